This is an optimization exercise on Yosys and OpenROAD, whose aim is small area, a short achievable clock period and few clock cycles, not a production implementation. RTL that was checked went through simulation tests only; none was proved equivalent to the original. Order is by start time. A run may have started before the one above it ended, and the first run may already hold edits. The series may have gaps, and a smaller design here may also do less where the tests do not look. The RTL of runs 1 to 5, 10 to 14 and 16 was laid out without a check of its function.

==> design.v <==
`timescale 1ns / 1ps
`timescale 1ns / 1ps
module cpu8080(addr,      
               data_in,   
               data_out,  
               readmem,   
               writemem,  
               intr,      
               inta,      
               reset,     
               clock);    
   output [15:0] addr;
   input  [7:0] data_in;
   output [7:0] data_out;
   output readmem;
   output writemem;
   input  intr;
   output inta;
   input  reset;
   input  clock;
   wire   waitr = 1'b0;  
   reg           readmem;
   reg           writemem;
   reg    [15:0] pc;
   reg    [15:0] addr;
   reg           readio;
   reg           writeio;
   reg           inta;
   reg    [15:0] sp;
   reg    [5:0]  state;        
   reg    [2:0]  regd;         
   reg    [7:0]  datao;        
   reg           dataeno;      
   reg    [15:0] waddrhold;    
   reg    [15:0] raddrhold;    
   reg    [7:0]  wdatahold;    
   reg    [7:0]  wdatahold2;   
   reg    [7:0]  rdatahold;    
   reg    [7:0]  rdatahold2;   
   reg    [1:0]  popdes;       
   reg    [5:0]  statesel;     
   reg    [5:0]  nextstate;    
   reg           eienb;        
   reg    [7:0]  opcode;       
   reg    [7:0]  regfil[0:7];
   reg           carry;  
   reg           auxcar;  
   reg           sign;  
   reg           zero;  
   reg           parity;  
   reg           ei;  
   reg           intcyc;  
   wire   [7:0]  alures;   
   reg    [7:0]  aluopra;  
   reg    [7:0]  aluoprb;  
   reg           alucin;   
   wire          alucout;  
   wire          alupar;   
   wire          aluaxc;   
   reg    [2:0]  alusel;   
   alu alu(alures, aluopra, aluoprb, alucin, alucout, aluzout, alusout, alupar,
           aluaxc, alusel);
   always @(posedge clock)
      if (reset) begin  
      state    <= 6'h01;  
      pc       <= 0;  
      dataeno  <= 0;  
      readmem  <= 0;  
      writemem <= 0;
      readio   <= 0;
      writeio  <= 0;
      inta     <= 0;
      intcyc   <= 0;
      ei       <= 1;  
      eienb    <= 0;
   end else case (state)
      6'h01: begin  
         if (intr&&ei) begin
            intcyc <= 1;  
            inta   <= 1;  
            ei     <= 0;  
         end else begin
            intcyc  <= 0;  
            readmem <= 1;  
         end
         addr <= pc;  
         if (eienb) ei <=1;  
         eienb <=0;  
         state <= 6'h02;  
      end
      6'h02: begin  
         state <= 6'h03;  
       end
      6'h03: begin  
            begin  
            opcode <= data_in;  
            readmem <= 0;  
            inta <= 0;  
            state <= 6'h04;  
         end
      end
      6'h04: begin  
         case (opcode[7:6])  
            2'b00: begin  
               case (opcode[5:0])  
                  6'b000000: begin  
                     state <= 6'h01;  
                     pc <= pc+16'h1;  
                  end
                  6'b110111: begin  
                     carry <= 1;  
                     state <= 6'h01;  
                     pc <= pc+16'h1;  
                  end
                  6'b111111: begin  
                     carry <= ~carry;  
                     state <= 6'h01;  
                     pc <= pc+16'h1;  
                  end
                  6'b101111: begin  
                     regfil[3'b111] <= ~regfil[3'b111];  
                     state <= 6'h01;  
                     pc <= pc+16'h1;  
                  end
                  6'b100111: begin  
                     if (regfil[3'b111][3:0] > 9 || auxcar)
                        { auxcar, regfil[3'b111] } <= regfil[3'b111]+8'h06;
                     state <= 6'h22;  
                     pc <= pc+16'h1;  
                  end
                  6'b000100, 6'b001100, 6'b010100, 6'b011100, 6'b100100, 
                  6'b101100, 6'b110100, 6'b111100, 6'b000101, 6'b001101, 
                  6'b010101, 6'b011101, 6'b100101, 6'b101101, 6'b110101, 
                  6'b111101: begin  
                     regd <= opcode[5:3];  
                     aluopra <= regfil[opcode[5:3]];  
                     aluoprb <= 1;  
                     if (opcode[0]) alusel <= 3'b010;  
                     else alusel <= 3'b000;  
                     if (opcode[5:3] == 3'b110) begin
                        raddrhold <= regfil[3'b100]<<8|regfil[3'b101];
                        statesel <= 60;  
                        state <= 6'h12;  
                     end else state <= 6'h07;  
                     pc <= pc+16'h1;  
                  end
                  6'b000010, 6'b010010: begin  
                     wdatahold <= regfil[3'b111];  
                     if (opcode[4])  
                        waddrhold <= regfil[3'b010]<<8|regfil[3'b011];
                     else  
                        waddrhold <= regfil[3'b000]<<8|regfil[3'b001];
                     statesel <= 1;  
                     state <= 6'h0e;
                     pc <= pc+16'h1;  
                  end
                  6'b001010, 6'b011010: begin  
                     regd <= 3'b111;  
                     if (opcode[4])  
                        raddrhold <= regfil[3'b010]<<8|regfil[3'b011];
                     else  
                        raddrhold <= regfil[3'b000]<<8|regfil[3'b001];
                     statesel <= 2;  
                     state <= 6'h12;
                     pc <= pc+16'h1;  
                  end
                  6'b000111: begin  
                     { carry, regfil[3'b111] } <= 
                        (regfil[3'b111] << 1)+regfil[3'b111][7];
                     state <= 6'h01;  
                     pc <= pc+16'h1;  
                  end
                  6'b010111: begin  
                     { carry, regfil[3'b111] } <= (regfil[3'b111] << 1)+carry;
                     state <= 6'h01;  
                     pc <= pc+16'h1;  
                  end
                  6'b001111: begin  
                     regfil[3'b111] <= 
                        (regfil[3'b111] >> 1)+(regfil[3'b111][0] << 7);
                     carry <= regfil[3'b111][0];
                     state <= 6'h01;  
                     pc <= pc+16'h1;  
                  end
                  6'b011111: begin  
                     regfil[3'b111] <= (regfil[3'b111] >> 1)+(carry << 7);
                     carry <= regfil[3'b111][0];
                     state <= 6'h01;  
                     pc <= pc+16'h1;  
                  end
                  6'b001001: begin  
                     { carry, regfil[3'b100], regfil[3'b101] } <= 
                        (regfil[3'b100] << 8)+regfil[3'b101]+
                        (regfil[3'b000] << 8)+regfil[3'b001];
                     state <= 6'h01;  
                     pc <= pc+16'h1;  
                  end
                  6'b011001: begin  
                     { carry, regfil[3'b100], regfil[3'b101] } <= 
                        (regfil[3'b100] << 8)+regfil[3'b101]+
                        (regfil[3'b010] << 8)+regfil[3'b011];
                     state <= 6'h01;  
                     pc <= pc+16'h1;  
                  end
                  6'b101001: begin  
                     { carry, regfil[3'b100], regfil[3'b101] } <= 
                        (regfil[3'b100] << 8)+regfil[3'b101]+
                        (regfil[3'b100] << 8)+regfil[3'b101];
                     state <= 6'h01;  
                     pc <= pc+16'h1;  
                  end
                  6'b111001: begin  
                     { carry, regfil[3'b100], regfil[3'b101] } <= 
                        (regfil[3'b100] << 8)+regfil[3'b101]+sp;
                     state <= 6'h01;  
                     pc <= pc+16'h1;  
                  end
                  6'b000011: begin  
                     regfil[3'b000] <= 
                        (((regfil[3'b000] << 8)+regfil[3'b001])+16'h1)>>8;
                     regfil[3'b001] <= 
                        ((regfil[3'b000] << 8)+regfil[3'b001])+16'h1;
                     state <= 6'h01;  
                     pc <= pc+16'h1;  
                  end
                  6'b010011: begin  
                     regfil[3'b010] <= 
                        (((regfil[3'b010] << 8)+regfil[3'b011])+16'h1)>>8;
                     regfil[3'b011] <= 
                        ((regfil[3'b010] << 8)+regfil[3'b011])+16'h1;
                     state <= 6'h01;  
                     pc <= pc+16'h1;  
                  end
                  6'b100011: begin  
                     regfil[3'b100] <= 
                        (((regfil[3'b100] << 8)+regfil[3'b101])+16'h1)>>8;
                     regfil[3'b101] <= 
                        ((regfil[3'b100] << 8)+regfil[3'b101])+16'h1;
                     state <= 6'h01;  
                     pc <= pc+16'h1;  
                  end
                  6'b110011: begin  
                     sp <= sp + 16'b1;
                     state <= 6'h01;  
                     pc <= pc+16'h1;  
                  end
                  6'b001011: begin  
                     regfil[3'b000] <= 
                        (((regfil[3'b000] << 8)+regfil[3'b001])-16'h1)>>8;
                     regfil[3'b001] <= 
                        ((regfil[3'b000] << 8)+regfil[3'b001])-16'h1;
                     state <= 6'h01;  
                     pc <= pc+16'h1;  
                  end
                  6'b011011: begin  
                     regfil[3'b010] <= 
                        (((regfil[3'b010] << 8)+regfil[3'b011])-16'h1)>>8;
                     regfil[3'b011] <= 
                        ((regfil[3'b010] << 8)+regfil[3'b011])-16'h1;
                     state <= 6'h01;  
                     pc <= pc+16'h1;  
                  end
                  6'b101011: begin  
                     regfil[3'b100] <= 
                        (((regfil[3'b100] << 8)+regfil[3'b101])-16'h1)>>8;
                     regfil[3'b101] <= 
                        ((regfil[3'b100] << 8)+regfil[3'b101])-16'h1;
                     state <= 6'h01;  
                     pc <= pc+1'h1;  
                  end
                  6'b111011: begin  
                     sp <= sp-16'b1;
                     state <= 6'h01;  
                     pc <= pc+16'h1;  
                  end
                  6'b000001: begin  
                     raddrhold <= pc+16'h1;  
                     statesel <= 4;  
                     state <= 6'h12;
                     pc <= pc+16'h3;  
                  end
                  6'b010001: begin  
                     raddrhold <= pc+16'h1;  
                     statesel <= 6;  
                     state <= 6'h12;
                     pc <= pc+16'h3;  
                  end
                  6'b100001: begin  
                     raddrhold <= pc+16'h1;  
                     statesel <= 8;  
                     state <= 6'h12;
                     pc <= pc+16'h3;  
                  end
                  6'b110001: begin  
                     raddrhold <= pc+16'h1;  
                     statesel <= 10;  
                     state <= 6'h12;
                     pc <= pc+16'h3;  
                  end
                  6'b000110, 6'b001110, 6'b010110, 6'b011110, 6'b100110, 
                  6'b101110, 6'b110110, 6'b111110: begin  
                     regd <= opcode[5:3];  
                     raddrhold <= pc+16'h1;  
                     if (opcode[5:3] == 3'b110) begin  
                        regd <= opcode[5:3];  
                        waddrhold <= { regfil[3'b100], regfil[3'b101] };
                        statesel <= 12;  
                     end else 
                        statesel <= 15;  
                     state <= 6'h12;
                     pc <= pc+16'h2;  
                  end
                  6'b110010: begin  
                     wdatahold <= regfil[3'b111];  
                     raddrhold <= pc+16'h1;  
                     statesel <= 17;  
                     state <= 6'h12;
                     pc <= pc + 16'h3;  
                  end
                  6'b111010: begin  
                     raddrhold <= pc+16'h1;  
                     regd <= 3'b111;  
                     statesel <= 21;  
                     state <= 6'h12;
                     pc <= pc+16'h3;  
                  end
                  6'b100010: begin  
                     wdatahold <= regfil[3'b101];  
                     wdatahold2 <= regfil[3'b100];
                     raddrhold <= pc+16'h1;  
                     statesel <= 26;  
                     state <= 6'h12;
                     pc <= pc+16'h3;  
                  end
                  6'b101010: begin  
                     raddrhold <= pc+16'h1;  
                     statesel <= 31;  
                     state <= 6'h12;
                     pc <= pc+16'h3;  
                  end
                  6'b001000, 6'b010000, 6'b011000, 6'b100000, 6'b101000, 
                  6'b110000, 6'b111000: begin 
                     state <= 6'h01;  
                     pc <= pc+16'h1;  
                  end
               endcase
            end
            2'b01: begin  
               if (opcode == 8'b01110110) state <= 6'h05;
               else begin
                  if (opcode[2:0] == 3'b110) begin
                     raddrhold <= regfil[3'b100]<<8|regfil[3'b101];
                     regd <= opcode[5:3];  
                     statesel <= 2;  
                     state <= 6'h12;
                  end else if (opcode[5:3] == 3'b110) begin
                     waddrhold <= regfil[3'b100]<<8|regfil[3'b101];
                     wdatahold <= regfil[opcode[2:0]];  
                     statesel <= 1;  
                     state <= 6'h0e;
                  end else begin
                     regfil[opcode[5:3]] <= regfil[opcode[2:0]];
                     state <= 6'h01;  
                  end
               end
               pc <= pc+16'h1;  
            end
            2'b10: begin  
               aluopra <= regfil[3'b111];  
               aluoprb <= regfil[opcode[2:0]];  
               alusel <= opcode[5:3];  
               alucin <= carry;  
               if (opcode[2:0] == 3'b110) begin
                  raddrhold <= regfil[3'b100]<<8|regfil[3'b101];
                  statesel <= 58;  
                  state <= 6'h12;  
               end else
                  state <= 6'h06;  
               pc <= pc+16'h1;  
            end
            2'b11: begin  
               case (opcode[5:0])  
                  6'b000101, 6'b010101, 6'b100101, 6'b110101: begin  
                     waddrhold <= sp-16'h2;  
                     sp <= sp-16'h2;  
                     case (opcode[5:4])  
                        2'b00: { wdatahold2, wdatahold } <= 
                                  { regfil[3'b000], regfil[3'b001] };
                        2'b01: { wdatahold2, wdatahold } <= 
                                  { regfil[3'b010], regfil[3'b011] };
                        2'b10: { wdatahold2, wdatahold } <= 
                                  { regfil[3'b100], regfil[3'b101] };
                        2'b11: { wdatahold2, wdatahold } <= 
                                  { regfil[3'b111], sign, zero, 1'b0, auxcar, 
                                    1'b0, parity, 1'b1, carry };
                     endcase
                     statesel <= 37;  
                     state <= 6'h0e;
                     pc <= pc+16'h1;  
                  end
                  6'b000001, 6'b010001, 6'b100001, 6'b110001: begin  
                     popdes <= opcode[5:4];  
                     raddrhold <= sp;  
                     sp <= sp+16'h2;  
                     statesel <= 39;  
                     state <= 6'h12;
                     pc <= pc+16'h1;  
                  end
                  6'b101011: begin  
                     regfil[3'b010] <= regfil[3'b100];
                     regfil[3'b011] <= regfil[3'b101];
                     regfil[3'b100] <= regfil[3'b010];
                     regfil[3'b101] <= regfil[3'b011];
                     state <= 6'h01;  
                     pc <= pc+16'h1;  
                  end
                  6'b100011: begin  
                     raddrhold <= sp;  
                     waddrhold <= sp;  
                     wdatahold <= regfil[3'b101];  
                     wdatahold2 <= regfil[3'b100];
                     statesel <= 41;  
                     state <= 6'h12;
                     pc <= pc+16'h1;  
                  end
                  6'b111001: begin  
                     sp <= { regfil[3'b100], regfil[3'b101] };
                     state <= 6'h01;  
                     pc <= pc+16'h1;  
                  end
                  6'b000110, 6'b001110, 6'b010110, 6'b011110, 6'b100110, 
                  6'b101110, 6'b110110, 
                  6'b111110: begin  
                     aluopra <= regfil[3'b111];  
                     alusel <= opcode[5:3];  
                     alucin <= carry;  
                     raddrhold <= pc+16'h1;  
                     statesel <= 45;  
                     state <= 6'h12;
                     pc <= pc+16'h2;  
                  end
                  6'b101001: begin  
                     state <= 6'h01;  
                     pc <= { regfil[3'b100], regfil[3'b101] };
                  end
                  6'b000011: begin  
                     raddrhold <= pc+16'h1;  
                     statesel <= 46;  
                     state <= 6'h12;
                  end
                  6'b000010, 6'b001010, 6'b010010, 6'b011010, 6'b100010, 
                  6'b101010, 6'b110010, 6'b111010: begin  
                     raddrhold <= pc+16'h1;  
                     statesel <= 46;  
                     case (opcode[5:3])  
                        3'b000: if (zero) state <= 6'h01;
                                else state <= 6'h12;
                        3'b001: if (!zero) state <= 6'h01;
                                else state <= 6'h12;
                        3'b010: if (carry) state <= 6'h01;
                                else state <= 6'h12;
                        3'b011: if (!carry) state <= 6'h01;
                                else state <= 6'h12;
                        3'b100: if (parity) state <= 6'h01;
                                else state <= 6'h12;
                        3'b101: if (!parity) state <= 6'h01;
                                else state <= 6'h12;
                        3'b110: if (sign) state <= 6'h01;
                                else state <= 6'h12;
                        3'b111: if (!sign) state <= 6'h01;
                                else state <= 6'h12;
                     endcase
                     pc <= pc+16'h3;  
                  end
                  6'b001101: begin  
                     raddrhold <= pc+16'h1;  
                     waddrhold <= sp-16'h2;  
                     if (intcyc) { wdatahold2, wdatahold } <= pc;
                     else { wdatahold2, wdatahold } <= pc+16'h3;
                     statesel <= 48;  
                     state <= 6'h12;
                  end
                  6'b000100, 6'b001100, 6'b010100, 6'b011100, 6'b100100, 
                  6'b101100, 6'b110100, 6'b111100: begin  
                     raddrhold <= pc+16'h1;  
                     waddrhold <= sp-16'h2;  
                     { wdatahold2, wdatahold } <= pc + 16'h3;
                     statesel <= 48;  
                     case (opcode[5:3])  
                        3'b000: if (zero) state <= 6'h01; 
                                else state <= 6'h12;
                        3'b001: if (!zero) state <= 6'h01;
                                else state <= 6'h12;
                        3'b010: if (carry) state <= 6'h01;
                                else state <= 6'h12;
                        3'b011: if (!carry) state <= 6'h01;
                                else state <= 6'h12;
                        3'b100: if (parity) state <= 6'h01;
                                else state <= 6'h12;
                        3'b101: if (!parity) state <= 6'h01;
                                else state <= 6'h12;
                        3'b110: if (sign) state <= 6'h01;
                                else state <= 6'h12;
                        3'b111: if (!sign) state <= 6'h01;
                                else state <= 6'h12;
                     endcase
                     pc <= pc+16'h3;  
                  end
                  6'b001001: begin  
                     raddrhold <= sp;  
                     statesel <= 56;  
                     state <= 6'h12;
                  end
                  6'b000000, 6'b001000, 6'b010000, 6'b011000, 6'b100000, 
                  6'b101000, 6'b110000, 6'b111000: begin  
                     raddrhold <= sp;  
                     statesel <= 56;  
                     case (opcode[5:3])  
                        3'b000: if (zero) state <= 6'h01; 
                                else state <= 6'h12;
                        3'b001: if (!zero) state <= 6'h01;
                                else state <= 6'h12;
                        3'b010: if (carry) state <= 6'h01;
                                else state <= 6'h12;
                        3'b011: if (!carry) state <= 6'h01;
                                else state <= 6'h12;
                        3'b100: if (parity) state <= 6'h01;
                                else state <= 6'h12;
                        3'b101: if (!parity) state <= 6'h01;
                                else state <= 6'h12;
                        3'b110: if (sign) state <= 6'h01;
                                else state <= 6'h12;
                        3'b111: if (!sign) state <= 6'h01;
                                else state <= 6'h12;
                     endcase
                     pc <= pc+16'h1;  
                  end
                  6'b000111, 6'b001111, 6'b010111, 6'b011111, 6'b100111, 
                  6'b101111, 6'b110111, 6'b111111: begin  
                     pc <= opcode & 8'b00111000;  
                     waddrhold <= sp-16'h2;  
                     if (intcyc) { wdatahold2, wdatahold } <= pc;
                     else { wdatahold2, wdatahold } <= pc+16'h3;
                     { wdatahold2, wdatahold } <= pc+16'h1;  
                     sp <= sp-16'h2;  
                     statesel <= 37;  
                     state <= 6'h0e;  
                  end
                  6'b111011: begin  
                     eienb <= 1'b1;  
                     state <= 6'h01;  
                     pc <= pc+16'h1;  
                  end
                  6'b110011: begin  
                     ei <= 1'b0;
                     state <= 6'h01;  
                     pc <= pc+16'h1;  
                  end
                  6'b011011: begin  
                     state <= 6'h01;  
                     pc <= pc+16'h1;  
                  end
                  6'b010011: begin  
                     state <= 6'h01;  
                     pc <= pc+16'h1;  
                  end
                  6'b001011, 6'b011001, 6'b011101, 6'b101101, 
                  6'b111101: begin
                     state <= 6'h01;  
                     pc <= pc+16'h1;  
                  end
               endcase
            end
         endcase
      end
      6'h0e: begin
         addr <= waddrhold;  
         waddrhold <= waddrhold + 1'b1;  
         datao <= wdatahold;  
         wdatahold <= wdatahold2;  
         dataeno <= 1;  
         state <= 6'h0f;  
      end
      6'h0f: begin  
         writemem <= 1;  
         state <= 6'h10;  
      end
      6'h10: begin  
            begin  
            writemem <= 0;  
            state <= 6'h11;  
         end
      end
      6'h11: begin  
         dataeno <= 0;  
         state <= nextstate;  
         statesel <= statesel+6'b1;  
      end
      6'h12: begin
         addr <= raddrhold;  
         raddrhold <= raddrhold + 16'h1;  
         if (intcyc) inta <= 1;  
         else readmem <= 1;  
         state <= 6'h13;  
      end
      6'h13: begin  
         state <= 6'h14;  
      end
      6'h14: begin  
            begin  
            rdatahold2 <= rdatahold;  
            rdatahold <= data_in;  
            readmem <= 0;  
            inta <= 0;  
            state <= nextstate;  
            statesel <= statesel+6'b1;  
         end
      end
      6'h15: begin  
         case (popdes)  
            2'b00: { regfil[3'b000], regfil[3'b001] } <= 
                      { rdatahold, rdatahold2 };
            2'b01: { regfil[3'b010], regfil[3'b011] } <= 
                      { rdatahold, rdatahold2 };
            2'b10: { regfil[3'b100], regfil[3'b101] } <= 
                      { rdatahold, rdatahold2 };
            2'b11: begin
               regfil[3'b111] <= rdatahold;
               sign   <= ((rdatahold2 >> 7)& 1'b1) ? 1'b1:1'b0;
               zero   <= ((rdatahold2 >> 6)& 1'b1) ? 1'b1:1'b0;
               auxcar <= ((rdatahold2 >> 4)& 1'b1) ? 1'b1:1'b0;
               parity <= ((rdatahold2 >> 2)& 1'b1) ? 1'b1:1'b0;
               carry  <= ((rdatahold2 >> 0)& 1'b1) ? 1'b1:1'b0;
            end
         endcase
         state <= 6'h01;  
      end
      6'h0d: begin  
         state <= 6'h01;  
         pc <= { rdatahold, rdatahold2 };
      end
      6'h23: begin  
         sp <= sp-16'h2;  
         state <= 6'h01;  
         pc <= { rdatahold, rdatahold2 };
      end
      6'h24: begin  
         sp <= sp+16'h2;  
         state <= 6'h01;  
         pc <= { rdatahold, rdatahold2 };
      end
      6'h05: begin  
         if (intr&&ei) state <= 6'h01;  
         else state <= 6'h05;
      end
      6'h1d: begin  
         regfil[regd] <= rdatahold;  
         state <= nextstate;  
         statesel <= statesel+6'b1;  
      end
      6'h25: begin  
         aluopra <= rdatahold;  
         state <= nextstate;  
         statesel <= statesel+6'b1;  
      end
      6'h26: begin  
         aluoprb <= rdatahold;  
         state <= nextstate;  
         statesel <= statesel+6'b1;  
      end
      6'h06: begin  
         regfil[3'b111] <= alures;  
         carry <= alucout;  
         sign <= alusout;  
         zero <= aluzout;  
         parity <= alupar;  
         auxcar <= aluaxc;  
         state <= 6'h01;  
      end
      6'h07: begin  
         regfil[regd] <= alures;  
         sign <= alures[7];  
         zero <= aluzout;  
         parity <= alupar;  
         auxcar <= aluaxc;  
         state <= 6'h01;  
      end
      6'h27: begin  
         waddrhold <= regfil[3'b100]<<8|regfil[3'b101];  
         wdatahold <= alures;  
         sign <= alures[7];  
         zero <= aluzout;  
         parity <= alupar;  
         auxcar <= aluaxc;  
         state <= nextstate;  
         statesel <= statesel+6'b1;  
      end
      6'h08: begin  
         regfil[3'b000] <= rdatahold;  
         regfil[3'b001] <= rdatahold2;  
         state <= 6'h01;  
      end
      6'h09: begin  
         regfil[3'b010] <= rdatahold;  
         regfil[3'b011] <= rdatahold2;  
         state <= 6'h01;  
      end
      6'h0a: begin  
         regfil[3'b100] <= rdatahold;  
         regfil[3'b101] <= rdatahold2;  
         state <= 6'h01;  
      end
      6'h0b: begin  
         sp <= { rdatahold, rdatahold2 };  
         state <= 6'h01;  
      end
      6'h1e: begin  
         wdatahold <= rdatahold;  
         state <= nextstate;  
         statesel <= statesel+6'b1;  
      end
      6'h1f: begin  
         waddrhold <= { rdatahold, rdatahold2 };
         state <= nextstate;  
         statesel <= statesel+6'b1;  
      end
      6'h20: begin  
         raddrhold <= { rdatahold, rdatahold2 };
         state <= nextstate;  
         statesel <= statesel+6'b1;  
      end
      6'h0c: begin  
         regfil[3'b101] <= rdatahold2;  
         regfil[3'b100] <= rdatahold;  
         state <= nextstate;  
         statesel <= statesel+6'b1;  
      end
      6'h21: begin
         aluoprb <= rdatahold;  
         state <= 6'h06;  
      end
      6'h22: begin
         if (regfil[3'b111][7:4] > 9 || carry)
            { carry, regfil[3'b111] } <= regfil[3'b111]+8'h60;
         state <= 6'h01;  
      end
      default: state <= 6'h01;
   endcase
   assign data_out = datao;
   always @(statesel) case (statesel)
       1: nextstate = 6'h01;  
       2: nextstate = 6'h1d;  
       3: nextstate = 6'h01;  
       4: nextstate = 6'h12;  
       5: nextstate = 6'h08;  
       6: nextstate = 6'h12;  
       7: nextstate = 6'h09;  
       8: nextstate = 6'h12;  
       9: nextstate = 6'h0a;  
      10: nextstate = 6'h12;  
      11: nextstate = 6'h0b;  
      12: nextstate = 6'h1e;  
      13: nextstate = 6'h0e;  
      14: nextstate = 6'h01;  
      15: nextstate = 6'h1d;  
      16: nextstate = 6'h01;  
      17: nextstate = 6'h12;  
      18: nextstate = 6'h1f;  
      19: nextstate = 6'h0e;  
      20: nextstate = 6'h01;  
      21: nextstate = 6'h12;  
      22: nextstate = 6'h20;  
      23: nextstate = 6'h12;  
      24: nextstate = 6'h1d;  
      25: nextstate = 6'h01;  
      26: nextstate = 6'h12;  
      27: nextstate = 6'h1f;  
      28: nextstate = 6'h0e;  
      29: nextstate = 6'h0e;  
      30: nextstate = 6'h01;  
      31: nextstate = 6'h12;  
      32: nextstate = 6'h20;  
      33: nextstate = 6'h12;  
      34: nextstate = 6'h12;  
      35: nextstate = 6'h0c;  
      36: nextstate = 6'h01;  
      37: nextstate = 6'h0e;  
      38: nextstate = 6'h01;  
      39: nextstate = 6'h12;  
      40: nextstate = 6'h15;  
      41: nextstate = 6'h12;  
      42: nextstate = 6'h0e;  
      43: nextstate = 6'h0e;  
      44: nextstate = 6'h0a;  
      45: nextstate = 6'h21;  
      46: nextstate = 6'h12;  
      47: nextstate = 6'h0d;  
      48: nextstate = 6'h12;  
      49: nextstate = 6'h0e;  
      50: nextstate = 6'h0e;  
      51: nextstate = 6'h23;  
      52: nextstate = 6'h16;  
      53: nextstate = 6'h19;  
      54: nextstate = 6'h0e;  
      55: nextstate = 6'h0d;  
      56: nextstate = 6'h12;  
      57: nextstate = 6'h24;  
      58: nextstate = 6'h26;  
      59: nextstate = 6'h06;  
      60: nextstate = 6'h25;  
      61: nextstate = 6'h27;  
      62: nextstate = 6'h0e;  
      63: nextstate = 6'h01;  
      default nextstate = 6'h01;  
   endcase
endmodule
module alu(res, opra, oprb, cin, cout, zout, sout, parity, auxcar, sel);
   input  [7:0] opra;    
   input  [7:0] oprb;    
   input        cin;     
   output       cout;    
   output       zout;    
   output       sout;    
   output       parity;  
   output       auxcar;  
   input  [2:0] sel;     
   output [7:0] res;     
   reg       cout;    
   reg       zout;    
   reg       sout;    
   reg       parity;  
   reg       auxcar;  
   reg [7:0] resi;    
   reg [7:0] res;     
   always @(opra, oprb, cin, sel, res, resi) begin
      case (sel)
         3'b000: begin  
            { cout, resi } = opra+oprb;  
            auxcar = (((opra[3:0]+oprb[3:0]) >> 4) & 8'b1) ? 1'b1 : 1'b0;
         end
         3'b001: begin  
            { cout, resi } = opra+oprb+cin;  
            auxcar = (((opra[3:0]+oprb[3:0]+cin) >> 4) & 8'b1) ? 1'b1 : 1'b0;
         end
         3'b010, 3'b111: begin  
            { cout, resi } = opra-oprb;  
            auxcar = (((opra[3:0]-oprb[3:0]) >> 4) & 8'b1) ? 1'b1 : 1'b0;
         end
         3'b011: begin  
            { cout, resi } = opra-oprb-cin;  
            auxcar = (((opra[3:0]-oprb[3:0]-cin >> 4)) & 8'b1) ? 1'b1 : 1'b0;
         end
         3'b100: begin  
            { cout, resi } = {1'b0, opra&oprb};  
            auxcar = 1'b0;  
          end
         3'b101: begin  
            { cout, resi } = {1'b0, opra^oprb};  
            auxcar = 1'b0;  
         end
         3'b110:  begin  
            { cout, resi } = {1'b0, opra|oprb};  
            auxcar = 1'b0;  
         end
      endcase
      if (sel != 3'b111) res = resi; else res = opra;
      zout <= ~|resi;  
      sout <= resi[7];  
      parity <= ~^resi;  
   end
endmodule
==> run.sh <==
#!/bin/bash
# synth_recipe.tcl (not shown) runs the flow's synth.tcl, then flattens the netlist and writes it again
# the make line also repeats each setting of config.mk as NAME=value (left out here)
make -C /OpenROAD-flow-scripts/flow DESIGN_CONFIG=/design/flow/config.mk WORK_HOME=/design/flow/orfs CLKGATE_MAP_FILE= SYNTH_SCRIPT=/design/flow/synth_recipe.tcl finish
==> config.mk <==
export PLATFORM = sky130hd
export DESIGN_NAME = cpu8080
export DESIGN_NICKNAME = cpu8080
export VERILOG_FILES = /design/flow/design.v
export SDC_FILE = /design/flow/constraint.sdc
export NUM_CORES = 4
export LEC_CHECK = 0
export CAP_MARGIN = 20
export CORE_MARGIN = 2
export CORE_UTILIZATION = 40
export PLACE_DENSITY = 0.6
export SLEW_MARGIN = 20
==> constraint.sdc <==
create_clock -name core_clock -period 7.0 [get_ports {clock}]
set_input_delay 1.4000 -clock core_clock [delete_from_list [all_inputs] [get_ports {clock}]]
set_output_delay 1.4000 -clock core_clock [all_outputs]
set_load 0.01 [all_outputs]
==> results.ini, run 1 <==
[synthesis]
synth-seq-cells = 252
yosysWarnings = 4
synth_cells = 3677
synth.distinct_cells = 114
synth_edf_count = 212
avgSynthCellArea_um2 = 7.976
netlist_area_um2 = 29330
syn_nets = 3815
ys_seq_area_share_pct = 24.44
synthArstFlopShare_pct = 0
synth-main-ff-cell = edfxtp_1

[critical_path]
cp.arrival_ns = 5.20
setup.worst_path.end_class = flop
cp_cell_sequence = buf_4 -> nor2_1 -> nand2_1 -> o21a_1 -> nand2_1 -> nor2_1 -> nand4_1 -> o2111a_1
cp-start-kind = flop
reg2reg_slack_ns = 2.00
cpMaxStageDelayCell = nor2_1
cp_max_fo = 49
crit_required_ns = 7.20
path_class = flop to flop
max_stage_delay_ns = 0.87

[clocking]
cts_tree = built
cts_hold_buffers = 0
path_clk_slew_ns = 0.06
h-tree-depth = 2
ctsResizeCount = 0
cts_sinks = 252
numCtsBuffers = 35
cts_root_buffer = clkbuf_16
clk_latency_ns = 0.59
cts_setup_buffers = 0
cts_buffer_depth = 3

[sta]
skew_ns = 0.04781
final.period_utilization_pct = 71.42
finalMaxSlewViolations = 0
setup_viol = 0
min_period_ns = 4.999
rsz0062_at_grt = no
slew_headroom_pct = 18.94
max_freq_mhz = 200.0
fin_ws_ns = 2.001
fin_tns_setup_ns = 0
hold_viol_final = 0
tightest_slew_ns = 1.216

[placement]
io_buffers = 37
hpwl_mm = 100.5
dpl-instance-area_um2 = 30330
place_ws_ns = 2.063
dp.cells = 4445
gp_congestion = 1.031

[global_route]
grt_max_degree = 79
grt_antenna_before_repair = 3
grt-ovfl-total = 0
grt_usage_pct = 36.29
grt_pass1_vias = 28652
grt_pass1_wl_mm = 202.4

[finish]
drive_above_1_share_pct = 9.803
area_delta_synth_final_pct = 7.368
nets = 3662
stdcell_count = 4510
design_area_um2 = 31490

[run]
drv_cap = 0

[die]
start_util_pct = 40.34
core_area_um2 = 72710
io_pins = 38
die_w_um = 274.8
rows = 99
dieHeight_um = 274.8
design.die.area_um2 = 75500

[drt]
vias = 31649
post_drt_wl_per_cell_um = 31.14
drt_pre_antenna_iters = 7
drc = 0
drt_iter0_markers = 5513
wirelength_mm = 140.4
via_per_inst = 7.018
ant_nets = 0

[min_path]
min_path_type = flop to flop

[outcome]
status = timing/DRC/antenna clean

-- kinds of logic after synthesis --
kind of cell	after synthesis	share of synthesized area (%)
AO/OA/AOI/OAI	1299	30.69
XOR/XNOR	216	6.450
adder cells (fa/ha/maj)	127	5.572
buffers and inverters	456	6.480
flip-flops	252	24.44
multiplexers	149	7.167
AND/OR/NAND/NOR	1178	19.21
-- sequential cells by signal, summed over array words and instances, names as in the netlist, 16 cells and up, named ones only --
| register | count |
|---|---|
| regfil | 64 |
| pc | 16 |
| raddrhold | 16 |
| waddrhold | 16 |
| sp | 16 |
| addr | 16 |
-- through the flow --
stage,hold slack (ns),utilization [%]
2_1_floorplan,0.4003,-
3_3_place_gp,0.4009,41.71
3_5_place_dp,0.4056,41.72
4_1_cts,0.4196,43.28
5_1_grt,0.4282,43.30
6_report,0.4166,43.31
-- cell type report --
| type | count | area, µm² |
|---|---|---|
| timing repair buffer | 146 | 1184 |
| tap | 959 | 1200 |
| clock buffer | 48 | 1018 |
| antenna | 1 | 2.502 |
| inverter | 120 | 451.7 |
| fill | 7360 | 41220 |
| multi-input combinational | 2969 | 20340 |
| sequential | 252 | 7167 |
| clock inverter | 15 | 122.6 |
-- metal layers --
layer | vias to the layer above | track usage (%) | routed length [µm] | share of wire, %
li1 | 13728 | - | - | -
met1 | 15156 | 48.94 | 54100 | 39
met2 | 2306 | 50.56 | 55700 | 40
met3 | 455 | 9.331 | 19040 | 14
met4 | 4 | 24.69 | 11570 | 8.2
met5 | - | 0 | 21 | 0.015
-- layout by cell type, fill, tap and decap left out, drive strengths merged, types with 29 or more instances in the layout --
cell type,netlist,final
a221oi,99,99
o21ai,284,284
a22oi,54,54
o221ai,42,42
clkbuf,238,48
a211oi,72,72
nand2b,33,33
nor2,309,309
xnor2,144,144
clkdlybuf4s50,0,36
nor2b,31,31
ha,121,121
a31oi,46,46
mux4,45,45
o22ai,37,37
dfxtp,40,40
a221o,48,48
and3,32,32
or2,29,29
o211ai,67,67
xor2,72,72
a21oi,272,272
nor3,107,107
nand3,108,108
mux2,35,35
nand2,370,370
inv,118,119
mux2i,69,69
edfxtp,212,212
buf,98,110
-- synth_stat cells (67+ instances only) --
master    instances  area (µm²)
nand2_1         367        1378
nor2_1          309        1160
a21oi_1         269        1346
o21ai_0         265        1326
clkbuf_1        233       874.6
edfxtp_1        212        6366
xnor2_1         144        1261
ha_1            121        1514
inv_1           116       435.4
nand3_1         108       540.5
nor3_1          101       505.5
a221oi_1         98       858.3
xor2_1           72       630.6
a211oi_1         69       518.0
mux2i_1          68       680.7
o211ai_1         67       503.0
-- critical path: cells and delay by family, from the launching register on --
| kind | cells | cell delay (ns) |
|---|---|---|
| simple gates | 5 | 2.66 |
| buf+inv | 1 | 0.30 |
| compound gates | 2 | 1.30 |
| flops | 1 | 0.35 |
-- worst paths after layout --
check | start | endpoint | depth (start not counted)
worst max-delay path | opcode[2] | raddrhold[13] | 8
worst min register to register | wdatahold[2] | datao[2] | 0
worst max register to register | opcode[2] | raddrhold[13] | 8
worst min-delay path | wdatahold[2] | datao[2] | 0
Power of run 1 is not shown: the default activity estimate is doubtful for this run.
==> run 2, diff against run 1 <==
==> design.v (replaced) <==
`timescale 1ns / 1ps
module cpu8080(addr,      
               data_in,   
               data_out,  
               readmem,   
               writemem,  
               intr,      
               inta,      
               reset,     
               clock);    
   output [15:0] addr;
   input  [7:0]  data_in;
   output [7:0]  data_out;
   output        readmem;
   output        writemem;
   input         intr;
   output        inta;
   input         reset;
   input         clock;
   localparam S_EX   = 3'd0;  
   localparam S_1    = 3'd1;
   localparam S_2    = 3'd2;
   localparam S_3    = 3'd3;
   localparam S_4    = 3'd4;
   localparam S_HALT = 3'd5;  
   localparam S_IA   = 3'd6;  
   localparam S_F0   = 3'd7;  
   localparam A_PC = 3'd0, A_HL = 3'd1, A_BC = 3'd2, A_DE = 3'd3,
              A_SP = 3'd4, A_SM2 = 3'd5, A_WZ = 3'd6;
   localparam D_SRC = 3'd0, D_A = 3'd1, D_L = 3'd2, D_H = 3'd3,
              D_PL = 3'd4, D_PH = 3'd5, D_PCL = 3'd6, D_PCH = 3'd7;
   reg    [7:0]  A, B, C, D, E, H, L;
   reg    [7:0]  T;               
   reg    [15:0] SP, PC, WZ;
   reg    [7:0]  IR;
   reg    [2:0]  st;
   reg           fS, fZ, fAC, fP, fCY;
   reg           ei;
   wire   [2:0]  dd = IR[5:3];
   wire   [2:0]  ss = IR[2:0];
   wire   [1:0]  rp = IR[5:4];
   wire g0 = IR[7:6] == 2'b00;
   wire g1 = IR[7:6] == 2'b01;
   wire g2 = IR[7:6] == 2'b10;
   wire g3 = IR[7:6] == 2'b11;
   wire i_hlt   = IR == 8'h76;
   wire i_movrm = g1 && ss == 3'd6 && dd != 3'd6;
   wire i_movmr = g1 && dd == 3'd6 && ss != 3'd6;
   wire i_movrr = g1 && dd != 3'd6 && ss != 3'd6;
   wire i_alu   = g2;
   wire i_alum  = g2 && ss == 3'd6;
   wire i_lxi   = g0 && IR[3:0] == 4'h1;
   wire i_dad   = g0 && IR[3:0] == 4'h9;
   wire i_stax  = g0 && !IR[5] && IR[3:0] == 4'h2;
   wire i_ldax  = g0 && !IR[5] && IR[3:0] == 4'hA;
   wire i_shld  = IR == 8'h22;
   wire i_lhld  = IR == 8'h2A;
   wire i_sta   = IR == 8'h32;
   wire i_lda   = IR == 8'h3A;
   wire i_incx  = g0 && IR[2:0] == 3'd3;   
   wire i_incdec= g0 && IR[2:1] == 2'b10;  
   wire i_indm  = i_incdec && dd == 3'd6;
   wire i_mvi   = g0 && ss == 3'd6;
   wire i_mvim  = i_mvi && dd == 3'd6;
   wire i_rot   = g0 && ss == 3'd7 && !IR[5];
   wire i_daa   = IR == 8'h27;
   wire i_cma   = IR == 8'h2F;
   wire i_stc   = IR == 8'h37;
   wire i_cmc   = IR == 8'h3F;
   wire i_rcc   = g3 && ss == 3'd0;
   wire i_pop   = g3 && IR[3:0] == 4'h1;
   wire i_ret   = IR == 8'hC9;
   wire i_pchl  = IR == 8'hE9;
   wire i_sphl  = IR == 8'hF9;
   wire i_jcc   = g3 && ss == 3'd2;
   wire i_jmp   = IR == 8'hC3;
   wire i_xthl  = IR == 8'hE3;
   wire i_xchg  = IR == 8'hEB;
   wire i_di    = IR == 8'hF3;
   wire i_ei    = IR == 8'hFB;
   wire i_ccc   = g3 && ss == 3'd4;
   wire i_push  = g3 && IR[3:0] == 4'h5;
   wire i_call  = IR == 8'hCD;
   wire i_alui  = g3 && ss == 3'd6;
   wire i_rst   = g3 && ss == 3'd7;
   reg fl;
   always @* case (dd[2:1])
      2'd0: fl = fZ;
      2'd1: fl = fCY;
      2'd2: fl = fP;
      default: fl = fS;
   endcase
   wire cond = fl == dd[0];
   wire i_retx  = i_ret || (i_rcc && cond);             
   wire i_callx = i_call || (i_ccc && cond);            
   wire i_imm2  = i_shld || i_lhld || i_sta || i_lda || i_jmp || i_jcc ||
                  i_call || i_ccc;                      
   reg [7:0] src_s, src_d;
   always @* case (ss)
      3'd0: src_s = B; 3'd1: src_s = C; 3'd2: src_s = D; 3'd3: src_s = E;
      3'd4: src_s = H; 3'd5: src_s = L; 3'd6: src_s = T; default: src_s = A;
   endcase
   always @* case (dd)
      3'd0: src_d = B; 3'd1: src_d = C; 3'd2: src_d = D; 3'd3: src_d = E;
      3'd4: src_d = H; 3'd5: src_d = L; 3'd6: src_d = T; default: src_d = A;
   endcase
   wire [7:0] flagbyte = { fS, fZ, 1'b0, fAC, 1'b0, fP, 1'b1, fCY };
   reg  [7:0] rpl, rph;  
   always @* case (rp)
      2'd0: begin rpl = C; rph = B; end
      2'd1: begin rpl = E; rph = D; end
      2'd2: begin rpl = L; rph = H; end
      default: begin rpl = g3 ? flagbyte : SP[7:0]; rph = g3 ? A : SP[15:8]; end
   endcase
   reg [7:0] aa, bb;
   reg [2:0] aop;
   always @* begin
      aa = A; bb = src_s; aop = dd;
      if (i_incdec) begin
         aa = src_d; bb = 8'd1; aop = IR[0] ? 3'd2 : 3'd0;
      end else if (i_dad) begin
         aa = st[0] ? H : L; bb = st[0] ? rph : rpl; aop = st[0] ? 3'd1 : 3'd0;
      end else if (i_daa) begin
         bb = st[0] ? 8'h60 : 8'h06; aop = 3'd0;
      end
   end
   wire       asub = aop == 3'd2 || aop == 3'd3 || aop == 3'd7;
   wire       acin = aop == 3'd1 ? fCY : aop == 3'd3 ? ~fCY : asub;
   wire [7:0] bx   = bb ^ {8{asub}};
   wire [4:0] slo  = {1'b0, aa[3:0]} + {1'b0, bx[3:0]} + {4'd0, acin};
   wire [4:0] shi  = {1'b0, aa[7:4]} + {1'b0, bx[7:4]} + {4'd0, slo[4]};
   wire       arith = !aop[2] || aop == 3'd7;
   reg  [7:0] ares;
   always @* case (aop)
      3'd4: ares = aa & bb;
      3'd5: ares = aa ^ bb;
      3'd6: ares = aa | bb;
      default: ares = {shi[3:0], slo[3:0]};
   endcase
   wire a_cy = arith & (shi[4] ^ asub);
   wire a_ac = arith & (slo[4] ^ asub);
   wire a_z  = ares == 8'd0;
   wire a_p  = ~^ares;
   wire c8   = shi[4];        
   wire daa1 = (A[3:0] > 4'd9) || fAC;
   wire daa2 = (A[7:4] > 4'd9) || fCY;
   reg  [15:0] idu_in;
   reg         idu_dec;
   always @* begin
      idu_in = SP; idu_dec = 1'b0;
      if (i_incx) begin
         case (rp)
            2'd0: idu_in = {B, C};
            2'd1: idu_in = {D, E};
            2'd2: idu_in = {H, L};
            default: idu_in = SP;
         endcase
         idu_dec = IR[3];
      end else if (i_shld || i_lhld) idu_in = WZ;
      else if (i_push || i_rst || i_callx) idu_dec = 1'b1;
      else if (i_xthl) idu_dec = st[0];
   end
   wire [15:0] idu = idu_dec ? idu_in - 16'd1 : idu_in + 16'd1;
   wire [15:0] pcinc = PC + 16'd1;
   wire [15:0] spm2 = SP - 16'd2;
   reg       rd, wr, ia, fin;
   reg [2:0] asel, dsel;
   always @* begin
      rd = 1'b0; wr = 1'b0; ia = 1'b0; fin = 1'b0; asel = A_PC; dsel = D_SRC;
      case (st)
         S_F0: fin = 1'b1;
         S_IA: ia = 1'b1;
         S_HALT: ;
         S_EX: begin
            if (i_hlt || i_dad || i_daa || i_pchl) ;
            else if (i_movrm || i_alum || i_indm) begin rd = 1'b1; asel = A_HL; end
            else if (i_movmr) begin wr = 1'b1; asel = A_HL; dsel = D_SRC; end
            else if (i_alui || i_mvi || i_lxi || i_imm2) rd = 1'b1;
            else if (i_stax) begin wr = 1'b1; asel = IR[4] ? A_DE : A_BC; dsel = D_A; end
            else if (i_ldax) begin rd = 1'b1; asel = IR[4] ? A_DE : A_BC; end
            else if (i_retx || i_pop || i_xthl) begin rd = 1'b1; asel = A_SP; end
            else if (i_push) begin wr = 1'b1; asel = A_SM2; dsel = D_PL; end
            else if (i_rst) begin wr = 1'b1; asel = A_SM2; dsel = D_PCL; end
            else fin = 1'b1;
         end
         S_1: begin
            if (i_mvim) begin wr = 1'b1; asel = A_HL; dsel = D_SRC; end
            else if (i_indm) ;
            else if (i_lxi || i_imm2) rd = 1'b1;
            else if (i_retx || i_pop || i_xthl) begin rd = 1'b1; asel = A_SP; end
            else if (i_push) begin wr = 1'b1; asel = A_SP; dsel = D_PH; end
            else if (i_rst) begin wr = 1'b1; asel = A_SP; dsel = D_PCH; end
            else fin = 1'b1;
         end
         S_2: begin
            if (i_indm) begin wr = 1'b1; asel = A_HL; dsel = D_SRC; end
            else if (i_shld) begin wr = 1'b1; asel = A_WZ; dsel = D_L; end
            else if (i_sta) begin wr = 1'b1; asel = A_WZ; dsel = D_A; end
            else if (i_lhld || i_lda) begin rd = 1'b1; asel = A_WZ; end
            else if (i_callx) begin wr = 1'b1; asel = A_SM2; dsel = D_PCL; end
            else if (i_xthl) begin wr = 1'b1; asel = A_SP; dsel = D_L; end
            else fin = 1'b1;
         end
         S_3: begin
            if (i_shld) begin wr = 1'b1; asel = A_WZ; dsel = D_H; end
            else if (i_lhld) begin rd = 1'b1; asel = A_WZ; end
            else if (i_callx) begin wr = 1'b1; asel = A_SP; dsel = D_PCH; end
            else if (i_xthl) begin wr = 1'b1; asel = A_SP; dsel = D_H; end
            else fin = 1'b1;
         end
         default: fin = 1'b1;  
      endcase
      if (fin) rd = 1'b1;
   end
   reg [15:0] addr;
   always @* case (asel)
      A_PC:  addr = PC;
      A_HL:  addr = {H, L};
      A_BC:  addr = {B, C};
      A_DE:  addr = {D, E};
      A_SP:  addr = SP;
      A_SM2: addr = spm2;
      default: addr = WZ;
   endcase
   reg [7:0] data_out;
   always @* case (dsel)
      D_SRC: data_out = (st == S_EX) ? src_s : T;
      D_A:   data_out = A;
      D_L:   data_out = L;
      D_H:   data_out = H;
      D_PL:  data_out = rpl;
      D_PH:  data_out = rph;
      D_PCL: data_out = PC[7:0];
      default: data_out = PC[15:8];
   endcase
   assign readmem  = rd;
   assign writemem = wr;
   assign inta     = ia;
   wire ex     = st == S_EX;
   wire ei_eff = ei & ~(ex & i_di);
   wire take   = intr & ei_eff;
   always @(posedge clock) begin
      if (reset) begin
         st <= S_F0;
         PC <= 16'd0;
         ei <= 1'b1;
      end else begin
         case (st)
         S_EX: begin
            if (i_hlt) st <= S_HALT;
            else if (!fin) st <= S_1;
            if (i_movrr) begin
               case (dd)
                  3'd0: B <= src_s; 3'd1: C <= src_s; 3'd2: D <= src_s;
                  3'd3: E <= src_s; 3'd4: H <= src_s; 3'd5: L <= src_s;
                  default: A <= src_s;
               endcase
            end
            if (i_movrm || i_mvi) begin
               case (dd)
                  3'd0: B <= data_in; 3'd1: C <= data_in; 3'd2: D <= data_in;
                  3'd3: E <= data_in; 3'd4: H <= data_in; 3'd5: L <= data_in;
                  3'd6: T <= data_in; default: A <= data_in;
               endcase
            end
            if (i_alum || i_indm || i_alui) T <= data_in;
            if (i_ldax) A <= data_in;
            if (i_alu && !i_alum) begin
               if (aop != 3'd7) A <= ares;
               fS <= ares[7]; fZ <= a_z; fP <= a_p; fCY <= a_cy; fAC <= a_ac;
            end
            if (i_incdec && !i_indm) begin
               case (dd)
                  3'd0: B <= ares; 3'd1: C <= ares; 3'd2: D <= ares;
                  3'd3: E <= ares; 3'd4: H <= ares; 3'd5: L <= ares;
                  default: A <= ares;
               endcase
               fS <= ares[7]; fZ <= a_z; fP <= a_p; fAC <= a_ac;
            end
            if (i_incx) begin
               case (rp)
                  2'd0: {B, C} <= idu;
                  2'd1: {D, E} <= idu;
                  2'd2: {H, L} <= idu;
                  default: SP <= idu;
               endcase
            end
            if (i_lxi || i_pop) begin
               case (rp)
                  2'd0: C <= data_in;
                  2'd1: E <= data_in;
                  2'd2: L <= data_in;
                  default: if (g3) begin
                     fS <= data_in[7]; fZ <= data_in[6]; fAC <= data_in[4];
                     fP <= data_in[2]; fCY <= data_in[0];
                  end else SP[7:0] <= data_in;
               endcase
            end
            if (i_alui || i_mvi || i_lxi || i_imm2) PC <= pcinc;
            if (i_imm2 || i_retx || i_xthl) WZ[7:0] <= data_in;
            if (i_retx || i_pop || i_xthl || i_push || i_rst) SP <= idu;
            if (i_dad) begin L <= ares; fCY <= c8; end
            if (i_daa && daa1) begin A <= ares; fAC <= c8; end
            if (i_pchl) PC <= {H, L};
            if (i_rot) begin
               case (IR[4:3])
                  2'd0: begin A <= {A[6:0], A[7]}; fCY <= A[7]; end
                  2'd1: begin A <= {A[0], A[7:1]}; fCY <= A[0]; end
                  2'd2: begin A <= {A[6:0], fCY}; fCY <= A[7]; end
                  default: begin A <= {fCY, A[7:1]}; fCY <= A[0]; end
               endcase
            end
            if (i_cma) A <= ~A;
            if (i_stc) fCY <= 1'b1;
            if (i_cmc) fCY <= ~fCY;
            if (i_xchg) begin D <= H; E <= L; H <= D; L <= E; end
            if (i_sphl) SP <= {H, L};
         end
         S_1: begin
            st <= S_2;
            if (i_alum || i_alui) begin
               if (aop != 3'd7) A <= ares;
               fS <= ares[7]; fZ <= a_z; fP <= a_p; fCY <= a_cy; fAC <= a_ac;
            end
            if (i_dad) begin H <= ares; fCY <= c8; end
            if (i_daa && daa2) begin A <= ares; fCY <= c8; end
            if (i_indm) begin
               T <= ares;
               fS <= ares[7]; fZ <= a_z; fP <= a_p; fAC <= a_ac;
            end
            if (i_lxi) begin
               case (rp)
                  2'd0: B <= data_in;
                  2'd1: D <= data_in;
                  2'd2: H <= data_in;
                  default: SP[15:8] <= data_in;
               endcase
            end
            if (i_pop) begin
               case (rp)
                  2'd0: B <= data_in;
                  2'd1: D <= data_in;
                  2'd2: H <= data_in;
                  default: A <= data_in;
               endcase
            end
            if (i_lxi || i_shld || i_lhld || i_sta || i_lda || i_call || i_ccc ||
                (i_jcc && !cond)) PC <= pcinc;
            if (i_jmp || (i_jcc && cond) || i_retx) PC <= {data_in, WZ[7:0]};
            if (i_imm2 || i_xthl) WZ[15:8] <= data_in;
            if (i_retx || i_pop || i_xthl || i_push || i_rst) SP <= idu;
            if (i_rst) PC <= {10'd0, dd, 3'd0};
         end
         S_2: begin
            st <= S_3;
            if (i_shld || i_lhld) WZ <= idu;
            if (i_lhld) L <= data_in;
            if (i_lda) A <= data_in;
            if (i_callx || i_xthl) SP <= idu;
            if (i_xthl) L <= WZ[7:0];
         end
         S_3: begin
            st <= S_4;
            if (i_lhld) H <= data_in;
            if (i_callx || i_xthl) SP <= idu;
            if (i_callx) PC <= WZ;
            if (i_xthl) H <= WZ[15:8];
         end
         S_HALT: begin
            if (intr && ei) begin
               st <= S_IA;
               ei <= 1'b0;
            end
         end
         S_IA: begin
            IR <= data_in;
            PC <= pcinc;
            st <= S_EX;
         end
         default: ;
         endcase
         if (fin) begin
            if (take) st <= S_IA;
            else begin
               IR <= data_in;
               PC <= pcinc;
               st <= S_EX;
            end
            ei <= (ex & i_ei) | (ei_eff & ~take);
         end
      end
   end
endmodule
--- a/config.mk
+++ b/config.mk
@@ -5,8 +5,10 @@
 export SDC_FILE = /design/flow/constraint.sdc
 export NUM_CORES = 4
 export LEC_CHECK = 0
+export ABC_CLOCK_PERIOD_IN_PS = 3500
 export CAP_MARGIN = 20
 export CORE_MARGIN = 2
 export CORE_UTILIZATION = 40
 export PLACE_DENSITY = 0.6
+export SETUP_SLACK_MARGIN = 3.0
 export SLEW_MARGIN = 20
==> results.ini, run 2 <==
[critical_path]
cp_max_fo = 5  ; -90%
reg2reg_slack_ns = 1.61  ; -0.39 ns
path_class = flop to flop
setup.worst_path.end_class = flop
cp.arrival_ns = 5.67  ; +0.47 ns
cp-start-kind = flop
crit_required_ns = 7.28  ; +0.08 ns

[die]
start_util_pct = 40.48  ; +0.15 points
dieHeight_um = 215.6  ; -22%
io_pins = 38  ; unchanged
design.die.area_um2 = 46460  ; -38%
rows = 77  ; -22%
core_area_um2 = 44220  ; -39%
die_w_um = 215.6  ; -22%

[finish]
design_area_um2 = 24880  ; -21%
nets = 2729  ; -25%
drive_above_1_share_pct = 33.76  ; +24 points
fillerInstances = 4010  ; -46%
area_delta_synth_final_pct = 39.00
mostFrequentLayoutCells = nand2_1, buf_4, nor2_1, a21oi_1, o21ai_0
layout_commonest_cell = nand2_1

[clocking]
numCtsBuffers = 17  ; -51%
cts_buffer_depth = 2  ; -1
cts_sinks = 129  ; -49%
clk_latency_ns = 0.53  ; -0.06 ns
h-tree-depth = 4  ; +2
cts_tree = built
path_clk_slew_ns = 0.07  ; about the same
cts_root_buffer = clkbuf_16

[sta]
min_period_ns = 5.389  ; +0.3895 ns
rsz0062_at_grt = yes
skew_ns = 0.02670  ; -0.02110 ns
finalMaxSlewViolations = 0  ; unchanged
final.period_utilization_pct = 76.98  ; +5.6 points
hold_viol_final = 0  ; unchanged
tightest_slew_ns = 1.269  ; +0.05316 ns
slew_headroom_pct = 15.08  ; -3.9 points
setup_viol = 0  ; unchanged
max_freq_mhz = 185.6  ; -7.2%
fin_tns_setup_ns = 0  ; unchanged

[synthesis]
synth_edf_count = 109  ; -49%
yosysWarnings = 1  ; -3
synthTopCellsByArea = edfxtp_1, nand2_1, o21ai_0
synth_cells = 2436  ; -34%
syn_nets = 2494  ; -35%
synth_top_area_share_pct = 18.28  ; -3.4 points
synthArstFlopShare_pct = 0  ; unchanged
netlist_area_um2 = 17900  ; -39%
synth_most_common_cell = nand2_1
synth-seq-cells = 129  ; -49%
synth-main-ff-cell = edfxtp_1
avgSynthCellArea_um2 = 7.349  ; -7.9%
synth_common_cells = nand2_1, o21ai_0, nor2_1
synth_top_area_cell = edfxtp_1
synth.distinct_cells = 101  ; -11%
ys_seq_area_share_pct = 20.52  ; -3.9 points

[global_route]
grt_usage_pct = 49.16  ; +13 points
top_usage_layer = met2
grt_antenna_before_repair = 7  ; +4
grt_max_degree = 35  ; -56%
grt_pass1_vias = 22052  ; -23%
grt_pass1_wl_mm = 164.3  ; -19%
grtUsageMet2_pct = 66.09  ; +16 points
grt-ovfl-total = 0  ; unchanged
grtUsageMet3_pct = 22.78  ; +13 points
grt_use_met1_pct = 61.06  ; +12 points

[run]
drv_cap = 0  ; unchanged

[outcome]
status = timing/DRC/antenna clean

[drt]
vias = 24697  ; -22%
drc = 0  ; unchanged
drt_iter0_markers = 5013  ; -9.1%
wirelength_mm = 120.6  ; -14%
via_per_inst = 7.523  ; +7.2%
ant_nets = 0  ; unchanged
drt_pre_antenna_iters = 14  ; +7
post_drt_wl_per_cell_um = 36.75  ; +18%

[placement]
gp_congestion = 1.173  ; +14%
hpwl_mm = 76.71  ; -24%
dpl-instance-area_um2 = 19190  ; -37%
io_buffers = 37  ; unchanged

[min_path]
min_path_type = flop to flop

==> run 2: cell count changes after synthesis, moves of 78 or more <==
cell | before | now
a221oi_1 | 98 | 20
ha_1 | 121 | 42
a21oi_1 | 269 | 186
xnor2_1 | 144 | 49
edfxtp_1 | 212 | 109
nor2_1 | 309 | 197
==> run 2: worst max-delay path, cell delays in order, from the launching register on <==
cell	delay, ns
edfxtp_1	0.52
buf_6	0.20
buf_12	0.12
mux2_2	0.33
o22ai_1	0.26
a31oi_1	0.15
o311a_1	0.38
o21ai_2	0.13
xnor2_2	0.15
inv_1	0.08
fa_2	0.41
inv_2	0.08
a21o_1	0.13
a21oi_2	0.08
fa_2	0.36
inv_2	0.08
fa_2	0.49
mux2i_4	0.23
buf_12	0.16
nor2_2	0.05
a2111oi_2	0.27
a2111oi_1	0.13
a311o_1	0.36
==> run 2: cells by family (layout without fill, tap and decap cells) <==
| group | count (synthesis) | in the layout | share of synthesized area (%) |
|---|---|---|---|
| AO/OA/AOI/OAI | 889 | 890 | 33.32 |
| AND/OR/NAND/NOR | 858 | 860 | 22.16 |
| buffers and inverters | 280 | 525 | 6.444 |
| multiplexers | 160 | 160 | 10.48 |
| flip-flops | 129 | 129 | 20.52 |
| XOR/XNOR | 73 | 73 | 3.571 |
| adder cells (fa/ha/maj) | 47 | 47 | 3.495 |
| other | 0 | 7 | 0 |
==> run 2: worst paths after layout <==
check	startpoint	to	cells past startpoint
max reg2reg	IR[4]	H[5]	22
max	IR[4]	H[5]	22
min reg2reg	st[0]	st[0]	1
min	st[0]	st[0]	1
==> run 2: metrics by stage <==
step                cells  util, %  hold WS (ns)  setup slack [ns]
floorplan            2436        -        0.4877             2.072
global placement     2946    43.38        0.4826            0.9355
detailed placement   2946    43.39        0.4803            0.8937
CTS                  3171    51.44        0.4924             1.764
global route         3277    56.24        0.5195             1.535
finish               3283    56.27        0.5083             1.611
==> run 2: per-layer routing <==
layer	wire [µm]	up-vias
met1	42200	11597
met5	97	-
met4	11630	6
met3	20900	827
li1	-	9734
met2	45800	2533
==> run 2: timing repair <==
item	CTS	global route
endpoints found under the setup margin	143	125
cloned	15	5
resized for setup	409	293
hold buffers	0	0
setup buffers	178	100
pin swaps	100	171
==> run 2: final cells by class <==
type	instances	area [µm²]	share of cell area [%]
diodes	7	17.52	0.07039
clock buffers	17	425.4	1.710
clock inverters	15	143.9	0.5782
inverters	41	168.9	0.6788
multi-input cells	2030	15290	61.46
flip-flops and latches	129	3676	14.77
well taps	592	740.7	2.977
repair buffers	452	4418	17.75
Power of run 2 is not shown: the default activity estimate is doubtful for this run.
==> run 3, diff against run 2 <==
==> design.v (replaced) <==
`timescale 1ns / 1ps
module cpu8080_ctl(st, ir, cond,
                   rd, wr, ia, fin, asel, dsel,
                   aidx, bidx, aop, azero, bconst, bsp, bk);
   input  [2:0] st;
   input  [7:0] ir;
   input        cond;
   output reg   rd, wr, ia, fin;
   output reg [6:0] asel;    
   output reg [8:0] dsel;    
   output reg [2:0] aidx, bidx, aop;
   output reg   azero, bconst, bsp;
   output reg [7:0] bk;
   localparam S_EX = 3'd0, S_1 = 3'd1, S_2 = 3'd2, S_3 = 3'd3, S_4 = 3'd4,
              S_HALT = 3'd5, S_IA = 3'd6, S_F0 = 3'd7;
   wire [2:0] dd = ir[5:3];
   wire [2:0] ss = ir[2:0];
   wire [1:0] rp = ir[5:4];
   wire g0 = ir[7:6] == 2'b00;
   wire g1 = ir[7:6] == 2'b01;
   wire g2 = ir[7:6] == 2'b10;
   wire g3 = ir[7:6] == 2'b11;
   wire i_hlt   = ir == 8'h76;
   wire i_movrm = g1 && ss == 3'd6 && dd != 3'd6;
   wire i_movmr = g1 && dd == 3'd6 && ss != 3'd6;
   wire i_movrr = g1 && dd != 3'd6 && ss != 3'd6;
   wire i_alum  = g2 && ss == 3'd6;
   wire i_lxi   = g0 && ir[3:0] == 4'h1;
   wire i_dad   = g0 && ir[3:0] == 4'h9;
   wire i_stax  = g0 && !ir[5] && ir[3:0] == 4'h2;
   wire i_ldax  = g0 && !ir[5] && ir[3:0] == 4'hA;
   wire i_shld  = ir == 8'h22;
   wire i_lhld  = ir == 8'h2A;
   wire i_sta   = ir == 8'h32;
   wire i_lda   = ir == 8'h3A;
   wire i_incdec= g0 && ir[2:1] == 2'b10;
   wire i_indm  = i_incdec && dd == 3'd6;
   wire i_mvi   = g0 && ss == 3'd6;
   wire i_mvim  = i_mvi && dd == 3'd6;
   wire i_daa   = ir == 8'h27;
   wire i_cma   = ir == 8'h2F;
   wire i_rcc   = g3 && ss == 3'd0;
   wire i_pop   = g3 && ir[3:0] == 4'h1;
   wire i_ret   = ir == 8'hC9;
   wire i_pchl  = ir == 8'hE9;
   wire i_jcc   = g3 && ss == 3'd2;
   wire i_jmp   = ir == 8'hC3;
   wire i_xthl  = ir == 8'hE3;
   wire i_ccc   = g3 && ss == 3'd4;
   wire i_push  = g3 && ir[3:0] == 4'h5;
   wire i_call  = ir == 8'hCD;
   wire i_alui  = g3 && ss == 3'd6;
   wire i_rst   = g3 && ss == 3'd7;
   wire i_retx  = i_ret || (i_rcc && cond);
   wire i_callx = i_call || (i_ccc && cond);
   wire i_imm2  = i_shld || i_lhld || i_sta || i_lda || i_jmp || i_jcc ||
                  i_call || i_ccc;
   localparam P_PC = 0, P_HL = 1, P_BC = 2, P_DE = 3, P_SP = 4, P_SM2 = 5,
              P_WZ = 6;
   localparam Q_RB = 0, Q_Z = 1, Q_A = 2, Q_L = 3, Q_H = 4, Q_PL = 5,
              Q_PH = 6, Q_PCL = 7, Q_PCH = 8;
   always @* begin
      rd = 1'b0; wr = 1'b0; ia = 1'b0; fin = 1'b0;
      asel = 7'd0; dsel = 9'd0;
      case (st)
         S_F0: fin = 1'b1;
         S_IA: ia = 1'b1;
         S_HALT: ;
         S_EX: begin
            if (i_hlt || i_dad || i_daa || i_pchl) ;
            else if (i_movrm || i_alum || i_indm) begin rd = 1'b1; asel[P_HL] = 1'b1; end
            else if (i_movmr) begin wr = 1'b1; asel[P_HL] = 1'b1; dsel[Q_RB] = 1'b1; end
            else if (i_alui || i_mvi || i_lxi || i_imm2) begin rd = 1'b1; asel[P_PC] = 1'b1; end
            else if (i_stax) begin wr = 1'b1; asel[P_DE] = ir[4]; asel[P_BC] = !ir[4]; dsel[Q_A] = 1'b1; end
            else if (i_ldax) begin rd = 1'b1; asel[P_DE] = ir[4]; asel[P_BC] = !ir[4]; end
            else if (i_ret || i_rcc || i_pop || i_xthl) begin rd = 1'b1; asel[P_SP] = 1'b1; end
            else if (i_push) begin wr = 1'b1; asel[P_SM2] = 1'b1; dsel[Q_PL] = 1'b1; end
            else if (i_rst) begin wr = 1'b1; asel[P_SM2] = 1'b1; dsel[Q_PCL] = 1'b1; end
            else fin = 1'b1;
         end
         S_1: begin
            if (i_mvim) begin wr = 1'b1; asel[P_HL] = 1'b1; dsel[Q_Z] = 1'b1; end
            else if (i_indm) ;
            else if (i_lxi || i_imm2) begin rd = 1'b1; asel[P_PC] = 1'b1; end
            else if (i_retx || i_pop) begin rd = 1'b1; asel[P_SP] = 1'b1; end
            else if (i_xthl) begin wr = 1'b1; asel[P_SP] = 1'b1; dsel[Q_L] = 1'b1; end
            else if (i_push) begin wr = 1'b1; asel[P_SP] = 1'b1; dsel[Q_PH] = 1'b1; end
            else if (i_rst) begin wr = 1'b1; asel[P_SP] = 1'b1; dsel[Q_PCH] = 1'b1; end
            else fin = 1'b1;
         end
         S_2: begin
            if (i_indm) begin wr = 1'b1; asel[P_HL] = 1'b1; dsel[Q_Z] = 1'b1; end
            else if (i_shld) begin wr = 1'b1; asel[P_WZ] = 1'b1; dsel[Q_L] = 1'b1; end
            else if (i_sta) begin wr = 1'b1; asel[P_WZ] = 1'b1; dsel[Q_A] = 1'b1; end
            else if (i_lhld || i_lda) begin rd = 1'b1; asel[P_WZ] = 1'b1; end
            else if (i_callx) begin wr = 1'b1; asel[P_SM2] = 1'b1; dsel[Q_PCL] = 1'b1; end
            else if (i_xthl) begin rd = 1'b1; asel[P_SP] = 1'b1; end
            else fin = 1'b1;
         end
         S_3: begin
            if (i_shld) begin wr = 1'b1; asel[P_WZ] = 1'b1; dsel[Q_H] = 1'b1; end
            else if (i_lhld) begin rd = 1'b1; asel[P_WZ] = 1'b1; end
            else if (i_callx) begin wr = 1'b1; asel[P_SP] = 1'b1; dsel[Q_PCH] = 1'b1; end
            else if (i_xthl) begin wr = 1'b1; asel[P_SP] = 1'b1; dsel[Q_H] = 1'b1; end
            else fin = 1'b1;
         end
         default: fin = 1'b1;  
      endcase
      if (fin) begin rd = 1'b1; asel = 7'd1; end
   end
   always @* begin
      aidx = 3'd7; bidx = ss; aop = dd; azero = 1'b0; bconst = 1'b0;
      bsp = 1'b0; bk = 8'h01;
      if (i_movrr || i_xthl) begin           
         azero = 1'b1; aop = 3'd6;
         if (i_xthl) bidx = 3'd6;
      end else if (i_incdec) begin
         aidx = dd; bconst = 1'b1; aop = ir[0] ? 3'd2 : 3'd0;
      end else if (i_dad) begin
         aidx = st[0] ? 3'd4 : 3'd5; bidx = {rp, ~st[0]};
         bsp = rp == 2'd3; aop = {2'b00, st[0]};
      end else if (i_daa) begin
         bconst = 1'b1; bk = st[0] ? 8'h60 : 8'h06; aop = 3'd0;
      end else if (i_cma) begin
         bconst = 1'b1; bk = 8'hFF; aop = 3'd5;
      end
   end
endmodule
module cpu8080(addr,      
               data_in,   
               data_out,  
               readmem,   
               writemem,  
               intr,      
               inta,      
               reset,     
               clock);    
   output [15:0] addr;
   input  [7:0]  data_in;
   output [7:0]  data_out;
   output        readmem;
   output        writemem;
   input         intr;
   output        inta;
   input         reset;
   input         clock;
   localparam S_EX   = 3'd0;  
   localparam S_1    = 3'd1;
   localparam S_2    = 3'd2;
   localparam S_3    = 3'd3;
   localparam S_4    = 3'd4;
   localparam S_HALT = 3'd5;  
   localparam S_IA   = 3'd6;  
   localparam S_F0   = 3'd7;  
   reg    [7:0]  A, B, C, D, E, H, L;
   reg    [7:0]  W, Z;            
   reg    [15:0] SP, PC;
   reg    [7:0]  IR;
   reg    [2:0]  st;
   reg           fS, fZ, fAC, fP, fCY;
   reg           ei;
   wire   [2:0]  dd = IR[5:3];
   wire   [1:0]  rp = IR[5:4];
   wire   [15:0] WZ = {W, Z};
   wire g0 = IR[7:6] == 2'b00;
   wire g1 = IR[7:6] == 2'b01;
   wire g2 = IR[7:6] == 2'b10;
   wire g3 = IR[7:6] == 2'b11;
   wire i_hlt   = IR == 8'h76;
   wire i_movrm = g1 && IR[2:0] == 3'd6 && dd != 3'd6;
   wire i_movrr = g1 && dd != 3'd6 && IR[2:0] != 3'd6;
   wire i_alum  = g2 && IR[2:0] == 3'd6;
   wire i_lxi   = g0 && IR[3:0] == 4'h1;
   wire i_dad   = g0 && IR[3:0] == 4'h9;
   wire i_ldax  = g0 && !IR[5] && IR[3:0] == 4'hA;
   wire i_shld  = IR == 8'h22;
   wire i_lhld  = IR == 8'h2A;
   wire i_sta   = IR == 8'h32;
   wire i_lda   = IR == 8'h3A;
   wire i_incx  = g0 && IR[2:0] == 3'd3;   
   wire i_incdec= g0 && IR[2:1] == 2'b10;  
   wire i_indm  = i_incdec && dd == 3'd6;
   wire i_mvi   = g0 && IR[2:0] == 3'd6;
   wire i_rot   = g0 && IR[2:0] == 3'd7 && !IR[5];
   wire i_daa   = IR == 8'h27;
   wire i_cma   = IR == 8'h2F;
   wire i_stc   = IR == 8'h37;
   wire i_cmc   = IR == 8'h3F;
   wire i_rcc   = g3 && IR[2:0] == 3'd0;
   wire i_pop   = g3 && IR[3:0] == 4'h1;
   wire i_ret   = IR == 8'hC9;
   wire i_pchl  = IR == 8'hE9;
   wire i_sphl  = IR == 8'hF9;
   wire i_jcc   = g3 && IR[2:0] == 3'd2;
   wire i_jmp   = IR == 8'hC3;
   wire i_xthl  = IR == 8'hE3;
   wire i_xchg  = IR == 8'hEB;
   wire i_di    = IR == 8'hF3;
   wire i_ei    = IR == 8'hFB;
   wire i_ccc   = g3 && IR[2:0] == 3'd4;
   wire i_push  = g3 && IR[3:0] == 4'h5;
   wire i_call  = IR == 8'hCD;
   wire i_alui  = g3 && IR[2:0] == 3'd6;
   wire i_rst   = g3 && IR[2:0] == 3'd7;
   reg fl;
   always @* case (dd[2:1])
      2'd0: fl = fZ;
      2'd1: fl = fCY;
      2'd2: fl = fP;
      default: fl = fS;
   endcase
   wire cond = fl == dd[0];
   wire i_retx  = i_ret || (i_rcc && cond);             
   wire i_callx = i_call || (i_ccc && cond);            
   wire i_imm2  = i_shld || i_lhld || i_sta || i_lda || i_jmp || i_jcc ||
                  i_call || i_ccc;                      
   reg        rd, wr, ia, fin;
   reg  [6:0] asel;
   reg  [8:0] dsel;
   reg  [2:0] aidx, bidx, aop;
   reg        azero, bconst, bsp;
   reg  [7:0] bk;
   wire ex     = st == S_EX;
   wire ei_eff = ei & ~(ex & i_di);
   wire take   = intr & ei_eff;
   reg  [2:0] st_n;
   always @* begin
      if (fin) st_n = take ? S_IA : S_EX;
      else case (st)
         S_EX:   st_n = i_hlt ? S_HALT : S_1;
         S_1:    st_n = S_2;
         S_2:    st_n = S_3;
         S_3:    st_n = S_4;
         S_HALT: st_n = (intr && ei) ? S_IA : S_HALT;
         S_IA:   st_n = S_EX;
         default: st_n = S_EX;
      endcase
   end
   wire [7:0] ir_n = ((fin && !take) || st == S_IA) ? data_in : IR;
   wire       n_rd, n_wr, n_ia, n_fin;
   wire [6:0] n_asel;
   wire [8:0] n_dsel;
   wire [2:0] n_aidx, n_bidx, n_aop;
   wire       n_azero, n_bconst, n_bsp;
   wire [7:0] n_bk;
   cpu8080_ctl nxt(.st(st_n), .ir(ir_n), .cond(cond),
                   .rd(n_rd), .wr(n_wr), .ia(n_ia), .fin(n_fin),
                   .asel(n_asel), .dsel(n_dsel),
                   .aidx(n_aidx), .bidx(n_bidx), .aop(n_aop),
                   .azero(n_azero), .bconst(n_bconst), .bsp(n_bsp), .bk(n_bk));
   always @(posedge clock) begin
      if (reset) begin
         rd <= 1'b1; wr <= 1'b0; ia <= 1'b0; fin <= 1'b1; asel <= 7'd1;
         dsel <= 9'd0;
      end else begin
         rd <= n_rd; wr <= n_wr; ia <= n_ia; fin <= n_fin; asel <= n_asel;
         dsel <= n_dsel;
      end
      aidx <= n_aidx; bidx <= n_bidx; aop <= n_aop; azero <= n_azero;
      bconst <= n_bconst; bsp <= n_bsp; bk <= n_bk;
   end
   reg [7:0] ra, rb;
   always @* case (aidx)
      3'd0: ra = B; 3'd1: ra = C; 3'd2: ra = D; 3'd3: ra = E;
      3'd4: ra = H; 3'd5: ra = L; 3'd6: ra = Z; default: ra = A;
   endcase
   always @* case (bidx)
      3'd0: rb = B; 3'd1: rb = C; 3'd2: rb = D; 3'd3: rb = E;
      3'd4: rb = H; 3'd5: rb = L; 3'd6: rb = Z; default: rb = A;
   endcase
   wire [7:0] aa = azero ? 8'd0 : ra;
   wire [7:0] bb = bconst ? bk : bsp ? (st[0] ? SP[15:8] : SP[7:0]) : rb;
   wire       asub = aop == 3'd2 || aop == 3'd3 || aop == 3'd7;
   wire       acin = aop == 3'd1 ? fCY : aop == 3'd3 ? ~fCY : asub;
   wire [7:0] bx   = bb ^ {8{asub}};
   wire [4:0] slo  = {1'b0, aa[3:0]} + {1'b0, bx[3:0]} + {4'd0, acin};
   wire [4:0] shi  = {1'b0, aa[7:4]} + {1'b0, bx[7:4]} + {4'd0, slo[4]};
   wire       arith = !aop[2] || aop == 3'd7;
   reg  [7:0] ares;
   always @* case (aop)
      3'd4: ares = aa & bb;
      3'd5: ares = aa ^ bb;
      3'd6: ares = aa | bb;
      default: ares = {shi[3:0], slo[3:0]};
   endcase
   wire a_cy = arith & (shi[4] ^ asub);
   wire a_ac = arith & (slo[4] ^ asub);
   wire a_z  = ares == 8'd0;
   wire a_p  = ~^ares;
   wire c8   = shi[4];        
   reg [7:0] rres;
   reg       rcy;
   always @* case (IR[4:3])
      2'd0: begin rres = {A[6:0], A[7]}; rcy = A[7]; end
      2'd1: begin rres = {A[0], A[7:1]}; rcy = A[0]; end
      2'd2: begin rres = {A[6:0], fCY};  rcy = A[7]; end
      default: begin rres = {fCY, A[7:1]}; rcy = A[0]; end
   endcase
   wire daa1 = (A[3:0] > 4'd9) || fAC;
   wire daa2 = (A[7:4] > 4'd9) || fCY;
   reg  [15:0] idu_in;
   reg         idu_dec;
   always @* begin
      idu_in = SP; idu_dec = 1'b0;
      if (i_incx) begin
         case (rp)
            2'd0: idu_in = {B, C};
            2'd1: idu_in = {D, E};
            2'd2: idu_in = {H, L};
            default: idu_in = SP;
         endcase
         idu_dec = IR[3];
      end else if (i_shld || i_lhld) idu_in = WZ;
      else if (i_push || i_rst || i_callx) idu_dec = 1'b1;
      else if (i_xthl) idu_dec = st[1];
   end
   wire [15:0] idu = idu_dec ? idu_in - 16'd1 : idu_in + 16'd1;
   wire [15:0] pcinc = PC + 16'd1;
   wire [15:0] spm2 = SP - 16'd2;
   assign addr = ({16{asel[0]}} & PC) | ({16{asel[1]}} & {H, L}) |
                 ({16{asel[2]}} & {B, C}) | ({16{asel[3]}} & {D, E}) |
                 ({16{asel[4]}} & SP) | ({16{asel[5]}} & spm2) |
                 ({16{asel[6]}} & WZ);
   wire [7:0] flagbyte = { fS, fZ, 1'b0, fAC, 1'b0, fP, 1'b1, fCY };
   reg  [7:0] pl, ph;
   always @* case (rp)
      2'd0: begin pl = C; ph = B; end
      2'd1: begin pl = E; ph = D; end
      2'd2: begin pl = L; ph = H; end
      default: begin pl = flagbyte; ph = A; end
   endcase
   assign data_out = ({8{dsel[0]}} & rb) | ({8{dsel[1]}} & Z) |
                     ({8{dsel[2]}} & A) | ({8{dsel[3]}} & L) |
                     ({8{dsel[4]}} & H) | ({8{dsel[5]}} & pl) |
                     ({8{dsel[6]}} & ph) | ({8{dsel[7]}} & PC[7:0]) |
                     ({8{dsel[8]}} & PC[15:8]);
   assign readmem  = rd;
   assign writemem = wr;
   assign inta     = ia;
   reg        we, wdin, wrot;
   reg  [2:0] wi;
   reg        fl_alu, fl_szpa, fl_cy8, fl_ac8, fl_pop, fl_rot;
   always @* begin
      we = 1'b0; wdin = 1'b0; wrot = 1'b0; wi = dd;
      fl_alu = 1'b0; fl_szpa = 1'b0; fl_cy8 = 1'b0; fl_ac8 = 1'b0;
      fl_pop = 1'b0; fl_rot = 1'b0;
      case (st)
         S_EX: begin
            if (i_movrr) we = 1'b1;
            if (i_movrm || i_mvi) begin we = 1'b1; wdin = 1'b1; end
            if (i_alum || i_indm || i_alui || i_imm2 || i_retx || i_xthl) begin
               we = 1'b1; wdin = 1'b1; wi = 3'd6;
            end
            if (i_ldax) begin we = 1'b1; wdin = 1'b1; wi = 3'd7; end
            if (g2 && !i_alum) begin
               we = dd != 3'd7; wi = 3'd7; fl_alu = 1'b1;
            end
            if (i_incdec && !i_indm) begin we = 1'b1; fl_szpa = 1'b1; end
            if ((i_lxi || i_pop) && rp != 2'd3) begin
               we = 1'b1; wdin = 1'b1; wi = {rp, 1'b1};
            end
            if (i_pop && rp == 2'd3) fl_pop = 1'b1;
            if (i_dad) begin we = 1'b1; wi = 3'd5; fl_cy8 = 1'b1; end
            if (i_daa && daa1) begin we = 1'b1; wi = 3'd7; fl_ac8 = 1'b1; end
            if (i_cma) begin we = 1'b1; wi = 3'd7; end
            if (i_rot) begin we = 1'b1; wi = 3'd7; wrot = 1'b1; fl_rot = 1'b1; end
         end
         S_1: begin
            if (i_alum || i_alui) begin
               we = dd != 3'd7; wi = 3'd7; fl_alu = 1'b1;
            end
            if (i_dad) begin we = 1'b1; wi = 3'd4; fl_cy8 = 1'b1; end
            if (i_daa && daa2) begin we = 1'b1; wi = 3'd7; fl_cy8 = 1'b1; end
            if (i_indm) begin we = 1'b1; wi = 3'd6; fl_szpa = 1'b1; end
            if ((i_lxi && rp != 2'd3) || i_pop) begin
               we = 1'b1; wdin = 1'b1; wi = rp == 2'd3 ? 3'd7 : {rp, 1'b0};
            end
            if (i_xthl) begin we = 1'b1; wi = 3'd5; end
         end
         S_2: begin
            if (i_lhld) begin we = 1'b1; wdin = 1'b1; wi = 3'd5; end
            if (i_lda) begin we = 1'b1; wdin = 1'b1; wi = 3'd7; end
            if (i_xthl) begin we = 1'b1; wdin = 1'b1; wi = 3'd6; end
         end
         S_3: begin
            if (i_lhld) begin we = 1'b1; wdin = 1'b1; wi = 3'd4; end
            if (i_xthl) begin we = 1'b1; wi = 3'd4; end
         end
         default: ;
      endcase
   end
   wire [7:0] wv = wdin ? data_in : wrot ? rres : ares;
   always @(posedge clock) begin
      if (we) case (wi)
         3'd0: B <= wv; 3'd1: C <= wv; 3'd2: D <= wv; 3'd3: E <= wv;
         3'd4: H <= wv; 3'd5: L <= wv; 3'd6: Z <= wv; default: A <= wv;
      endcase
      if (ex && i_incx) begin
         case (rp)
            2'd0: {B, C} <= idu;
            2'd1: {D, E} <= idu;
            2'd2: {H, L} <= idu;
            default: ;
         endcase
      end
      if (ex && i_xchg) begin D <= H; E <= L; H <= D; L <= E; end
      if (st == S_1 && i_imm2) W <= data_in;
      if (st == S_2 && (i_shld || i_lhld)) {W, Z} <= idu;
      if (fl_alu || fl_szpa) begin
         fS <= ares[7]; fZ <= a_z; fP <= a_p; fAC <= a_ac;
      end
      if (fl_alu) fCY <= a_cy;
      if (fl_cy8) fCY <= c8;
      if (fl_ac8) fAC <= c8;
      if (fl_rot) fCY <= rcy;
      if (fl_pop) begin
         fS <= data_in[7]; fZ <= data_in[6]; fAC <= data_in[4];
         fP <= data_in[2]; fCY <= data_in[0];
      end
      if (ex && i_stc) fCY <= 1'b1;
      if (ex && i_cmc) fCY <= ~fCY;
      if (reset) begin
         st <= S_F0;
         PC <= 16'd0;
         ei <= 1'b1;
      end else begin
         st <= st_n;
         if (fin) begin
            if (!take) begin
               IR <= data_in;
               PC <= pcinc;
            end
            ei <= (ex & i_ei) | (ei_eff & ~take);
         end else case (st)
         S_EX: begin
            if (i_alui || i_mvi || i_lxi || i_imm2) PC <= pcinc;
            if (i_lxi && rp == 2'd3) SP[7:0] <= data_in;
            if (i_retx || i_pop || i_push || i_rst) SP <= idu;
            if (i_pchl) PC <= {H, L};
         end
         S_1: begin
            if (i_lxi && rp == 2'd3) SP[15:8] <= data_in;
            if (i_lxi || i_shld || i_lhld || i_sta || i_lda || i_call || i_ccc ||
                (i_jcc && !cond)) PC <= pcinc;
            if (i_jmp || (i_jcc && cond) || i_retx) PC <= {data_in, Z};
            if (i_retx || i_pop || i_xthl || i_push || i_rst) SP <= idu;
            if (i_rst) PC <= {10'd0, dd, 3'd0};
         end
         S_2: begin
            if (i_callx) SP <= idu;
         end
         S_3: begin
            if (i_callx || i_xthl) SP <= idu;
            if (i_callx) PC <= WZ;
         end
         S_HALT: begin
            if (intr && ei) ei <= 1'b0;
         end
         S_IA: begin
            IR <= data_in;
            PC <= pcinc;
         end
         default: ;
         endcase
         if (fin && ex) begin
            if (i_incx && rp == 2'd3) SP <= idu;
            if (i_sphl) SP <= {H, L};
         end
      end
   end
endmodule
--- a/config.mk
+++ b/config.mk
@@ -5,10 +5,10 @@
 export SDC_FILE = /design/flow/constraint.sdc
 export NUM_CORES = 4
 export LEC_CHECK = 0
-export ABC_CLOCK_PERIOD_IN_PS = 3500
+export ABC_CLOCK_PERIOD_IN_PS = 4000
 export CAP_MARGIN = 20
 export CORE_MARGIN = 2
 export CORE_UTILIZATION = 40
 export PLACE_DENSITY = 0.6
-export SETUP_SLACK_MARGIN = 3.0
+export SETUP_SLACK_MARGIN = 2.5
 export SLEW_MARGIN = 20
==> results.ini, run 3 <==
[outcome]
status = timing/DRC/antenna clean

[finish]
fillerInstances = 3934  ; -1.9%
reg.largest.list = PC: 16 flops, SP: 16 flops, dsel: 9 flops
area_delta_synth_final_pct = 18.82
drive_above_1_share_pct = 21.09  ; -13 points
nets = 2231  ; -18%
multi_input_comb_area_um2 = 12160  ; -21%
seq_area_um2 = 3716  ; +1.1%
final_util_pct = 48.31  ; -8.0 points
layout_commonest_cell = nand2_1
mostFrequentLayoutCells = nand2_1, nor2_1, buf_4, a21oi_1, o21ai_0

[synthesis]
yosysWarnings = 2  ; +1
synth_most_common_cell = nand2_1
synth.distinct_cells = 119  ; +18%
synth_top_area_cell = dfxtp_1
netlist_area_um2 = 16230  ; -9.4%
synthTopCellsByArea = dfxtp_1, edfxtp_1, mux2i_1
synth_edf_count = 53  ; -51%
ys_seq_area_share_pct = 22.76  ; +2.2 points
synth_top_area_share_pct = 12.95  ; -5.3 points
syn_nets = 2177  ; -13%
synth-seq-cells = 158  ; +22%
synth_common_cells = nand2_1, nor2_1, a21oi_1
avgSynthCellArea_um2 = 7.658  ; +4.2%
synth-main-ff-cell = dfxtp_1
synthArstFlopShare_pct = 0  ; unchanged
synth_cells = 2119  ; -13%

[critical_path]
crit_buf_inv = 1  ; -5
r2r_start = bidx[0]
critPathTopFamily = adder cells
reg2reg_slack_ns = 1.90  ; +0.29 ns
critPathLaunch = bidx[0]
ff2ff_path_depth = 19  ; -14%
cp_cell_sequence = mux4_2 -> mux2_4 -> a21oi_4 -> o21ai_2 -> o21ai_2 -> o21ai_4 -> xnor2_2 -> fa_2 -> fa_2 -> a21o_1 -> a21o_1 -> fa_2 -> inv_2 -> fa_2 -> a22o_1 -> ha_2 -> xor2_1 -> xnor2_1 -> o21ai_1
cpMaxStageDelayCell = mux4_2
crit_required_ns = 7.20  ; -0.08 ns
setup.worst_path.end_class = flop
cp.arrival_ns = 5.30  ; -0.37 ns
path_common_cell = fa_2
cp-start-kind = flop
crit_cells = 19  ; -14%
cp_max_fo = 4  ; -1
max_stage_delay_ns = 0.50  ; -0.02 ns
timing.rr.end = fP
path_class = flop to flop
crit_end = fP

[clocking]
numCtsBuffers = 17  ; unchanged
clk_latency_ns = 0.48  ; -0.05 ns
h-tree-depth = 4  ; unchanged
path_clk_slew_ns = 0.07  ; about the same
cts_sinks = 158  ; +22%
cts_root_buffer = clkbuf_16
cts_tree = built
cts_buffer_depth = 2  ; unchanged

[global_route]
grt_pass1_wl_mm = 127.5  ; -22%
grt_max_degree = 42  ; +20%
grt-ovfl-total = 0  ; unchanged
grt_usage_pct = 42.29  ; -6.9 points
grt_antenna_before_repair = 9  ; +2
grt_pass1_vias = 17662  ; -20%

[sta]
skew_ns = 0.01607  ; -0.01063 ns
rsz0062_at_grt = yes
slew_headroom_pct = 17.64  ; +2.6 points
hold_viol_final = 0  ; unchanged
fin_tns_setup_ns = 0  ; unchanged
min_period_ns = 5.103  ; -0.2857 ns
finalMaxSlewViolations = 0  ; unchanged
final.period_utilization_pct = 72.90  ; -4.1 points
max_freq_mhz = 196.0  ; +5.6%
setup_viol = 0  ; unchanged
tightest_slew_ns = 1.233  ; -0.03567 ns
fin_ws_ns = 1.897  ; +0.2857 ns

[min_path]
hold_depth = 2  ; +1
min_path_type = flop to flop

[drt]
vias = 19363  ; -22%
drt_iter0_markers = 2834  ; -43%
via_per_inst = 7.132  ; -5.2%
post_drt_wl_per_cell_um = 33.35  ; -9.2%
drt_pre_antenna_iters = 6  ; -8
drc = 0  ; unchanged
wirelength_mm = 90.55  ; -25%
ant_nets = 0  ; unchanged

[placement]
io_buffers = 37  ; unchanged
hpwl_mm = 64.55  ; -16%
gp_congestion = 1.062  ; -9.5%
place_ws_ns = 1.384  ; +0.4899 ns

[die]
core_area_um2 = 39910  ; -9.7%
design.die.area_um2 = 42190  ; -9.2%
rows = 73  ; -5.2%
die_w_um = 205.4  ; -4.7%
start_util_pct = 40.65  ; +0.17 points
io_pins = 38  ; unchanged
dieHeight_um = 205.4  ; -4.7%

[run]
drv_cap = 0  ; unchanged

[run 3: changes by cell type after synthesis, moves of 21 or more]
cell,change
nand2_1,-137
a21oi_1,-24
o21ai_0,-38
a22oi_1,+49
a31oi_1,-21
dfxtp_1,+85
edfxtp_1,-56
clkbuf_1,-47
o211ai_1,-76
[run 3: cells by family (layout without fill, tap and decap cells)]
kind of cell | count (synthesis) | count (layout) | synth area share [%]
XOR/XNOR | 59 | 59 | 3.346
AND/OR/NAND/NOR | 719 | 719 | 21.74
multiplexers | 151 | 151 | 10.80
buffers and inverters | 247 | 314 | 6.423
flip-flops | 158 | 158 | 22.76
AO/OA/AOI/OAI | 738 | 738 | 31.07
other | 0 | 4 | 0
adder cells (fa/ha/maj) | 47 | 47 | 3.855
[run 3: final cells by class]
class                      instances  share of cell area (%)
antenna                            4                 0.05191
clock buffer                      20                   2.427
clock inverter                    12                  0.6684
inverter                          61                   1.226
multi-input combinational       1714                   63.05
sequential                       158                   19.27
tap                              525                   3.407
timing repair buffer             221                   9.896
[run 3: timing repair]
item,4_1_cts,5_1_grt
hold buffers,0,0
buffers inserted,57,51
cloned,1,1
setup endpoints to repair,99,99
pin swaps,30,39
gates resized for setup,102,92
[run 3: worst min-delay path by stage]
stage                start     end  slack (ns)
finish                  ei      ei        0.57
global route            ei      ei        0.62
CTS                     ei      ei        0.57
detailed placement      ei      ei        0.55
global placement        ei      ei        0.52
floorplan           PC[15]  PC[15]        0.47
[run 3: worst min-delay path, delay by kind of cell, from the launching register on]
kind            cells  cell delay (ns)
compound gates      2             0.16
flops               1             0.37
[run 3: per-stage QoR]
stage / cell area (µm²) / std cells / hold slack (ns)
2_1_floorplan: 16260 / 2119 / 0.4693
3_3_place_gp: 17030 / 2568 / 0.5201
3_5_place_dp: 17040 / 2569 / 0.5543
4_1_cts: 18480 / 2659 / 0.5717
5_1_grt: 19270 / 2711 / 0.6156
6_report: 19280 / 2715 / 0.5741
[run 3: routing by layer]
| layer | wire, µm | share of wire [%] | vias to the layer above | global-route usage [%] |
|---|---|---|---|---|
| met2 | 37650 | 42 | 1660 | 62.83 |
| li1 | - | - | 8071 | - |
| met4 | 6283 | 6.9 | 8 | 23.74 |
| met5 | 49 | 0.054 | - | 0 |
| met1 | 33640 | 37 | 9205 | 53.21 |
| met3 | 12920 | 14 | 419 | 14.73 |
Power of run 3 is not shown: the default activity estimate is doubtful for this run.
==> run 4, diff against run 3 <==
--- a/design.v
+++ b/design.v
@@ -1,7 +1,7 @@
 `timescale 1ns / 1ps
 module cpu8080_ctl(st, ir, cond,
                    rd, wr, ia, fin, asel, dsel,
-                   aidx, bidx, aop, azero, bconst, bsp, bk);
+                   aidx, bidx, aop, azero, bconst, bsp, bk, isel, idec);
    input  [2:0] st;
    input  [7:0] ir;
    input        cond;
@@ -11,6 +11,8 @@
    output reg [2:0] aidx, bidx, aop;
    output reg   azero, bconst, bsp;
    output reg [7:0] bk;
+   output reg [4:0] isel;    
+   output reg   idec;
    localparam S_EX = 3'd0, S_1 = 3'd1, S_2 = 3'd2, S_3 = 3'd3, S_4 = 3'd4,
               S_HALT = 3'd5, S_IA = 3'd6, S_F0 = 3'd7;
    wire [2:0] dd = ir[5:3];
@@ -34,6 +36,7 @@
    wire i_sta   = ir == 8'h32;
    wire i_lda   = ir == 8'h3A;
    wire i_incdec= g0 && ir[2:1] == 2'b10;
+   wire i_incx  = g0 && ir[2:0] == 3'd3;
    wire i_indm  = i_incdec && dd == 3'd6;
    wire i_mvi   = g0 && ss == 3'd6;
    wire i_mvim  = i_mvi && dd == 3'd6;
@@ -109,6 +112,15 @@
       if (fin) begin rd = 1'b1; asel = 7'd1; end
    end
    always @* begin
+      isel = 5'b00001; idec = 1'b0;
+      if (i_incx) begin
+         isel = 5'b00000; isel[rp == 2'd3 ? 0 : rp + 1] = 1'b1;
+         idec = ir[3];
+      end else if (i_shld || i_lhld) isel = 5'b10000;
+      else if (i_push || i_rst || i_callx) idec = 1'b1;
+      else if (i_xthl) idec = st[1];
+   end
+   always @* begin
       aidx = 3'd7; bidx = ss; aop = dd; azero = 1'b0; bconst = 1'b0;
       bsp = 1'b0; bk = 8'h01;
       if (i_movrr || i_xthl) begin           
@@ -220,6 +232,8 @@
    reg  [2:0] aidx, bidx, aop;
    reg        azero, bconst, bsp;
    reg  [7:0] bk;
+   reg  [4:0] isel;
+   reg        idec;
    wire ex     = st == S_EX;
    wire ei_eff = ei & ~(ex & i_di);
    wire take   = intr & ei_eff;
@@ -243,11 +257,14 @@
    wire [2:0] n_aidx, n_bidx, n_aop;
    wire       n_azero, n_bconst, n_bsp;
    wire [7:0] n_bk;
+   wire [4:0] n_isel;
+   wire       n_idec;
    cpu8080_ctl nxt(.st(st_n), .ir(ir_n), .cond(cond),
                    .rd(n_rd), .wr(n_wr), .ia(n_ia), .fin(n_fin),
                    .asel(n_asel), .dsel(n_dsel),
                    .aidx(n_aidx), .bidx(n_bidx), .aop(n_aop),
-                   .azero(n_azero), .bconst(n_bconst), .bsp(n_bsp), .bk(n_bk));
+                   .azero(n_azero), .bconst(n_bconst), .bsp(n_bsp), .bk(n_bk),
+                   .isel(n_isel), .idec(n_idec));
    always @(posedge clock) begin
       if (reset) begin
          rd <= 1'b1; wr <= 1'b0; ia <= 1'b0; fin <= 1'b1; asel <= 7'd1;
@@ -258,6 +275,7 @@
       end
       aidx <= n_aidx; bidx <= n_bidx; aop <= n_aop; azero <= n_azero;
       bconst <= n_bconst; bsp <= n_bsp; bk <= n_bk;
+      isel <= n_isel; idec <= n_idec;
    end
    reg [7:0] ra, rb;
    always @* case (aidx)
@@ -270,24 +288,46 @@
    endcase
    wire [7:0] aa = azero ? 8'd0 : ra;
    wire [7:0] bb = bconst ? bk : bsp ? (st[0] ? SP[15:8] : SP[7:0]) : rb;
+   function [8:0] carries;
+      input [7:0] g;
+      input [7:0] p;
+      input       cin;
+      reg   [7:0] gg, pp;
+      integer     lv, i, j;
+      begin
+         gg = g; pp = p;
+         for (lv = 0; lv < 3; lv = lv + 1)
+            for (i = 0; i < 8; i = i + 1)
+               if (i & (1 << lv)) begin
+                  j = (i & ~((2 << lv) - 1)) + (1 << lv) - 1;
+                  gg[i] = gg[i] | (pp[i] & gg[j]);
+                  pp[i] = pp[i] & pp[j];
+               end
+         carries[0] = cin;
+         for (i = 0; i < 8; i = i + 1)
+            carries[i + 1] = gg[i] | (pp[i] & cin);
+      end
+   endfunction
    wire       asub = aop == 3'd2 || aop == 3'd3 || aop == 3'd7;
    wire       acin = aop == 3'd1 ? fCY : aop == 3'd3 ? ~fCY : asub;
    wire [7:0] bx   = bb ^ {8{asub}};
-   wire [4:0] slo  = {1'b0, aa[3:0]} + {1'b0, bx[3:0]} + {4'd0, acin};
-   wire [4:0] shi  = {1'b0, aa[7:4]} + {1'b0, bx[7:4]} + {4'd0, slo[4]};
+   wire [7:0] ap   = aa ^ bx;
+   wire [7:0] ag   = aa & bx;
+   wire [8:0] cy   = carries(ag, ap, acin);
+   wire [7:0] sum  = ap ^ cy[7:0];
    wire       arith = !aop[2] || aop == 3'd7;
-   reg  [7:0] ares;
-   always @* case (aop)
-      3'd4: ares = aa & bb;
-      3'd5: ares = aa ^ bb;
-      3'd6: ares = aa | bb;
-      default: ares = {shi[3:0], slo[3:0]};
+   reg  [7:0] lres;
+   always @* case (aop[1:0])
+      2'd0: lres = aa & bb;
+      2'd1: lres = aa ^ bb;
+      default: lres = aa | bb;
    endcase
-   wire a_cy = arith & (shi[4] ^ asub);
-   wire a_ac = arith & (slo[4] ^ asub);
+   wire [7:0] ares = arith ? sum : lres;
+   wire a_cy = arith & (cy[8] ^ asub);
+   wire a_ac = arith & (cy[4] ^ asub);
    wire a_z  = ares == 8'd0;
-   wire a_p  = ~^ares;
-   wire c8   = shi[4];        
+   wire a_p  = arith ? ~(^ap ^ ^cy[7:0]) : ~^lres;
+   wire c8   = cy[8];         
    reg [7:0] rres;
    reg       rcy;
    always @* case (IR[4:3])
@@ -298,24 +338,22 @@
    endcase
    wire daa1 = (A[3:0] > 4'd9) || fAC;
    wire daa2 = (A[7:4] > 4'd9) || fCY;
-   reg  [15:0] idu_in;
-   reg         idu_dec;
-   always @* begin
-      idu_in = SP; idu_dec = 1'b0;
-      if (i_incx) begin
-         case (rp)
-            2'd0: idu_in = {B, C};
-            2'd1: idu_in = {D, E};
-            2'd2: idu_in = {H, L};
-            default: idu_in = SP;
-         endcase
-         idu_dec = IR[3];
-      end else if (i_shld || i_lhld) idu_in = WZ;
-      else if (i_push || i_rst || i_callx) idu_dec = 1'b1;
-      else if (i_xthl) idu_dec = st[1];
-   end
-   wire [15:0] idu = idu_dec ? idu_in - 16'd1 : idu_in + 16'd1;
-   wire [15:0] pcinc = PC + 16'd1;
+   function [15:0] incdec16;
+      input [15:0] x;
+      input        dec;
+      integer      i;
+      reg   [15:0] y;
+      begin
+         y = x ^ {16{dec}};
+         for (i = 0; i < 16; i = i + 1)
+            incdec16[i] = x[i] ^ ((y & ((16'd1 << i) - 16'd1)) == ((16'd1 << i) - 16'd1));
+      end
+   endfunction
+   wire [15:0] idu_in = ({16{isel[0]}} & SP) | ({16{isel[1]}} & {B, C}) |
+                        ({16{isel[2]}} & {D, E}) | ({16{isel[3]}} & {H, L}) |
+                        ({16{isel[4]}} & WZ);
+   wire [15:0] idu = incdec16(idu_in, idec);
+   wire [15:0] pcinc = incdec16(PC, 1'b0);
    wire [15:0] spm2 = SP - 16'd2;
    assign addr = ({16{asel[0]}} & PC) | ({16{asel[1]}} & {H, L}) |
                  ({16{asel[2]}} & {B, C}) | ({16{asel[3]}} & {D, E}) |
==> results.ini, run 4 <==
[synthesis]
synth_top_area_cell = dfxtp_1
synth_xor_area_share_pct = 4.089  ; +0.74 points
synth_top_family_by_area = compound AO/OA/AOI/OAI gates
ys_seq_area_share_pct = 23.38  ; +0.62 points
synth-seq-cells = 164  ; +3.8%
yosysWarnings = 2  ; unchanged
avgSynthCellArea_um2 = 7.526  ; -1.7%
synth-main-ff-cell = dfxtp_1
synthTopCellsByArea = dfxtp_1, edfxtp_1, nand2_1
synthMuxAreaShare_pct = 6.529  ; -4.3 points
netlist_area_um2 = 16310  ; +0.50%
synth_most_common_cell = nand2_1
synth_common_cells = nand2_1, nor2_1, clkbuf_1
synth_edf_count = 53  ; unchanged
synth_compound_area_share_pct = 33.08  ; +2.0 points
synth.distinct_cells = 96  ; -19%
synth_top_area_share_pct = 13.63  ; +0.67 points
synthArstFlopShare_pct = 0  ; unchanged
syn_nets = 2212  ; +1.6%
synthSimpleGateAreaFrac_pct = 24.30  ; +2.6 points
synth_cells = 2167  ; +2.3%
synth-adder-area-share_pct = 2.655  ; -1.2 points

[finish]
layout_commonest_cell = nand2_1
nets = 2161  ; -3.1%
drive_above_1_share_pct = 12.07  ; -9.0 points
area_delta_synth_final_pct = 11.12
reg.largest.list = PC: 16 flops, SP: 16 flops, dsel: 9 flops
mostFrequentLayoutCells = nand2_1, nor2_1, o21ai_0, a21oi_1, a22oi_1

[die]
core_area_um2 = 40010  ; +0.23%
die_w_um = 205.9  ; +0.25%
dieHeight_um = 205.9  ; +0.25%
rows = 73  ; unchanged
start_util_pct = 40.76  ; +0.11 points
design.die.area_um2 = 42400  ; +0.49%
io_pins = 38  ; unchanged

[clocking]
cts_sinks = 164  ; +3.8%
cts_hold_buffers = 0  ; unchanged
cts_buffer_depth = 2  ; unchanged
cts_tree = built
h-tree-depth = 4  ; unchanged
cts_root_buffer = clkbuf_16
clk_latency_ns = 0.51  ; +0.03 ns
numCtsBuffers = 17  ; unchanged
path_clk_slew_ns = 0.07  ; about the same

[outcome]
status = timing/DRC/antenna clean

[drt]
wl_met3_mm = 12.67  ; -2.0%
wl_met2_mm = 36.08  ; -4.2%
drt_iter0_markers = 3634  ; +28%
ant_nets = 0  ; unchanged
drt_pre_antenna_iters = 10  ; +4
via_per_inst = 7.424  ; +4.1%
wirelength_mm = 89.36  ; -1.3%
post_drt_wl_per_cell_um = 33.61  ; +0.77%
m1WireLength_mm = 34.53  ; +2.6%
vias = 19741  ; +2.0%
top_layer_used = met5
drc = 0  ; unchanged

[sta]
hold_viol_final = 0  ; unchanged
min_period_ns = 4.547  ; -0.5559 ns
fin_tns_setup_ns = 0  ; unchanged
finalMaxSlewViolations = 0  ; unchanged
rsz0062_at_grt = yes
final.period_utilization_pct = 64.96  ; -7.9 points
max_freq_mhz = 219.9  ; +12%
setup_viol = 0  ; unchanged
tightest_slew_ns = 1.130  ; -0.1038 ns
slew_headroom_pct = 22.74  ; +5.1 points
skew_ns = 0.01451  ; -0.001560 ns

[critical_path]
cpMaxStageDelayCell = edfxtp_1
path_class = flop to output port
critPathTopFamily = compound AO/OA/AOI/OAI gates
max_stage_delay_ns = 0.55  ; +0.05 ns
cp_max_fo = 6  ; +2
crit_required_ns = 5.60  ; -1.60 ns
cp.arrival_ns = 3.15  ; -2.15 ns
crit_buf_inv = 1  ; unchanged
setup.worst_path.end_class = output port
cp_cell_sequence = a22oi_1 -> nand2_1 -> a221oi_1 -> o21ai_0 -> a221oi_1 -> o21ai_0 -> clkdlybuf4s50_1
cp-start-kind = flop

[placement]
hpwl_mm = 63.97  ; -0.90%
io_buffers = 37  ; unchanged
gp_congestion = 1.043  ; -1.7%

[global_route]
grt_antenna_before_repair = 7  ; -2
grt_pass1_wl_mm = 127.5  ; about the same
grt_pass1_vias = 17816  ; +0.87%
grt_usage_pct = 41.77  ; -0.51 points
grt-ovfl-total = 0  ; unchanged
grt_max_degree = 49  ; +17%

[min_path]
min_path_type = flop to flop

[run]
drv_cap = 0  ; unchanged

run 4: cell types whose count changed in the layout (fill, tap and decap cells not counted), moves of 22 or more:
cell | previous run | this run
nand3_1 | 57 | 94
buf_4 | 155 | 85
a211oi_1 | 16 | 38
a222oi_1 | 4 | 26
mux2i_1 | 92 | 43
a21oi_1 | 148 | 122
buf_6 | 23 | 0
nor2_1 | 186 | 153
run 4: cell type report:
type                            count  area, µm²
Antenna cell                        5      12.51
Clock buffer                       19      454.2
Clock inverter                     13      152.6
Fill cell                        4101      21880
Inverter                           51      191.4
Multi-Input combinational cell   1757      11750
Sequential cell                   164       3832
Tap cell                          525      656.9
Timing Repair Buffer              125       1069
run 4: what timing repair did:
action / 4_1_cts / 5_1_grt
gates resized for setup: 22 / 44
setup endpoints to repair: 93 / 115
setup buffers: 5 / 21
pin swaps: 3 / 7
run 4: path summary, 6_finish.rpt:
| path | start | to | slack (ns) | depth (start not counted) |
|---|---|---|---|---|
| setup / recovery | A[4] | data_out[4] | 2.45 | 7 |
| hold / removal | ei | ei | 0.55 | 2 |
| setup reg to reg | IR[2] | Z[1] | 2.51 | 9 |
| hold reg to reg | ei | ei | 0.55 | 2 |
run 4: kinds of logic (layout without fill, tap and decap cells):
family,count (synthesis),count (layout)
simple gates,791,791
compound gates,768,768
buf+inv,246,208
flops,164,164
mux,90,90
xor+xnor,74,74
fa+ha+maj,34,34
other cells,0,5
run 4: routing by layer:
layer / global-route usage, % / vias to the layer above
li1: - / 8228
met4: 24.01 / 6
met3: 13.95 / 366
met1: 55.06 / 9411
met2: 59.19 / 1730
met5: 0 / -
run 4: worst min-delay path, delay by kind of cell, from the launching register on:
family          cells  cell delay (ns)
compound gates      2             0.16
flops               1             0.37
run 4: stage by stage:
stage	cells	worst slack (ns)	cell area (µm²)	hold WS, ns	util, %
2_1_floorplan	2167	2.688	16310	0.4770	-
5_1_grt	2654	2.453	18110	0.5677	45.26
3_3_place_gp	2596	1.986	17050	0.5193	42.61
4_1_cts	2633	2.493	17770	0.5414	44.41
3_5_place_dp	2596	1.915	17050	0.5228	42.61
6_report	2659	2.453	18120	0.5488	45.30
Power of run 4 is not shown: the default activity estimate is doubtful for this run.
==> run 5, diff against run 4 <==
==> design.v (replaced) <==
`timescale 1ns / 1ps
module cpu8080_ctl(st, ir, cond,
                   rd, wr, ia, fin, asel, dsel,
                   asrc, bsrc, aop, bk, isel, idec,
                   wsel, wdin, wrot,
                   fl_alu, fl_szpa, fl_cy8, fl_ac8, fl_pop, fl_rot, fl_stc,
                   fl_cmc, pairw, xchg, wload, wzinc);
   input  [2:0] st;
   input  [7:0] ir;
   input        cond;
   output reg   rd, wr, ia, fin;
   output reg [6:0] asel;    
   output reg [10:0] dsel;   
   output reg [7:0] asrc;    
   output reg [10:0] bsrc;   
   output reg [2:0] aop;
   output reg [1:0] bk;      
   output reg [4:0] isel;    
   output reg   idec;
   output reg [7:0] wsel;    
   output reg   wdin, wrot;
   output reg   fl_alu, fl_szpa, fl_cy8, fl_ac8, fl_pop, fl_rot, fl_stc,
                fl_cmc;
   output reg   pairw, xchg, wload, wzinc;
   localparam S_EX = 3'd0, S_1 = 3'd1, S_2 = 3'd2, S_3 = 3'd3, S_4 = 3'd4,
              S_HALT = 3'd5, S_IA = 3'd6, S_F0 = 3'd7;
   wire [2:0] dd = ir[5:3];
   wire [2:0] ss = ir[2:0];
   wire [1:0] rp = ir[5:4];
   wire g0 = ir[7:6] == 2'b00;
   wire g1 = ir[7:6] == 2'b01;
   wire g2 = ir[7:6] == 2'b10;
   wire g3 = ir[7:6] == 2'b11;
   wire i_hlt   = ir == 8'h76;
   wire i_movrm = g1 && ss == 3'd6 && dd != 3'd6;
   wire i_movmr = g1 && dd == 3'd6 && ss != 3'd6;
   wire i_movrr = g1 && dd != 3'd6 && ss != 3'd6;
   wire i_alum  = g2 && ss == 3'd6;
   wire i_lxi   = g0 && ir[3:0] == 4'h1;
   wire i_dad   = g0 && ir[3:0] == 4'h9;
   wire i_stax  = g0 && !ir[5] && ir[3:0] == 4'h2;
   wire i_ldax  = g0 && !ir[5] && ir[3:0] == 4'hA;
   wire i_shld  = ir == 8'h22;
   wire i_lhld  = ir == 8'h2A;
   wire i_sta   = ir == 8'h32;
   wire i_lda   = ir == 8'h3A;
   wire i_incx  = g0 && ir[2:0] == 3'd3;
   wire i_incdec= g0 && ir[2:1] == 2'b10;
   wire i_indm  = i_incdec && dd == 3'd6;
   wire i_mvi   = g0 && ss == 3'd6;
   wire i_mvim  = i_mvi && dd == 3'd6;
   wire i_rot   = g0 && ss == 3'd7 && !ir[5];
   wire i_daa   = ir == 8'h27;
   wire i_cma   = ir == 8'h2F;
   wire i_stc   = ir == 8'h37;
   wire i_cmc   = ir == 8'h3F;
   wire i_rcc   = g3 && ss == 3'd0;
   wire i_pop   = g3 && ir[3:0] == 4'h1;
   wire i_ret   = ir == 8'hC9;
   wire i_pchl  = ir == 8'hE9;
   wire i_jcc   = g3 && ss == 3'd2;
   wire i_jmp   = ir == 8'hC3;
   wire i_xthl  = ir == 8'hE3;
   wire i_xchg  = ir == 8'hEB;
   wire i_ccc   = g3 && ss == 3'd4;
   wire i_push  = g3 && ir[3:0] == 4'h5;
   wire i_call  = ir == 8'hCD;
   wire i_alui  = g3 && ss == 3'd6;
   wire i_rst   = g3 && ss == 3'd7;
   wire i_retx  = i_ret || (i_rcc && cond);
   wire i_callx = i_call || (i_ccc && cond);
   wire i_imm2  = i_shld || i_lhld || i_sta || i_lda || i_jmp || i_jcc ||
                  i_call || i_ccc;
   localparam P_PC = 0, P_HL = 1, P_BC = 2, P_DE = 3, P_SP = 4, P_SM2 = 5,
              P_WZ = 6;
   localparam Q_L = 5, Q_H = 4, Q_Z = 6, Q_A = 7, Q_PCL = 9, Q_PCH = 10;
   wire [3:0] q_pl = rp == 2'd3 ? 4'd8 : {1'b0, rp, 1'b1};
   wire [3:0] q_ph = rp == 2'd3 ? 4'd7 : {1'b0, rp, 1'b0};
   always @* begin
      rd = 1'b0; wr = 1'b0; ia = 1'b0; fin = 1'b0;
      asel = 7'd0; dsel = 11'd0;
      case (st)
         S_F0: fin = 1'b1;
         S_IA: ia = 1'b1;
         S_HALT: ;
         S_EX: begin
            if (i_hlt || i_dad || i_daa || i_pchl) ;
            else if (i_movrm || i_alum || i_indm) begin rd = 1'b1; asel[P_HL] = 1'b1; end
            else if (i_movmr) begin wr = 1'b1; asel[P_HL] = 1'b1; dsel[ss] = 1'b1; end
            else if (i_alui || i_mvi || i_lxi || i_imm2) begin rd = 1'b1; asel[P_PC] = 1'b1; end
            else if (i_stax) begin wr = 1'b1; asel[P_DE] = ir[4]; asel[P_BC] = !ir[4]; dsel[Q_A] = 1'b1; end
            else if (i_ldax) begin rd = 1'b1; asel[P_DE] = ir[4]; asel[P_BC] = !ir[4]; end
            else if (i_ret || i_rcc || i_pop || i_xthl) begin rd = 1'b1; asel[P_SP] = 1'b1; end
            else if (i_push) begin wr = 1'b1; asel[P_SM2] = 1'b1; dsel[q_pl] = 1'b1; end
            else if (i_rst) begin wr = 1'b1; asel[P_SM2] = 1'b1; dsel[Q_PCL] = 1'b1; end
            else fin = 1'b1;
         end
         S_1: begin
            if (i_mvim) begin wr = 1'b1; asel[P_HL] = 1'b1; dsel[Q_Z] = 1'b1; end
            else if (i_indm) ;
            else if (i_lxi || i_imm2) begin rd = 1'b1; asel[P_PC] = 1'b1; end
            else if (i_retx || i_pop) begin rd = 1'b1; asel[P_SP] = 1'b1; end
            else if (i_xthl) begin wr = 1'b1; asel[P_SP] = 1'b1; dsel[Q_L] = 1'b1; end
            else if (i_push) begin wr = 1'b1; asel[P_SP] = 1'b1; dsel[q_ph] = 1'b1; end
            else if (i_rst) begin wr = 1'b1; asel[P_SP] = 1'b1; dsel[Q_PCH] = 1'b1; end
            else fin = 1'b1;
         end
         S_2: begin
            if (i_indm) begin wr = 1'b1; asel[P_HL] = 1'b1; dsel[Q_Z] = 1'b1; end
            else if (i_shld) begin wr = 1'b1; asel[P_WZ] = 1'b1; dsel[Q_L] = 1'b1; end
            else if (i_sta) begin wr = 1'b1; asel[P_WZ] = 1'b1; dsel[Q_A] = 1'b1; end
            else if (i_lhld || i_lda) begin rd = 1'b1; asel[P_WZ] = 1'b1; end
            else if (i_callx) begin wr = 1'b1; asel[P_SM2] = 1'b1; dsel[Q_PCL] = 1'b1; end
            else if (i_xthl) begin rd = 1'b1; asel[P_SP] = 1'b1; end
            else fin = 1'b1;
         end
         S_3: begin
            if (i_shld) begin wr = 1'b1; asel[P_WZ] = 1'b1; dsel[Q_H] = 1'b1; end
            else if (i_lhld) begin rd = 1'b1; asel[P_WZ] = 1'b1; end
            else if (i_callx) begin wr = 1'b1; asel[P_SP] = 1'b1; dsel[Q_PCH] = 1'b1; end
            else if (i_xthl) begin wr = 1'b1; asel[P_SP] = 1'b1; dsel[Q_H] = 1'b1; end
            else fin = 1'b1;
         end
         default: fin = 1'b1;  
      endcase
      if (fin) begin rd = 1'b1; asel = 7'd1; end
   end
   always @* begin
      isel = 5'b00001; idec = 1'b0;
      if (i_incx) begin
         isel = 5'b00000; isel[rp == 2'd3 ? 0 : rp + 1] = 1'b1;
         idec = ir[3];
      end else if (i_shld || i_lhld) isel = 5'b10000;
      else if (i_push || i_rst || i_callx) idec = 1'b1;
      else if (i_xthl) idec = st[1];
   end
   reg [2:0] aidx, bidx;
   reg       azero, bconst, bsp;
   always @* begin
      aidx = 3'd7; bidx = ss; aop = dd; azero = 1'b0; bconst = 1'b0;
      bsp = 1'b0; bk = 2'd0;
      if (i_movrr || i_xthl) begin           
         azero = 1'b1; aop = 3'd6;
         if (i_xthl) bidx = 3'd6;
      end else if (i_incdec) begin
         aidx = dd; bconst = 1'b1; aop = ir[0] ? 3'd2 : 3'd0;
      end else if (i_dad) begin
         aidx = st[0] ? 3'd4 : 3'd5; bidx = {rp, ~st[0]};
         bsp = rp == 2'd3; aop = {2'b00, st[0]};
      end else if (i_daa) begin
         bconst = 1'b1; bk = st[0] ? 2'd2 : 2'd1; aop = 3'd0;
      end else if (i_cma) begin
         bconst = 1'b1; bk = 2'd3; aop = 3'd5;
      end
      asrc = azero ? 8'd0 : (8'd1 << aidx);
      bsrc = bconst ? 11'h100 : bsp ? (st[0] ? 11'h400 : 11'h200)
                    : (11'd1 << bidx);
   end
   reg       we;
   reg [2:0] wi;
   always @* begin
      we = 1'b0; wdin = 1'b0; wrot = 1'b0; wi = dd;
      fl_alu = 1'b0; fl_szpa = 1'b0; fl_cy8 = 1'b0; fl_ac8 = 1'b0;
      fl_pop = 1'b0; fl_rot = 1'b0; fl_stc = 1'b0; fl_cmc = 1'b0;
      pairw = 1'b0; xchg = 1'b0; wload = 1'b0; wzinc = 1'b0;
      case (st)
         S_EX: begin
            if (i_movrr) we = 1'b1;
            if (i_movrm || i_mvi) begin we = 1'b1; wdin = 1'b1; end
            if (i_alum || i_indm || i_alui || i_imm2 || i_ret || i_rcc ||
                i_xthl) begin
               we = 1'b1; wdin = 1'b1; wi = 3'd6;
            end
            if (i_ldax) begin we = 1'b1; wdin = 1'b1; wi = 3'd7; end
            if (g2 && !i_alum) begin
               we = dd != 3'd7; wi = 3'd7; fl_alu = 1'b1;
            end
            if (i_incdec && !i_indm) begin we = 1'b1; fl_szpa = 1'b1; end
            if ((i_lxi || i_pop) && rp != 2'd3) begin
               we = 1'b1; wdin = 1'b1; wi = {rp, 1'b1};
            end
            if (i_pop && rp == 2'd3) fl_pop = 1'b1;
            if (i_dad) begin we = 1'b1; wi = 3'd5; fl_cy8 = 1'b1; end
            if (i_daa) begin we = 1'b1; wi = 3'd7; fl_ac8 = 1'b1; end
            if (i_cma) begin we = 1'b1; wi = 3'd7; end
            if (i_rot) begin we = 1'b1; wi = 3'd7; wrot = 1'b1; fl_rot = 1'b1; end
            fl_stc = i_stc;
            fl_cmc = i_cmc;
            pairw = i_incx && rp != 2'd3;
            xchg = i_xchg;
         end
         S_1: begin
            if (i_alum || i_alui) begin
               we = dd != 3'd7; wi = 3'd7; fl_alu = 1'b1;
            end
            if (i_dad) begin we = 1'b1; wi = 3'd4; fl_cy8 = 1'b1; end
            if (i_daa) begin we = 1'b1; wi = 3'd7; fl_cy8 = 1'b1; end
            if (i_indm) begin we = 1'b1; wi = 3'd6; fl_szpa = 1'b1; end
            if ((i_lxi && rp != 2'd3) || i_pop) begin
               we = 1'b1; wdin = 1'b1; wi = rp == 2'd3 ? 3'd7 : {rp, 1'b0};
            end
            if (i_xthl) begin we = 1'b1; wi = 3'd5; end
            wload = i_imm2;
         end
         S_2: begin
            if (i_lhld) begin we = 1'b1; wdin = 1'b1; wi = 3'd5; end
            if (i_lda) begin we = 1'b1; wdin = 1'b1; wi = 3'd7; end
            if (i_xthl) begin we = 1'b1; wdin = 1'b1; wi = 3'd6; end
            wzinc = i_shld || i_lhld;
         end
         S_3: begin
            if (i_lhld) begin we = 1'b1; wdin = 1'b1; wi = 3'd4; end
            if (i_xthl) begin we = 1'b1; wi = 3'd4; end
         end
         default: ;
      endcase
      wsel = we ? (8'd1 << wi) : 8'd0;
   end
endmodule
module cpu8080(addr,      
               data_in,   
               data_out,  
               readmem,   
               writemem,  
               intr,      
               inta,      
               reset,     
               clock);    
   output [15:0] addr;
   input  [7:0]  data_in;
   output [7:0]  data_out;
   output        readmem;
   output        writemem;
   input         intr;
   output        inta;
   input         reset;
   input         clock;
   localparam S_EX   = 3'd0;  
   localparam S_1    = 3'd1;
   localparam S_2    = 3'd2;
   localparam S_3    = 3'd3;
   localparam S_4    = 3'd4;
   localparam S_HALT = 3'd5;  
   localparam S_IA   = 3'd6;  
   localparam S_F0   = 3'd7;  
   reg    [7:0]  A, B, C, D, E, H, L;
   reg    [7:0]  W, Z;            
   reg    [15:0] SP, PC;
   reg    [7:0]  IR;
   reg    [2:0]  st;
   reg           fS, fZ, fAC, fP, fCY;
   reg           ei;
   wire   [2:0]  dd = IR[5:3];
   wire   [1:0]  rp = IR[5:4];
   wire   [15:0] WZ = {W, Z};
   wire g0 = IR[7:6] == 2'b00;
   wire g3 = IR[7:6] == 2'b11;
   wire i_hlt   = IR == 8'h76;
   wire i_lxi   = g0 && IR[3:0] == 4'h1;
   wire i_shld  = IR == 8'h22;
   wire i_lhld  = IR == 8'h2A;
   wire i_sta   = IR == 8'h32;
   wire i_lda   = IR == 8'h3A;
   wire i_incx  = g0 && IR[2:0] == 3'd3;   
   wire i_mvi   = g0 && IR[2:0] == 3'd6;
   wire i_daa   = IR == 8'h27;
   wire i_rcc   = g3 && IR[2:0] == 3'd0;
   wire i_pop   = g3 && IR[3:0] == 4'h1;
   wire i_ret   = IR == 8'hC9;
   wire i_pchl  = IR == 8'hE9;
   wire i_sphl  = IR == 8'hF9;
   wire i_jcc   = g3 && IR[2:0] == 3'd2;
   wire i_jmp   = IR == 8'hC3;
   wire i_xthl  = IR == 8'hE3;
   wire i_di    = IR == 8'hF3;
   wire i_ei    = IR == 8'hFB;
   wire i_ccc   = g3 && IR[2:0] == 3'd4;
   wire i_push  = g3 && IR[3:0] == 4'h5;
   wire i_call  = IR == 8'hCD;
   wire i_alui  = g3 && IR[2:0] == 3'd6;
   wire i_rst   = g3 && IR[2:0] == 3'd7;
   reg fl;
   always @* case (dd[2:1])
      2'd0: fl = fZ;
      2'd1: fl = fCY;
      2'd2: fl = fP;
      default: fl = fS;
   endcase
   wire cond = fl == dd[0];
   wire i_retx  = i_ret || (i_rcc && cond);             
   wire i_callx = i_call || (i_ccc && cond);            
   wire i_imm2  = i_shld || i_lhld || i_sta || i_lda || i_jmp || i_jcc ||
                  i_call || i_ccc;                      
   reg        rd, wr, ia, fin;
   reg  [6:0] asel;
   reg  [10:0] dsel;
   reg  [7:0] asrc;
   reg  [10:0] bsrc;
   reg  [2:0] aop;
   reg        asub, arith, ci_cy, ci_ncy;
   reg  [1:0] bk;
   reg  [4:0] isel;
   reg        idec;
   reg  [7:0] wsel;
   reg        wdin, wrot;
   reg        fl_alu, fl_szpa, fl_cy8, fl_ac8, fl_pop, fl_rot, fl_stc, fl_cmc;
   reg        pairw, xchg, wload, wzinc;
   wire ex     = st == S_EX;
   wire ei_eff = ei & ~(ex & i_di);
   wire take   = intr & ei_eff;
   reg  [2:0] st_n;
   always @* begin
      if (fin) st_n = take ? S_IA : S_EX;
      else case (st)
         S_EX:   st_n = i_hlt ? S_HALT : S_1;
         S_1:    st_n = S_2;
         S_2:    st_n = S_3;
         S_3:    st_n = S_4;
         S_HALT: st_n = (intr && ei) ? S_IA : S_HALT;
         S_IA:   st_n = S_EX;
         default: st_n = S_EX;
      endcase
   end
   wire       go_ia = (fin & take) | (st == S_HALT & intr & ei);
   wire       newi  = fin | (st == S_IA);
   wire [2:0] st_a  = (st == S_EX && i_hlt) ? S_HALT :
                      st == S_HALT ? S_HALT : st + 3'd1;
   wire       n_rd, n_wr, n_ia, n_fin;
   wire [6:0] n_asel;
   wire [10:0] n_dsel;
   wire [7:0] n_asrc;
   wire [10:0] n_bsrc;
   wire [2:0] n_aop;
   wire [1:0] n_bk;
   wire [4:0] n_isel;
   wire       n_idec;
   wire [7:0] n_wsel;
   wire       n_wdin, n_wrot;
   wire       n_fl_alu, n_fl_szpa, n_fl_cy8, n_fl_ac8, n_fl_pop, n_fl_rot,
              n_fl_stc, n_fl_cmc;
   wire       n_pairw, n_xchg, n_wload, n_wzinc;
   wire x_rd, y_rd;
   wire x_wr, y_wr;
   wire x_ia, y_ia;
   wire x_fin, y_fin;
   wire [6:0] x_asel, y_asel;
   wire [10:0] x_dsel, y_dsel;
   wire [7:0] x_asrc, y_asrc;
   wire [10:0] x_bsrc, y_bsrc;
   wire [2:0] x_aop, y_aop;
   wire [1:0] x_bk, y_bk;
   wire [4:0] x_isel, y_isel;
   wire x_idec, y_idec;
   wire [7:0] x_wsel, y_wsel;
   wire x_wdin, y_wdin;
   wire x_wrot, y_wrot;
   wire x_fl_alu, y_fl_alu;
   wire x_fl_szpa, y_fl_szpa;
   wire x_fl_cy8, y_fl_cy8;
   wire x_fl_ac8, y_fl_ac8;
   wire x_fl_pop, y_fl_pop;
   wire x_fl_rot, y_fl_rot;
   wire x_fl_stc, y_fl_stc;
   wire x_fl_cmc, y_fl_cmc;
   wire x_pairw, y_pairw;
   wire x_xchg, y_xchg;
   wire x_wload, y_wload;
   wire x_wzinc, y_wzinc;
   cpu8080_ctl ctl_x(.st(S_EX), .ir(data_in), .cond(cond),
      .rd(x_rd),
      .wr(x_wr),
      .ia(x_ia),
      .fin(x_fin),
      .asel(x_asel),
      .dsel(x_dsel),
      .asrc(x_asrc),
      .bsrc(x_bsrc),
      .aop(x_aop),
      .bk(x_bk),
      .isel(x_isel),
      .idec(x_idec),
      .wsel(x_wsel),
      .wdin(x_wdin),
      .wrot(x_wrot),
      .fl_alu(x_fl_alu),
      .fl_szpa(x_fl_szpa),
      .fl_cy8(x_fl_cy8),
      .fl_ac8(x_fl_ac8),
      .fl_pop(x_fl_pop),
      .fl_rot(x_fl_rot),
      .fl_stc(x_fl_stc),
      .fl_cmc(x_fl_cmc),
      .pairw(x_pairw),
      .xchg(x_xchg),
      .wload(x_wload),
      .wzinc(x_wzinc));
   cpu8080_ctl ctl_y(.st(st_a), .ir(IR), .cond(cond),
      .rd(y_rd),
      .wr(y_wr),
      .ia(y_ia),
      .fin(y_fin),
      .asel(y_asel),
      .dsel(y_dsel),
      .asrc(y_asrc),
      .bsrc(y_bsrc),
      .aop(y_aop),
      .bk(y_bk),
      .isel(y_isel),
      .idec(y_idec),
      .wsel(y_wsel),
      .wdin(y_wdin),
      .wrot(y_wrot),
      .fl_alu(y_fl_alu),
      .fl_szpa(y_fl_szpa),
      .fl_cy8(y_fl_cy8),
      .fl_ac8(y_fl_ac8),
      .fl_pop(y_fl_pop),
      .fl_rot(y_fl_rot),
      .fl_stc(y_fl_stc),
      .fl_cmc(y_fl_cmc),
      .pairw(y_pairw),
      .xchg(y_xchg),
      .wload(y_wload),
      .wzinc(y_wzinc));
   wire c_rd = newi ? x_rd : y_rd;
   wire c_wr = newi ? x_wr : y_wr;
   wire c_ia = newi ? x_ia : y_ia;
   wire c_fin = newi ? x_fin : y_fin;
   wire [6:0] c_asel = newi ? x_asel : y_asel;
   wire [10:0] c_dsel = newi ? x_dsel : y_dsel;
   wire [7:0] c_asrc = newi ? x_asrc : y_asrc;
   wire [10:0] c_bsrc = newi ? x_bsrc : y_bsrc;
   wire [2:0] c_aop = newi ? x_aop : y_aop;
   wire [1:0] c_bk = newi ? x_bk : y_bk;
   wire [4:0] c_isel = newi ? x_isel : y_isel;
   wire c_idec = newi ? x_idec : y_idec;
   wire [7:0] c_wsel = newi ? x_wsel : y_wsel;
   wire c_wdin = newi ? x_wdin : y_wdin;
   wire c_wrot = newi ? x_wrot : y_wrot;
   wire c_fl_alu = newi ? x_fl_alu : y_fl_alu;
   wire c_fl_szpa = newi ? x_fl_szpa : y_fl_szpa;
   wire c_fl_cy8 = newi ? x_fl_cy8 : y_fl_cy8;
   wire c_fl_ac8 = newi ? x_fl_ac8 : y_fl_ac8;
   wire c_fl_pop = newi ? x_fl_pop : y_fl_pop;
   wire c_fl_rot = newi ? x_fl_rot : y_fl_rot;
   wire c_fl_stc = newi ? x_fl_stc : y_fl_stc;
   wire c_fl_cmc = newi ? x_fl_cmc : y_fl_cmc;
   wire c_pairw = newi ? x_pairw : y_pairw;
   wire c_xchg = newi ? x_xchg : y_xchg;
   wire c_wload = newi ? x_wload : y_wload;
   wire c_wzinc = newi ? x_wzinc : y_wzinc;
   assign n_rd = c_rd & ~go_ia;
   assign n_wr = c_wr & ~go_ia;
   assign n_ia = c_ia | go_ia;
   assign n_fin = c_fin & ~go_ia;
   assign n_asrc = c_asrc; assign n_bsrc = c_bsrc; assign n_aop = c_aop;
   assign n_bk = c_bk; assign n_isel = c_isel; assign n_idec = c_idec;
   assign n_wdin = c_wdin; assign n_wrot = c_wrot;
   assign n_asel = go_ia ? 7'd0 : c_asel;
   assign n_dsel = go_ia ? 11'd0 : c_dsel;
   assign n_wsel = go_ia ? 8'd0 : c_wsel;
   assign n_fl_alu = c_fl_alu & ~go_ia;
   assign n_fl_szpa = c_fl_szpa & ~go_ia;
   assign n_fl_cy8 = c_fl_cy8 & ~go_ia;
   assign n_fl_ac8 = c_fl_ac8 & ~go_ia;
   assign n_fl_pop = c_fl_pop & ~go_ia;
   assign n_fl_rot = c_fl_rot & ~go_ia;
   assign n_fl_stc = c_fl_stc & ~go_ia;
   assign n_fl_cmc = c_fl_cmc & ~go_ia;
   assign n_pairw = c_pairw & ~go_ia;
   assign n_xchg = c_xchg & ~go_ia;
   assign n_wload = c_wload & ~go_ia;
   assign n_wzinc = c_wzinc & ~go_ia;
   always @(posedge clock) begin
      if (reset) begin
         rd <= 1'b1; wr <= 1'b0; ia <= 1'b0; fin <= 1'b1; asel <= 7'd1;
         dsel <= 11'd0;
         wsel <= 8'd0; fl_alu <= 1'b0; fl_szpa <= 1'b0; fl_cy8 <= 1'b0;
         fl_ac8 <= 1'b0; fl_pop <= 1'b0; fl_rot <= 1'b0; fl_stc <= 1'b0;
         fl_cmc <= 1'b0; pairw <= 1'b0; xchg <= 1'b0; wload <= 1'b0;
         wzinc <= 1'b0;
      end else begin
         rd <= n_rd; wr <= n_wr; ia <= n_ia; fin <= n_fin; asel <= n_asel;
         dsel <= n_dsel;
         wsel <= n_wsel; fl_alu <= n_fl_alu; fl_szpa <= n_fl_szpa;
         fl_cy8 <= n_fl_cy8; fl_ac8 <= n_fl_ac8; fl_pop <= n_fl_pop;
         fl_rot <= n_fl_rot; fl_stc <= n_fl_stc; fl_cmc <= n_fl_cmc;
         pairw <= n_pairw; xchg <= n_xchg; wload <= n_wload;
         wzinc <= n_wzinc;
      end
      asrc <= n_asrc; bsrc <= n_bsrc; aop <= n_aop; bk <= n_bk;
      asub <= n_aop == 3'd2 || n_aop == 3'd3 || n_aop == 3'd7;
      arith <= !n_aop[2] || n_aop == 3'd7;
      ci_cy <= n_aop == 3'd1;
      ci_ncy <= n_aop == 3'd3;
      isel <= n_isel; idec <= n_idec; wdin <= n_wdin; wrot <= n_wrot;
   end
   wire daa1 = (A[3:0] > 4'd9) || fAC;
   wire daa2 = (A[7:4] > 4'd9) || fCY;
   reg  [7:0] kv;
   always @* case (bk)
      2'd0: kv = 8'h01;
      2'd1: kv = daa1 ? 8'h06 : 8'h00;
      2'd2: kv = daa2 ? 8'h60 : 8'h00;
      default: kv = 8'hFF;
   endcase
   wire [7:0] aa = ({8{asrc[0]}} & B) | ({8{asrc[1]}} & C) |
                   ({8{asrc[2]}} & D) | ({8{asrc[3]}} & E) |
                   ({8{asrc[4]}} & H) | ({8{asrc[5]}} & L) |
                   ({8{asrc[6]}} & Z) | ({8{asrc[7]}} & A);
   wire [7:0] rb = ({8{bsrc[0]}} & B) | ({8{bsrc[1]}} & C) |
                   ({8{bsrc[2]}} & D) | ({8{bsrc[3]}} & E) |
                   ({8{bsrc[4]}} & H) | ({8{bsrc[5]}} & L) |
                   ({8{bsrc[6]}} & Z) | ({8{bsrc[7]}} & A);
   wire [7:0] bb = rb | ({8{bsrc[8]}} & kv) | ({8{bsrc[9]}} & SP[7:0]) |
                   ({8{bsrc[10]}} & SP[15:8]);
   function [8:0] carries;
      input [7:0] g;
      input [7:0] p;
      input       cin;
      reg   [7:0] gg, pp;
      integer     lv, i, j;
      begin
         gg = g; pp = p;
         for (lv = 0; lv < 3; lv = lv + 1)
            for (i = 0; i < 8; i = i + 1)
               if (i & (1 << lv)) begin
                  j = (i & ~((2 << lv) - 1)) + (1 << lv) - 1;
                  gg[i] = gg[i] | (pp[i] & gg[j]);
                  pp[i] = pp[i] & pp[j];
               end
         carries[0] = cin;
         for (i = 0; i < 8; i = i + 1)
            carries[i + 1] = gg[i] | (pp[i] & cin);
      end
   endfunction
   wire       acin = (ci_cy & fCY) | (ci_ncy & ~fCY) | (asub & ~ci_ncy);
   wire [7:0] bx   = bb ^ {8{asub}};
   wire [7:0] ap   = aa ^ bx;
   wire [7:0] ag   = aa & bx;
   wire [8:0] cy   = carries(ag, ap, acin);
   wire [7:0] sum  = ap ^ cy[7:0];
   reg  [7:0] lres;
   always @* case (aop[1:0])
      2'd0: lres = aa & bb;
      2'd1: lres = aa ^ bb;
      default: lres = aa | bb;
   endcase
   wire [7:0] ares = arith ? sum : lres;
   wire a_cy = arith & (cy[8] ^ asub);
   wire a_ac = arith & (cy[4] ^ asub);
   wire a_z  = ares == 8'd0;
   wire a_p  = arith ? ~(^ap ^ ^cy[7:0]) : ~^lres;
   wire c8   = cy[8];         
   reg [7:0] rres;
   reg       rcy;
   always @* case (IR[4:3])
      2'd0: begin rres = {A[6:0], A[7]}; rcy = A[7]; end
      2'd1: begin rres = {A[0], A[7:1]}; rcy = A[0]; end
      2'd2: begin rres = {A[6:0], fCY};  rcy = A[7]; end
      default: begin rres = {fCY, A[7:1]}; rcy = A[0]; end
   endcase
   function [15:0] incdec16;
      input [15:0] x;
      input        dec;
      integer      i;
      reg   [15:0] y;
      begin
         y = x ^ {16{dec}};
         for (i = 0; i < 16; i = i + 1)
            incdec16[i] = x[i] ^ ((y & ((16'd1 << i) - 16'd1)) == ((16'd1 << i) - 16'd1));
      end
   endfunction
   wire [15:0] idu_in = ({16{isel[0]}} & SP) | ({16{isel[1]}} & {B, C}) |
                        ({16{isel[2]}} & {D, E}) | ({16{isel[3]}} & {H, L}) |
                        ({16{isel[4]}} & WZ);
   wire [15:0] idu = incdec16(idu_in, idec);
   wire [15:0] pcinc = incdec16(PC, 1'b0);
   wire [15:0] spm2 = SP - 16'd2;
   assign addr = ({16{asel[0]}} & PC) | ({16{asel[1]}} & {H, L}) |
                 ({16{asel[2]}} & {B, C}) | ({16{asel[3]}} & {D, E}) |
                 ({16{asel[4]}} & SP) | ({16{asel[5]}} & spm2) |
                 ({16{asel[6]}} & WZ);
   wire [7:0] flagbyte = { fS, fZ, 1'b0, fAC, 1'b0, fP, 1'b1, fCY };
   assign data_out = ({8{dsel[0]}} & B) | ({8{dsel[1]}} & C) |
                     ({8{dsel[2]}} & D) | ({8{dsel[3]}} & E) |
                     ({8{dsel[4]}} & H) | ({8{dsel[5]}} & L) |
                     ({8{dsel[6]}} & Z) | ({8{dsel[7]}} & A) |
                     ({8{dsel[8]}} & flagbyte) | ({8{dsel[9]}} & PC[7:0]) |
                     ({8{dsel[10]}} & PC[15:8]);
   assign readmem  = rd;
   assign writemem = wr;
   assign inta     = ia;
   wire [7:0] wv = wdin ? data_in : wrot ? rres : ares;
   wire fl_szp = fl_alu | fl_szpa;
   wire fl_cya = fl_alu | fl_cy8;        
   wire fS_o  = fl_pop ? data_in[7] : fS;
   wire fZ_o  = fl_pop ? data_in[6] : fZ;
   wire fP_o  = fl_pop ? data_in[2] : fP;
   wire fAC_o = fl_pop ? data_in[4] : fAC;
   wire fCY_o = fl_pop ? data_in[0] : fl_rot ? rcy : fl_stc ? 1'b1 :
                fl_cmc ? ~fCY : fCY;
   always @(posedge clock) begin
      if (wsel[0]) B <= wv;
      if (wsel[1]) C <= wv;
      if (wsel[2]) D <= wv;
      if (wsel[3]) E <= wv;
      if (wsel[4]) H <= wv;
      if (wsel[5]) L <= wv;
      if (wsel[6]) Z <= wv;
      if (wsel[7]) A <= wv;
      if (pairw) begin
         case (rp)
            2'd0: {B, C} <= idu;
            2'd1: {D, E} <= idu;
            default: {H, L} <= idu;
         endcase
      end
      if (xchg) begin D <= H; E <= L; H <= D; L <= E; end
      if (wload) W <= data_in;
      if (wzinc) {W, Z} <= idu;
      fS  <= fl_szp ? ares[7] : fS_o;
      fZ  <= fl_szp ? a_z : fZ_o;
      fP  <= fl_szp ? a_p : fP_o;
      fAC <= fl_szp ? a_ac : fl_ac8 ? c8 : fAC_o;
      fCY <= fl_cya ? a_cy : fCY_o;
      if (reset) begin
         st <= S_F0;
         PC <= 16'd0;
         ei <= 1'b1;
      end else begin
         st <= st_n;
         if (fin) begin
            if (!take) begin
               IR <= data_in;
               PC <= pcinc;
            end
            ei <= (ex & i_ei) | (ei_eff & ~take);
         end else case (st)
         S_EX: begin
            if (i_alui || i_mvi || i_lxi || i_imm2) PC <= pcinc;
            if (i_lxi && rp == 2'd3) SP[7:0] <= data_in;
            if (i_retx || i_pop || i_push || i_rst) SP <= idu;
            if (i_pchl) PC <= {H, L};
         end
         S_1: begin
            if (i_lxi && rp == 2'd3) SP[15:8] <= data_in;
            if (i_lxi || i_shld || i_lhld || i_sta || i_lda || i_call || i_ccc ||
                (i_jcc && !cond)) PC <= pcinc;
            if (i_jmp || (i_jcc && cond) || i_retx) PC <= {data_in, Z};
            if (i_retx || i_pop || i_xthl || i_push || i_rst) SP <= idu;
            if (i_rst) PC <= {10'd0, dd, 3'd0};
         end
         S_2: begin
            if (i_callx) SP <= idu;
         end
         S_3: begin
            if (i_callx || i_xthl) SP <= idu;
            if (i_callx) PC <= WZ;
         end
         S_HALT: begin
            if (intr && ei) ei <= 1'b0;
         end
         S_IA: begin
            IR <= data_in;
            PC <= pcinc;
         end
         default: ;
         endcase
         if (fin && ex) begin
            if (i_incx && rp == 2'd3) SP <= idu;
            if (i_sphl) SP <= {H, L};
         end
      end
   end
endmodule
--- a/config.mk
+++ b/config.mk
@@ -5,10 +5,9 @@
 export SDC_FILE = /design/flow/constraint.sdc
 export NUM_CORES = 4
 export LEC_CHECK = 0
-export ABC_CLOCK_PERIOD_IN_PS = 4000
 export CAP_MARGIN = 20
 export CORE_MARGIN = 2
 export CORE_UTILIZATION = 40
 export PLACE_DENSITY = 0.6
-export SETUP_SLACK_MARGIN = 2.5
+export SETUP_SLACK_MARGIN = 3.0
 export SLEW_MARGIN = 20
==> results.ini, run 5 <==
[outcome]
status = timing/DRC/antenna clean

[critical_path]
crit_required_ns = 7.40  ; +1.80 ns
timing.rr.end = SP[12]
crit_cells = 13  ; +6
cpMaxStageDelayCell = clkdlybuf4s50_1
path_class = input pin to flop
r2r_start = IR[5]
crit_buf_inv = 6  ; +5
cp_cell_sequence = clkdlybuf4s50_1 -> buf_8 -> clkinvlp_4 -> ha_2 -> nand3b_1 -> nor3_2 -> a211oi_2 -> buf_4 -> buf_4 -> nand3_1 -> nor2_1 -> inv_1 -> o32ai_1
reg2reg_slack_ns = 3.01  ; +0.50 ns
cp.arrival_ns = 4.40  ; +1.25 ns
setup.worst_path.end_class = flop
critPathTopFamily = buffers and inverters
ff2ff_path_depth = 14  ; +5
cp-start-kind = input pin
max_stage_delay_ns = 0.49  ; -0.06 ns
path_common_cell = buf_4
cp_max_fo = 12  ; +6

[die]
design.die.area_um2 = 44010  ; +3.8%
dieHeight_um = 209.8  ; +1.9%
die_w_um = 209.8  ; +1.9%
rows = 75  ; +2.7%
io_pins = 38  ; unchanged
start_util_pct = 40.47  ; -0.30 points
core_area_um2 = 41850  ; +4.6%

[finish]
nets = 2266  ; +4.9%
reg.largest.list = PC: 16 flops, SP: 16 flops
layout_commonest_cell = nand2_1
fillerInstances = 4163  ; +1.5%
drive_above_1_share_pct = 13.49  ; +1.4 points
mostFrequentLayoutCells = nand2_1, nor2_1, a22oi_1, dfxtp_1, o21ai_0
area_delta_synth_final_pct = 14.22
design_area_um2 = 19350  ; +6.8%

[placement]
place_ws_ns = 1.577  ; -0.3380 ns
io_buffers = 37  ; unchanged
gp_congestion = 1.026  ; -1.7%
dpl-instance-area_um2 = 17680  ; +3.7%
hpwl_mm = 68.70  ; +7.4%

[clocking]
numCtsBuffers = 17  ; unchanged
cts_tree = built
path_clk_slew_ns = 0.08  ; about the same
cts_root_buffer = clkbuf_16
cts_sinks = 198  ; +21%
clk_latency_ns = 0.52  ; about the same
cts_buffer_depth = 2  ; unchanged
h-tree-depth = 4  ; unchanged

[sta]
fin_ws_ns = 3.002  ; +0.5494 ns
hold_viol_final = 0  ; unchanged
min_period_ns = 3.998  ; -0.5493 ns
hold_ws_ns = 0.4923  ; -0.05643 ns
fin_tns_setup_ns = 0  ; unchanged
skew_ns = 0.01140  ; -0.003107 ns
finalMaxSlewViolations = 0  ; unchanged
tightest_slew_ns = 1.230  ; +0.1003 ns
setup_viol = 0  ; unchanged
rsz0062_at_grt = yes
final.period_utilization_pct = 57.11  ; -7.8 points
max_freq_mhz = 250.1  ; +14%
slew_headroom_pct = 17.73  ; -5.0 points

[synthesis]
synth_top_area_share_pct = 17.14  ; +3.5 points
netlist_area_um2 = 16940  ; +3.9%
yosysWarnings = 2  ; unchanged
syn_nets = 2281  ; +3.1%
avgSynthCellArea_um2 = 7.657  ; +1.7%
synthArstFlopShare_pct = 0  ; unchanged
synth-main-ff-cell = dfxtp_1
synth_common_cells = nand2_1, nor2_1, clkbuf_1
synth_cells = 2212  ; +2.1%
synthTopCellsByArea = dfxtp_1, edfxtp_1, a22oi_1
synth.distinct_cells = 90  ; -6.3%
synth-seq-cells = 198  ; +21%
synth_top_area_cell = dfxtp_1
ys_seq_area_share_pct = 26.53  ; +3.1 points
synth_edf_count = 53  ; unchanged
synth_most_common_cell = nand2_1

[global_route]
grt_antenna_before_repair = 3  ; -4
grt_pass1_vias = 18596  ; +4.4%
grt-ovfl-total = 0  ; unchanged
grt_usage_pct = 42.55  ; +0.78 points
grt_max_degree = 37  ; -24%
grt_pass1_wl_mm = 135.7  ; +6.4%

[drt]
drt_iter0_markers = 3568  ; -1.8%
ant_nets = 0  ; unchanged
vias = 20409  ; +3.4%
drt_pre_antenna_iters = 8  ; -2
drc = 0  ; unchanged
via_per_inst = 7.421  ; about the same
wirelength_mm = 95.62  ; +7.0%
post_drt_wl_per_cell_um = 34.77  ; +3.5%

[min_path]
worstHoldStart = ei
hold_depth = 2  ; unchanged
min_path_type = flop to flop
hold_path_end = ei

[run]
drv_cap = 0  ; unchanged

run 5: cell count changes after synthesis, moves of 23 or more:
cell,previous run,this run
nand4_1,31,62
dfxtp_1,111,145
a22oi_1,106,140
mux2_2,37,12
nand3_1,95,72
ha_1,33,57
nand2_1,236,203
run 5: routing by layer:
metal	vias up	track usage, %	wire length, µm
met4	0	25.87	7057
met1	9757	56.23	37440
li1	8521	-	-
met2	1704	62.41	39570
met3	427	10.55	11550
met5	-	0	0
run 5: layout make-up:
cell class	instances	area, µm²	area share [%]
diodes	2	5.005	0.02587
inverters	71	275.3	1.423
clock inverters	12	132.6	0.6855
repair buffers	159	1331	6.881
multi-input cells	1750	11950	61.76
well taps	539	674.4	3.486
clock buffers	19	475.5	2.458
flip-flops and latches	198	4504	23.28
run 5: logic make-up (layout without fill, tap and decap cells):
family                   after synthesis  in the layout  share of synthesized area (%)
flip-flops                           198            198                          26.53
adder cells (fa/ha/maj)               58             58                          4.329
AO/OA/AOI/OAI                        807            807                          33.93
XOR/XNOR                              66             66                          3.457
buffers and inverters                264            261                          5.998
multiplexers                          53             53                          3.221
AND/OR/NAND/NOR                      766            766                          22.53
other                                  0              2                              0
run 5: worst max path at each step:
stage | start | endpoint
floorplan | A[2] | Z[6]
global placement | data_in[0] | dsel[9]
detailed placement | data_in[0] | asel[0]
CTS | SP[3] | addr[8]
global route | A[1] | Z[6]
finish | data_in[1] | dsel[4]
run 5: worst min-delay path, cell delays in order (launching register included):
cell	delay, ns
dfxtp_1	0.32
nand2_1	0.05
o211ai_1	0.08
run 5: what timing repair did:
action                                  in CTS  in global routing
endpoints found under the setup margin     138                124
endpoints found under the hold margin        0                  0
hold buffers                                 0                  0
setup buffers                               44                 25
pin swaps                                   14                 20
resized for setup                           60                 89
run 5: per-stage QoR:
stage / utilization (%) / instances
after global placement: 42.19 / 2647
after CTS: 44.89 / 2723
after detailed placement: 42.25 / 2648
after global routing: 46.22 / 2749
final: 46.22 / 2750
after floorplan: - / 2212
Power of run 5 is not shown: the default activity estimate is doubtful for this run.
==> run 6, diff against run 5 <==
--- a/design.v
+++ b/design.v
@@ -323,8 +323,9 @@
    end
    wire       go_ia = (fin & take) | (st == S_HALT & intr & ei);
    wire       newi  = fin | (st == S_IA);
-   wire [2:0] st_a  = (st == S_EX && i_hlt) ? S_HALT :
+   wire [2:0] st_a  = newi ? S_EX : (st == S_EX && i_hlt) ? S_HALT :
                       st == S_HALT ? S_HALT : st + 3'd1;
+   wire [7:0] ir_n  = newi ? data_in : IR;
    wire       n_rd, n_wr, n_ia, n_fin;
    wire [6:0] n_asel;
    wire [10:0] n_dsel;
@@ -339,123 +340,28 @@
    wire       n_fl_alu, n_fl_szpa, n_fl_cy8, n_fl_ac8, n_fl_pop, n_fl_rot,
               n_fl_stc, n_fl_cmc;
    wire       n_pairw, n_xchg, n_wload, n_wzinc;
-   wire x_rd, y_rd;
-   wire x_wr, y_wr;
-   wire x_ia, y_ia;
-   wire x_fin, y_fin;
-   wire [6:0] x_asel, y_asel;
-   wire [10:0] x_dsel, y_dsel;
-   wire [7:0] x_asrc, y_asrc;
-   wire [10:0] x_bsrc, y_bsrc;
-   wire [2:0] x_aop, y_aop;
-   wire [1:0] x_bk, y_bk;
-   wire [4:0] x_isel, y_isel;
-   wire x_idec, y_idec;
-   wire [7:0] x_wsel, y_wsel;
-   wire x_wdin, y_wdin;
-   wire x_wrot, y_wrot;
-   wire x_fl_alu, y_fl_alu;
-   wire x_fl_szpa, y_fl_szpa;
-   wire x_fl_cy8, y_fl_cy8;
-   wire x_fl_ac8, y_fl_ac8;
-   wire x_fl_pop, y_fl_pop;
-   wire x_fl_rot, y_fl_rot;
-   wire x_fl_stc, y_fl_stc;
-   wire x_fl_cmc, y_fl_cmc;
-   wire x_pairw, y_pairw;
-   wire x_xchg, y_xchg;
-   wire x_wload, y_wload;
-   wire x_wzinc, y_wzinc;
-   cpu8080_ctl ctl_x(.st(S_EX), .ir(data_in), .cond(cond),
-      .rd(x_rd),
-      .wr(x_wr),
-      .ia(x_ia),
-      .fin(x_fin),
-      .asel(x_asel),
-      .dsel(x_dsel),
-      .asrc(x_asrc),
-      .bsrc(x_bsrc),
-      .aop(x_aop),
-      .bk(x_bk),
-      .isel(x_isel),
-      .idec(x_idec),
-      .wsel(x_wsel),
-      .wdin(x_wdin),
-      .wrot(x_wrot),
-      .fl_alu(x_fl_alu),
-      .fl_szpa(x_fl_szpa),
-      .fl_cy8(x_fl_cy8),
-      .fl_ac8(x_fl_ac8),
-      .fl_pop(x_fl_pop),
-      .fl_rot(x_fl_rot),
-      .fl_stc(x_fl_stc),
-      .fl_cmc(x_fl_cmc),
-      .pairw(x_pairw),
-      .xchg(x_xchg),
-      .wload(x_wload),
-      .wzinc(x_wzinc));
-   cpu8080_ctl ctl_y(.st(st_a), .ir(IR), .cond(cond),
-      .rd(y_rd),
-      .wr(y_wr),
-      .ia(y_ia),
-      .fin(y_fin),
-      .asel(y_asel),
-      .dsel(y_dsel),
-      .asrc(y_asrc),
-      .bsrc(y_bsrc),
-      .aop(y_aop),
-      .bk(y_bk),
-      .isel(y_isel),
-      .idec(y_idec),
-      .wsel(y_wsel),
-      .wdin(y_wdin),
-      .wrot(y_wrot),
-      .fl_alu(y_fl_alu),
-      .fl_szpa(y_fl_szpa),
-      .fl_cy8(y_fl_cy8),
-      .fl_ac8(y_fl_ac8),
-      .fl_pop(y_fl_pop),
-      .fl_rot(y_fl_rot),
-      .fl_stc(y_fl_stc),
-      .fl_cmc(y_fl_cmc),
-      .pairw(y_pairw),
-      .xchg(y_xchg),
-      .wload(y_wload),
-      .wzinc(y_wzinc));
-   wire c_rd = newi ? x_rd : y_rd;
-   wire c_wr = newi ? x_wr : y_wr;
-   wire c_ia = newi ? x_ia : y_ia;
-   wire c_fin = newi ? x_fin : y_fin;
-   wire [6:0] c_asel = newi ? x_asel : y_asel;
-   wire [10:0] c_dsel = newi ? x_dsel : y_dsel;
-   wire [7:0] c_asrc = newi ? x_asrc : y_asrc;
-   wire [10:0] c_bsrc = newi ? x_bsrc : y_bsrc;
-   wire [2:0] c_aop = newi ? x_aop : y_aop;
-   wire [1:0] c_bk = newi ? x_bk : y_bk;
-   wire [4:0] c_isel = newi ? x_isel : y_isel;
-   wire c_idec = newi ? x_idec : y_idec;
-   wire [7:0] c_wsel = newi ? x_wsel : y_wsel;
-   wire c_wdin = newi ? x_wdin : y_wdin;
-   wire c_wrot = newi ? x_wrot : y_wrot;
-   wire c_fl_alu = newi ? x_fl_alu : y_fl_alu;
-   wire c_fl_szpa = newi ? x_fl_szpa : y_fl_szpa;
-   wire c_fl_cy8 = newi ? x_fl_cy8 : y_fl_cy8;
-   wire c_fl_ac8 = newi ? x_fl_ac8 : y_fl_ac8;
-   wire c_fl_pop = newi ? x_fl_pop : y_fl_pop;
-   wire c_fl_rot = newi ? x_fl_rot : y_fl_rot;
-   wire c_fl_stc = newi ? x_fl_stc : y_fl_stc;
-   wire c_fl_cmc = newi ? x_fl_cmc : y_fl_cmc;
-   wire c_pairw = newi ? x_pairw : y_pairw;
-   wire c_xchg = newi ? x_xchg : y_xchg;
-   wire c_wload = newi ? x_wload : y_wload;
-   wire c_wzinc = newi ? x_wzinc : y_wzinc;
+   wire       c_rd, c_wr, c_ia, c_fin;
+   wire [6:0] c_asel;
+   wire [10:0] c_dsel;
+   wire [7:0] c_wsel;
+   wire       c_fl_alu, c_fl_szpa, c_fl_cy8, c_fl_ac8, c_fl_pop, c_fl_rot,
+              c_fl_stc, c_fl_cmc;
+   wire       c_pairw, c_xchg, c_wload, c_wzinc;
+   cpu8080_ctl nxt(.st(st_a), .ir(ir_n), .cond(cond),
+                   .rd(c_rd), .wr(c_wr), .ia(c_ia), .fin(c_fin),
+                   .asel(c_asel), .dsel(c_dsel),
+                   .asrc(n_asrc), .bsrc(n_bsrc), .aop(n_aop), .bk(n_bk),
+                   .isel(n_isel), .idec(n_idec),
+                   .wsel(c_wsel), .wdin(n_wdin), .wrot(n_wrot),
+                   .fl_alu(c_fl_alu), .fl_szpa(c_fl_szpa), .fl_cy8(c_fl_cy8),
+                   .fl_ac8(c_fl_ac8), .fl_pop(c_fl_pop), .fl_rot(c_fl_rot),
+                   .fl_stc(c_fl_stc), .fl_cmc(c_fl_cmc),
+                   .pairw(c_pairw), .xchg(c_xchg), .wload(c_wload),
+                   .wzinc(c_wzinc));
    assign n_rd = c_rd & ~go_ia;
    assign n_wr = c_wr & ~go_ia;
    assign n_ia = c_ia | go_ia;
    assign n_fin = c_fin & ~go_ia;
-   assign n_asrc = c_asrc; assign n_bsrc = c_bsrc; assign n_aop = c_aop;
-   assign n_bk = c_bk; assign n_isel = c_isel; assign n_idec = c_idec;
-   assign n_wdin = c_wdin; assign n_wrot = c_wrot;
    assign n_asel = go_ia ? 7'd0 : c_asel;
    assign n_dsel = go_ia ? 11'd0 : c_dsel;
    assign n_wsel = go_ia ? 8'd0 : c_wsel;
==> results.ini, run 6 <==
[synthesis]
synthArstFlopShare_pct = 0  ; unchanged
synth_cells = 2026  ; -8.4%
yosysWarnings = 2  ; unchanged
synth_common_cells = nand2_1, nor2_1, clkbuf_1
synth-main-ff-cell = dfxtp_1
netlist_area_um2 = 15770  ; -6.9%
syn_nets = 2088  ; -8.5%
ys_seq_area_share_pct = 28.49  ; +2.0 points
synthTopCellsByArea = dfxtp_1, edfxtp_1, a22oi_1
synth-seq-cells = 198  ; unchanged
synth.distinct_cells = 94  ; +4.4%
synth_most_common_cell = nand2_1
synth_edf_count = 53  ; unchanged
avgSynthCellArea_um2 = 7.785  ; +1.7%
synth_top_area_share_pct = 18.40  ; +1.3 points
synth_top_area_cell = dfxtp_1

[finish]
mostFrequentLayoutCells = nand2_1, nor2_1, buf_4, a22oi_1, dfxtp_1
layout_commonest_cell = nand2_1
reg.largest.list = PC: 16 flops, SP: 16 flops
drive_above_1_share_pct = 17.65  ; +4.2 points
area_delta_synth_final_pct = 18.48
fillerInstances = 3825  ; -8.1%
nets = 2117  ; -6.6%

[global_route]
grt_use_met1_pct = 48.23  ; -8.0 points
grt_usage_pct = 38.58  ; -4.0 points
grt_pass1_vias = 17069  ; -8.2%
grt-ovfl-total = 0  ; unchanged
grtUsageMet3_pct = 9.069  ; -1.5 points
top_usage_layer = met2
grtUsageMet2_pct = 58.32  ; -4.1 points
grt_pass1_wl_mm = 116.7  ; -14%
grt_antenna_before_repair = 2  ; -1
grt_max_degree = 43  ; +16%

[sta]
setup_viol = 0  ; unchanged
tightest_slew_ns = 1.162  ; -0.06825 ns
slew_headroom_pct = 22.31  ; +4.6 points
rsz0062_at_grt = yes
hold_viol_final = 0  ; unchanged
max_freq_mhz = 251.3  ; +0.46%
finalMaxSlewViolations = 0  ; unchanged
final.period_utilization_pct = 56.85  ; -0.26 points
min_period_ns = 3.980  ; -0.01822 ns
fin_tns_setup_ns = 0  ; unchanged
skew_ns = 0.01562  ; +0.004215 ns

[drt]
drt_pre_antenna_iters = 13  ; +5
ant_nets = 0  ; unchanged
post_drt_wl_per_cell_um = 31.37  ; -9.8%
vias = 18414  ; -9.8%
drt_iter0_markers = 3162  ; -11%
drc = 0  ; unchanged
wirelength_mm = 81.16  ; -15%
via_per_inst = 7.118  ; -4.1%

[critical_path]
cp.arrival_ns = 4.38  ; -0.02 ns
critPathLaunch = reset
path_class = input pin to flop
r2r_start = bk[0]
reg2reg_slack_ns = 3.06  ; +0.05 ns
path_common_cell = nor2_1
max_stage_delay_ns = 1.01  ; +0.52 ns
cp_cell_sequence = clkdlybuf4s50_1 -> nor2_1 -> o21ai_1 -> nor2_1 -> nand2_1 -> a21oi_1
crit_end = asel[1]
setup.worst_path.end_class = flop
crit_cells = 6  ; -7
timing.rr.end = Z[7]
crit_required_ns = 7.40  ; about the same
cp_max_fo = 21  ; +9
critPathTopFamily = simple AND/OR/NAND/NOR gates
cp-start-kind = input pin
crit_buf_inv = 1  ; -5
cpMaxStageDelayCell = clkdlybuf4s50_1
ff2ff_path_depth = 15  ; +1

[die]
core_area_um2 = 38830  ; -7.2%
design.die.area_um2 = 41040  ; -6.7%
rows = 72  ; -4.0%
start_util_pct = 40.62  ; +0.15 points
io_pins = 38  ; unchanged
die_w_um = 202.6  ; -3.4%
dieHeight_um = 202.6  ; -3.4%

[outcome]
status = timing/DRC/antenna clean

[placement]
gp_congestion = 1.004  ; -2.1%
hpwl_mm = 58.52  ; -15%
io_buffers = 37  ; unchanged

[clocking]
path_clk_slew_ns = 0.08  ; about the same
clk_latency_ns = 0.51  ; about the same
cts_tree = built
cts_buffer_depth = 2  ; unchanged
cts_hold_buffers = 0  ; unchanged
cts_sinks = 198  ; unchanged
numCtsBuffers = 17  ; unchanged
cts_root_buffer = clkbuf_16
h-tree-depth = 4  ; unchanged

[min_path]
min_path_type = flop to flop

[run]
drv_cap = 0  ; unchanged

run 6: cell count changes after synthesis, moves of 9 or more:
cell,before,now
nand3_1,72,57
o22ai_1,35,17
nand2b_1,14,28
nor2b_1,30,17
o31ai_1,16,3
o21ai_0,137,125
clkbuf_1,167,150
nand4_1,62,42
and3_1,34,24
mux2i_1,41,28
o32ai_1,20,9
nor4_1,17,26
a221o_1,24,13
run 6: worst min-delay path by stage:
stage	slack, ns	endpoint	cells past startpoint	startpoint
after floorplan	0.44	ei	2	ei
after global placement	0.45	ei	2	ei
after detailed placement	0.46	ei	2	ei
after CTS	0.47	ei	2	ei
after global routing	0.51	ei	2	ei
final	0.48	ei	2	ei
run 6: through the flow:
step           utilization (%)  hold WS, ns  std cells  worst slack (ns)  instance area (µm²)
2_1_floorplan                -       0.4401       2026             2.904                15820
3_3_place_gp             42.52       0.4508       2451             1.463                16510
3_5_place_dp             42.52       0.4617       2451             1.401                16510
4_1_cts                  46.25       0.4735       2542             2.920                17960
5_1_grt                  48.12       0.5058       2586             2.939                18680
6_report                 48.13       0.4771       2587             3.020                18690
run 6: final cells by class:
cell class              count  area (µm²)  area share [%]
multi-input cells        1581       11120           59.51
repair buffers            189        1553           8.309
clock inverters            11       101.3          0.5423
flip-flops and latches    198        4507           24.12
inverters                  68       262.8           1.406
well taps                 518       648.1           3.468
diodes                      1       2.502         0.01339
clock buffers              21       491.7           2.631
run 6: logic make-up (layout without fill, tap and decap cells):
group / Yosys count / in the layout / synth area share [%]
AO/OA/AOI/OAI: 717 / 718 / 32.31
AND/OR/NAND/NOR: 699 / 699 / 21.77
buffers and inverters: 248 / 289 / 6.195
flip-flops: 198 / 198 / 28.49
XOR/XNOR: 69 / 69 / 4.149
adder cells (fa/ha/maj): 51 / 51 / 4.093
multiplexers: 44 / 44 / 2.991
other: 0 / 1 / 0
run 6: repair_timing:
action | CTS | global route
setup endpoints to repair | 120 | 115
resized for setup | 124 | 95
pin swaps | 42 | 49
setup buffers | 59 | 43
cloned | 0 | 1
run 6: per-layer routing:
metal / part of all wire, % / vias up
met1: 37 / 8768
met4: 9.2 / 0
met5: 0 / -
li1: - / 7786
met3: 12 / 404
met2: 42 / 1456
run 6: worst register-to-register path, stage by stage, from the launching register on:
cell and delay (ns):
dfxtp_4 0.37, inv_1 0.04, ha_1 0.28, a22o_1 0.20
a221oi_2 0.20, and3_4 0.28, xnor2_4 0.15, ha_4 0.23
ha_2 0.17, a221o_2 0.43, buf_6 0.15, a21o_1 0.17
a211o_1 0.30, a211oi_2 0.26, a21oi_4 0.11, mux2_4 0.34
Testbench counts for the RTL of run 6, summed over its fixed seeds: cycles 103,935.
Power of run 6 is not shown: the default activity estimate is doubtful for this run.
==> run 7, diff against run 6 <==
--- a/config.mk
+++ b/config.mk
@@ -5,9 +5,10 @@
 export SDC_FILE = /design/flow/constraint.sdc
 export NUM_CORES = 4
 export LEC_CHECK = 0
+export ABC_AREA = 1
 export CAP_MARGIN = 20
 export CORE_MARGIN = 2
 export CORE_UTILIZATION = 40
 export PLACE_DENSITY = 0.6
-export SETUP_SLACK_MARGIN = 3.0
+export SETUP_SLACK_MARGIN = 3.5
 export SLEW_MARGIN = 20
==> results.ini, run 7 <==
[outcome]
status = timing/DRC/antenna clean

[clocking]
cts_sinks = 198  ; unchanged
cts_tree = built
cts_root_buffer = clkbuf_16
cts_buffer_depth = 2  ; unchanged
path_clk_slew_ns = 0.08  ; about the same
cts_hold_buffers = 0  ; unchanged
h-tree-depth = 4  ; unchanged
numCtsBuffers = 17  ; unchanged
clk_latency_ns = 0.51  ; about the same

[placement]
hpwl_mm = 75.12  ; +28%
dp.cells = 3301  ; +35%
io_buffers = 37  ; unchanged
gp_congestion = 1.055  ; +5.0%

[critical_path]
cp_max_fo = 3  ; -86%
cp-start-kind = flop
cp_cell_sequence = inv_1 -> o22ai_1 -> nor4_4 -> inv_1 -> ha_1 -> ha_1 -> xnor2_2 -> xnor2_2 -> xnor2_2 -> xnor2_2 -> xor2_2 -> or2_4 -> nand2_1 -> a21oi_2
path_common_cell = xnor2_2
critPathTopFamily = XOR/XNOR gates
max_stage_delay_ns = 0.54  ; -0.47 ns
crit_required_ns = 7.26  ; -0.14 ns
crit_buf_inv = 2  ; +1
cpMaxStageDelayCell = edfxtp_1
path_class = flop to flop
setup.worst_path.end_class = flop
cp.arrival_ns = 4.25  ; -0.13 ns

[finish]
stdcell_count = 3484  ; +35%
layout_commonest_cell = nand2_1
drive_above_1_share_pct = 21.77  ; +4.1 points
reg.largest.list = PC: 16 flops, SP: 16 flops
mostFrequentLayoutCells = nand2_1, inv_1, nor2_1, o21ai_0, nand3_1
area_delta_synth_final_pct = 23.34
nets = 2947  ; +39%

[sta]
final.period_utilization_pct = 57.05  ; +0.19 points
setup_viol = 0  ; unchanged
rsz0062_at_grt = yes
hold_viol_final = 0  ; unchanged
min_period_ns = 3.993  ; +0.01343 ns
hold_ws_ns = 0.5243  ; +0.04715 ns
tightest_slew_ns = 0.8615  ; -0.3002 ns
skew_ns = 0.01247  ; -0.003152 ns
max_freq_mhz = 250.4  ; -0.34%
finalMaxSlewViolations = 0  ; unchanged
slew_headroom_pct = 42.36  ; +20 points
fin_tns_setup_ns = 0  ; unchanged

[drt]
vias = 21878  ; +19%
drt_pre_antenna_iters = 11  ; -2
ant_nets = 0  ; unchanged
drt_iter0_markers = 3562  ; +13%
post_drt_wl_per_cell_um = 29.44  ; -6.2%
drc = 0  ; unchanged
wirelength_mm = 102.6  ; +26%
via_per_inst = 6.280  ; -12%

[synthesis]
ys_seq_area_share_pct = 26.00  ; -2.5 points
synth_cells = 2764  ; +36%
synth_top_area_cell = nand2_1
synth-seq-cells = 198  ; unchanged
synth_top_area_share_pct = 17.11  ; -1.3 points
synth.distinct_cells = 70  ; -26%
synth-main-ff-cell = dfxtp_1
synthArstFlopShare_pct = 0  ; unchanged
avgSynthCellArea_um2 = 6.254  ; -20%
netlist_area_um2 = 17290  ; +9.6%
synth_edf_count = 53  ; unchanged
syn_nets = 2826  ; +35%
synthTopCellsByArea = nand2_1, dfxtp_1, edfxtp_1
synth_most_common_cell = nand2_1
yosysWarnings = 2  ; unchanged
synth_common_cells = nand2_1, inv_1, o21ai_0

[die]
core_area_um2 = 42890  ; +10%
start_util_pct = 40.31  ; -0.31 points
design.die.area_um2 = 44900  ; +9.4%
die_w_um = 211.9  ; +4.6%
io_pins = 38  ; unchanged
rows = 76  ; +5.6%
dieHeight_um = 211.9  ; +4.6%

[global_route]
grt_usage_pct = 44.92  ; +6.3 points
grt_max_degree = 40  ; -7.0%
grt_pass1_vias = 19912  ; +17%
grt_antenna_before_repair = 6  ; +4
grt_pass1_wl_mm = 141.6  ; +21%
grt-ovfl-total = 0  ; unchanged

[min_path]
min_path_type = flop to flop

[run]
drv_cap = 0  ; unchanged

-- run 7: final cells by class --
class                   count  area (µm²)
diodes                      1       2.502
flip-flops and latches    198        4603
multi-input cells        2074       12090
inverters                 386        1520
well taps                 585       732.0
fillers                  4447       21560
clock buffers              17       425.4
repair buffers            208        1757
clock inverters            15       190.2
-- run 7: timing repair --
item,4_1_cts,5_1_grt
gates cloned,1,0
resized for setup,316,233
pin swaps,52,113
setup endpoints to repair,184,150
buffers inserted,99,50
-- run 7: worst paths after layout --
kind / slack [ns] / depth (start not counted) / endpoint / start
worst max register to register: 3.01 / 14 / fP / Z[2]
worst max-delay path: 3.01 / 14 / fP / Z[2]
worst min-delay path: 0.52 / 2 / PC[7] / PC[7]
worst min register to register: 0.52 / 2 / PC[7] / PC[7]
-- run 7: per-stage QoR --
stage          setup slack, ns  util (%)  cell area (µm²)
2_1_floorplan            3.540         -            17290
3_3_place_gp             1.889     42.18            18090
3_5_place_dp             1.828     42.18            18090
4_1_cts                  3.022     47.11            20200
5_1_grt                  2.896     49.71            21320
6_report                 3.007     49.72            21320
-- run 7: cell families after synthesis --
group | count (synthesis) | share of synthesized area [%]
DFF | 198 | 26.00
adders and majority gates | 51 | 3.735
xor gates and xnor gates | 45 | 2.280
buffers and inverters | 493 | 11.08
and+or+nand+nor | 1369 | 35.35
AOI/OAI and AO/OA | 608 | 21.55
-- run 7: worst register-to-register path, cell delays in order, from the launching register on --
cell and delay, ns:
edfxtp_1 0.54, inv_1 0.33, o22ai_1 0.19, nor4_4 0.45, inv_1 0.13, ha_1 0.39, ha_1 0.35, xnor2_2 0.23
xnor2_2 0.13, xnor2_2 0.16, xnor2_2 0.28, xor2_2 0.15, or2_4 0.27, nand2_1 0.08, a21oi_2 0.06
-- run 7: per-layer routing --
metal | part of all wire [%] | track usage (%) | wire, µm | up-vias
met3 | 12 | 11.36 | 12680 | 449
met1 | 36 | 55.42 | 37370 | 10312
li1 | - | - | - | 9464
met4 | 9.1 | 34.92 | 9326 | 10
met2 | 42 | 66.82 | 43140 | 1643
met5 | 0.056 | 0 | 57 | -
Power of run 7 is not shown: the default activity estimate is doubtful for this run.
==> run 8, diff against run 7 <==
--- a/config.mk
+++ b/config.mk
@@ -5,10 +5,9 @@
 export SDC_FILE = /design/flow/constraint.sdc
 export NUM_CORES = 4
 export LEC_CHECK = 0
-export ABC_AREA = 1
 export CAP_MARGIN = 20
 export CORE_MARGIN = 2
 export CORE_UTILIZATION = 40
 export PLACE_DENSITY = 0.6
-export SETUP_SLACK_MARGIN = 3.5
+export SETUP_SLACK_MARGIN = 2.5
 export SLEW_MARGIN = 20
==> results.ini, run 8 <==
[finish]
layout_commonest_cell = nand2_1
area_delta_synth_final_pct = 12.13
drive_above_1_share_pct = 10.92  ; -11 points
antenna_cells = 0  ; -1
nets = 2054  ; -30%
reg.largest.list = PC: 16 flops, SP: 16 flops
final_util_pct = 45.55  ; -4.2 points
design_area_um2 = 17690  ; -17%
fillerInstances = 3932  ; -12%
mostFrequentLayoutCells = nand2_1, nor2_1, dfxtp_1, a22oi_1, o21ai_0

[synthesis]
synth.distinct_cells = 94  ; +34%
avgSynthCellArea_um2 = 7.785  ; +24%
netlist_area_um2 = 15770  ; -8.8%
synth_top_area_cell = dfxtp_1
synth-seq-cells = 198  ; unchanged
synth_most_common_cell = nand2_1
synth_edf_count = 53  ; unchanged
synth-main-ff-cell = dfxtp_1
ys_seq_area_share_pct = 28.49  ; +2.5 points
syn_nets = 2088  ; -26%
yosysWarnings = 2  ; unchanged
synthTopCellsByArea = dfxtp_1, edfxtp_1, a22oi_1
synth_cells = 2026  ; -27%
synth_common_cells = nand2_1, nor2_1, clkbuf_1
synthArstFlopShare_pct = 0  ; unchanged
synth_top_area_share_pct = 18.40  ; +1.3 points

[drt]
ant_nets = 0  ; unchanged
drt_iter0_markers = 3368  ; -5.4%
drc = 0  ; unchanged
post_drt_wl_per_cell_um = 30.61  ; +4.0%
wirelength_mm = 77.22  ; -25%
vias = 17980  ; -18%
via_per_inst = 7.126  ; +13%
drt_pre_antenna_iters = 10  ; -1

[placement]
gp_congestion = 0.9971  ; -5.5%
io_buffers = 37  ; unchanged
dpl-instance-area_um2 = 16480  ; -8.9%
hpwl_mm = 57.29  ; -24%

[sta]
min_period_ns = 4.516  ; +0.5223 ns
skew_ns = 0.01295  ; +0.0004822 ns
setup_viol = 0  ; unchanged
max_freq_mhz = 221.5  ; -12%
fin_tns_setup_ns = 0  ; unchanged
tightest_slew_ns = 1.203  ; +0.3417 ns
final.period_utilization_pct = 64.51  ; +7.5 points
rsz0062_at_grt = yes
slew_headroom_pct = 19.79  ; -23 points
hold_ws_ns = 0.4751  ; -0.04922 ns
hold_viol_final = 0  ; unchanged
finalMaxSlewViolations = 0  ; unchanged

[die]
core_area_um2 = 38830  ; -9.5%
io_pins = 38  ; unchanged
design.die.area_um2 = 41040  ; -8.6%
rows = 72  ; -5.3%
dieHeight_um = 202.6  ; -4.4%
start_util_pct = 40.62  ; +0.31 points
die_w_um = 202.6  ; -4.4%

[critical_path]
cp-start-kind = flop
r2r_start = isel[1]
ff2ff_path_depth = 7  ; -7
critPathLaunch = isel[1]
reg2reg_slack_ns = 2.48  ; -0.52 ns
cp.arrival_ns = 4.68  ; +0.43 ns
timing.rr.end = W[4]
path_class = flop to flop
crit_required_ns = 7.16  ; -0.10 ns
setup.worst_path.end_class = flop
cp_max_fo = 16  ; +13

[run]
drv_cap = 0  ; unchanged

[outcome]
status = timing/DRC/antenna clean

[min_path]
hold_depth = 2  ; unchanged
hold_path_end = ei
worstHoldStart = ei
min_path_type = flop to flop

[global_route]
grt_max_degree = 43  ; +7.5%
grt_pass1_wl_mm = 113.3  ; -20%
grt_usage_pct = 36.86  ; -8.1 points
grt_pass1_vias = 16859  ; -15%
grt-ovfl-total = 0  ; unchanged
grt_antenna_before_repair = 1  ; -5

[clocking]
path_clk_slew_ns = 0.08  ; about the same
h-tree-depth = 4  ; unchanged
clk_latency_ns = 0.48  ; -0.03 ns
cts_root_buffer = clkbuf_16
cts_tree = built
cts_buffer_depth = 2  ; unchanged
cts_hold_buffers = 0  ; unchanged
numCtsBuffers = 17  ; unchanged
cts_sinks = 198  ; unchanged

==> run 8: cell count changes after synthesis, sizes merged, moves of 78 or more <==
| cell | change |
|---|---|
| inv | -310 |
| nand3 | -120 |
| nand2 | -630 |
| nor2 | -85 |
| clkbuf | +78 |
| o21ai | -113 |
| a22oi | +127 |
==> run 8: metal layers <==
layer	track usage [%]	vias up	wire length [µm]
li1	-	7667	-
met1	47.15	8507	29240
met2	55.25	1456	32760
met3	7.335	350	8597
met4	26.85	0	6622
met5	0	-	0
==> run 8: timing repair <==
item,CTS,global route
setup endpoints to repair,74,77
gates resized for setup,37,39
pin swaps,5,11
buffers inserted,9,30
==> run 8: worst max path at each step <==
stage | to | slack [ns] | cells past startpoint
finish | W[4] | 2.48 | 7
global route | addr[15] | 2.46 | 6
detailed placement | rd | 1.25 | 11
global placement | wsel[5] | 1.38 | 11
CTS | wsel[3] | 2.49 | 13
floorplan | wsel[3] | 2.53 | 15
==> run 8: kinds of logic (layout without fill, tap and decap cells) <==
logic type / count (synthesis) / in the layout / share of synthesized area [%]
flip-flops: 198 / 198 / 28.49
AND/OR/NAND/NOR: 699 / 699 / 21.77
buffers and inverters: 248 / 227 / 6.195
AO/OA/AOI/OAI: 717 / 717 / 32.31
XOR/XNOR: 69 / 69 / 4.149
multiplexers: 44 / 44 / 2.991
adder cells (fa/ha/maj): 51 / 51 / 4.093
==> run 8: worst max-delay path, cell delays in order (launching register included) <==
cell and delay [ns]:
dfxtp_1 0.84, a222oi_1 0.24, and3_1 0.36, or3_1 0.47, a222oi_1 1.06, nand2_2 0.19
xor2_1 0.74, mux2i_1 0.30
==> run 8: cell type report <==
cell class	count	area, µm²	share of cell area [%]
Clock buffer	18	429.2	2.427
Clock inverter	14	156.4	0.8843
Sequential cell	198	4497	25.43
Multi-Input combinational cell	1580	10640	60.18
Timing Repair Buffer	127	1051	5.943
Tap cell	518	648.1	3.665
Inverter	68	261.5	1.479
==> run 8: stage by stage <==
step / setup slack (ns) / cells
2_1_floorplan: 2.529 / 2026
3_3_place_gp: 1.379 / 2451
3_5_place_dp: 1.248 / 2452
4_1_cts: 2.490 / 2493
5_1_grt: 2.462 / 2523
6_report: 2.484 / 2523
Power of run 8 is not shown: the default activity estimate is doubtful for this run.
==> run 9, diff against run 8 <==
--- a/config.mk
+++ b/config.mk
@@ -9,5 +9,5 @@
 export CORE_MARGIN = 2
 export CORE_UTILIZATION = 40
 export PLACE_DENSITY = 0.6
-export SETUP_SLACK_MARGIN = 2.5
+export SETUP_SLACK_MARGIN = 3.3
 export SLEW_MARGIN = 20
==> results.ini, run 9 <==
[drt]
vias = 18837  ; +4.8%
drt_pre_antenna_iters = 10  ; unchanged
drt_iter0_markers = 3161  ; -6.1%
post_drt_wl_per_cell_um = 31.44  ; +2.7%
wirelength_mm = 83.42  ; +8.0%
ant_nets = 0  ; unchanged
drc = 0  ; unchanged
via_per_inst = 7.100  ; -0.37%

[synthesis]
synth_common_cells = nand2_1, nor2_1, clkbuf_1
synthTopCellsByArea = dfxtp_1, edfxtp_1, a22oi_1
synth-seq-cells = 198  ; unchanged
synth_edf_count = 53  ; unchanged
synth_cells = 2026  ; unchanged
synthArstFlopShare_pct = 0  ; unchanged
synth_top_area_share_pct = 18.40  ; unchanged
netlist_area_um2 = 15770  ; unchanged
avgSynthCellArea_um2 = 7.785  ; unchanged
yosysWarnings = 2  ; unchanged
synth.distinct_cells = 94  ; unchanged
syn_nets = 2088  ; unchanged
synth_top_area_cell = dfxtp_1
synth-main-ff-cell = dfxtp_1
ys_seq_area_share_pct = 28.49  ; unchanged
synth_most_common_cell = nand2_1

[clocking]
cts_tree = built
cts_sinks = 198  ; unchanged
cts_buffer_depth = 2  ; unchanged
path_clk_slew_ns = 0.09  ; about the same
cts_root_buffer = clkbuf_16
clk_latency_ns = 0.49  ; about the same
h-tree-depth = 4  ; unchanged
cts_hold_buffers = 0  ; unchanged
numCtsBuffers = 17  ; unchanged

[placement]
gp_congestion = 1.016  ; +1.9%
dpl-instance-area_um2 = 16590  ; +0.68%
hpwl_mm = 59.61  ; +4.1%
place_ws_ns = 1.323  ; +0.07518 ns
dp.cells = 2450  ; -0.082%
io_buffers = 37  ; unchanged

[critical_path]
cp-start-kind = flop
cp.arrival_ns = 4.40  ; -0.28 ns
reg2reg_slack_ns = 2.97  ; +0.49 ns
cpMaxStageDelayCell = edfxtp_1
critPathLaunch = A[1]
max_stage_delay_ns = 0.48  ; -0.58 ns
r2r_start = A[1]
crit_required_ns = 7.37  ; +0.21 ns
cp_cell_sequence = o21a_1 -> o21a_1 -> o21ai_2 -> nand4_1 -> buf_4 -> xor2_1 -> ha_1 -> ha_2 -> a221o_2 -> a21o_4 -> a21o_4 -> o32a_1 -> a22oi_2 -> buf_6 -> a21oi_2 -> a221o_1
cp_max_fo = 8  ; -8
setup.worst_path.end_class = flop
path_class = flop to flop

[finish]
reg.largest.list = PC: 16 flops, SP: 16 flops
seq_area_um2 = 4509  ; +0.28%
stdcell_count = 2653  ; +5.2%
multi_input_comb_area_um2 = 11500  ; +8.1%
design_area_um2 = 19660  ; +11%
layout_commonest_cell = nand2_1
drive_above_1_share_pct = 23.34  ; +12 points
nets = 2183  ; +6.3%
fillerInstances = 3734  ; -5.0%
mostFrequentLayoutCells = nand2_1, buf_4, nor2_1, a22oi_1, dfxtp_1
area_delta_synth_final_pct = 24.65

[global_route]
grt_usage_pct = 39.53  ; +2.7 points
grt_antenna_before_repair = 1  ; unchanged
grt_pass1_vias = 17428  ; +3.4%
grt_pass1_wl_mm = 120.5  ; +6.4%
grt-ovfl-total = 0  ; unchanged
grt_max_degree = 43  ; unchanged

[sta]
finalMaxSlewViolations = 0  ; unchanged
min_period_ns = 4.030  ; -0.4854 ns
fin_tns_setup_ns = 0  ; unchanged
max_freq_mhz = 248.1  ; +12%
setup_viol = 0  ; unchanged
final.period_utilization_pct = 57.57  ; -6.9 points
rsz0062_at_grt = yes
fin_ws_ns = 2.970  ; +0.4854 ns
hold_viol_final = 0  ; unchanged
tightest_slew_ns = 1.125  ; -0.07832 ns
slew_headroom_pct = 25.01  ; +5.2 points
skew_ns = 0.01397  ; +0.001019 ns

[die]
rows = 72  ; unchanged
io_pins = 38  ; unchanged
design.die.area_um2 = 41040  ; unchanged
start_util_pct = 40.62  ; unchanged
die_w_um = 202.6  ; unchanged
dieHeight_um = 202.6  ; unchanged
core_area_um2 = 38830  ; unchanged

[outcome]
status = timing/DRC/antenna clean

[min_path]
min_path_type = flop to flop
worstHoldStart = ei

[run]
drv_cap = 0  ; unchanged

-- run 9: cell counts after synthesis --
No cell type changed its count.
-- run 9: timing repair --
action / CTS / global route
gates resized for setup: 246 / 112
endpoints found under the setup margin: 164 / 135
setup buffers: 131 / 37
gates cloned: 1 / 0
pin swaps: 68 / 80
-- run 9: worst paths after layout --
| path | to | cells after the start |
|---|---|---|
| min | ei | 2 |
| max | E[6] | 16 |
| min reg2reg | ei | 2 |
| max reg2reg | E[6] | 16 |
-- run 9: cell type report --
type                    instances  area share (%)
multi-input cells            1580           58.51
flip-flops and latches        198           22.94
repair buffers                256           10.87
well taps                     518           3.297
clock buffers                  18           2.183
inverters                      68           1.451
clock inverters                14          0.7446
diodes                          1         0.01273
-- run 9: cells by family after synthesis --
group | synth area share, %
fa+ha+maj | 4.093
flops | 28.49
simple gates | 21.77
xor+xnor | 4.149
compound gates | 32.31
buf+inv | 6.195
mux | 2.991
-- run 9: worst max-delay path, delay by kind of cell, from the launching register on --
family          cells  cell delay, ns
flops               1            0.48
xor+xnor            1            0.14
simple gates        1            0.12
compound gates     10            2.28
buf+inv             2            0.35
fa+ha+maj           2            0.53
-- run 9: routing by layer --
layer	vias up	GRT usage, %	wire [µm]
met3	342	7.159	8894
met5	-	0	11
met4	2	27.19	6793
met1	9072	50.02	31460
li1	7933	-	-
met2	1488	61.19	36260
-- run 9: metrics by stage --
step / hold slack [ns] / utilization [%]
6_report: 0.4857 / 50.63
5_1_grt: 0.4951 / 50.63
4_1_cts: 0.4779 / 48.89
3_5_place_dp: 0.4674 / 42.73
3_3_place_gp: 0.4561 / 42.73
2_1_floorplan: 0.4401 / -
Power of run 9 is not shown: the default activity estimate is doubtful for this run.
==> run 10, diff against run 9 <==
--- a/design.v
+++ b/design.v
@@ -403,13 +403,15 @@
    end
    wire daa1 = (A[3:0] > 4'd9) || fAC;
    wire daa2 = (A[7:4] > 4'd9) || fCY;
-   reg  [7:0] kv;
-   always @* case (bk)
-      2'd0: kv = 8'h01;
-      2'd1: kv = daa1 ? 8'h06 : 8'h00;
-      2'd2: kv = daa2 ? 8'h60 : 8'h00;
-      default: kv = 8'hFF;
-   endcase
+   reg  [7:0] kvr;            
+   reg        kdaa1, kdaa2;    
+   always @(posedge clock) begin
+      kvr <= n_bk == 2'd0 ? 8'h01 : n_bk == 2'd1 ? 8'h06 :
+             n_bk == 2'd2 ? 8'h60 : 8'hFF;
+      kdaa1 <= n_bk == 2'd1;
+      kdaa2 <= n_bk == 2'd2;
+   end
+   wire       kon = ~(kdaa1 & ~daa1) & ~(kdaa2 & ~daa2);
    wire [7:0] aa = ({8{asrc[0]}} & B) | ({8{asrc[1]}} & C) |
                    ({8{asrc[2]}} & D) | ({8{asrc[3]}} & E) |
                    ({8{asrc[4]}} & H) | ({8{asrc[5]}} & L) |
@@ -418,7 +420,7 @@
                    ({8{bsrc[2]}} & D) | ({8{bsrc[3]}} & E) |
                    ({8{bsrc[4]}} & H) | ({8{bsrc[5]}} & L) |
                    ({8{bsrc[6]}} & Z) | ({8{bsrc[7]}} & A);
-   wire [7:0] bb = rb | ({8{bsrc[8]}} & kv) | ({8{bsrc[9]}} & SP[7:0]) |
+   wire [7:0] bb = rb | ({8{bsrc[8] & kon}} & kvr) | ({8{bsrc[9]}} & SP[7:0]) |
                    ({8{bsrc[10]}} & SP[15:8]);
    function [8:0] carries;
       input [7:0] g;
@@ -507,14 +509,6 @@
    wire fCY_o = fl_pop ? data_in[0] : fl_rot ? rcy : fl_stc ? 1'b1 :
                 fl_cmc ? ~fCY : fCY;
    always @(posedge clock) begin
-      if (wsel[0]) B <= wv;
-      if (wsel[1]) C <= wv;
-      if (wsel[2]) D <= wv;
-      if (wsel[3]) E <= wv;
-      if (wsel[4]) H <= wv;
-      if (wsel[5]) L <= wv;
-      if (wsel[6]) Z <= wv;
-      if (wsel[7]) A <= wv;
       if (pairw) begin
          case (rp)
             2'd0: {B, C} <= idu;
@@ -525,6 +519,14 @@
       if (xchg) begin D <= H; E <= L; H <= D; L <= E; end
       if (wload) W <= data_in;
       if (wzinc) {W, Z} <= idu;
+      if (wsel[0]) B <= wv;
+      if (wsel[1]) C <= wv;
+      if (wsel[2]) D <= wv;
+      if (wsel[3]) E <= wv;
+      if (wsel[4]) H <= wv;
+      if (wsel[5]) L <= wv;
+      if (wsel[6]) Z <= wv;
+      if (wsel[7]) A <= wv;
       fS  <= fl_szp ? ares[7] : fS_o;
       fZ  <= fl_szp ? a_z : fZ_o;
       fP  <= fl_szp ? a_p : fP_o;
--- a/config.mk
+++ b/config.mk
@@ -9,5 +9,5 @@
 export CORE_MARGIN = 2
 export CORE_UTILIZATION = 40
 export PLACE_DENSITY = 0.6
-export SETUP_SLACK_MARGIN = 3.3
+export SETUP_SLACK_MARGIN = 3.0
 export SLEW_MARGIN = 20
==> results.ini, run 10 <==
[outcome]
status = timing/DRC/antenna clean

[min_path]
hold_path_end = ei
worstHoldStart = ei
min_path_type = flop to flop
hold_depth = 2  ; unchanged

[critical_path]
timing.rr.end = D[3]
setup.worst_path.end_class = output port
path_class = flop to output port
ff2ff_path_depth = 15  ; -1
cp.arrival_ns = 2.76  ; -1.64 ns
critPathLaunch = SP[4]
cp_max_fo = 4  ; -4
crit_required_ns = 5.60  ; -1.77 ns
r2r_start = C[1]
reg2reg_slack_ns = 2.92  ; -0.05 ns
cp-start-kind = flop

[finish]
antenna_cells = 0  ; -1
drive_above_1_share_pct = 14.38  ; -9.0 points
nets = 2081  ; -4.7%
area_delta_synth_final_pct = 16.81
mostFrequentLayoutCells = nand2_1, nor2_1, a22oi_1, a21oi_1, o21ai_0
layout_commonest_cell = nand2_1
reg.largest.list = PC: 16 flops, SP: 16 flops

[sta]
final.period_utilization_pct = 59.49  ; +1.9 points
tightest_slew_ns = 1.080  ; -0.04496 ns
hold_viol_final = 0  ; unchanged
slew_headroom_pct = 27.56  ; +2.6 points
max_freq_mhz = 240.1  ; -3.2%
skew_ns = 0.01165  ; -0.002321 ns
min_period_ns = 4.165  ; +0.1345 ns
rsz0062_at_grt = yes
finalMaxSlewViolations = 0  ; unchanged
setup_viol = 0  ; unchanged
fin_tns_setup_ns = 0  ; unchanged

[global_route]
grt_antenna_before_repair = 1  ; unchanged
grt-ovfl-total = 0  ; unchanged
grt_usage_pct = 39.95  ; +0.43 points
grt_pass1_wl_mm = 121.5  ; +0.86%
grt_pass1_vias = 16871  ; -3.2%
grt_max_degree = 50  ; +16%

[die]
dieHeight_um = 204.5  ; +0.94%
start_util_pct = 40.46  ; -0.16 points
core_area_um2 = 39730  ; +2.3%
io_pins = 38  ; unchanged
design.die.area_um2 = 41810  ; +1.9%
die_w_um = 204.5  ; +0.94%
rows = 73  ; +1.4%

[synthesis]
synthMuxAreaShare_pct = 2.654  ; -0.34 points
synth_xor_area_share_pct = 3.736  ; -0.41 points
netlist_area_um2 = 16080  ; +1.9%
synth_most_common_cell = nand2_1
synth-adder-area-share_pct = 4.094  ; about the same
synth.distinct_cells = 90  ; -4.3%
synthSimpleGateAreaFrac_pct = 22.05  ; +0.28 points
synth_top_area_share_pct = 18.87  ; +0.46 points
synth_cells = 2008  ; -0.89%
yosysWarnings = 2  ; unchanged
synth-seq-cells = 202  ; +2.0%
synthTopCellsByArea = edfxtp_1, dfxtp_1, a22oi_1
synthArstFlopShare_pct = 0  ; unchanged
synth_common_cells = nand2_1, nor2_1, clkbuf_1
synth_edf_count = 101  ; +91%
synth-main-ff-cell = edfxtp_1
ys_seq_area_share_pct = 31.44  ; +2.9 points
synth_compound_area_share_pct = 30.09  ; -2.2 points
avgSynthCellArea_um2 = 8.006  ; +2.8%
synth_top_area_cell = edfxtp_1
syn_nets = 2071  ; -0.81%
synth_top_family_by_area = compound AO/OA/AOI/OAI gates

[drt]
wirelength_mm = 85.85  ; +2.9%
post_drt_wl_per_cell_um = 33.50  ; +6.5%
ant_nets = 0  ; unchanged
drt_iter0_markers = 3295  ; +4.2%
via_per_inst = 7.212  ; +1.6%
vias = 18485  ; -1.9%
drc = 0  ; unchanged
drt_pre_antenna_iters = 8  ; -2

[run]
drv_cap = 0  ; unchanged

[placement]
io_buffers = 37  ; unchanged
gp_congestion = 1.040  ; +2.3%
hpwl_mm = 61.26  ; +2.8%

[clocking]
cts_sinks = 202  ; +2.0%
cts_buffer_depth = 3  ; +1
clk_latency_ns = 0.56  ; +0.07 ns
cts_root_buffer = clkbuf_16
cts_hold_buffers = 0  ; unchanged
h-tree-depth = 1  ; -3
cts_tree = built
path_clk_slew_ns = 0.06  ; -0.03 ns
numCtsBuffers = 26  ; +9

## run 10: cell count changes after synthesis, sizes merged, moves of 10 or more
cell / previous run / this run
dfxtp: 145 / 101
a221oi: 31 / 41
nor3: 47 / 64
edfxtp: 53 / 101
a221o: 14 / 4
a21o: 17 / 6
nor4: 27 / 16
## run 10: worst max-delay path: stages, from the launching register on
cell	delay (ns)
edfxtp_1	0.40
or4_4	0.56
nor3_4	0.20
buf_6	0.15
nand2_8	0.07
nor4_4	0.18
xor2_1	0.16
nand2_1	0.07
nand4_1	0.23
buf_2	0.18
## run 10: how the worst max path moves through the flow
| stage | to | depth (start not counted) | slack (ns) |
|---|---|---|---|
| 2_1_floorplan | dsel[7] | 15 | 2.94 |
| 3_3_place_gp | dsel[7] | 13 | 1.36 |
| 3_5_place_dp | dsel[7] | 13 | 1.33 |
| 4_1_cts | addr[15] | 9 | 2.79 |
| 5_1_grt | fP | 17 | 2.70 |
| 6_report | addr[12] | 9 | 2.84 |
## run 10: metrics by stage
| step | instances | worst slack [ns] | hold slack, ns | instance area (µm²) | util (%) |
|---|---|---|---|---|---|
| finish | 2563 | 2.835 | 0.5049 | 18780 | 47.27 |
| global route | 2563 | 2.704 | 0.5455 | 18780 | 47.27 |
| CTS | 2522 | 2.788 | 0.5100 | 18170 | 45.73 |
| detailed placement | 2432 | 1.329 | 0.5004 | 16720 | 42.09 |
| global placement | 2432 | 1.364 | 0.4929 | 16720 | 42.09 |
| floorplan | 2008 | 2.936 | 0.4730 | 16180 | - |
## run 10: repair_timing
| action | in CTS | in global routing |
|---|---|---|
| pin swaps | 14 | 20 |
| setup endpoints to repair | 137 | 117 |
| gates resized for setup | 103 | 80 |
| buffers inserted | 42 | 41 |
## run 10: cell families after synthesis
logic type | after synthesis
simple gates | 722
compound gates | 687
buf+inv | 238
flops | 202
xor+xnor | 67
fa+ha+maj | 52
mux | 40
## run 10: layout make-up
class,count,area [µm²]
clock buffers,36,803.3
clock inverters,12,101.3
fillers,3921,20950
multi-input cells,1568,10640
repair buffers,153,1271
well taps,525,656.9
inverters,67,254.0
flip-flops and latches,202,5056
## run 10: per-layer routing
metal / part of all wire [%] / GRT usage [%] / vias up
met2: 41 / 58.40 / 1597
li1: - / - / 7698
met1: 38 / 52.39 / 8821
met4: 6.1 / 17.91 / 4
met5: 0.15 / 1.548 / -
met3: 15 / 14.40 / 365
Power of run 10 is not shown: the default activity estimate is doubtful for this run.
==> run 11, diff against run 10 <==
--- a/design.v
+++ b/design.v
@@ -84,7 +84,7 @@
          S_IA: ia = 1'b1;
          S_HALT: ;
          S_EX: begin
-            if (i_hlt || i_dad || i_daa || i_pchl) ;
+            if (i_hlt || i_dad || i_daa) ;
             else if (i_movrm || i_alum || i_indm) begin rd = 1'b1; asel[P_HL] = 1'b1; end
             else if (i_movmr) begin wr = 1'b1; asel[P_HL] = 1'b1; dsel[ss] = 1'b1; end
             else if (i_alui || i_mvi || i_lxi || i_imm2) begin rd = 1'b1; asel[P_PC] = 1'b1; end
@@ -123,7 +123,10 @@
          end
          default: fin = 1'b1;  
       endcase
-      if (fin) begin rd = 1'b1; asel = 7'd1; end
+      if (fin) begin
+         rd = 1'b1;
+         asel = (st == S_EX && i_pchl) ? 7'd2 : 7'd1;    
+      end
    end
    always @* begin
       isel = 5'b00001; idec = 1'b0;
@@ -131,6 +134,7 @@
          isel = 5'b00000; isel[rp == 2'd3 ? 0 : rp + 1] = 1'b1;
          idec = ir[3];
       end else if (i_shld || i_lhld) isel = 5'b10000;
+      else if (i_pchl) isel = 5'b01000;
       else if (i_push || i_rst || i_callx) idec = 1'b1;
       else if (i_xthl) idec = st[1];
    end
@@ -310,7 +314,7 @@
    wire take   = intr & ei_eff;
    reg  [2:0] st_n;
    always @* begin
-      if (fin) st_n = take ? S_IA : S_EX;
+      if (fin) st_n = S_EX;
       else case (st)
          S_EX:   st_n = i_hlt ? S_HALT : S_1;
          S_1:    st_n = S_2;
@@ -321,7 +325,7 @@
          default: st_n = S_EX;
       endcase
    end
-   wire       go_ia = (fin & take) | (st == S_HALT & intr & ei);
+   wire       go_ia = st == S_HALT & intr & ei;
    wire       newi  = fin | (st == S_IA);
    wire [2:0] st_a  = newi ? S_EX : (st == S_EX && i_hlt) ? S_HALT :
                       st == S_HALT ? S_HALT : st + 3'd1;
@@ -496,9 +500,9 @@
                      ({8{dsel[6]}} & Z) | ({8{dsel[7]}} & A) |
                      ({8{dsel[8]}} & flagbyte) | ({8{dsel[9]}} & PC[7:0]) |
                      ({8{dsel[10]}} & PC[15:8]);
-   assign readmem  = rd;
+   assign readmem  = rd & ~(fin & take);
    assign writemem = wr;
-   assign inta     = ia;
+   assign inta     = ia | (fin & take);
    wire [7:0] wv = wdin ? data_in : wrot ? rres : ares;
    wire fl_szp = fl_alu | fl_szpa;
    wire fl_cya = fl_alu | fl_cy8;        
@@ -539,17 +543,14 @@
       end else begin
          st <= st_n;
          if (fin) begin
-            if (!take) begin
-               IR <= data_in;
-               PC <= pcinc;
-            end
+            IR <= data_in;
+            PC <= (ex & i_pchl) ? idu : pcinc;
             ei <= (ex & i_ei) | (ei_eff & ~take);
          end else case (st)
          S_EX: begin
             if (i_alui || i_mvi || i_lxi || i_imm2) PC <= pcinc;
             if (i_lxi && rp == 2'd3) SP[7:0] <= data_in;
             if (i_retx || i_pop || i_push || i_rst) SP <= idu;
-            if (i_pchl) PC <= {H, L};
          end
          S_1: begin
             if (i_lxi && rp == 2'd3) SP[15:8] <= data_in;
==> results.ini, run 11 <==
[finish]
mostFrequentLayoutCells = buf_4, nand2_1, a22oi_1, nor2_1, a21oi_1
nets = 2219  ; +6.6%
fillerInstances = 3911  ; -0.26%
area_delta_synth_final_pct = 24.47
layout_commonest_cell = buf_4
antenna_cells = 0  ; unchanged
reg.largest.list = PC: 16 flops, SP: 16 flops
design_area_um2 = 20380  ; +8.5%
final_util_pct = 50.14  ; +2.9 points
drive_above_1_share_pct = 21.40  ; +7.0 points

[sta]
finalMaxSlewViolations = 0  ; unchanged
setup_viol = 0  ; unchanged
tightest_slew_ns = 1.232  ; +0.1522 ns
slew_headroom_pct = 17.27  ; -10 points
hold_viol_final = 0  ; unchanged
skew_ns = 0.01696  ; +0.005310 ns
final.period_utilization_pct = 59.67  ; +0.17 points
fin_tns_setup_ns = 0  ; unchanged
rsz0062_at_grt = yes
hold_ws_ns = 0.5326  ; +0.02769 ns
max_freq_mhz = 239.4  ; -0.29%
min_period_ns = 4.177  ; +0.01224 ns

[synthesis]
synth_common_cells = nand2_1, a22oi_1, clkbuf_1
synth_xor_area_share_pct = 4.172  ; +0.44 points
netlist_area_um2 = 16370  ; +1.8%
synthSimpleGateAreaFrac_pct = 21.63  ; -0.42 points
synth-main-ff-cell = edfxtp_1
synth_compound_area_share_pct = 29.80  ; -0.29 points
synth.distinct_cells = 86  ; -4.4%
synthMuxAreaShare_pct = 4.111  ; +1.5 points
synth_edf_count = 101  ; unchanged
synth-adder-area-share_pct = 4.096  ; about the same
synth-seq-cells = 202  ; unchanged
synth_top_family_by_area = compound AO/OA/AOI/OAI gates
syn_nets = 2100  ; +1.4%
synth_most_common_cell = nand2_1
synthArstFlopShare_pct = 0  ; unchanged
synth_top_area_share_pct = 18.52  ; -0.34 points
ys_seq_area_share_pct = 30.87  ; -0.57 points
avgSynthCellArea_um2 = 8.042  ; +0.44%
synth_cells = 2036  ; +1.4%
synthTopCellsByArea = edfxtp_1, dfxtp_1, a22oi_1
yosysWarnings = 2  ; unchanged
synth_top_area_cell = edfxtp_1

[die]
dieHeight_um = 206.3  ; +0.90%
die_w_um = 206.3  ; +0.90%
core_area_um2 = 40650  ; +2.3%
rows = 74  ; +1.4%
start_util_pct = 40.28  ; -0.18 points
design.die.area_um2 = 42570  ; +1.8%
io_pins = 38  ; unchanged

[drt]
wirelength_mm = 91.19  ; +6.2%
drt_pre_antenna_iters = 12  ; +4
drt_iter0_markers = 3263  ; -0.97%
post_drt_wl_per_cell_um = 33.71  ; +0.65%
via_per_inst = 7.209  ; about the same
vias = 19499  ; +5.5%
ant_nets = 0  ; unchanged
drc = 0  ; unchanged

[clocking]
cts_tree = built
cts_buffer_depth = 3  ; unchanged
cts_hold_buffers = 0  ; unchanged
cts_sinks = 202  ; unchanged
path_clk_slew_ns = 0.07  ; about the same
cts_root_buffer = clkbuf_16
numCtsBuffers = 25  ; -3.8%
h-tree-depth = 1  ; unchanged
clk_latency_ns = 0.57  ; about the same

[placement]
dpl-instance-area_um2 = 17240  ; +3.1%
io_buffers = 37  ; unchanged
hpwl_mm = 65.01  ; +6.1%
gp_congestion = 1.028  ; -1.1%

[outcome]
status = timing/DRC/antenna clean

[critical_path]
setup.worst_path.end_class = output port
cp-start-kind = flop
cp_max_fo = 4  ; unchanged
cp.arrival_ns = 2.78  ; +0.02 ns
path_class = flop to output port
crit_required_ns = 5.60  ; about the same

[global_route]
grt_pass1_wl_mm = 126.5  ; +4.1%
grt-ovfl-total = 0  ; unchanged
grt_max_degree = 52  ; +4.0%
grt_pass1_vias = 17532  ; +3.9%
grt_antenna_before_repair = 4  ; +3
grt_usage_pct = 41.33  ; +1.4 points

[run]
drv_cap = 0  ; unchanged

[min_path]
min_path_type = flop to flop

run 11: worst max-delay path, stage by stage (launching register included):
cell      delay, ns
edfxtp_1       0.42
or4_4          0.58
nor3_4         0.18
nand2_2        0.14
buf_6          0.14
nor3_4         0.12
xor2_1         0.16
nand2_1        0.07
nand4_1        0.22
buf_2          0.18
run 11: kinds of logic (layout without fill, tap and decap cells):
family | count (synthesis) | in the layout
adder cells (fa/ha/maj) | 53 | 53
AO/OA/AOI/OAI | 697 | 697
flip-flops | 202 | 202
buffers and inverters | 227 | 364
multiplexers | 64 | 64
XOR/XNOR | 78 | 78
AND/OR/NAND/NOR | 715 | 715
run 11: final cells by class:
class                   instances  area, µm²  area share (%)
well taps                     532      665.6           3.266
repair buffers                254       2077           10.19
inverters                      65      261.5           1.283
flip-flops and latches        202       5062           24.84
clock buffers                  30      685.7           3.364
multi-input cells            1607      11460           56.24
clock inverters                15      166.4          0.8166
run 11: routing by layer:
layer	track usage [%]	wire (µm)	part of all wire, %
met4	22.02	5965	6.5
met3	13.47	12900	14
met5	0	13	0.014
met2	60.40	37700	41
met1	53.83	34610	38
run 11: per-stage QoR:
stage               instances  setup slack [ns]
floorplan                2036             2.975
global placement         2496             1.515
detailed placement       2496             1.460
CTS                      2616             2.843
global route             2705             2.803
finish                   2705             2.823
run 11: path summary, 6_finish.rpt:
| path | slack [ns] | startpoint | depth (start not counted) | to |
|---|---|---|---|---|
| worst max-delay path | 2.82 | SP[6] | 9 | addr[14] |
| worst min-delay path | 0.53 | ei | 2 | ei |
| worst max register to register | 2.95 | C[4] | 15 | fP |
| worst min register to register | 0.53 | ei | 2 | ei |
run 11: timing repair:
item                                    CTS  global route
pin swaps                                22            58
resized for setup                       157           114
endpoints found under the setup margin  142            99
buffers inserted                         75            88
hold endpoints to repair                  0             0
Power of run 11 is not shown: the default activity estimate is doubtful for this run.
==> run 12, diff against run 11 <==
--- a/config.mk
+++ b/config.mk
@@ -7,7 +7,7 @@
 export LEC_CHECK = 0
 export CAP_MARGIN = 20
 export CORE_MARGIN = 2
-export CORE_UTILIZATION = 40
-export PLACE_DENSITY = 0.6
+export CORE_UTILIZATION = 50
+export PLACE_DENSITY = 0.65
 export SETUP_SLACK_MARGIN = 3.0
 export SLEW_MARGIN = 20
==> results.ini, run 12 <==
[sta]
slew_headroom_pct = 7.044  ; -10 points
setup_viol = 0  ; unchanged
rsz0062_at_grt = yes
tightest_slew_ns = 1.384  ; +0.1515 ns
finalMaxSlewViolations = 0  ; unchanged
max_freq_mhz = 238.8  ; -0.26%
hold_viol_final = 0  ; unchanged
skew_ns = 0.01163  ; -0.005325 ns
hold_ws_ns = 0.5548  ; +0.02218 ns
min_period_ns = 4.188  ; +0.01071 ns
fin_tns_setup_ns = 0  ; unchanged
final.period_utilization_pct = 59.82  ; +0.15 points

[run]
drv_cap = 0  ; unchanged

[synthesis]
synth_cells = 2036  ; unchanged
avgSynthCellArea_um2 = 8.042  ; unchanged
ys_seq_area_share_pct = 30.87  ; unchanged
netlist_area_um2 = 16370  ; unchanged
synth_edf_count = 101  ; unchanged
syn_nets = 2100  ; unchanged
synth_common_cells = nand2_1, a22oi_1, clkbuf_1
synthTopCellsByArea = edfxtp_1, dfxtp_1, a22oi_1
synth-seq-cells = 202  ; unchanged
synthArstFlopShare_pct = 0  ; unchanged
synth-main-ff-cell = edfxtp_1
synth_top_area_share_pct = 18.52  ; unchanged
synth.distinct_cells = 86  ; unchanged
synth_top_area_cell = edfxtp_1
synth_most_common_cell = nand2_1
yosysWarnings = 2  ; unchanged

[clocking]
cts_hold_buffers = 0  ; unchanged
clk_latency_ns = 0.56  ; about the same
path_clk_slew_ns = 0.06  ; about the same
cts_buffer_depth = 3  ; unchanged
cts_tree = built
h-tree-depth = 1  ; unchanged
cts_root_buffer = clkbuf_16
numCtsBuffers = 25  ; unchanged
cts_sinks = 202  ; unchanged

[outcome]
status = timing/DRC/antenna clean

[critical_path]
cp.arrival_ns = 2.79  ; about the same
path_class = flop to output port
r2r_start = SP[1]
crit_buf_inv = 3  ; +1
ff2ff_path_depth = 14  ; -1
max_stage_delay_ns = 0.58  ; about the same
crit_required_ns = 5.60  ; about the same
path_common_cell = nor3_4
timing.rr.end = H[5]
reg2reg_slack_ns = 2.92  ; -0.03 ns
setup.worst_path.end_class = output port
cp_cell_sequence = or4_4 -> nor3_4 -> nand2_2 -> buf_4 -> buf_6 -> nor3_4 -> xor2_1 -> nand2_1 -> nand4_1 -> buf_2
cp_max_fo = 4  ; unchanged
critPathTopFamily = simple AND/OR/NAND/NOR gates
cpMaxStageDelayCell = or4_4
cp-start-kind = flop

[min_path]
worstHoldStart = fl_cmc
hold_path_end = fCY
hold_depth = 2  ; unchanged
min_path_type = flop to flop

[drt]
ant_nets = 0  ; unchanged
drt_pre_antenna_iters = 10  ; -2
m1WireLength_mm = 29.99  ; -13%
wl_met3_mm = 14.01  ; +8.6%
wl_met2_mm = 33.12  ; -12%
vias = 19708  ; +1.1%
post_drt_wl_per_cell_um = 31.99  ; -5.1%
wirelength_mm = 83.89  ; -8.0%
via_per_inst = 7.516  ; +4.3%
drt_iter0_markers = 3814  ; +17%
top_layer_used = met5
drc = 0  ; unchanged

[finish]
layout_commonest_cell = nand2_1
area_delta_synth_final_pct = 24.37  ; about the same
reg.largest.list = PC: 16 flops, SP: 16 flops
nets = 2221  ; +0.090%
final_util_pct = 62.91  ; +13 points
drive_above_1_share_pct = 21.14  ; -0.26 points
mostFrequentLayoutCells = nand2_1, buf_4, a22oi_1, nor2_1, a21oi_1

[global_route]
grt_pass1_wl_mm = 117.1  ; -7.5%
grt_max_degree = 51  ; -1.9%
grt_antenna_before_repair = 5  ; +1
grt-ovfl-total = 0  ; unchanged
grt_usage_pct = 46.83  ; +5.5 points
grt_pass1_vias = 17394  ; -0.79%

[die]
design.die.area_um2 = 34210  ; -20%
die_w_um = 185.0  ; -10%
core_area_um2 = 32370  ; -20%
dieHeight_um = 185.0  ; -10%
rows = 66  ; -11%
io_pins = 38  ; unchanged
start_util_pct = 50.58  ; +10 points

[placement]
gp_congestion = 1.104  ; +7.4%
hpwl_mm = 58.74  ; -9.7%
io_buffers = 37  ; unchanged

run 12: worst max path at each step:
| stage | from | to | depth (start not counted) |
|---|---|---|---|
| CTS | SP[5] | addr[11] | 9 |
| finish | SP[4] | addr[11] | 10 |
| floorplan | data_in[2] | rd | 14 |
| global placement | data_in[4] | wsel[3] | 16 |
| detailed placement | data_in[4] | wsel[0] | 16 |
| global route | SP[4] | addr[11] | 10 |
run 12: worst min-delay path, delay by kind of cell (launching register included):
family	cells	cell delay, ns
and+or+nand+nor	2	0.13
DFF	1	0.30
run 12: routing by layer:
layer / track usage [%] / vias to the layer above
met5: 0 / -
met4: 27.14 / 2
met3: 16.40 / 468
met2: 66.43 / 1934
met1: 61.32 / 9201
li1: - / 8103
run 12: what timing repair did:
item / in CTS / in global routing
resized for setup: 155 / 124
buffers inserted: 79 / 95
gates cloned: 0 / 3
setup endpoints to repair: 137 / 90
pin swaps: 19 / 47
run 12: kinds of logic after synthesis:
group,Yosys count,share of synthesized area (%)
and+or+nand+nor,715,21.63
AOI/OAI and AO/OA,697,29.80
buffers and inverters,227,5.319
DFF,202,30.87
xor gates and xnor gates,78,4.172
muxes,64,4.111
adders and majority gates,53,4.096
run 12: cell type report:
type / instances / area, µm²
fillers: 2865 / 12010
multi-input cells: 1607 / 11410
flip-flops and latches: 202 / 5065
repair buffers: 256 / 2216
clock buffers: 36 / 753.2
well taps: 442 / 553.0
inverters: 65 / 284.0
clock inverters: 10 / 68.82
diodes: 4 / 10.01
run 12: stage by stage:
stage                     std cells  cell area (µm²)  setup WS [ns]
after floorplan                2036            16460          2.975
after global placement         2393            17030          1.478
after detailed placement       2393            17030          1.357
after CTS                      2518            18950          2.842
after global routing           2618            20350          2.725
final                          2622            20360          2.812
Power of run 12 is not shown: the default activity estimate is doubtful for this run.
==> run 13, diff against run 12 <==
--- a/design.v
+++ b/design.v
@@ -407,15 +407,13 @@
    end
    wire daa1 = (A[3:0] > 4'd9) || fAC;
    wire daa2 = (A[7:4] > 4'd9) || fCY;
-   reg  [7:0] kvr;            
-   reg        kdaa1, kdaa2;    
-   always @(posedge clock) begin
-      kvr <= n_bk == 2'd0 ? 8'h01 : n_bk == 2'd1 ? 8'h06 :
-             n_bk == 2'd2 ? 8'h60 : 8'hFF;
-      kdaa1 <= n_bk == 2'd1;
-      kdaa2 <= n_bk == 2'd2;
-   end
-   wire       kon = ~(kdaa1 & ~daa1) & ~(kdaa2 & ~daa2);
+   reg  [7:0] kv;
+   always @* case (bk)
+      2'd0: kv = 8'h01;
+      2'd1: kv = daa1 ? 8'h06 : 8'h00;
+      2'd2: kv = daa2 ? 8'h60 : 8'h00;
+      default: kv = 8'hFF;
+   endcase
    wire [7:0] aa = ({8{asrc[0]}} & B) | ({8{asrc[1]}} & C) |
                    ({8{asrc[2]}} & D) | ({8{asrc[3]}} & E) |
                    ({8{asrc[4]}} & H) | ({8{asrc[5]}} & L) |
@@ -424,7 +422,7 @@
                    ({8{bsrc[2]}} & D) | ({8{bsrc[3]}} & E) |
                    ({8{bsrc[4]}} & H) | ({8{bsrc[5]}} & L) |
                    ({8{bsrc[6]}} & Z) | ({8{bsrc[7]}} & A);
-   wire [7:0] bb = rb | ({8{bsrc[8] & kon}} & kvr) | ({8{bsrc[9]}} & SP[7:0]) |
+   wire [7:0] bb = rb | ({8{bsrc[8]}} & kv) | ({8{bsrc[9]}} & SP[7:0]) |
                    ({8{bsrc[10]}} & SP[15:8]);
    function [8:0] carries;
       input [7:0] g;
@@ -513,6 +511,14 @@
    wire fCY_o = fl_pop ? data_in[0] : fl_rot ? rcy : fl_stc ? 1'b1 :
                 fl_cmc ? ~fCY : fCY;
    always @(posedge clock) begin
+      if (wsel[0]) B <= wv;
+      if (wsel[1]) C <= wv;
+      if (wsel[2]) D <= wv;
+      if (wsel[3]) E <= wv;
+      if (wsel[4]) H <= wv;
+      if (wsel[5]) L <= wv;
+      if (wsel[6]) Z <= wv;
+      if (wsel[7]) A <= wv;
       if (pairw) begin
          case (rp)
             2'd0: {B, C} <= idu;
@@ -523,14 +529,6 @@
       if (xchg) begin D <= H; E <= L; H <= D; L <= E; end
       if (wload) W <= data_in;
       if (wzinc) {W, Z} <= idu;
-      if (wsel[0]) B <= wv;
-      if (wsel[1]) C <= wv;
-      if (wsel[2]) D <= wv;
-      if (wsel[3]) E <= wv;
-      if (wsel[4]) H <= wv;
-      if (wsel[5]) L <= wv;
-      if (wsel[6]) Z <= wv;
-      if (wsel[7]) A <= wv;
       fS  <= fl_szp ? ares[7] : fS_o;
       fZ  <= fl_szp ? a_z : fZ_o;
       fP  <= fl_szp ? a_p : fP_o;
--- a/config.mk
+++ b/config.mk
@@ -7,7 +7,7 @@
 export LEC_CHECK = 0
 export CAP_MARGIN = 20
 export CORE_MARGIN = 2
-export CORE_UTILIZATION = 50
-export PLACE_DENSITY = 0.65
+export CORE_UTILIZATION = 40
+export PLACE_DENSITY = 0.6
 export SETUP_SLACK_MARGIN = 3.0
 export SLEW_MARGIN = 20
==> results.ini, run 13 <==
[outcome]
status = timing/DRC/antenna clean

[drt]
ant_nets = 0  ; unchanged
vias = 19352  ; -1.8%
drc = 0  ; unchanged
drt_iter0_markers = 3283  ; -14%
via_per_inst = 7.199  ; -4.2%
drt_pre_antenna_iters = 9  ; -1
post_drt_wl_per_cell_um = 34.23  ; +7.0%
wirelength_mm = 92.00  ; +9.7%

[synthesis]
synth_xor_area_share_pct = 4.269  ; +0.097 points
avgSynthCellArea_um2 = 7.871  ; -2.1%
synth_most_common_cell = nand2_1
synth_top_area_share_pct = 17.31  ; -1.2 points
synth-seq-cells = 198  ; -2.0%
synth_edf_count = 53  ; -48%
yosysWarnings = 2  ; unchanged
synth.distinct_cells = 117  ; +36%
synthArstFlopShare_pct = 0  ; unchanged
synthMuxAreaShare_pct = 3.597  ; -0.51 points
synthTopCellsByArea = dfxtp_1, edfxtp_1, a22oi_1
netlist_area_um2 = 16760  ; +2.4%
synthSimpleGateAreaFrac_pct = 22.09  ; +0.47 points
synth-adder-area-share_pct = 3.926  ; -0.17 points
synth_top_family_by_area = compound AO/OA/AOI/OAI gates
ys_seq_area_share_pct = 26.81  ; -4.1 points
synth_common_cells = nand2_1, nor2_1, clkbuf_1, dfxtp_1, a22oi_1
synth_cells = 2130  ; +4.6%
synth_compound_area_share_pct = 32.70  ; +2.9 points
synth_top_area_cell = dfxtp_1
synth-main-ff-cell = dfxtp_1
syn_nets = 2193  ; +4.4%

[clocking]
cts_tree = built
cts_hold_buffers = 0  ; unchanged
clk_latency_ns = 0.50  ; -0.06 ns
cts_root_buffer = clkbuf_16
cts_buffer_depth = 2  ; -1
path_clk_slew_ns = 0.08  ; +0.02 ns
cts_sinks = 198  ; -2.0%
h-tree-depth = 4  ; +3
numCtsBuffers = 17  ; -32%

[run]
drv_cap = 0  ; unchanged

[sta]
hold_viol_final = 0  ; unchanged
rsz0062_at_grt = yes
fin_tns_setup_ns = 0  ; unchanged
tightest_slew_ns = 1.245  ; -0.1391 ns
slew_headroom_pct = 16.43  ; +9.4 points
setup_viol = 0  ; unchanged
min_period_ns = 4.132  ; -0.05534 ns
max_freq_mhz = 242.0  ; +1.3%
final.period_utilization_pct = 59.03  ; -0.79 points
skew_ns = 0.01784  ; +0.006213 ns
finalMaxSlewViolations = 0  ; unchanged

[critical_path]
crit_required_ns = 7.40  ; +1.80 ns
critPathLaunch = A[1]
setup.worst_path.end_class = flop
cp-start-kind = flop
r2r_start = A[1]
path_class = flop to flop
cp_max_fo = 8  ; +4
cp.arrival_ns = 4.53  ; +1.74 ns

[global_route]
grt_usage_pct = 41.17  ; -5.7 points
grt_pass1_vias = 17827  ; +2.5%
grt_pass1_wl_mm = 129.8  ; +11%
grt_antenna_before_repair = 2  ; -3
grt_max_degree = 59  ; +16%
grt-ovfl-total = 0  ; unchanged

[finish]
area_delta_synth_final_pct = 15.90
mostFrequentLayoutCells = nand2_1, nor2_1, dfxtp_1, buf_4, a22oi_1
layout_commonest_cell = nand2_1
fillerInstances = 4143  ; +45%
reg.largest.list = PC: 16 flops, SP: 16 flops
nets = 2197  ; -1.1%
drive_above_1_share_pct = 17.93  ; -3.2 points
design_area_um2 = 19430  ; -4.6%

[die]
io_pins = 38  ; unchanged
core_area_um2 = 41670  ; +29%
dieHeight_um = 208.7  ; +13%
die_w_um = 208.7  ; +13%
design.die.area_um2 = 43570  ; +27%
rows = 75  ; +14%
start_util_pct = 40.24  ; -10 points

[placement]
io_buffers = 37  ; unchanged
dpl-instance-area_um2 = 17340  ; +1.8%
gp_congestion = 1.045  ; -5.3%
hpwl_mm = 66.55  ; +13%

[min_path]
min_path_type = flop to flop
worstHoldStart = fl_cmc

==> run 13: cell types whose count changed after synthesis, sizes merged, moves of 15 or more <==
cell | previous run | this run
o21ai | 106 | 133
buf | 21 | 43
edfxtp | 101 | 53
dfxtp | 101 | 145
mux2i | 47 | 32
nor2 | 141 | 163
==> run 13: worst max-delay path, cell delays in order, from the launching register on <==
cell and delay (ns):
edfxtp_1 0.48, o21a_1 0.21, o21a_1 0.17, o21ai_2 0.18
nand4_1 0.13, buf_6 0.17, xor2_2 0.14, ha_1 0.38
ha_2 0.22, a221o_1 0.39, or2_4 0.28, a211o_1 0.28
a211oi_2 0.27, o31a_4 0.28, a211oi_1 0.11, a221o_1 0.29
==> run 13: area by class of cell <==
cell class                      instances  area (µm²)  area share (%)
Clock buffer                           19       454.2           2.337
Antenna cell                            2       5.005         0.02576
Multi-Input combinational cell       1667       11920           61.34
Inverter                               76       301.5           1.552
Tap cell                              539       674.4           3.471
Sequential cell                       198        4503           23.17
Clock inverter                         13       157.7          0.8113
Timing Repair Buffer                  174        1416           7.289
==> run 13: kinds of logic after synthesis <==
| group | after synthesis |
|---|---|
| DFF | 198 |
| xor gates and xnor gates | 75 |
| buffers and inverters | 265 |
| and+or+nand+nor | 736 |
| muxes | 55 |
| adders and majority gates | 52 |
| AOI/OAI and AO/OA | 749 |
==> run 13: metal layers <==
metal / global-route usage [%] / vias to the layer above / share of wire [%]
li1: - / 8133 / -
met1: 51.41 / 9263 / 37
met2: 61.39 / 1555 / 43
met3: 10.52 / 401 / 12
met4: 30.25 / 0 / 8.7
met5: 0 / - / 0
==> run 13: through the flow <==
| stage | instances | hold WS [ns] | utilization [%] | setup WS, ns |
|---|---|---|---|---|
| 2_1_floorplan | 2130 | 0.4655 | - | 3.022 |
| 3_3_place_gp | 2559 | 0.5178 | 41.62 | 1.396 |
| 3_5_place_dp | 2559 | 0.5238 | 41.62 | 1.271 |
| 4_1_cts | 2647 | 0.5517 | 44.99 | 2.957 |
| 5_1_grt | 2687 | 0.5918 | 46.63 | 2.704 |
| 6_report | 2688 | 0.5510 | 46.64 | 2.868 |
==> run 13: worst paths after layout <==
kind	end	slack [ns]	depth (start not counted)
max	L[6]	2.87	15
min	fCY	0.55	2
min reg2reg	fCY	0.55	2
max reg2reg	L[6]	2.87	15
==> run 13: what timing repair did <==
action | in CTS | in global routing
gates resized for setup | 137 | 91
buffers inserted | 56 | 39
endpoints found under the setup margin | 123 | 103
pin swaps | 34 | 48
Power of run 13 is not shown: the default activity estimate is doubtful for this run.
==> run 14, diff against run 13 <==
--- a/config.mk
+++ b/config.mk
@@ -9,5 +9,5 @@
 export CORE_MARGIN = 2
 export CORE_UTILIZATION = 40
 export PLACE_DENSITY = 0.6
-export SETUP_SLACK_MARGIN = 3.0
+export SETUP_SLACK_MARGIN = 3.15
 export SLEW_MARGIN = 20
==> results.ini, run 14 <==
[drt]
via_per_inst = 7.235  ; +0.49%
post_drt_wl_per_cell_um = 34.07  ; -0.47%
ant_nets = 0  ; unchanged
drt_pre_antenna_iters = 10  ; +1
wirelength_mm = 92.93  ; +1.0%
wl_met3_mm = 10.50  ; -2.4%
wl_met2_mm = 39.52  ; +1.1%
top_layer_used = met5
vias = 19737  ; +2.0%
drc = 0  ; unchanged
m1WireLength_mm = 34.72  ; +1.8%
drt_iter0_markers = 3377  ; +2.9%

[finish]
reg.largest.list = PC: 16 flops, SP: 16 flops
area_delta_synth_final_pct = 20.24
final_util_pct = 48.38  ; +1.7 points
nets = 2239  ; +1.9%
drive_above_1_share_pct = 21.88  ; +4.0 points
mostFrequentLayoutCells = nand2_1, nor2_1, buf_4, dfxtp_1, a22oi_1
stdcell_count = 2728  ; +1.5%
layout_commonest_cell = nand2_1
antenna_cells = 0  ; -2

[critical_path]
cpMaxStageDelayCell = edfxtp_1
reg2reg_slack_ns = 2.82  ; -0.04 ns
cp_cell_sequence = buf_6 -> a22oi_2 -> nand2_1 -> a221oi_2 -> nand4_1 -> buf_6 -> xor2_1 -> ha_1 -> ha_4 -> buf_4 -> buf_6 -> nand2_4 -> a31oi_4 -> o211ai_1 -> a2111oi_1 -> a31oi_1 -> a21o_2 -> a311o_1 -> o21ai_1
setup.worst_path.end_class = flop
crit_buf_inv = 4  ; +3
path_class = flop to flop
path_common_cell = buf_6
cp_max_fo = 8  ; unchanged
crit_required_ns = 7.43  ; +0.03 ns
max_stage_delay_ns = 0.48  ; about the same
cp.arrival_ns = 4.61  ; +0.08 ns
critPathTopFamily = compound AO/OA/AOI/OAI gates
cp-start-kind = flop

[clocking]
numCtsBuffers = 17  ; unchanged
h-tree-depth = 4  ; unchanged
path_clk_slew_ns = 0.09  ; about the same
cts_root_buffer = clkbuf_16
cts_sinks = 198  ; unchanged
clk_latency_ns = 0.51  ; about the same
cts_buffer_depth = 2  ; unchanged
cts_tree = built

[sta]
max_freq_mhz = 239.5  ; -1.0%
final.period_utilization_pct = 59.66  ; +0.63 points
min_period_ns = 4.176  ; +0.04376 ns
rsz0062_at_grt = yes
hold_ws_ns = 0.5389  ; -0.01211 ns
setup_viol = 0  ; unchanged
tightest_slew_ns = 1.103  ; -0.1414 ns
slew_headroom_pct = 26.14  ; +9.7 points
hold_viol_final = 0  ; unchanged
skew_ns = 0.02059  ; +0.002743 ns
finalMaxSlewViolations = 0  ; unchanged
fin_tns_setup_ns = 0  ; unchanged

[die]
core_area_um2 = 41670  ; unchanged
start_util_pct = 40.24  ; unchanged
dieHeight_um = 208.7  ; unchanged
rows = 75  ; unchanged
design.die.area_um2 = 43570  ; unchanged
io_pins = 38  ; unchanged
die_w_um = 208.7  ; unchanged

[global_route]
grt_max_degree = 59  ; unchanged
grt-ovfl-total = 0  ; unchanged
grt_antenna_before_repair = 2  ; unchanged
grt_pass1_wl_mm = 131.8  ; +1.5%
grt_pass1_vias = 18364  ; +3.0%
grt_usage_pct = 41.63  ; +0.46 points

[synthesis]
synth_common_cells = nand2_1, nor2_1, clkbuf_1, dfxtp_1, a22oi_1
yosysWarnings = 2  ; unchanged
synth-main-ff-cell = dfxtp_1
synth_edf_count = 53  ; unchanged
synth-seq-cells = 198  ; unchanged
synth_cells = 2130  ; unchanged
synth_top_area_share_pct = 17.31  ; unchanged
synth.distinct_cells = 117  ; unchanged
ys_seq_area_share_pct = 26.81  ; unchanged
synthArstFlopShare_pct = 0  ; unchanged
netlist_area_um2 = 16760  ; unchanged
avgSynthCellArea_um2 = 7.871  ; unchanged
synth_top_area_cell = dfxtp_1
syn_nets = 2193  ; unchanged
synthTopCellsByArea = dfxtp_1, edfxtp_1, a22oi_1
synth_most_common_cell = nand2_1

[placement]
io_buffers = 37  ; unchanged
hpwl_mm = 66.75  ; +0.30%
gp_congestion = 1.029  ; -1.6%
dp.cells = 2562  ; +0.12%

[run]
drv_cap = 0  ; unchanged

[min_path]
min_path_type = flop to flop

[outcome]
status = timing/DRC/antenna clean

run 14: final cells by class:
cell class / instances / area, µm²
clock buffer: 19 / 452.9
inverter: 76 / 294.0
timing repair buffer: 216 / 1819
tap: 539 / 674.4
fill: 4095 / 21510
clock inverter: 13 / 182.7
sequential: 198 / 4519
multi-input combinational: 1667 / 12220
run 14: per-stage QoR:
step	setup WS [ns]	instance area, µm²
6_report	2.824	20160
5_1_grt	2.725	20160
4_1_cts	2.859	19360
3_5_place_dp	1.713	17400
3_3_place_gp	1.672	17400
2_1_floorplan	3.140	16850
run 14: cell families after synthesis:
group | after synthesis | share of synthesized area (%)
AO/OA/AOI/OAI | 749 | 32.70
AND/OR/NAND/NOR | 736 | 22.09
buffers and inverters | 265 | 6.612
flip-flops | 198 | 26.81
XOR/XNOR | 75 | 4.269
multiplexers | 55 | 3.597
adder cells (fa/ha/maj) | 52 | 3.926
run 14: repair_timing:
item	CTS	global route
resized for setup	223	121
hold buffers	0	0
pin swaps	75	53
buffers inserted	90	44
setup endpoints to repair	135	107
run 14: final timing paths:
path | from | to | cells past startpoint
min reg2reg | fl_cmc | fCY | 2
max | A[1] | D[7] | 19
max reg2reg | A[1] | D[7] | 19
min | fl_cmc | fCY | 2
run 14: per-layer routing:
layer	up-vias	global-route usage (%)
met1	9629	51.93
li1	8199	-
met4	2	28.25
met2	1493	63.53
met3	414	10.25
met5	-	0
run 14: tightest hold or removal path, stage by stage, from the launching register on:
cell and delay (ns):
dfxtp_1 0.31, nor4_1 0.05, nand2_1 0.06
Power of run 14 is not shown: the default activity estimate is doubtful for this run.
==> run 15, diff against run 14 <==
==> design.v: back to that of run 6 <==
--- a/config.mk
+++ b/config.mk
@@ -8,6 +8,6 @@
 export CAP_MARGIN = 20
 export CORE_MARGIN = 2
 export CORE_UTILIZATION = 40
-export PLACE_DENSITY = 0.6
-export SETUP_SLACK_MARGIN = 3.15
+export PLACE_DENSITY = 0.7
+export SETUP_SLACK_MARGIN = 3.0
 export SLEW_MARGIN = 20
==> results.ini, run 15 <==
[clocking]
cts_buffer_depth = 2  ; unchanged
numCtsBuffers = 17  ; unchanged
cts_hold_buffers = 0  ; unchanged
cts_root_buffer = clkbuf_16
h-tree-depth = 4  ; unchanged
path_clk_slew_ns = 0.09  ; about the same
clk_latency_ns = 0.48  ; -0.03 ns
cts_tree = built
cts_sinks = 198  ; unchanged

[global_route]
grt_antenna_before_repair = 1  ; -1
grt_pass1_wl_mm = 114.3  ; -13%
grt-ovfl-total = 0  ; unchanged
grt_max_degree = 43  ; -27%
grt_usage_pct = 37.11  ; -4.5 points
grt_pass1_vias = 17186  ; -6.4%

[synthesis]
avgSynthCellArea_um2 = 7.785  ; -1.1%
synth-seq-cells = 198  ; unchanged
synth_top_area_share_pct = 18.40  ; +1.1 points
synth.distinct_cells = 94  ; -20%
synthTopCellsByArea = dfxtp_1, edfxtp_1, a22oi_1
synth_most_common_cell = nand2_1
ys_seq_area_share_pct = 28.49  ; +1.7 points
synthArstFlopShare_pct = 0  ; unchanged
syn_nets = 2088  ; -4.8%
netlist_area_um2 = 15770  ; -5.9%
synth_top_area_cell = dfxtp_1
yosysWarnings = 2  ; unchanged
synth-main-ff-cell = dfxtp_1
synth_common_cells = nand2_1, nor2_1, clkbuf_1
synth_edf_count = 53  ; unchanged
synth_cells = 2026  ; -4.9%

[sta]
fin_ws_ns = 2.910  ; +0.08605 ns
min_period_ns = 4.090  ; -0.08605 ns
setup_viol = 0  ; unchanged
final.period_utilization_pct = 58.43  ; -1.2 points
fin_tns_setup_ns = 0  ; unchanged
max_freq_mhz = 244.5  ; +2.1%
hold_viol_final = 0  ; unchanged
rsz0062_at_grt = yes
finalMaxSlewViolations = 0  ; unchanged
skew_ns = 0.01504  ; -0.005544 ns
tightest_slew_ns = 1.221  ; +0.1175 ns
slew_headroom_pct = 18.51  ; -7.6 points

[placement]
place_ws_ns = 1.009  ; -0.7045 ns
gp_congestion = 1.056  ; +2.6%
hpwl_mm = 56.73  ; -15%
dp.cells = 2446  ; -4.5%
dpl-instance-area_um2 = 16500  ; -5.2%
io_buffers = 37  ; unchanged

[die]
io_pins = 38  ; unchanged
die_w_um = 202.6  ; -2.9%
rows = 72  ; -4.0%
core_area_um2 = 38830  ; -6.8%
design.die.area_um2 = 41040  ; -5.8%
dieHeight_um = 202.6  ; -2.9%
start_util_pct = 40.62  ; +0.39 points

[critical_path]
crit_buf_inv = 2  ; -2
path_class = flop to output port
critPathTopFamily = simple AND/OR/NAND/NOR gates
cp_max_fo = 4  ; -4
cp_cell_sequence = nor4_4 -> nand2b_1 -> nor2_2 -> nand2_2 -> buf_6 -> nor4_4 -> xor2_1 -> nand2_1 -> nand4_1 -> buf_2
cpMaxStageDelayCell = edfxtp_1
max_stage_delay_ns = 0.48  ; about the same
setup.worst_path.end_class = output port
cp-start-kind = flop
path_common_cell = nor4_4
cp.arrival_ns = 2.69  ; -1.92 ns
crit_required_ns = 5.60  ; -1.83 ns

[outcome]
status = timing/DRC/antenna clean

[min_path]
min_path_type = flop to flop

[finish]
design_area_um2 = 18890  ; -6.3%
reg.largest.list = PC: 16 flops, SP: 16 flops
mostFrequentLayoutCells = nand2_1, nor2_1, dfxtp_1, a22oi_1, buf_4
nets = 2120  ; -5.3%
layout_commonest_cell = nand2_1
drive_above_1_share_pct = 18.41  ; -3.5 points
seq_area_um2 = 4499  ; -0.44%
stdcell_count = 2588  ; -5.1%
area_delta_synth_final_pct = 19.75
fillerInstances = 3738  ; -8.7%
multi_input_comb_area_um2 = 11250  ; -7.9%
antenna_cells = 0  ; unchanged

[drt]
drc = 0  ; unchanged
vias = 18615  ; -5.7%
drt_iter0_markers = 3277  ; -3.0%
ant_nets = 0  ; unchanged
drt_pre_antenna_iters = 9  ; -1
wirelength_mm = 78.90  ; -15%
via_per_inst = 7.193  ; -0.58%
post_drt_wl_per_cell_um = 30.49  ; -11%

[run]
drv_cap = 0  ; unchanged

-- run 15: changes by cell type in the layout (fill, tap and decap cells not counted), sizes merged, moves of 8 or more --
| cell | before | now |
|---|---|---|
| a22oi | 131 | 142 |
| buf | 189 | 160 |
| a31oi | 27 | 14 |
| nor2 | 163 | 172 |
| or4 | 11 | 3 |
| a222oi | 30 | 38 |
| clkdlybuf4s50 | 11 | 21 |
| o41ai | 8 | 0 |
| xnor2 | 45 | 35 |
| o2111ai | 10 | 2 |
| o31ai | 17 | 3 |
| nor3 | 67 | 47 |
| dlymetal6s2s | 9 | 1 |
| nand2b | 16 | 28 |
-- run 15: what timing repair did --
action	CTS	global route
cloned	0	0
pin swaps	45	63
setup buffers	76	35
setup endpoints to repair	144	109
endpoints found under the hold margin	0	0
resized for setup	136	127
-- run 15: cell families after synthesis --
family	count (synthesis)	synth area share [%]
AND/OR/NAND/NOR	699	21.77
XOR/XNOR	69	4.149
multiplexers	44	2.991
buffers and inverters	248	6.195
AO/OA/AOI/OAI	717	32.31
adder cells (fa/ha/maj)	51	4.093
flip-flops	198	28.49
-- run 15: area by class of cell --
type / count / area share, %
clock buffers: 18 / 2.385
clock inverters: 13 / 0.8015
inverters: 68 / 1.457
multi-input cells: 1580 / 59.55
flip-flops and latches: 198 / 23.82
well taps: 518 / 3.431
repair buffers: 193 / 8.552
-- run 15: per-layer routing --
metal / part of all wire, % / up-vias / track usage [%]
li1: - / 7802 / -
met2: 42 / 1622 / 55.70
met3: 13 / 392 / 8.668
met5: 0 / - / 0
met4: 8.6 / 0 / 25.91
met1: 37 / 8799 / 47.03
-- run 15: final timing paths --
check / endpoint / from / slack, ns / cells after the start
worst max register to register: H[4] / A[1] / 2.97 / 17
worst max-delay path: addr[15] / SP[5] / 2.91 / 10
worst min register to register: ei / ei / 0.50 / 2
worst min-delay path: ei / ei / 0.50 / 2
-- run 15: worst register-to-register path, cell delays in order (launching register included) --
cell,delay (ns)
edfxtp_1,0.53
o21a_1,0.23
o21a_1,0.17
o21ai_2,0.15
nand4_1,0.11
buf_6,0.15
xor2_1,0.14
ha_1,0.35
ha_2,0.18
a221o_2,0.42
buf_6,0.15
a211o_1,0.26
a41o_1,0.29
o31ai_2,0.19
buf_4,0.23
nand2_1,0.07
o211ai_1,0.11
o221ai_1,0.14
-- run 15: through the flow --
stage	util (%)	hold slack, ns
floorplan	-	0.4401
global placement	42.45	0.4533
detailed placement	42.49	0.4938
CTS	46.76	0.5064
global route	48.65	0.5425
finish	48.65	0.5016
Testbench counts for the RTL of run 15, summed over its fixed seeds: cycles 103,935.
Power of run 15 is not shown: the default activity estimate is doubtful for this run.
==> run 16, diff against run 15 <==
--- a/design.v
+++ b/design.v
@@ -310,7 +310,7 @@
    wire take   = intr & ei_eff;
    reg  [2:0] st_n;
    always @* begin
-      if (fin) st_n = take ? S_IA : S_EX;
+      if (fin) st_n = S_EX;
       else case (st)
          S_EX:   st_n = i_hlt ? S_HALT : S_1;
          S_1:    st_n = S_2;
@@ -321,7 +321,7 @@
          default: st_n = S_EX;
       endcase
    end
-   wire       go_ia = (fin & take) | (st == S_HALT & intr & ei);
+   wire       go_ia = st == S_HALT & intr & ei;
    wire       newi  = fin | (st == S_IA);
    wire [2:0] st_a  = newi ? S_EX : (st == S_EX && i_hlt) ? S_HALT :
                       st == S_HALT ? S_HALT : st + 3'd1;
@@ -494,9 +494,9 @@
                      ({8{dsel[6]}} & Z) | ({8{dsel[7]}} & A) |
                      ({8{dsel[8]}} & flagbyte) | ({8{dsel[9]}} & PC[7:0]) |
                      ({8{dsel[10]}} & PC[15:8]);
-   assign readmem  = rd;
+   assign readmem  = rd & ~(fin & take);
    assign writemem = wr;
-   assign inta     = ia;
+   assign inta     = ia | (fin & take);
    wire [7:0] wv = wdin ? data_in : wrot ? rres : ares;
    wire fl_szp = fl_alu | fl_szpa;
    wire fl_cya = fl_alu | fl_cy8;        
@@ -537,10 +537,8 @@
       end else begin
          st <= st_n;
          if (fin) begin
-            if (!take) begin
-               IR <= data_in;
-               PC <= pcinc;
-            end
+            IR <= data_in;
+            PC <= pcinc;
             ei <= (ex & i_ei) | (ei_eff & ~take);
          end else case (st)
          S_EX: begin
--- a/config.mk
+++ b/config.mk
@@ -8,6 +8,6 @@
 export CAP_MARGIN = 20
 export CORE_MARGIN = 2
 export CORE_UTILIZATION = 40
-export PLACE_DENSITY = 0.7
+export PLACE_DENSITY = 0.6
 export SETUP_SLACK_MARGIN = 3.0
 export SLEW_MARGIN = 20
==> results.ini, run 16 <==
[sta]
finalMaxSlewViolations = 0  ; unchanged
tightest_slew_ns = 1.146  ; -0.07488 ns
rsz0062_at_grt = yes
fin_tns_setup_ns = 0  ; unchanged
final.period_utilization_pct = 59.43  ; +1.0 points
hold_viol_final = 0  ; unchanged
min_period_ns = 4.160  ; +0.06995 ns
setup_viol = 0  ; unchanged
slew_headroom_pct = 23.06  ; +4.6 points
max_freq_mhz = 240.4  ; -1.7%
skew_ns = 0.01489  ; -0.0001488 ns

[clocking]
cts_hold_buffers = 0  ; unchanged
h-tree-depth = 4  ; unchanged
clk_latency_ns = 0.51  ; +0.03 ns
path_clk_slew_ns = 0.08  ; about the same
numCtsBuffers = 17  ; unchanged
cts_buffer_depth = 2  ; unchanged
cts_tree = built
cts_root_buffer = clkbuf_16
cts_sinks = 198  ; unchanged

[drt]
ant_nets = 0  ; unchanged
drt_iter0_markers = 3399  ; +3.7%
drc = 0  ; unchanged
wirelength_mm = 91.48  ; +16%
via_per_inst = 7.266  ; +1.0%
drt_pre_antenna_iters = 10  ; +1
vias = 19429  ; +4.4%
post_drt_wl_per_cell_um = 34.21  ; +12%

[synthesis]
synthTopCellsByArea = dfxtp_1, edfxtp_1, a22oi_1
synth_top_area_cell = dfxtp_1
synth_most_common_cell = nand2_1
ys_seq_area_share_pct = 27.77  ; -0.73 points
synth.distinct_cells = 105  ; +12%
avgSynthCellArea_um2 = 7.782  ; about the same
synth_cells = 2080  ; +2.7%
synth-main-ff-cell = dfxtp_1
synth_edf_count = 53  ; unchanged
synth-seq-cells = 198  ; unchanged
synth_common_cells = nand2_1, nor2_1, dfxtp_1
yosysWarnings = 2  ; unchanged
syn_nets = 2142  ; +2.6%
synthArstFlopShare_pct = 0  ; unchanged
synth_top_area_share_pct = 17.93  ; -0.47 points
netlist_area_um2 = 16190  ; +2.6%

[placement]
hpwl_mm = 66.73  ; +18%
io_buffers = 37  ; unchanged
gp_congestion = 1.029  ; -2.5%

[die]
start_util_pct = 40.64  ; about the same
design.die.area_um2 = 42090  ; +2.6%
core_area_um2 = 39820  ; +2.6%
die_w_um = 205.2  ; +1.3%
rows = 73  ; +1.4%
dieHeight_um = 205.2  ; +1.3%
io_pins = 38  ; unchanged

[critical_path]
cp-start-kind = flop
max_stage_delay_ns = 0.58  ; +0.10 ns
cp_max_fo = 2  ; -2
setup.worst_path.end_class = output port
reg2reg_slack_ns = 2.91  ; -0.06 ns
cp.arrival_ns = 2.76  ; +0.07 ns
crit_required_ns = 5.60  ; about the same
cp_cell_sequence = or4_4 -> nor3_4 -> nand2_2 -> buf_6 -> nor4_4 -> xor2_1 -> nand2_1 -> nand4_1 -> buf_2
cpMaxStageDelayCell = or4_4
path_class = flop to output port

[global_route]
grt_antenna_before_repair = 1  ; unchanged
grt_pass1_vias = 18079  ; +5.2%
grt_pass1_wl_mm = 130.0  ; +14%
grt_usage_pct = 43.20  ; +6.1 points
grt_max_degree = 44  ; +2.3%
grt-ovfl-total = 0  ; unchanged

[run]
drv_cap = 0  ; unchanged

[finish]
nets = 2197  ; +3.6%
fillerInstances = 4058  ; +8.6%
mostFrequentLayoutCells = nand2_1, nor2_1, buf_4, dfxtp_1, a22oi_1
drive_above_1_share_pct = 18.11  ; -0.30 points
area_delta_synth_final_pct = 18.05
reg.largest.list = PC: 16 flops, SP: 16 flops
layout_commonest_cell = nand2_1

[outcome]
status = timing/DRC/antenna clean

[min_path]
min_path_type = flop to flop

==> run 16: timing repair <==
item | in CTS | in global routing
pin swaps | 38 | 42
buffers inserted | 77 | 45
gates resized for setup | 137 | 82
endpoints found under the setup margin | 128 | 113
==> run 16: cell families after synthesis <==
group | after synthesis | share of synthesized area (%)
mux | 47 | 3.061
flops | 198 | 27.77
simple gates | 707 | 21.47
xor+xnor | 68 | 3.904
buf+inv | 250 | 6.370
compound gates | 759 | 33.43
fa+ha+maj | 51 | 3.989
==> run 16: layout make-up <==
type / count / area (µm²) / area share (%)
clock inverter: 14 / 182.7 / 0.9561
clock buffer: 18 / 429.2 / 2.246
inverter: 76 / 312.8 / 1.637
sequential: 198 / 4498 / 23.54
antenna: 1 / 2.502 / 0.01310
tap: 525 / 656.9 / 3.438
timing repair buffer: 210 / 1707 / 8.932
multi-input combinational: 1632 / 11320 / 59.24
==> run 16: worst paths after layout <==
kind                             start        to  cells past startpoint
worst max-delay path             SP[6]  addr[15]                      9
worst min-delay path            fl_cmc       fCY                      2
worst max register to register    A[2]      E[7]                     17
worst min register to register  fl_cmc       fCY                      2
==> run 16: worst max-delay path, delay by kind of cell (launching register included) <==
family | cells | cell delay, ns
AND/OR/NAND/NOR | 6 | 1.26
buffers and inverters | 2 | 0.33
XOR/XNOR | 1 | 0.17
flip-flops | 1 | 0.49
==> run 16: stage by stage <==
stage	std cells	area, µm²	util [%]	hold WS (ns)	setup WS (ns)
2_1_floorplan	2080	16250	-	0.4744	3.007
3_3_place_gp	2519	16910	42.46	0.4951	1.514
3_5_place_dp	2519	16920	42.48	0.5188	1.505
4_1_cts	2628	18510	46.47	0.5374	2.855
5_1_grt	2673	19100	47.97	0.5604	2.789
6_report	2674	19110	47.98	0.5351	2.840
==> run 16: layer usage <==
metal	vias to the layer above	global-route usage [%]	wire length, µm
li1	8097	-	-
met1	9216	53.17	33600
met4	2	32.01	8379
met5	-	0	9
met2	1648	63.91	37850
met3	466	12.49	11650
Power of run 16 is not shown: the default activity estimate is doubtful for this run.
==> run 17, diff against run 16 <==
--- a/design.v
+++ b/design.v
@@ -310,7 +310,7 @@
    wire take   = intr & ei_eff;
    reg  [2:0] st_n;
    always @* begin
-      if (fin) st_n = S_EX;
+      if (fin) st_n = take ? S_IA : S_EX;
       else case (st)
          S_EX:   st_n = i_hlt ? S_HALT : S_1;
          S_1:    st_n = S_2;
@@ -321,7 +321,7 @@
          default: st_n = S_EX;
       endcase
    end
-   wire       go_ia = st == S_HALT & intr & ei;
+   wire       go_ia = (fin & take) | (st == S_HALT & intr & ei);
    wire       newi  = fin | (st == S_IA);
    wire [2:0] st_a  = newi ? S_EX : (st == S_EX && i_hlt) ? S_HALT :
                       st == S_HALT ? S_HALT : st + 3'd1;
@@ -494,9 +494,9 @@
                      ({8{dsel[6]}} & Z) | ({8{dsel[7]}} & A) |
                      ({8{dsel[8]}} & flagbyte) | ({8{dsel[9]}} & PC[7:0]) |
                      ({8{dsel[10]}} & PC[15:8]);
-   assign readmem  = rd & ~(fin & take);
+   assign readmem  = rd;
    assign writemem = wr;
-   assign inta     = ia | (fin & take);
+   assign inta     = ia;
    wire [7:0] wv = wdin ? data_in : wrot ? rres : ares;
    wire fl_szp = fl_alu | fl_szpa;
    wire fl_cya = fl_alu | fl_cy8;        
@@ -537,8 +537,10 @@
       end else begin
          st <= st_n;
          if (fin) begin
-            IR <= data_in;
-            PC <= pcinc;
+            if (!take) begin
+               IR <= data_in;
+               PC <= pcinc;
+            end
             ei <= (ex & i_ei) | (ei_eff & ~take);
          end else case (st)
          S_EX: begin
--- a/config.mk
+++ b/config.mk
@@ -5,9 +5,9 @@
 export SDC_FILE = /design/flow/constraint.sdc
 export NUM_CORES = 4
 export LEC_CHECK = 0
-export CAP_MARGIN = 20
+export CAP_MARGIN = 10
 export CORE_MARGIN = 2
 export CORE_UTILIZATION = 40
 export PLACE_DENSITY = 0.6
 export SETUP_SLACK_MARGIN = 3.0
-export SLEW_MARGIN = 20
+export SLEW_MARGIN = 10
==> results.ini, run 17 <==
[outcome]
status = timing/DRC/antenna clean

[critical_path]
crit_buf_inv = 1  ; -1
path_common_cell = nor2_1
critPathTopFamily = simple AND/OR/NAND/NOR gates
crit_required_ns = 7.40  ; +1.80 ns
cp_cell_sequence = clkdlybuf4s50_1 -> nor2_1 -> o21ai_1 -> nor2_1 -> nand2_1 -> a21oi_1
cp-start-kind = input pin
cp_max_fo = 21  ; +19
max_stage_delay_ns = 1.01  ; +0.43 ns
path_class = input pin to flop
setup.worst_path.end_class = flop
cp.arrival_ns = 4.38  ; +1.62 ns
cpMaxStageDelayCell = clkdlybuf4s50_1

[synthesis]
synth_top_area_cell = dfxtp_1
synth_cells = 2026  ; -2.6%
synth_most_common_cell = nand2_1
yosysWarnings = 2  ; unchanged
synthTopCellsByArea = dfxtp_1, edfxtp_1, a22oi_1
netlist_area_um2 = 15770  ; -2.6%
synth_common_cells = nand2_1, nor2_1, clkbuf_1
synthArstFlopShare_pct = 0  ; unchanged
syn_nets = 2088  ; -2.5%
synth_top_area_share_pct = 18.40  ; +0.47 points
synth-seq-cells = 198  ; unchanged
ys_seq_area_share_pct = 28.49  ; +0.73 points
synth_edf_count = 53  ; unchanged
avgSynthCellArea_um2 = 7.785  ; about the same
synth-main-ff-cell = dfxtp_1
synth.distinct_cells = 94  ; -10%

[sta]
skew_ns = 0.01562  ; +0.0007242 ns
tightest_slew_ns = 1.162  ; +0.01588 ns
rsz0062_at_grt = yes
finalMaxSlewViolations = 0  ; unchanged
min_period_ns = 3.980  ; -0.1801 ns
setup_viol = 0  ; unchanged
fin_tns_setup_ns = 0  ; unchanged
slew_headroom_pct = 22.31  ; -0.75 points
max_freq_mhz = 251.3  ; +4.5%
final.period_utilization_pct = 56.85  ; -2.6 points
hold_viol_final = 0  ; unchanged
hold_ws_ns = 0.4771  ; -0.05791 ns

[die]
start_util_pct = 40.62  ; about the same
dieHeight_um = 202.6  ; -1.3%
core_area_um2 = 38830  ; -2.5%
die_w_um = 202.6  ; -1.3%
io_pins = 38  ; unchanged
rows = 72  ; -1.4%
design.die.area_um2 = 41040  ; -2.5%

[finish]
drive_above_1_share_pct = 17.65  ; -0.46 points
mostFrequentLayoutCells = nand2_1, nor2_1, buf_4, a22oi_1, dfxtp_1
nets = 2117  ; -3.6%
multi_input_comb_area_um2 = 11120  ; -1.7%
area_delta_synth_final_pct = 18.48
layout_commonest_cell = nand2_1
reg.largest.list = PC: 16 flops, SP: 16 flops
seq_area_um2 = 4507  ; +0.19%
fillerInstances = 3825  ; -5.7%
stdcell_count = 2587  ; -3.3%

[global_route]
grt_pass1_wl_mm = 116.7  ; -10%
grt_pass1_vias = 17069  ; -5.6%
grt_usage_pct = 38.58  ; -4.6 points
grt_antenna_before_repair = 2  ; +1
grt-ovfl-total = 0  ; unchanged
grt_max_degree = 43  ; -2.3%

[run]
drv_cap = 0  ; unchanged

[clocking]
path_clk_slew_ns = 0.08  ; about the same
numCtsBuffers = 17  ; unchanged
cts_tree = built
cts_hold_buffers = 0  ; unchanged
clk_latency_ns = 0.51  ; about the same
cts_sinks = 198  ; unchanged
cts_root_buffer = clkbuf_16
h-tree-depth = 4  ; unchanged
cts_buffer_depth = 2  ; unchanged

[placement]
gp_congestion = 1.004  ; -2.4%
dp.cells = 2451  ; -2.7%
io_buffers = 37  ; unchanged
hpwl_mm = 58.52  ; -12%

[drt]
drt_iter0_markers = 3162  ; -7.0%
via_per_inst = 7.118  ; -2.0%
vias = 18414  ; -5.2%
wirelength_mm = 81.16  ; -11%
post_drt_wl_per_cell_um = 31.37  ; -8.3%
ant_nets = 0  ; unchanged
drt_pre_antenna_iters = 13  ; +3
drc = 0  ; unchanged

[min_path]
min_path_type = flop to flop

## run 17: cells by family (layout without fill, tap and decap cells)
logic type               Yosys count  in the layout  synth area share (%)
buffers and inverters            248            289                 6.195
XOR/XNOR                          69             69                 4.149
flip-flops                       198            198                 28.49
AND/OR/NAND/NOR                  699            699                 21.77
adder cells (fa/ha/maj)           51             51                 4.093
multiplexers                      44             44                 2.991
AO/OA/AOI/OAI                    717            718                 32.31
other                              0              1                     0
## run 17: timing repair
item / CTS / global route
gates cloned: 0 / 1
pin swaps: 42 / 49
buffers inserted: 59 / 43
endpoints found under the setup margin: 120 / 115
gates resized for setup: 124 / 95
## run 17: worst paths after layout
path / start / end / slack, ns / cells after the start
worst max-delay path: reset / asel[1] / 3.02 / 6
worst min-delay path: ei / ei / 0.48 / 2
worst max register to register: bk[0] / Z[7] / 3.06 / 15
worst min register to register: ei / ei / 0.48 / 2
## run 17: worst register-to-register path: stages, from the launching register on
cell and delay (ns):
dfxtp_4 0.37, inv_1 0.04, ha_1 0.28, a22o_1 0.20, a221oi_2 0.20, and3_4 0.28
xnor2_4 0.15, ha_4 0.23, ha_2 0.17, a221o_2 0.43, buf_6 0.15, a21o_1 0.17
a211o_1 0.30, a211oi_2 0.26, a21oi_4 0.11, mux2_4 0.34
## run 17: metrics by stage
| step | util, % | area (µm²) | worst slack [ns] |
|---|---|---|---|
| detailed placement | 42.52 | 16510 | 1.401 |
| global route | 48.12 | 18680 | 2.939 |
| global placement | 42.52 | 16510 | 1.463 |
| CTS | 46.25 | 17960 | 2.920 |
| floorplan | - | 15820 | 2.904 |
| finish | 48.13 | 18690 | 3.020 |
## run 17: area by class of cell
| class | instances | area share [%] |
|---|---|---|
| multi-input combinational | 1581 | 59.51 |
| sequential | 198 | 24.12 |
| timing repair buffer | 189 | 8.309 |
| tap | 518 | 3.468 |
| clock buffer | 21 | 2.631 |
| inverter | 68 | 1.406 |
| clock inverter | 11 | 0.5423 |
| antenna | 1 | 0.01339 |
## run 17: routing by layer
metal	vias up	share of wire, %	GRT usage (%)
li1	7786	-	-
met1	8768	37	48.23
met2	1456	42	58.32
met3	404	12	9.069
met4	0	9.2	27.71
met5	-	0	0
Testbench counts for the RTL of run 17, summed over its fixed seeds: cycles 103,935.
Power of run 17 is not shown: the default activity estimate is doubtful for this run.
==> run 18, diff against run 17 <==
--- a/config.mk
+++ b/config.mk
@@ -5,9 +5,10 @@
 export SDC_FILE = /design/flow/constraint.sdc
 export NUM_CORES = 4
 export LEC_CHECK = 0
-export CAP_MARGIN = 10
+export CAP_MARGIN = 20
 export CORE_MARGIN = 2
 export CORE_UTILIZATION = 40
+export GPL_ROUTABILITY_DRIVEN = 0
 export PLACE_DENSITY = 0.6
 export SETUP_SLACK_MARGIN = 3.0
-export SLEW_MARGIN = 10
+export SLEW_MARGIN = 20
==> results.ini, run 18 <==
[critical_path]
crit_buf_inv = 2  ; +1
max_stage_delay_ns = 0.52  ; -0.49 ns
critPathTopFamily = simple AND/OR/NAND/NOR gates
setup.worst_path.end_class = output port
crit_required_ns = 5.60  ; -1.80 ns
reg2reg_slack_ns = 2.99  ; -0.07 ns
cp.arrival_ns = 2.70  ; -1.68 ns
critPathLaunch = SP[3]
crit_cells = 10  ; +4
crit_end = addr[15]
path_class = flop to output port
r2r_start = SP[1]
timing.rr.end = Z[7]
cpMaxStageDelayCell = edfxtp_1
cp-start-kind = flop
cp_max_fo = 3  ; -86%
ff2ff_path_depth = 14  ; -1
cp_cell_sequence = nor4_2 -> nand2b_1 -> nor2_2 -> nand2_2 -> buf_6 -> nor4_4 -> xor2_1 -> nand2_1 -> nand4_1 -> buf_2

[sta]
finalMaxSlewViolations = 0  ; unchanged
min_period_ns = 4.098  ; +0.1182 ns
slew_headroom_pct = 15.17  ; -7.1 points
setup_viol = 0  ; unchanged
rsz0062_at_grt = yes
skew_ns = 0.01959  ; +0.003973 ns
final.period_utilization_pct = 58.54  ; +1.7 points
hold_viol_final = 0  ; unchanged
fin_tns_setup_ns = 0  ; unchanged
fin_ws_ns = 2.902  ; -0.1182 ns
max_freq_mhz = 244.0  ; -2.9%
tightest_slew_ns = 1.271  ; +0.1091 ns

[drt]
post_drt_wl_per_cell_um = 29.16  ; -7.1%
ant_nets = 0  ; unchanged
via_per_inst = 7.232  ; +1.6%
vias = 18643  ; +1.2%
wirelength_mm = 75.16  ; -7.4%
drt_iter0_markers = 3962  ; +25%
drt_pre_antenna_iters = 13  ; unchanged
drc = 0  ; unchanged

[synthesis]
synth_xor_area_share_pct = 4.149  ; unchanged
synth_compound_area_share_pct = 32.31  ; unchanged
synthArstFlopShare_pct = 0  ; unchanged
synthTopCellsByArea = dfxtp_1, edfxtp_1, a22oi_1
netlist_area_um2 = 15770  ; unchanged
synth_top_area_share_pct = 18.40  ; unchanged
yosysWarnings = 2  ; unchanged
synth_cells = 2026  ; unchanged
syn_nets = 2088  ; unchanged
ys_seq_area_share_pct = 28.49  ; unchanged
synth.distinct_cells = 94  ; unchanged
avgSynthCellArea_um2 = 7.785  ; unchanged
synth_top_area_cell = dfxtp_1
synth_edf_count = 53  ; unchanged
synth-adder-area-share_pct = 4.093  ; unchanged
synth-seq-cells = 198  ; unchanged
synth_top_family_by_area = compound AO/OA/AOI/OAI gates
synth_most_common_cell = nand2_1
synthSimpleGateAreaFrac_pct = 21.77  ; unchanged
synth_common_cells = nand2_1, nor2_1, clkbuf_1
synth-main-ff-cell = dfxtp_1
synthMuxAreaShare_pct = 2.991  ; unchanged

[global_route]
grt_pass1_wl_mm = 108.8  ; -6.8%
grt_max_degree = 52  ; +21%
grt_usage_pct = 34.95  ; -3.6 points
grt_pass1_vias = 16781  ; -1.7%
grt-ovfl-total = 0  ; unchanged
grt_antenna_before_repair = 0  ; -2

[finish]
seq_area_um2 = 4499  ; -0.17%
fillerInstances = 3693  ; -3.5%
nets = 2108  ; -0.43%
multi_input_comb_area_um2 = 11180  ; +0.52%
reg.largest.list = PC: 16 flops, SP: 16 flops
drive_above_1_share_pct = 17.19  ; -0.46 points
layout_commonest_cell = nand2_1
mostFrequentLayoutCells = nand2_1, nor2_1, dfxtp_1, a22oi_1, buf_4
area_delta_synth_final_pct = 18.38  ; about the same

[die]
start_util_pct = 40.62  ; unchanged
die_w_um = 202.6  ; unchanged
rows = 72  ; unchanged
core_area_um2 = 38830  ; unchanged
design.die.area_um2 = 41040  ; unchanged
io_pins = 38  ; unchanged
dieHeight_um = 202.6  ; unchanged

[clocking]
clk_latency_ns = 0.47  ; -0.04 ns
cts_root_buffer = clkbuf_16
cts_hold_buffers = 0  ; unchanged
cts_sinks = 198  ; unchanged
numCtsBuffers = 17  ; unchanged
cts_tree = built
h-tree-depth = 4  ; unchanged
path_clk_slew_ns = 0.08  ; about the same
cts_buffer_depth = 2  ; unchanged

[outcome]
status = timing/DRC/antenna clean

[placement]
io_buffers = 37  ; unchanged
hpwl_mm = 52.06  ; -11%
place_ws_ns = 1.103  ; -0.2980 ns

[min_path]
min_path_type = flop to flop

[run]
drv_cap = 0  ; unchanged

run 18: cell families (layout without fill, tap and decap cells):
kind of cell,after synthesis,count (layout)
other,0,1
multiplexers,44,44
AO/OA/AOI/OAI,717,717
XOR/XNOR,69,69
AND/OR/NAND/NOR,699,699
buffers and inverters,248,281
adder cells (fa/ha/maj),51,51
flip-flops,198,198
run 18: area by class of cell:
| cell class | count | area share (%) |
|---|---|---|
| Clock buffer | 18 | 2.298 |
| Timing Repair Buffer | 181 | 8.081 |
| Multi-Input combinational cell | 1580 | 59.87 |
| Clock inverter | 14 | 0.7304 |
| Inverter | 68 | 1.441 |
| Sequential cell | 198 | 24.10 |
| Tap cell | 518 | 3.471 |
| Antenna cell | 1 | 0.01340 |
run 18: worst reg2reg max path, cell delays in order, from the launching register on:
cell      delay (ns)
edfxtp_1        0.51
a22oi_2         0.20
nand2_1         0.09
a221oi_2        0.20
nand4_1         0.24
xor2_1          0.21
ha_1            0.33
ha_2            0.19
a221o_2         0.42
buf_6           0.15
a21o_1          0.17
a211o_1         0.31
a211oi_2        0.28
a21oi_4         0.12
mux2_4          0.35
run 18: worst min-delay path by stage:
stage | start | to | slack (ns) | cells after the start
2_1_floorplan | ei | ei | 0.44 | 2
3_3_place_gp | ei | ei | 0.45 | 2
3_5_place_dp | ei | ei | 0.47 | 2
4_1_cts | ei | ei | 0.49 | 2
5_1_grt | ei | ei | 0.55 | 2
6_report | ei | ei | 0.48 | 2
run 18: timing repair:
item                       4_1_cts  5_1_grt
pin swaps                       38       63
hold endpoints to repair         0        0
buffers inserted                68       42
resized for setup              125      107
cloned                           0        0
setup endpoints to repair      137      107
run 18: through the flow:
step	std cells	area, µm²	hold slack (ns)	utilization, %
floorplan	2026	15820	0.4401	-
global placement	2435	16390	0.4515	42.21
detailed placement	2435	16390	0.4696	42.21
CTS	2535	17900	0.4880	46.11
global route	2577	18670	0.5480	48.08
finish	2578	18670	0.4789	48.09
run 18: routing by layer:
layer	routed length, µm	vias up	track usage, %
li1	-	7777	-
met1	27880	8655	46.25
met2	29670	1750	48.62
met3	11330	459	11.52
met4	6232	2	22.03
met5	41	-	0
Power of run 18 is not shown: the default activity estimate is doubtful for this run.

afterwards: timing with drivers on the ports:
Ports are ideal in the flow. The routed layouts listed here were re-timed in OpenROAD. Step 1: set_driving_cell puts a clkbuf_16 on clock and a buf_2 on each other input, an assumption about the parent block. Step 2 moves the port delays by t, midway between the first and last clock arrival at a register: inputs arrive t later, outputs are due t later. That takes back most of the time a late clock gives input paths. Slacks: no drivers / after step 1 / after step 2; pairs: no drivers / after step 1.
run | t (ns) | setup WS [ns] | clock arrival spread, ns | slew at the worst register clock pin (ns) | pins driven straight from the clock port
run 1 | 0.633 | 2.001 / 2.001 / 1.867 | 0.048 / 0.048 | 0.07 / 0.07 | 1
run 2 | 0.574 | 1.611 / 1.566 / 1.611 | 0.027 / 0.027 | 0.09 / 0.09 | 1
run 3 | 0.530 | 1.897 / 1.897 / 1.897 | 0.017 / 0.016 | 0.08 / 0.08 | 1
run 4 | 0.562 | 2.453 / 2.393 / 2.148 | 0.014 / 0.015 | 0.08 / 0.08 | 1
run 5 | 0.573 | 3.002 / 2.965 / 2.463 | 0.011 / 0.011 | 0.09 / 0.09 | 1
run 6 | 0.557 | 3.020 / 2.965 / 2.494 | 0.016 / 0.015 | 0.09 / 0.09 | 1
run 7 | 0.566 | 3.007 / 3.007 / 2.977 | 0.012 / 0.013 | 0.09 / 0.09 | 1
run 8 | 0.534 | 2.484 / 2.484 / 2.102 | 0.013 / 0.013 | 0.08 / 0.08 | 1
run 9 | 0.535 | 2.970 / 2.969 / 2.806 | 0.014 / 0.014 | 0.09 / 0.09 | 1
run 10 | 0.618 | 2.835 / 2.776 / 2.425 | 0.012 / 0.012 | 0.06 / 0.06 | 1
run 11 | 0.619 | 2.823 / 2.766 / 2.424 | 0.017 / 0.018 | 0.08 / 0.08 | 1
run 12 | 0.611 | 2.812 / 2.759 / 2.480 | 0.011 / 0.012 | 0.06 / 0.06 | 1
run 13 | 0.553 | 2.868 / 2.868 / 2.480 | 0.018 / 0.018 | 0.09 / 0.09 | 1
run 14 | 0.560 | 2.824 / 2.821 / 2.648 | 0.020 / 0.021 | 0.09 / 0.09 | 1
run 15 | 0.529 | 2.910 / 2.855 / 2.561 | 0.016 / 0.016 | 0.09 / 0.09 | 1
run 16 | 0.565 | 2.840 / 2.780 / 2.482 | 0.015 / 0.015 | 0.09 / 0.09 | 1
run 17 | 0.557 | 3.020 / 2.965 / 2.494 | 0.016 / 0.015 | 0.09 / 0.09 | 1
run 18 | 0.515 | 2.902 / 2.847 / 2.482 | 0.020 / 0.020 | 0.09 / 0.09 | 1
After both steps setup and hold are still met in every run listed. The setup slack of run 5, which loses most, moves by -0.037 ns with the drivers and by -0.539 ns with both steps.
